This is an optimization exercise on Yosys and OpenROAD, whose aim is small area, not a production implementation. At most, simulation tests tie the RTL to the original design; equivalence was not proved. The runs stand in the order in which they began. Some may have run side by side, so a run need not build on the results above it, and the first need not be the original design. Some runs may be left out. An edit can pass the tests and still lose a function that they never use. No functional check of the RTL was part of runs 3 and 6. Power is estimated from default activity; no workload was simulated.

$ cat design/flow/config.mk
export PLATFORM = sky130hd
export DESIGN_NAME = sdr_ctrl
export DESIGN_NICKNAME = sdr_ctrl
export VERILOG_FILES = /design/flow/design.v
export SDC_FILE = /design/flow/constraint.sdc
export NUM_CORES = 4
export LEC_CHECK = 0
export CAP_MARGIN = 20
export CORE_MARGIN = 2
export CORE_UTILIZATION = 40
export SLEW_MARGIN = 20
$ cat design/flow/constraint.sdc
create_clock -name core_clock -period 10.0 [get_ports {clk}]
set_input_delay 2.0000 -clock core_clock [delete_from_list [all_inputs] [get_ports {clk}]]
set_output_delay 2.0000 -clock core_clock [all_outputs]
set_load 0.01 [all_outputs]
$ cat design/flow/design.v
module async_transmitter(
	input clk,
	input rst,
	input TxD_start,
	input [7:0] TxD_data,
	output TxD,
	output TxD_busy
);
parameter ClkFrequency = 25000000;	 
parameter Baud = 512000;
wire BitTick;
BaudTickGen #(ClkFrequency, Baud) tickgen(.clk(clk), .rst(rst), .enable(TxD_busy), .tick(BitTick));
reg [3:0] TxD_state;
wire TxD_ready = (TxD_state==0);
assign TxD_busy = ~TxD_ready;
reg [7:0] TxD_shift;
always @(posedge clk)
if (rst)
begin
	TxD_shift <= 0;
	TxD_state <= 0;
end
else
begin
	if(TxD_ready & TxD_start)
		TxD_shift <= TxD_data;
	else
	if(TxD_state[3] & BitTick)
		TxD_shift <= (TxD_shift >> 1);
	case(TxD_state)
		4'b0000: if(TxD_start) TxD_state <= 4'b0100;
		4'b0100: if(BitTick) TxD_state <= 4'b1000;   
		4'b1000: if(BitTick) TxD_state <= 4'b1001;   
		4'b1001: if(BitTick) TxD_state <= 4'b1010;   
		4'b1010: if(BitTick) TxD_state <= 4'b1011;   
		4'b1011: if(BitTick) TxD_state <= 4'b1100;   
		4'b1100: if(BitTick) TxD_state <= 4'b1101;   
		4'b1101: if(BitTick) TxD_state <= 4'b1110;   
		4'b1110: if(BitTick) TxD_state <= 4'b1111;   
		4'b1111: if(BitTick) TxD_state <= 4'b0010;   
		4'b0010: if(BitTick) TxD_state <= 4'b0011;   
		4'b0011: if(BitTick) TxD_state <= 4'b0000;   
		default: if(BitTick) TxD_state <= 4'b0000;
	endcase
end
assign TxD = (TxD_state<4) | (TxD_state[3] & TxD_shift[0]);   
endmodule
module async_receiver(
	input clk,
	input rst,
	input RxD,
	output reg RxD_data_ready,
	output reg [7:0] RxD_data,   
	output RxD_idle,   
	output reg RxD_endofpacket   
);
parameter ClkFrequency = 25000000;  
parameter Baud = 512000;
parameter Oversampling = 16;   
reg [3:0] RxD_state;
wire OversamplingTick;
BaudTickGen #(ClkFrequency, Baud, Oversampling) tickgen(.clk(clk), .rst(rst), .enable(1'b1), .tick(OversamplingTick));
reg [1:0] RxD_sync;
always @(posedge clk) if (rst) RxD_sync <= 2'b11; else if(OversamplingTick) RxD_sync <= {RxD_sync[0], RxD};
reg [1:0] Filter_cnt;
reg RxD_bit;
always @(posedge clk)
if (rst)
begin
	Filter_cnt <= 2'b11;
	RxD_bit <= 1'b1;
end
else
if(OversamplingTick)
begin
	if(RxD_sync[1]==1'b1 && Filter_cnt!=2'b11) Filter_cnt <= Filter_cnt + 1'd1;
	else 
	if(RxD_sync[1]==1'b0 && Filter_cnt!=2'b00) Filter_cnt <= Filter_cnt - 1'd1;
	if(Filter_cnt==2'b11) RxD_bit <= 1'b1;
	else
	if(Filter_cnt==2'b00) RxD_bit <= 1'b0;
end
function integer log2(input integer v); begin log2=0; while(v>>log2) log2=log2+1; end endfunction
localparam l2o = log2(Oversampling);
reg [l2o-2:0] OversamplingCnt;
always @(posedge clk) if (rst) OversamplingCnt <= 0; else if(OversamplingTick) OversamplingCnt <= (RxD_state==0) ? 1'd0 : OversamplingCnt + 1'd1;
wire sampleNow = OversamplingTick && (OversamplingCnt==Oversampling/2-1);
always @(posedge clk)
if (rst) RxD_state <= 4'b0000; else
case(RxD_state)
	4'b0000: if(~RxD_bit) RxD_state <=     4'b0001 ;   
	4'b0001: if(sampleNow) RxD_state <= 4'b1000;   
	4'b1000: if(sampleNow) RxD_state <= 4'b1001;   
	4'b1001: if(sampleNow) RxD_state <= 4'b1010;   
	4'b1010: if(sampleNow) RxD_state <= 4'b1011;   
	4'b1011: if(sampleNow) RxD_state <= 4'b1100;   
	4'b1100: if(sampleNow) RxD_state <= 4'b1101;   
	4'b1101: if(sampleNow) RxD_state <= 4'b1110;   
	4'b1110: if(sampleNow) RxD_state <= 4'b1111;   
	4'b1111: if(sampleNow) RxD_state <= 4'b0010;   
	4'b0010: if(sampleNow) RxD_state <= 4'b0000;   
	default: RxD_state <= 4'b0000;
endcase
always @(posedge clk)
if (rst) RxD_data <= 0; else
if(sampleNow && RxD_state[3]) RxD_data <= {RxD_bit, RxD_data[7:1]};
always @(posedge clk)
if (rst) RxD_data_ready <= 0; else
begin
	RxD_data_ready <= (sampleNow && RxD_state==4'b0010 && RxD_bit);   
end
reg [l2o+1:0] GapCnt;
always @(posedge clk) if (rst) GapCnt<=0; else if (RxD_state!=0) GapCnt<=0; else if(OversamplingTick & ~GapCnt[log2(Oversampling)+1]) GapCnt <= GapCnt + 1'h1;
assign RxD_idle = GapCnt[l2o+1];
always @(posedge clk) if (rst) RxD_endofpacket <= 0; else RxD_endofpacket <= OversamplingTick & ~GapCnt[l2o+1] & &GapCnt[l2o:0];
endmodule
module BaudTickGen(
	input clk, rst, enable,
	output tick   
);
parameter ClkFrequency = 25000000;
parameter Baud = 512000;
parameter Oversampling = 1;
function integer log2(input integer v); begin log2=0; while(v>>log2) log2=log2+1; end endfunction
localparam AccWidth = log2(ClkFrequency/Baud)+8;   
reg [AccWidth:0] Acc;
localparam ShiftLimiter = log2(Baud*Oversampling >> (31-AccWidth));   
localparam Inc = ((Baud*Oversampling << (AccWidth-ShiftLimiter))+(ClkFrequency>>(ShiftLimiter+1)))/(ClkFrequency>>ShiftLimiter);
always @(posedge clk) if (rst) Acc <= 0; else if(enable) Acc <= Acc[AccWidth-1:0] + Inc[AccWidth:0]; else Acc <= Inc[AccWidth:0];
assign tick = Acc[AccWidth];
endmodule
`timescale 1 ns / 1 ps
module dds_fm (
	output wire fout,
	input wire clk,
	input wire signed [31:0] faza_m,
	input wire signed [31:0] faza_f0,
	input wire rst
);
reg signed [31:0] Accum;
always @(posedge clk)
	if (rst)
		Accum<=0;
	else
		begin
			Accum<=Accum+faza_f0+faza_m;	
		end
	assign 	fout=Accum[31];
endmodule
`timescale 1 ns / 1 ps
module master_control (
	output wire [7:0] tx_data,
	output wire send,
	output wire [31:0] fm_freq,
	output wire [31:0] am_freq,
	output wire [1:0] switch,
	output wire led1, 
	output wire [18:0] adr_sram,
	output wire [15:0] wdata_sram,
	input  wire [15:0] rdata_sram, 
	output wire [31:0] sample_code,
	output wire z,
	output wire wr,
	output wire rd,	
	output wire tst,
	output wire regim_sram,
	input wire clk,
	input wire rbyte_ready,
	input wire uart_busy,
	input wire rst,
	input wire [7:0] rx_data
);
reg [7:0] step;
reg [7:0] char_byte [0:2];
reg flag_send;
reg [7:0] command [0:8]	;  
reg [7:0] crc;
reg [7:0] index; 
reg flag_start;
reg flag_end;
reg flag_rcv;
reg flag_crc_ok; 
reg [7:0] flag_error;
reg [31:0] freq_fm; 
reg [31:0] freq_am; 
reg [1:0] pos_switch;
reg led_ok;	  
reg flag_uart_tx;	 
reg [7:0] msg; 
reg [18:0] reg_adr_sram;
reg [15:0] mem_wdata;
reg [15:0] mem_rdata;
reg [31:0] cont_sample_clk;
reg reg_wr;
reg reg_rd;
reg regim_reg;  
reg tst_reg;
reg reg_z;
reg [31:0] zzz;
always @(posedge clk)
if (rst)
begin
zzz<=0;
led_ok<=0;
end
else
if (flag_crc_ok==1)
begin
zzz<=0;
end else
begin
if (zzz!=32'h0012000) begin zzz<=zzz+1; led_ok<=0; end else  led_ok<=1;
end
always @(posedge clk)
	if (rst)
		begin
		command[0]<=0;
		command[1]<=0;
		command[2]<=0;
		command[3]<=0;
		command[4]<=0;
		command[5]<=0;
		command[6]<=0;
		command[7]<=0;
		command[8]<=0;
		flag_send<=0;
		index<=0;
		flag_start<=0;
		flag_end<=0;
		crc<=0;	
		flag_rcv<=0;
		flag_crc_ok<=0;	
		flag_error<=0;
		msg<=0;
		reg_z<=0;
		char_byte[0]<=0;
		char_byte[1]<=0;
		char_byte[2]<=0;
		freq_fm<=32'h4cccccc;
		freq_am<=32'h33333333;
		pos_switch<=0;
		reg_adr_sram<=0;
		mem_wdata<=0;
		cont_sample_clk<=0;
		reg_wr<=0;
		reg_rd<=0;
		regim_reg<=0;
		tst_reg<=0;
		end 
	else
		if (rbyte_ready==1)     
			begin  
			char_byte[0]<=rx_data;
			char_byte[1]<=char_byte[0];
			char_byte[2]<=char_byte[1];
			flag_rcv<=1;
			end	
		else
	 if (flag_rcv==1)   
	 begin
		 flag_rcv<=0;
		 if ((char_byte[2]=="~")&&	  
			 (char_byte[1]=="0")&&
			 (char_byte[0]=="_"))
			begin 
			command[0]<=0;
			command[1]<=0;
			command[2]<=0;
			command[3]<=0;
			command[4]<=0;
			command[5]<=0;
			command[6]<=0;
			command[7]<=0;
			command[8]<=0;
				crc<=0;
				flag_start<=1;
				index<=0;
				flag_crc_ok<=0;
				flag_error<=0;
				msg<=0;
			end	 
		 if (flag_start==1)			  
			begin
			index<=index+1;
			command[index]<=char_byte[0];
			if (index<5) crc<=crc+char_byte[0];
			end	
	  end 
	  else
		  if ((flag_start==1)&&(index==6)) 	   
			  begin
				  flag_start<=0;
				  if (crc==command[index-1]) flag_crc_ok<=1; 
				  else 
					  begin  
					  flag_error<=1; 	 
					  flag_send<=1;
					  end 			  
			  end
			  else
				if (flag_crc_ok==1)	   
					begin
						flag_crc_ok<=0;
						flag_send<=1;
						reg_z<=1;
						if (command[0]=="f")    
							begin 								
								freq_fm<=(command[1]<<24)+(command[2]<<16)+(command[3]<<8)+(command[4]<<0);								
							end 
						else	
						if (command[0]=="a")     
							begin 								
								freq_am<=(command[1]<<24)+(command[2]<<16)+(command[3]<<8)+(command[4]<<0);								
							end 
						else
						if (command[0]=="z")     
							begin 								
								reg_adr_sram<=(command[1]<<24)+(command[2]<<16)+(command[3]<<8)+(command[4]<<0);
								flag_error<=8'h12;
							end 
						else 
						if (command[0]=="w")     
							begin 								
								mem_wdata<=(command[1]<<24)+(command[2]<<16)+(command[3]<<8)+(command[4]<<0);
								reg_wr<=1;
								flag_error<=8'h11;
							end 
						else
						if (command[0]=="c")     
							begin 								
								cont_sample_clk<=(command[1]<<24)+(command[2]<<16)+(command[3]<<8)+(command[4]<<0);
								reg_wr<=1;
							end 
						else
						if (command[0]=="r")     
							begin 								
								reg_rd<=1;
								flag_error<=8'h10; 
							end 
						else
						if (command[0]=="g")     
							begin 								
								reg_rd<=1;
							   regim_reg<=command[4];
							end 
						else
						if (command[0]=="i")     
							begin 								
								reg_rd<=1;
							   tst_reg<=command[4];
							end
						else
						if (command[0]=="s")	  
							begin 								
								pos_switch<=command[4];								
							end
							else  flag_error<=2; 
					end	
					else 
						if ((flag_send==1)||(flag_error>0))	 
							begin
								pos_switch<={1'b0,pos_switch[0]};
								reg_wr<=0;
								reg_rd<=0;
								flag_error<=0;
								flag_send<=0;
								msg<=flag_error;
								reg_z<=0;
							end
reg [8*14:1] string1;	
reg [8*11:1] string2;
reg [8*15:1] string3;  
reg [8*4 :1] string4;   
reg [8*12:1] string5;  
reg [8*13:1] string6;
reg [7:0] send_byte; 
reg [7:0] inx;	
reg [24:1] string_data;
always @(posedge clk)
	if (rst)
		begin
		 step<=0;
		 flag_uart_tx<=0; 
		 send_byte<=0;
		 inx<=0;		 
		 mem_rdata<=0;
		 string_data<=0;
		 string1 <= ("Hello, World!"<<8)+8'h0d;
		 string2 <= ("Error crc!"<<8)+8'h0d;
		 string3 <= ("Error command!"<<8)+8'h0d;
		 string4 <= ("ok!"<<8)+8'h0d;
		 string5 <= ("command WR!" <<8)+8'h0d;
		 string6 <= ("command ADR!"<<8)+8'h0d;
		end 
	else 
		if (step==0)
			begin
			flag_uart_tx<=0;
			step<=1;
			end
			else 			
		if (flag_send==1)
			begin
			 step<=2;
			 inx<=0; 
			 mem_rdata<=rdata_sram;
			string_data<={8'h7e,rdata_sram};  
  			string1 <= ("Hello, World!"<<8)+8'h0d;	
 			string2 <= ("Error crc!"<<8)+8'h0d;
 			string3 <= ("Error command!"<<8)+8'h0d;  
 			string4 <= ("ok!"<<8)+8'h0d;   
 			string5 <= ("command WR!" <<8)+8'h0d;  
 			string6 <= ("command ADR!"<<8)+8'h0d;
			end
		else
			if (step==2)
				begin
					if ((uart_busy==0)&&(flag_uart_tx==0))
						begin
							case (msg)
								8'h00:
									begin
									if (inx==4)  step<=0; else step<=3;
								    send_byte<=string4[8*4:8*4-7];
									string4<=string4<<8;									
									end
								8'h01:
									begin
									if (inx==11) step<=0; else step<=3;
									send_byte<=string2[8*11:8*11-7];
									string2<=string2<<8;
									end
								8'h02:
									begin
									if (inx==15) step<=0; else step<=3;
									send_byte<=string3[8*15:8*15-7];
									string3<=string3<<8;
									end	
								8'h10:
									begin
									if (inx==3) step<=0; else step<=3;
									send_byte<=string_data[8*3:8*3-7];
									string_data<=string_data<<8;
									end
								8'h11:
									begin
									if (inx==12) step<=0; else step<=3;
									send_byte<=string5[8*5:8*5-7];
									string5<=string5<<8;
									end	
								8'h12:
									begin
									if (inx==13) step<=0; else step<=3;
									send_byte<=string6[8*5:8*5-7];
									string6<=string6<<8;
									end
								8'hff: 
									begin
									if (inx==14) step<=0; else step<=3;
									send_byte<=string1[8*14:8*14-7];
									string1<=string1<<8; 
									end
							endcase
						end												
				end	
				else
					if (step==3)
						begin						
							inx<=inx+1; 
							flag_uart_tx<=1;
							step<=4;							
						end	
					else
						if (step==4)
							begin
							flag_uart_tx<=0;
							step<=2;									
							end				
assign 	send   =flag_uart_tx;
assign  tx_data=send_byte;			
assign 	fm_freq=freq_fm;
assign  am_freq=freq_am;
assign  switch =pos_switch;
assign  led1   =led_ok;	 
assign wr=reg_wr;
assign rd=reg_rd;
assign adr_sram  =reg_adr_sram;
assign wdata_sram=mem_wdata;
assign regim_sram=regim_reg;
assign sample_code=cont_sample_clk;
assign tst=tst_reg;
assign z=reg_z;
endmodule
`timescale 1 ns / 1 ps
module control_flash (	
	output wire tx_uart,
	input  wire rx_uart,
	output wire [7:0] command_data,
	output wire wr,
	output wire [23:0] adr_flash,
	input  wire [31:0] rddata_flash,
	input  wire bff,  
	input  wire rd,	
	output wire pause,
	input wire clk,
	input wire rst
);
reg pause_reg;
reg [31:0] rddata_flesh_reg;
reg [ 7:0] command_flash_reg; 
reg [23:0] reg_adr_flash;
reg [7:0] step;
reg [7:0] char_byte [0:2];
reg flag_send;
reg flag_send2;
reg [7:0] command [0:8]	;  
reg [7:0] crc;
reg [7:0] index; 
reg flag_start;
reg flag_end;
reg flag_rcv;
reg flag_crc_ok; 
reg [7:0] flag_error;
reg flag_uart_tx;	 
reg [7:0] msg; 
reg [7:0] msg2; 
reg [31:0] cont_sample_clk;
reg reg_wr;
reg reg_rd;
wire uart_busy;
wire [7:0] rx_data;
wire rbyte_ready;
assign 	command_data=command_flash_reg;
assign 	adr_flash=reg_adr_flash;
assign  wr=reg_wr; 
assign pause=pause_reg; 
always @(posedge clk)
if (rst)
	begin
		rddata_flesh_reg<=0;
		flag_send2<=0;
		msg2<=0;
	end
else
if (rd||bff)  
	begin
		rddata_flesh_reg<=rddata_flash;
		flag_send2<=1;
		if ( rd) msg2<=8'hf0;else 
		if (bff) msg2<=8'hf1;     
	end
else flag_send2<=0;
always @(posedge clk)
	if (rst)
		begin
		command[0]<=0;
		command[1]<=0;
		command[2]<=0;
		command[3]<=0;
		command[4]<=0;
		command[5]<=0;
		command[6]<=0;
		command[7]<=0;
		command[8]<=0;
		flag_send<=0;
		index<=0;
		flag_start<=0;
		flag_end<=0;
		crc<=0;	
		flag_rcv<=0;
		flag_crc_ok<=0;	
		flag_error<=0;
		msg<=0;
		char_byte[0]<=0;
		char_byte[1]<=0;
		char_byte[2]<=0;
		reg_wr<=0;
		reg_rd<=0;
		command_flash_reg<=0;
		reg_adr_flash<=0;
		end 
	else
		if (rbyte_ready==1)     
			begin  
			char_byte[0]<=rx_data;
			char_byte[1]<=char_byte[0];
			char_byte[2]<=char_byte[1];
			flag_rcv<=1;
			end	
		else
	 if (flag_rcv==1)   
	 begin
		 flag_rcv<=0;
		 if ((char_byte[2]=="~")&&	  
			 (char_byte[1]=="1")&&	  
			 (char_byte[0]=="_"))
			begin 
			command[0]<=0;
			command[1]<=0;
			command[2]<=0;
			command[3]<=0;
			command[4]<=0;
			command[5]<=0;
			command[6]<=0;
			command[7]<=0;
			command[8]<=0;
			crc<=0;
			flag_start<=1;
			index<=0;
			flag_crc_ok<=0;
			flag_error<=0;
			msg<=0;
			end	 
		 if (flag_start==1)			  
			begin
			index<=index+1;
			command[index]<=char_byte[0];
			if (index<5) crc<=crc+char_byte[0];
			end	
	  end 
	  else
		  if ((flag_start==1)&&(index==6)) 	   
			  begin
				  flag_start<=0;
				  if (crc==command[index-1]) flag_crc_ok<=1; 
				  else 
					  begin  
					  flag_error<=1; 	 
					  flag_send<=1;
					  end 			  
			  end
			  else
				if (flag_crc_ok==1)	   
					begin
						flag_crc_ok<=0;
						reg_wr<=1;  
						if (command[0]==8'h9f)     
							begin 								
								command_flash_reg<=8'h9f;
								flag_error<=8'haa; 
							end 
						else 
						if (command[0]==8'hc7)     
							begin 								
								command_flash_reg<=8'hc7;
								flag_error<=8'h00;
									flag_send<=1;
							end 
						else
						if (command[0]==8'h81)     
							begin 								
								command_flash_reg<=8'h81;
								reg_adr_flash<={command[1],command[2],command[3]};
								flag_error<=8'h00;
									flag_send<=1;
							end 
						else
						if (command[0]==8'hd7)     
							begin 								
								command_flash_reg<=8'hd7;
								flag_error<=8'haa; 
							end 
						else
						if (command[0]==8'he8)     
							begin 								
							   command_flash_reg<=8'he8; 
							   reg_adr_flash<={command[1],command[2],command[3]};
							   flag_error<=8'h00; 
									flag_send<=1;
							end 
						else
						if (command[0]==8'hd4)     
							begin 								
							   command_flash_reg<=8'hd4;
							   reg_adr_flash<={command[1],command[2],command[3]};
							   flag_error<=8'haa; 
							end
						else
						if (command[0]==8'hd6)	  
							begin 								
							   command_flash_reg<=8'hd6;
							   reg_adr_flash<={command[1],command[2],command[3]};
							   flag_error<=8'haa; 
							end
						else
						if (command[0]==8'h83)	  
							begin 								
							   command_flash_reg<=8'h83;
							   reg_adr_flash<={command[1],command[2],command[3]};
							   flag_error<=8'h00; 
										flag_send<=1;
							end
						else
						if (command[0]==8'h86)	  
							begin 								
							   command_flash_reg<=8'h86;
							   reg_adr_flash<={command[1],command[2],command[3]};
							   flag_error<=8'h00; 
										flag_send<=1;
							end
						else
						if (command[0]==8'h84)	  
							begin 								
							   command_flash_reg<=8'h84;
							   reg_adr_flash<={command[1],command[2],command[3]};
							   flag_error<=8'h00; 
										flag_send<=1;
							end
						else
						if (command[0]==8'h87)	  
							begin 								
							   command_flash_reg<=8'h87;
							   reg_adr_flash<={command[1],command[2],command[3]};
							   flag_error<=8'h00; 
										flag_send<=1;
							end
						else
						if (command[0]==8'h82)	  
							begin 								
							   command_flash_reg<=8'h82;
							   reg_adr_flash<={command[1],command[2],command[3]};
							   flag_error<=8'h00; 
										flag_send<=1;
							end
						else
						if (command[0]==8'h85)	  
							begin 								
							   command_flash_reg<=8'h85;
							   reg_adr_flash<={command[1],command[2],command[3]};
							   flag_error<=8'h00; 
										flag_send<=1;
							end
							else  flag_error<=2; 
					end	
					else 
						if ((flag_send==1)||(flag_error>0))	 
							begin
								reg_wr<=0;
								reg_rd<=0;
								flag_error<=0;
								flag_send<=0;
								msg<=flag_error;								
							end
reg [8*14:1] string1;	
reg [8*11:1] string2;
reg [8*15:1] string3;  
reg [8*4 :1] string4;   
reg [8*12:1] string5;  
reg [8*13:1] string6;
reg [8*13:1] string7;
reg [7:0] send_byte; 
reg [7:0] inx;	
reg [64:1] string_data;
reg [7:0] message;
always @(posedge clk)
	if (rst)
		begin
		 step<=0;
		 flag_uart_tx<=0; 
		 send_byte<=0;
		 inx<=0;		 
		 pause_reg<=0;
		 message<=0;
		 string_data<=0;
		 string1 <= ("Hello, World!"<<8)+8'h0d;
		 string2 <= ("Error crc!"<<8)+8'h0d;
		 string3 <= ("Error command!"<<8)+8'h0d;
		 string4 <= ("ok!"<<8)+8'h0d;
		 string5 <= ("command WR!" <<8)+8'h0d;
		 string6 <= ("command ADR!"<<8)+8'h0d;
		 string7 <= ("buffer full!"<<8)+8'h0d;
		end 
	else 
		if (step==0)
			begin
			flag_uart_tx<=0;
			step<=1;
			pause_reg<=0;
			end
			else 			
				if ((flag_send==1)||(flag_send2==1))
				begin
					 step<=2;
					 inx<=0;
					pause_reg<=1;
					string_data<={"~","k","_",rddata_flesh_reg,8'h0d};  
		  			string1 <= ("Hello, World!"<<8)+8'h0d;	
		 			string2 <= ("Error crc!"<<8)+8'h0d;
		 			string3 <= ("Error command!"<<8)+8'h0d;  
		 			string4 <= ("ok!"<<8)+8'h0d;   
		 			string5 <= ("command WR!" <<8)+8'h0d;  
		 			string6 <= ("command ADR!"<<8)+8'h0d;
					string7 <= ("buffer full!"<<8)+8'h0d;
					if (flag_send ) message<=msg;else
					if (flag_send2) message<=msg2;
				end
		else
			if (step==2)
				begin
					if ((uart_busy==0)&&(flag_uart_tx==0))
						begin
							case (message)
								8'h00:
									begin
									if (inx==4)  step<=0; else step<=3;
								   send_byte<=string4[8*4:8*4-7];
									string4<=string4<<8;									
									end
								8'h01:
									begin
									if (inx==11) step<=0; else step<=3;
									send_byte<=string2[8*11:8*11-7];
									string2<=string2<<8;
									end
								8'h02:
									begin
									if (inx==15) step<=0; else step<=3;
									send_byte<=string3[8*15:8*15-7];
									string3<=string3<<8;
									end	
								8'hf0:
									begin
									if (inx==8) step<=0; else step<=3;
									send_byte<=string_data[8*8:8*8-7];
									string_data<=string_data<<8;
									end
								8'hf1:
									begin
									if (inx==13) step<=0; else step<=3;
									send_byte<=string7[8*13:8*13-7];
									string7<=string7<<8;
									end
								8'h11:
									begin
									if (inx==12) step<=0; else step<=3;
									send_byte<=string5[8*5:8*5-7];
									string5<=string5<<8;
									end	
								8'h12:
									begin
									if (inx==13) step<=0; else step<=3;
									send_byte<=string6[8*5:8*5-7];
									string6<=string6<<8;
									end
								8'hff: 
									begin
									if (inx==14) step<=0; else step<=3;
									send_byte<=string1[8*14:8*14-7];
									string1<=string1<<8; 
									end
							endcase
						end												
				end	
				else
					if (step==3)
						begin						
							inx<=inx+1; 
							flag_uart_tx<=1;
							step<=4;							
						end	
					else
						if (step==4)
							begin
							flag_uart_tx<=0;
							step<=2;									
							end				
async_receiver
uart_rx(
	.clk(clk),
	.rst(rst),
	.RxD(rx_uart),
	.RxD_data_ready(rbyte_ready) ,
	.RxD_data(rx_data) ,   
	.RxD_idle(),   
	.RxD_endofpacket()   
);
async_transmitter
uart_tx(
	.clk(clk),
	.rst(rst),
	.TxD_start(flag_uart_tx),
	.TxD_data(send_byte),
	.TxD(tx_uart),
	.TxD_busy(uart_busy)
);
endmodule
 `timescale 1 ns / 1 ps
module upr_at45db321 (
	input wire rst,
	input wire clk,
	input wire [7:0] command,
	input wire en,
	input wire [23 :0] adr_data,
	input  wire [7 :0] data_in,
	output wire [31:0] data_out,
	output wire  fifo_rd,
	output wire  wr,
	output wire  bufer_full,
	output wire  flash_write,
	input  wire  pause,
	output wire  MOSI,
	output wire  CS_AT45,
	output wire  SCLK,
	input  wire  MISO
);
reg reg_fifo_rd;
reg [7:0] data_mosi;
reg [7:0] reg_comm;
reg [31:0] reg_data_out;
reg [31:0] read_data0; 
reg [31:0] read_data1;
reg wr_reg;
reg flash_write_reg;
reg reg_MOSI;
reg reg_SCLK;
reg reg_CS;
reg [7:0] MISO_data;
reg [2:0] frnt; 
reg [7:0] step;  
reg [15:0] sch_bit;  	 
reg [ 7:0] sch_bit_data; 
reg [31:0] comm_spi;	
reg [ 7:0] sch_tick;	 
reg [7:0] status;
reg [9:0] sch_byte;
reg bufer_full_reg;
assign bufer_full=bufer_full_reg;
assign data_out=read_data1;
assign MOSI=reg_MOSI;   
assign CS_AT45=reg_CS;
assign SCLK=(!reg_CS)?reg_SCLK:0;
assign wr=wr_reg;
assign fifo_rd=reg_fifo_rd;
assign flash_write=flash_write_reg;
always @(posedge clk) if (rst) frnt<=0; else frnt<={frnt[1:0],reg_SCLK};
always @(posedge clk)
	if (rst)
	begin
		sch_tick<=0;
		reg_SCLK<=0;
	end
	else
	begin
		if (sch_tick!=9) sch_tick<=sch_tick+1; 
		else
			begin			
				sch_tick<=0;
				reg_SCLK<=~reg_SCLK;				
			end	 		
	end
always @(posedge clk)
	if (rst) 
		begin
		step<=0;
		reg_CS<=1;
		reg_MOSI<=1;
		wr_reg<=0;
		status<=0;
		reg_fifo_rd<=0;
		data_mosi<=0;
		reg_comm<=0;
		read_data0<=0;
		read_data1<=0;
		flash_write_reg<=0;
		sch_bit<=0;
		sch_bit_data<=0;
		comm_spi<=0;
		sch_byte<=0;
		bufer_full_reg<=0;
		end
	else
		if (en)
		begin 
		reg_fifo_rd<=0;	
		reg_comm<=command;
		step<=1; 
		status<=0;
		reg_CS<=1;
		reg_MOSI<=1;
		wr_reg<=0;
		sch_bit_data<=0;
		sch_bit<=0;
		read_data0<=0; 
		data_mosi<=data_in;	
		sch_byte<=0;
		end
		else
			if (step==1)
				begin 
					step<=2;
					sch_bit_data<=0;
					case (reg_comm)	
					8'h9f:	   
					begin
						sch_bit<=32;
						comm_spi<={8'h9f,8'h00,8'h00,8'h00}; 
						status<=1;
						flash_write_reg<=0; 
					end	 
					8'hc7:	   
					begin
						sch_bit<=32;
						comm_spi<={8'hc7,8'h94,8'h80,8'h9a}; 
						status<=0; 
					end	
					8'h81:	   
					begin
						sch_bit<=32;
						comm_spi<={8'h81,adr_data[23:0]}; 
						status<=0;
					end
					8'hd7:	   
					begin
						sch_bit<=32;
						comm_spi<={8'hd7,8'h00,8'h00,8'h00};
						status<=1;	 
					end	
					8'he8:	   
					begin
						sch_bit<=64;
						comm_spi<={8'he8,adr_data[23:0]};  
						status<=2; 
					end	
					8'hd4:	   
					begin
						sch_bit<=32;
						comm_spi<={8'hd4,adr_data[23:0]};  
						status<=2; 
					end	 
					8'hd6:	   
					begin
						sch_bit<=32;
						comm_spi<={8'hd6,adr_data[23:0]};  
						status<=2; 
					end	
					8'h83:	   
					begin
						sch_bit<=32;
						comm_spi<={8'h83,adr_data[23:0]};  
						status<=1;
					end
					8'h86:	   
					begin
						sch_bit<=32;
						comm_spi<={8'h86,adr_data[23:0]};  
						status<=1;
					end
					8'h84:	   
					begin
						sch_bit<=32;
						comm_spi<={8'h84,adr_data[23:0]};  
						status<=3; 
					end	
					8'h87:	   
					begin
						sch_bit<=32;
						comm_spi<={8'h87,adr_data[23:0]};  
						status<=3; 
					end
					8'h82:	   
					begin
						sch_bit<=32;
						comm_spi<={8'h82,adr_data[23:0]};  
						status<=3; 
					end
					8'h85:	   
					begin
						sch_bit<=32;
						comm_spi<={8'h85,adr_data[23:0]};  
						status<=3; 
					end
					endcase				
				end
			else
			if (status==0)
				begin
					if (step==2)
						    begin
								if( sch_bit!=0) 
									begin
										if (frnt==3'b110)
											begin
											reg_CS<=0;
											reg_MOSI<=comm_spi[31];
											comm_spi<=comm_spi<<1;
											sch_bit<=sch_bit-1;	
											end
						    		 end
											else 
														begin
														step<=3;					
														reg_CS<=1;
														reg_MOSI<=1;
														read_data1<=read_data0;														
														end							
							end	
				end
				else
				if (status==1)
				begin
					if (step==2)
						    begin
								if( sch_bit!=0) 
									begin
										if (frnt==3'b110)
											begin
											reg_CS<=0;
											reg_MOSI<=comm_spi[31];
											comm_spi<=comm_spi<<1;
											sch_bit<=sch_bit-1;	
											if (reg_CS==0) sch_bit_data<=sch_bit_data+1;	
											if (sch_bit_data>7)  read_data0<={read_data0[30:0],MISO};
											end
						    		 end
											else 
														begin
														step<=3;					
														reg_CS<=1;
														reg_MOSI<=1;
														read_data1<=read_data0;	
														wr_reg<=1;
														end							
							end	
						else
							begin
							wr_reg<=0;							
							end
				end
				else
				if (pause==0)
				begin
							if (status==2)	    
							begin
								if (step==2)
										begin
											if (frnt==3'b110)
														begin
															reg_CS<=0;
															reg_MOSI<=comm_spi[31];
															comm_spi<=comm_spi<<1;
															sch_bit<=sch_bit-1;	
															read_data0<={read_data0[6:0],MISO};
															if (reg_CS==0) 
																begin
																	if (sch_bit_data!=7)  sch_bit_data<=sch_bit_data+1; 
																		else 
																			begin
																			sch_bit_data<=0;
																			read_data1<=read_data0[7:0]; 
																			wr_reg<=1;
																			end
																end
														end else wr_reg<=0;	
										end
							end
							else
								if (status==3)	  
									begin
									flash_write_reg<=1; 
									 if (step==2)
										begin
											if( sch_bit!=0) 
												begin
													if (frnt==3'b110)
														begin
														reg_CS<=0;
														reg_MOSI<=comm_spi[31];
														comm_spi<=comm_spi<<1;
														sch_bit<=sch_bit-1;								
														end
												end
												else
													if (frnt==3'b110)
														begin
															reg_MOSI<=data_mosi[7];
															data_mosi<=data_mosi<<1;	
															if (sch_bit_data!=7)  sch_bit_data<=sch_bit_data+1;
															else 
																begin 
																	data_mosi<=data_in;
																	reg_fifo_rd<=1;	
																	sch_bit_data<=0;
																	if (sch_byte<527) sch_byte<=sch_byte+1; 
																	else 
																		begin 
																			status<=4; 
																			bufer_full_reg<=1;
																		end
																end																
														end	else 
																begin 
																	reg_fifo_rd<=0;
																end	
										end							
									end
									else
										if (status==4)
											begin
											bufer_full_reg<=0;
											status<=0;
											step<=0;
											reg_CS<=1;	
											reg_MOSI<=1;
											end
			    end						
endmodule				
`timescale 1 ns / 1 ps
module sram_upr (
	output wire [15:0] data_to_fpga,
	output wire [15:0] data_to_sram,
	output wire [18:0] adr_sram,
	output wire cs_n,
	output wire we_n,
	output wire oe_n,
	output wire ub_n,
	output wire lb_n,
	input wire clk,			  
	input wire rst,
	input wire [15:0] data_fpga,	
	input wire [15:0] data_sram,
	input wire wr,
	input wire rd,
	input wire [18:0] adr,
	input wire tst,
	input wire [15:0] data_fpga_comp,	
	input wire wr_comp,
	input wire rd_comp,
	input wire [18:0] adr_comp
);
reg cs;
reg we;
reg oe;
reg ub;
reg lb;	
reg [15:0] data_rd;
reg [15:0] data_wr;  
reg [18:0] data_adr;
reg [7:0] step;
always @(posedge clk)
	if (rst)
		begin
			cs<=1;
			we<=1;
			oe<=1;
			ub<=1;
			lb<=1;
			data_rd<=0;
			data_wr<=0;
			data_adr<=0;
			step<=8'hff;
		end
	else
	if ((wr)||(wr_comp))
		begin
			cs<=0;
			we<=0;
			oe<=1;
			ub<=0;
			lb<=0;
			if (tst==0)
				begin
					data_adr<=adr;
			        data_wr <=data_fpga;
				end
			else 
				begin
					data_adr<=adr_comp;
			        data_wr <=data_fpga_comp;
				end
		end
	else
		if ((rd)||(rd_comp))
			begin
			step<=0;
			end
			else
				if (step==0)
					begin
						cs<=0;
						we<=1;
						oe<=0;
						ub<=0;
						lb<=0;	
						if (tst==1) data_adr<=adr; else data_adr<=adr_comp;
						step<=1;
					end	
				else
					if (step==1)
						begin							
						data_rd<=data_sram;
						step<=2;
						end
					else
						if (step==2)
							begin
							cs<=1;
							we<=1;
							oe<=1;
							ub<=1;
							lb<=1;	
							step<=3;
							end	
						else 
							begin
							cs<=1;
							we<=1;
							oe<=1;
							ub<=1;
							lb<=1;							
							end
assign 	data_to_fpga=data_rd;
assign 	adr_sram    =data_adr;
assign 	data_to_sram=data_wr;
assign 	cs_n=cs;
assign  we_n=we;
assign 	oe_n=oe;
assign  ub_n=ub;
assign 	lb_n=lb;
endmodule
`timescale 1 ns / 1 ps
module dma_sram_dds (
	output wire [15:0] data,
	output wire [18:0] adr,
	output wire wr,	
	output wire rd,
	input wire clk,		 
	input wire [31:0] code_clk_sample,
	input wire [15:0] in,
	input wire rst,
	input wire regim,   
	input wire en
);
reg [18:0] adr_sch_wr;
reg [18:0] adr_sch_rd;
reg [15:0] data_reg; 
reg wr_reg; 
reg rd_reg;
reg [2:0] fnt1;
reg [2:0] fnt2;
wire clk_sample;  
assign data=data_reg;
assign adr=(regim==1)?adr_sch_wr:adr_sch_rd;
assign wr=wr_reg;	 
assign rd=rd_reg;
always @(posedge clk) if (rst) fnt2<=0; else fnt2<={fnt2[1:0],regim};
always @(posedge clk) if (rst) fnt1<=0; else fnt1<={fnt1[1:0],clk_sample};
always @(posedge clk)
	if (rst)
	begin
		adr_sch_wr<=0;	
		data_reg<=0;
		wr_reg<=0;
	end
	else
		if (fnt2==3'b001)
			begin
			adr_sch_wr<=0;	
			end
			else
				if (regim==1)
				begin
					if (en)
					begin
						data_reg<=in;
						adr_sch_wr<=adr_sch_wr+1;
						wr_reg<=1;
					end
					else wr_reg<=0;	 
				end
always @(posedge clk)
	if (rst)
		begin
			adr_sch_rd<=0;			
			rd_reg<=0;
		end
	else
		if (fnt2==3'b110)
			begin				
			 adr_sch_rd<=0;					
			end
			else
			if (regim==0)
			begin
				if (fnt1==3'b001)
				begin
					adr_sch_rd<=adr_sch_rd+1;
					rd_reg<=1;			
				end
				else  rd_reg<=0;
			end
dds_fm
dds_sample(
	.fout(clk_sample),
	.clk(clk), 
	.faza_m (0), 
	.faza_f0(code_clk_sample),    
	.rst(rst)
);	
endmodule
`timescale 1ns / 1ps
module sdr_ctrl(
	input  wire clk,
	input  wire rst,
	input  wire        uart_rx,
	output wire        uart_tx,
	input  wire        stream_rx,
	output wire [31:0] fm_freq,
	output wire [31:0] am_freq,
	output wire [1:0]  chanel_am_fm,
	output wire        led1,
	output wire        z,
	output wire [31:0] sample_code,
	output wire [18:0] sram_a,
	output wire [15:0] sram_dout,
	input  wire [15:0] sram_din,
	output wire        sram_ce0,
	output wire        sram_we,
	output wire        sram_lb,
	output wire        sram_oe,
	output wire        sram_ub,
	input  wire        MISO_AT45,
	output wire        MOSI_AT45,
	output wire        SCLK_AT45,
	output wire        CS_AT45,
	input  wire [7:0]  flash_din,
	output wire        flash_fifo_rd,
	output wire        flash_write
);
wire uart_reciv_byte_flag;
wire [7:0] resive_byte_fpga;
async_receiver
fpga_u2_rx(
	.clk(clk),
	.rst(rst),
	.RxD(uart_rx),
	.RxD_data_ready(uart_reciv_byte_flag) ,
	.RxD_data(resive_byte_fpga) ,
	.RxD_idle(),
	.RxD_endofpacket()
);
wire send_uart_fpga;
wire uart_fpga_busy;
wire [7:0] send_byte_fpga;
wire tx_uart1;
wire tx_uart2;
assign uart_tx=tx_uart1&tx_uart2;
async_transmitter
fpga_u2_tx(
	.clk(clk),
	.rst(rst),
	.TxD_start(send_uart_fpga),
	.TxD_data(send_byte_fpga),
	.TxD(tx_uart1),
	.TxD_busy(uart_fpga_busy)
);
wire [15:0] data_sram_rd;
wire [15:0] data_sram_wr;
wire [18:0] wadr_sram;
wire wr;
wire rd;
wire regim_reg;
wire [18:0] adr_sram_comp;
wire [15:0] data_sram_comp;
wire wr_comp;
wire rd_comp;
wire tst_comp;
master_control
m1(
	.tx_data(send_byte_fpga),
	.send(send_uart_fpga),
	.fm_freq(fm_freq),
	.am_freq(am_freq),
	.switch(chanel_am_fm),
	.led1(led1),
	.adr_sram(adr_sram_comp),
	.wdata_sram(data_sram_comp),
	.rdata_sram(data_sram_rd),
	.sample_code(sample_code),
	.z(z),
	.wr(wr_comp),
	.rd(rd_comp),
	.tst(tst_comp),
	.regim_sram(regim_reg),
	.clk(clk),
	.rbyte_ready(uart_reciv_byte_flag),
	.uart_busy(uart_fpga_busy),
	.rst(rst),
	.rx_data(resive_byte_fpga)
);
wire uart_stream_reciv_byte_flag;
wire [7:0] stream_resive_byte_fpga;
async_receiver
fpga_u3_rx(
	.clk(clk),
	.rst(rst),
	.RxD(stream_rx),
	.RxD_data_ready(uart_stream_reciv_byte_flag) ,
	.RxD_data(stream_resive_byte_fpga) ,
	.RxD_idle(),
	.RxD_endofpacket()
);
dma_sram_dds
dma1(
	.data(data_sram_wr),
	.adr(wadr_sram),
	.wr(wr),
	.rd(rd),
	.clk(clk),
	.code_clk_sample(32'h3eea20),
	.in({8'hff,stream_resive_byte_fpga}),
	.rst(rst),
	.regim(regim_reg),
	.en(uart_stream_reciv_byte_flag)
);
sram_upr
s1(
	.data_to_fpga(data_sram_rd),
	.data_to_sram(sram_dout),
	.adr_sram(sram_a),
	.cs_n(sram_ce0),
	.we_n(sram_we),
	.oe_n(sram_oe),
	.ub_n(sram_ub),
	.lb_n(sram_lb),
	.clk(clk),
	.rst(rst),
	.data_fpga(data_sram_wr),
	.data_sram(sram_din),
	.wr(wr),
	.rd(rd),
	.adr(wadr_sram),
	.tst(tst_comp),
	.data_fpga_comp(data_sram_comp),
	.wr_comp(wr_comp),
	.rd_comp(rd_comp),
	.adr_comp(adr_sram_comp)
);
wire [7:0] command_to_spi;
wire en_to_spi;
wire [23:0] adr_to_spi;
wire [31:0] data_from_spi;
wire wr_to_comp_from_spi;
wire bufer_full_to_comp;
wire uart_pause;
control_flash
cf1(
	.tx_uart(tx_uart2),
	.rx_uart(uart_rx),
	.command_data(command_to_spi),
	.wr(en_to_spi),
	.adr_flash(adr_to_spi),
	.rddata_flash(data_from_spi),
	.bff(bufer_full_to_comp),
	.rd(wr_to_comp_from_spi),
	.pause(uart_pause),
	.clk(clk),
	.rst(rst)
);
upr_at45db321
upr_at45db321_1(
	.rst(rst),
	.clk(clk),
	.command(command_to_spi),
	.en(en_to_spi),
	.adr_data(adr_to_spi),
	.data_in(flash_din),
	.data_out(data_from_spi),
	.fifo_rd(flash_fifo_rd),
	.wr(wr_to_comp_from_spi),
	.bufer_full(bufer_full_to_comp),
	.flash_write(flash_write),
	.pause(uart_pause),
	.MOSI(MOSI_AT45),
	.CS_AT45(CS_AT45),
	.SCLK(SCLK_AT45),
	.MISO(MISO_AT45)
);
endmodule
$ cat design/flow/run.sh
#!/bin/bash
# synth_recipe.tcl (not shown) runs the flow's synth.tcl, then flattens the netlist and writes it again
# the make line also repeats each setting of config.mk as NAME=value (left out here)
make -C /OpenROAD-flow-scripts/flow DESIGN_CONFIG=/design/flow/config.mk WORK_HOME=/design/flow/orfs CLKGATE_MAP_FILE= SYNTH_SCRIPT=/design/flow/synth_recipe.tcl finish
==> reports/results.ini, run 1 <==
[status]
outcome = timing/DRC/antenna clean

[sta]
post-route-period-util_pct = 46.5
tightest_slew_ns = 1.09
period_needed_ns = 4.65
finalSetupViolCount = 0
finalSetupTns_ns = 0
skew_ns = 0.0245
hold_viol_final = 0
slew_violations = 0
rsz0062_at_grt = false
fmax_mhz = 215
slew_headroom_pct = 26.9

[yosys]
synth.area.mux_share_pct = 6.51
synth_area_per_cell_um2 = 9.55
yosysSeqAreaShare_pct = 53.3
synth_ff_type = dfxtp_1
synth_area_leader_cell = dfxtp_1
ys_async_sr_fraction_pct = 0
synth_edf_count = 256
synth-compound-area-share_pct = 13.1
ys_types = 85
yosys.cell_count.top_type = dfxtp_1
synthXorXnorAreaFrac_pct = 3.03
synth_top_family_by_area = simple AND/OR/NAND/NOR gates
synth_nets = 6536
synth.top_cells.by_count = 1257 x dfxtp_1, 914 x nor2_1, 662 x nand2_1
synthCells = 6451
synth.area.top_cells = dfxtp_1 41%, edfxtp_1 12%, nor2_1 5.6%
synth_top_area_share_pct = 40.8
ys_ff_latch = 1513
synth_simple_gate_area_share_pct = 19.6
yosysWarnings = 12
synth_fa_ha_area_share_pct = 1.16
syn_area_mm2 = 0.0616

[route]
routedWlPerCell_um = 17.0
firstDrtPassIters = 6
vias_per_cell = 5.31
drtAntennaViolNets = 0
routed_wirelength_um = 146000
drt_iter0_drc = 3250
drc = 0
vias = 45700

[place]
gp_congestion = 0.856
io_buffer_count = 174
hpwl_um = 95000

[floorplanning]
core-area_mm2 = 0.154
ios = 175
die_h_um = 396
die_w_um = 396
dieArea_mm2 = 0.157
fp-row-count = 144
initial_core_util_pct = 40.1

[global_route]
grt_overflow = 0
antenna_found_initial = 4
grt_usage_pct = 18.2
grt_pass1_vias = 43100
grt_max_degree = 171
grt_first_pass_wirelength_um = 235000

[clock_tree]
clk_path_buf_depth = 3
cts_htree_levels = 4
clk_latency_ns = 0.80
cts_resized = 0
clock_sinks = 1513
cts_tree = built
postCtsSetupBuffers = 0
clk_pin_slew_worst_paths_ns = 0.06
cts_buffers = 157
cts-root-buf = clkbuf_16
cts_hold_buf = 0

[critical_path]
cp-end-kind = flop
crit_required_ns = 10.70
crit_path_start_kind = flop
critPathArrivalTime_ns = 5.35
slowest_stage = buf_4
path_class = reg -> reg
path_cells = buf_4 > inv_1 > ha_1 > buf_4 > mux4_2 > mux4_2 > xor2_1 > nor4_1 > nand4_1 > or3_1 > a31oi_1
rrSetupSlack_ns = 5.35
path_max_fanout = 50
critPathMaxStageDelay_ns = 0.56

[layout]
drive_gt1_share_pct = 7.22
reg_top3 = cf1.command: 128 flops, m1.command: 128 flops
nets = 6512
syn_to_final_growth_pct = 13.9

[pwr]
power_density_mw_per_mm2 = 185
p_leak_nw = 24.5
power_mw = 13.0
peakVddDrop_uv = 188

[run]
cap_violations = 0

[worst_hold_path]
hold_path.class = reg -> reg

power breakdown:
| group | switching (mW) | total [mW] | internal (mW) |
|---|---|---|---|
| sequential | 0.131 | 6.42 | 6.29 |
| clock | 2.46 | 6.00 | 3.53 |
| combinational | 0.328 | 0.544 | 0.216 |
| total | 2.92 | 13.0 | 10.0 |
final timing paths:
path                                              start                                    end  cells after the start
hold reg to reg   cf1.command_flash_reg[7]$_SDFFE_PP0P_  cf1.command_flash_reg[7]$_SDFFE_PP0P_                      2
setup / recovery               m1.index[0]$_SDFFE_PP0P_            m1.flag_crc_ok$_SDFFE_PP0P_                     11
hold / removal    cf1.command_flash_reg[7]$_SDFFE_PP0P_  cf1.command_flash_reg[7]$_SDFFE_PP0P_                      2
setup reg to reg               m1.index[0]$_SDFFE_PP0P_            m1.flag_crc_ok$_SDFFE_PP0P_                     11
critical path: cells and delay by family, from the launching register on:
kind                       cells  cell delay, ns
AOI/OAI and AO/OA              1            0.13
buffers and inverters          3            1.34
adders and majority gates      1            0.53
DFF                            1            0.31
muxes                          2            1.04
xor gates and xnor gates       1            0.15
and+or+nand+nor                3            1.02
per-stage QoR:
step                      area (µm²)  instances  util (%)  setup slack (ns)  hold slack, ns
after CTS                      70200       8594      45.7              5.35           0.452
after global routing           70200       8594      45.7              5.14           0.468
after global placement         64900       8312      42.3              5.15           0.432
final                          70200       8595      45.7              5.35           0.450
after detailed placement       64900       8312      42.3              5.14           0.441
after floorplan                61600       6451         -              6.20           0.418
cells in the final DEF (no fill, tap or decap), drive strengths merged, types with 65 or more instances in the layout:
cell / synthesis / final
nand2: 662 / 662
dfxtp: 1257 / 1257
o21ai: 140 / 140
nand3: 146 / 146
mux4: 65 / 65
nand2b: 161 / 161
clkbuf: 351 / 219
xnor2: 103 / 103
a22o: 80 / 80
a21oi: 447 / 447
buf: 83 / 78
xor2: 109 / 109
and2: 161 / 161
inv: 86 / 96
mux2i: 243 / 243
nor2: 917 / 917
edfxtp: 256 / 256
a22oi: 151 / 151
clkdlybuf4s50: 0 / 173
nor3: 142 / 142
o22ai: 133 / 133
cell families after synthesis:
| family | Yosys count |
|---|---|
| flops | 1513 |
| mux | 318 |
| compound gates | 1259 |
| fa+ha+maj | 56 |
| buf+inv | 520 |
| simple gates | 2573 |
| xor+xnor | 212 |
routing by layer:
metal	global-route usage (%)	vias to the layer above	share of wire [%]
li1	-	22600	-
met4	4.94	0	2.1
met3	3.32	209	4.8
met5	0	-	0
met1	25.4	21900	47
met2	28.9	904	46
layout make-up:
class	count	area, µm²
Timing Repair Buffer	251	2340
Sequential cell	1513	32900
Antenna cell	1	2.50
Clock inverter	63	796
Fill cell	14500	83300
Multi-Input combinational cell	4418	26800
Tap cell	2044	2560
Inverter	86	323
Clock buffer	219	4520
==> run 2, diff against run 1 <==
==> design/flow/design.v (replaced) <==
module uart_os_tick(
	input  clk,
	input  rst,
	output tick
);
reg [14:0] Acc;
always @(posedge clk) if (rst) Acc <= 0; else Acc <= Acc[13:0] + 15'd5369;
assign tick = Acc[14];
endmodule
module async_receiver(
	input  clk,
	input  rst,
	input  tick,            
	input  RxD,
	output reg RxD_data_ready,
	output reg [7:0] RxD_data
);
reg [3:0] RxD_state;
reg [1:0] RxD_sync;
reg [1:0] Filter_cnt;
reg       RxD_bit;
reg [3:0] OversamplingCnt;
always @(posedge clk) if (rst) RxD_sync <= 2'b11; else if (tick) RxD_sync <= {RxD_sync[0], RxD};
always @(posedge clk)
if (rst) begin
	Filter_cnt <= 2'b11;
	RxD_bit <= 1'b1;
end else if (tick) begin
	if (RxD_sync[1] && Filter_cnt != 2'b11) Filter_cnt <= Filter_cnt + 1'd1;
	else if (!RxD_sync[1] && Filter_cnt != 2'b00) Filter_cnt <= Filter_cnt - 1'd1;
	if (Filter_cnt == 2'b11) RxD_bit <= 1'b1;
	else if (Filter_cnt == 2'b00) RxD_bit <= 1'b0;
end
always @(posedge clk) if (rst) OversamplingCnt <= 0; else if (tick) OversamplingCnt <= (RxD_state == 0) ? 4'd0 : OversamplingCnt + 1'd1;
wire sampleNow = tick && (OversamplingCnt == 4'd7);
always @(posedge clk)
if (rst) RxD_state <= 4'b0000; else
case (RxD_state)
	4'b0000: if (~RxD_bit)  RxD_state <= 4'b0001;
	4'b0001: if (sampleNow) RxD_state <= 4'b1000;
	4'b1000: if (sampleNow) RxD_state <= 4'b1001;
	4'b1001: if (sampleNow) RxD_state <= 4'b1010;
	4'b1010: if (sampleNow) RxD_state <= 4'b1011;
	4'b1011: if (sampleNow) RxD_state <= 4'b1100;
	4'b1100: if (sampleNow) RxD_state <= 4'b1101;
	4'b1101: if (sampleNow) RxD_state <= 4'b1110;
	4'b1110: if (sampleNow) RxD_state <= 4'b1111;
	4'b1111: if (sampleNow) RxD_state <= 4'b0010;
	4'b0010: if (sampleNow) RxD_state <= 4'b0000;
	default: RxD_state <= 4'b0000;
endcase
always @(posedge clk)
if (rst) RxD_data <= 0; else
if (sampleNow && RxD_state[3]) RxD_data <= {RxD_bit, RxD_data[7:1]};
always @(posedge clk)
if (rst) RxD_data_ready <= 0; else
RxD_data_ready <= (sampleNow && RxD_state == 4'b0010 && RxD_bit);
endmodule
module async_transmitter(
	input  clk,
	input  rst,
	input  TxD_start,
	input  [7:0] TxD_data,
	output TxD,
	output TxD_busy
);
reg [3:0]  TxD_state;
reg [10:0] Acc;              
wire BitTick = Acc[10];
assign TxD_busy = (TxD_state != 0);
always @(posedge clk)
if (rst) Acc <= 0;
else if (TxD_busy) Acc <= Acc[9:0] + 11'd21;
else Acc <= 11'd21;
always @(posedge clk)
if (rst) TxD_state <= 0; else
case (TxD_state)
	4'b0000: if (TxD_start) TxD_state <= 4'b0100;
	4'b0100: if (BitTick) TxD_state <= 4'b1000;
	4'b1000: if (BitTick) TxD_state <= 4'b1001;
	4'b1001: if (BitTick) TxD_state <= 4'b1010;
	4'b1010: if (BitTick) TxD_state <= 4'b1011;
	4'b1011: if (BitTick) TxD_state <= 4'b1100;
	4'b1100: if (BitTick) TxD_state <= 4'b1101;
	4'b1101: if (BitTick) TxD_state <= 4'b1110;
	4'b1110: if (BitTick) TxD_state <= 4'b1111;
	4'b1111: if (BitTick) TxD_state <= 4'b0010;
	4'b0010: if (BitTick) TxD_state <= 4'b0011;
	4'b0011: if (BitTick) TxD_state <= 4'b0000;
	default: if (BitTick) TxD_state <= 4'b0000;
endcase
assign TxD = (TxD_state < 4) | (TxD_state[3] & TxD_data[TxD_state[2:0]]);
endmodule
module dds_fm (
	output wire fout,
	input  wire clk,
	input  wire rst
);
reg [26:0] Accum;
always @(posedge clk)
	if (rst) Accum <= 0;
	else     Accum <= Accum + 27'h1f751;
assign fout = Accum[26];
endmodule
module master_control (
	output reg  [7:0]  tx_data,
	output reg         send,
	output reg  [31:0] fm_freq,
	output reg  [31:0] am_freq,
	output reg  [1:0]  switch,
	output reg         led1,
	output reg  [18:0] adr_sram,
	output reg  [15:0] wdata_sram,
	input  wire [15:0] rdata_sram,
	output reg  [31:0] sample_code,
	output reg         z,
	output reg         wr,
	output reg         rd,
	output reg         tst,
	output reg         regim_sram,
	input  wire clk,
	input  wire rst,
	input  wire flag_rcv,
	input  wire [7:0] c0,
	input  wire [7:0] c1,
	input  wire [7:0] c2,
	input  wire uart_busy
);
localparam K_NONE = 4'd0, K_F = 4'd1, K_A = 4'd2, K_Z = 4'd3, K_W = 4'd4, K_C = 4'd5,
           K_R = 4'd6, K_G = 4'd7, K_I = 4'd8, K_S = 4'd9;
localparam M_OK = 3'd0, M_CRC = 3'd1, M_CMD = 3'd2, M_DATA = 3'd3, M_WR = 3'd4, M_ADR = 3'd5;
function [3:0] kenc(input [7:0] b);
	case (b)
		"f": kenc = K_F; "a": kenc = K_A; "z": kenc = K_Z; "w": kenc = K_W; "c": kenc = K_C;
		"r": kenc = K_R; "g": kenc = K_G; "i": kenc = K_I; "s": kenc = K_S;
		default: kenc = K_NONE;
	endcase
endfunction
reg [3:0] cmd0;
reg [7:0] cmd1, cmd2;
reg [7:0] crc;
reg [2:0] index;
reg flag_start;
reg flag_crc_ok;
reg flag_send;
reg [2:0] flag_error;
reg [2:0] msg;
reg [16:0] zzz;
wire start_seq = (c2 == "~") && (c1 == "0") && (c0 == "_");
always @(posedge clk)
if (rst) begin
	zzz <= 0;
	led1 <= 0;
end else if (flag_crc_ok) begin
	zzz <= 0;
end else if (zzz != 17'h12000) begin
	zzz <= zzz + 1'd1;
	led1 <= 0;
end else led1 <= 1;
always @(posedge clk)
	if (rst) begin
		cmd0 <= K_NONE;
		cmd1 <= 0;
		cmd2 <= 0;
		flag_send <= 0;
		index <= 0;
		flag_start <= 0;
		crc <= 0;
		flag_crc_ok <= 0;
		flag_error <= M_OK;
		msg <= M_OK;
		z <= 0;
		fm_freq <= 32'h4cccccc;
		am_freq <= 32'h33333333;
		switch <= 0;
		adr_sram <= 0;
		wdata_sram <= 0;
		sample_code <= 0;
		wr <= 0;
		rd <= 0;
		regim_sram <= 0;
		tst <= 0;
	end else if (flag_rcv) begin
		if (start_seq) begin
			cmd0 <= K_NONE;
			crc <= 0;
			flag_start <= 1;
			index <= 0;
			flag_crc_ok <= 0;
			flag_error <= M_OK;
			msg <= M_OK;
		end
		if (flag_start) begin
			index <= index + 1'd1;
			case (index)
				3'd0: cmd0 <= kenc(c0);
				3'd1: cmd1 <= c0;
				3'd2: cmd2 <= c0;
				default: ;
			endcase
			if (index < 5) crc <= crc + c0;
		end
	end else if (flag_start && index == 3'd6) begin
		flag_start <= 0;
		if (crc == c0) flag_crc_ok <= 1;
		else begin
			flag_error <= M_CRC;
			flag_send <= 1;
		end
	end else if (flag_crc_ok) begin
		flag_crc_ok <= 0;
		flag_send <= 1;
		z <= 1;
		case (cmd0)
			K_F: fm_freq <= {cmd1, cmd2, c2, c1};
			K_A: am_freq <= {cmd1, cmd2, c2, c1};
			K_Z: begin adr_sram <= {cmd2[2:0], c2, c1}; flag_error <= M_ADR; end
			K_W: begin wdata_sram <= {c2, c1}; wr <= 1; flag_error <= M_WR; end
			K_C: begin sample_code <= {cmd1, cmd2, c2, c1}; wr <= 1; end
			K_R: begin rd <= 1; flag_error <= M_DATA; end
			K_G: begin rd <= 1; regim_sram <= c1[0]; end
			K_I: begin rd <= 1; tst <= c1[0]; end
			K_S: switch <= c1[1:0];
			default: flag_error <= M_CMD;
		endcase
	end else if (flag_send) begin
		switch <= {1'b0, switch[0]};
		wr <= 0;
		rd <= 0;
		flag_error <= M_OK;
		flag_send <= 0;
		msg <= flag_error;
		z <= 0;
	end
reg [2:0]  step;
reg [7:0]  inx;
reg [2:0]  n_ok;
reg [15:0] rdata;
function [7:0] t_ok(input [2:0] i);
	case (i) 0: t_ok = "o"; 1: t_ok = "k"; 2: t_ok = "!"; 3: t_ok = 8'h0d; default: t_ok = 0; endcase
endfunction
function [7:0] t_crc(input [7:0] i);
	case (i)
		0: t_crc = "E"; 1: t_crc = "r"; 2: t_crc = "r"; 3: t_crc = "o"; 4: t_crc = "r"; 5: t_crc = " ";
		6: t_crc = "c"; 7: t_crc = "r"; 8: t_crc = "c"; 9: t_crc = "!"; 10: t_crc = 8'h0d;
		default: t_crc = 0;
	endcase
endfunction
function [7:0] t_cmd(input [7:0] i);
	case (i)
		0: t_cmd = "E"; 1: t_cmd = "r"; 2: t_cmd = "r"; 3: t_cmd = "o"; 4: t_cmd = "r"; 5: t_cmd = " ";
		6: t_cmd = "c"; 7: t_cmd = "o"; 8: t_cmd = "m"; 9: t_cmd = "m"; 10: t_cmd = "a"; 11: t_cmd = "n";
		12: t_cmd = "d"; 13: t_cmd = "!"; 14: t_cmd = 8'h0d;
		default: t_cmd = 0;
	endcase
endfunction
function [7:0] t_wr(input [7:0] i);
	case (i) 0: t_wr = " "; 1: t_wr = "W"; 2: t_wr = "R"; 3: t_wr = "!"; 4: t_wr = 8'h0d; default: t_wr = 0; endcase
endfunction
function [7:0] t_adr(input [7:0] i);
	case (i) 0: t_adr = "A"; 1: t_adr = "D"; 2: t_adr = "R"; 3: t_adr = "!"; 4: t_adr = 8'h0d; default: t_adr = 0; endcase
endfunction
always @(posedge clk)
	if (rst) begin
		step <= 0;
		send <= 0;
		tx_data <= 0;
		inx <= 0;
		n_ok <= 0;
		rdata <= 0;
	end else if (step == 3'd0) begin
		send <= 0;
		step <= 3'd1;
	end else if (flag_send) begin
		step <= 3'd2;
		inx <= 0;
		n_ok <= 0;
		rdata <= rdata_sram;
	end else if (step == 3'd2) begin
		if (!uart_busy && !send) begin
			case (msg)
				M_OK: begin
					step <= (inx == 4) ? 3'd0 : 3'd3;
					tx_data <= t_ok(n_ok);
					if (n_ok != 3'd4) n_ok <= n_ok + 1'd1;
				end
				M_CRC: begin
					step <= (inx == 11) ? 3'd0 : 3'd3;
					tx_data <= t_crc(inx);
				end
				M_CMD: begin
					step <= (inx == 15) ? 3'd0 : 3'd3;
					tx_data <= t_cmd(inx);
				end
				M_DATA: begin
					step <= (inx == 3) ? 3'd0 : 3'd3;
					tx_data <= (inx == 0) ? 8'h7e : (inx == 1) ? rdata[15:8] : (inx == 2) ? rdata[7:0] : 8'h00;
				end
				M_WR: begin
					step <= (inx == 12) ? 3'd0 : 3'd3;
					tx_data <= t_wr(inx);
				end
				M_ADR: begin
					step <= (inx == 13) ? 3'd0 : 3'd3;
					tx_data <= t_adr(inx);
				end
				default: ;
			endcase
		end
	end else if (step == 3'd3) begin
		inx <= inx + 1'd1;
		send <= 1;
		step <= 3'd4;
	end else if (step == 3'd4) begin
		send <= 0;
		step <= 3'd2;
	end
endmodule
module control_flash (
	output reg  [7:0]  tx_data,
	output reg         send,
	input  wire        uart_busy,
	output reg  [3:0]  command_data,     
	output reg         wr,
	output reg  [23:0] adr_flash,
	input  wire [22:0] rddata_flash,     
	input  wire        bff,
	input  wire        rd,
	output reg         pause,
	input  wire clk,
	input  wire rst,
	input  wire flag_rcv,
	input  wire [7:0] c0,
	input  wire [7:0] c1,
	input  wire [7:0] c2
);
localparam K_NONE = 4'd0, K_9F = 4'd1, K_C7 = 4'd2, K_81 = 4'd3, K_D7 = 4'd4, K_E8 = 4'd5,
           K_D4 = 4'd6, K_D6 = 4'd7, K_83 = 4'd8, K_86 = 4'd9, K_84 = 4'd10, K_87 = 4'd11,
           K_82 = 4'd12, K_85 = 4'd13;
localparam M_OK = 2'd0, M_CRC = 2'd1, M_CMD = 2'd2, M_NONE = 2'd3;
localparam R_OK = 3'd0, R_CRC = 3'd1, R_CMD = 3'd2, R_NONE = 3'd3, R_DATA = 3'd4, R_FULL = 3'd5;
function [3:0] kenc(input [7:0] b);
	case (b)
		8'h9f: kenc = K_9F; 8'hc7: kenc = K_C7; 8'h81: kenc = K_81; 8'hd7: kenc = K_D7;
		8'he8: kenc = K_E8; 8'hd4: kenc = K_D4; 8'hd6: kenc = K_D6; 8'h83: kenc = K_83;
		8'h86: kenc = K_86; 8'h84: kenc = K_84; 8'h87: kenc = K_87; 8'h82: kenc = K_82;
		8'h85: kenc = K_85;
		default: kenc = K_NONE;
	endcase
endfunction
reg [22:0] rddata;
reg flag_send2;
reg msg2_full;
always @(posedge clk)
if (rst) begin
	rddata <= 0;
	flag_send2 <= 0;
	msg2_full <= 0;
end else if (rd || bff) begin
	rddata <= rddata_flash;
	flag_send2 <= 1;
	msg2_full <= !rd;
end else flag_send2 <= 0;
reg [3:0] cmd0;
reg [7:0] cmd1, cmd2;
reg [7:0] crc;
reg [2:0] index;
reg flag_start;
reg flag_crc_ok;
reg flag_send;
reg [1:0] flag_error;
reg [1:0] msg;
wire start_seq = (c2 == "~") && (c1 == "1") && (c0 == "_");
wire [23:0] adr_new = {cmd1, cmd2, c2};
always @(posedge clk)
	if (rst) begin
		cmd0 <= K_NONE;
		cmd1 <= 0;
		cmd2 <= 0;
		flag_send <= 0;
		index <= 0;
		flag_start <= 0;
		crc <= 0;
		flag_crc_ok <= 0;
		flag_error <= M_OK;
		msg <= M_OK;
		wr <= 0;
		command_data <= K_NONE;
		adr_flash <= 0;
	end else if (flag_rcv) begin
		if (start_seq) begin
			cmd0 <= K_NONE;
			crc <= 0;
			flag_start <= 1;
			index <= 0;
			flag_crc_ok <= 0;
			flag_error <= M_OK;
			msg <= M_OK;
		end
		if (flag_start) begin
			index <= index + 1'd1;
			case (index)
				3'd0: cmd0 <= kenc(c0);
				3'd1: cmd1 <= c0;
				3'd2: cmd2 <= c0;
				default: ;
			endcase
			if (index < 5) crc <= crc + c0;
		end
	end else if (flag_start && index == 3'd6) begin
		flag_start <= 0;
		if (crc == c0) flag_crc_ok <= 1;
		else begin
			flag_error <= M_CRC;
			flag_send <= 1;
		end
	end else if (flag_crc_ok) begin
		flag_crc_ok <= 0;
		wr <= 1;
		if (cmd0 != K_NONE) command_data <= cmd0;
		case (cmd0)
			K_9F, K_D7: flag_error <= M_NONE;
			K_D4, K_D6: begin adr_flash <= adr_new; flag_error <= M_NONE; end
			K_C7: begin flag_error <= M_OK; flag_send <= 1; end
			K_81, K_E8, K_83, K_86, K_84, K_87, K_82, K_85:
				begin adr_flash <= adr_new; flag_error <= M_OK; flag_send <= 1; end
			default: flag_error <= M_CMD;
		endcase
	end else if (flag_send || flag_error != M_OK) begin
		wr <= 0;
		flag_error <= M_OK;
		flag_send <= 0;
		msg <= flag_error;
	end
reg [2:0] step;
reg [7:0] inx;
reg [2:0] message;
function [7:0] t_ok(input [7:0] i);
	case (i) 0: t_ok = "o"; 1: t_ok = "k"; 2: t_ok = "!"; 3: t_ok = 8'h0d; default: t_ok = 0; endcase
endfunction
function [7:0] t_crc(input [7:0] i);
	case (i)
		0: t_crc = "E"; 1: t_crc = "r"; 2: t_crc = "r"; 3: t_crc = "o"; 4: t_crc = "r"; 5: t_crc = " ";
		6: t_crc = "c"; 7: t_crc = "r"; 8: t_crc = "c"; 9: t_crc = "!"; 10: t_crc = 8'h0d;
		default: t_crc = 0;
	endcase
endfunction
function [7:0] t_cmd(input [7:0] i);
	case (i)
		0: t_cmd = "E"; 1: t_cmd = "r"; 2: t_cmd = "r"; 3: t_cmd = "o"; 4: t_cmd = "r"; 5: t_cmd = " ";
		6: t_cmd = "c"; 7: t_cmd = "o"; 8: t_cmd = "m"; 9: t_cmd = "m"; 10: t_cmd = "a"; 11: t_cmd = "n";
		12: t_cmd = "d"; 13: t_cmd = "!"; 14: t_cmd = 8'h0d;
		default: t_cmd = 0;
	endcase
endfunction
function [7:0] t_full(input [7:0] i);
	case (i)
		0: t_full = "b"; 1: t_full = "u"; 2: t_full = "f"; 3: t_full = "f"; 4: t_full = "e"; 5: t_full = "r";
		6: t_full = " "; 7: t_full = "f"; 8: t_full = "u"; 9: t_full = "l"; 10: t_full = "l"; 11: t_full = "!";
		12: t_full = 8'h0d;
		default: t_full = 0;
	endcase
endfunction
function [7:0] t_data(input [7:0] i, input [22:0] d);
	case (i)
		0: t_data = "~"; 1: t_data = "k"; 2: t_data = "_"; 3: t_data = 8'h00;
		4: t_data = {1'b0, d[22:16]}; 5: t_data = d[15:8]; 6: t_data = d[7:0]; 7: t_data = 8'h0d;
		default: t_data = 0;
	endcase
endfunction
always @(posedge clk)
	if (rst) begin
		step <= 0;
		send <= 0;
		tx_data <= 0;
		inx <= 0;
		pause <= 0;
		message <= R_OK;
	end else if (step == 3'd0) begin
		send <= 0;
		step <= 3'd1;
		pause <= 0;
	end else if (flag_send || flag_send2) begin
		step <= 3'd2;
		inx <= 0;
		pause <= 1;
		if (flag_send) message <= {1'b0, msg};
		else message <= msg2_full ? R_FULL : R_DATA;
	end else if (step == 3'd2) begin
		if (!uart_busy && !send) begin
			case (message)
				R_OK: begin
					step <= (inx == 4) ? 3'd0 : 3'd3;
					tx_data <= t_ok(inx);
				end
				R_CRC: begin
					step <= (inx == 11) ? 3'd0 : 3'd3;
					tx_data <= t_crc(inx);
				end
				R_CMD: begin
					step <= (inx == 15) ? 3'd0 : 3'd3;
					tx_data <= t_cmd(inx);
				end
				R_DATA: begin
					step <= (inx == 8) ? 3'd0 : 3'd3;
					tx_data <= t_data(inx, rddata);
				end
				R_FULL: begin
					step <= (inx == 13) ? 3'd0 : 3'd3;
					tx_data <= t_full(inx);
				end
				default: ;
			endcase
		end
	end else if (step == 3'd3) begin
		inx <= inx + 1'd1;
		send <= 1;
		step <= 3'd4;
	end else if (step == 3'd4) begin
		send <= 0;
		step <= 3'd2;
	end
endmodule
module upr_at45db321 (
	input  wire rst,
	input  wire clk,
	input  wire [3:0] command,
	input  wire en,
	input  wire [23:0] adr_data,
	input  wire [7:0] data_in,
	output wire [22:0] data_out,     
	output reg  fifo_rd,
	output reg  wr,
	output reg  bufer_full,
	output reg  flash_write,
	input  wire pause,
	output reg  MOSI,
	output reg  CS_AT45,
	output wire SCLK,
	input  wire MISO
);
localparam K_NONE = 4'd0, K_9F = 4'd1, K_C7 = 4'd2, K_81 = 4'd3, K_D7 = 4'd4, K_E8 = 4'd5,
           K_D4 = 4'd6, K_D6 = 4'd7, K_83 = 4'd8, K_86 = 4'd9, K_84 = 4'd10, K_87 = 4'd11,
           K_82 = 4'd12, K_85 = 4'd13;
reg [3:0] sch_tick;
reg reg_SCLK;
reg [1:0] step;
reg [2:0] status;
reg [7:0] data_mosi;
reg [22:0] read_data0;
reg [22:0] read_data1;
reg [5:0] E;
reg [9:0] sch_byte;
assign data_out = read_data1;
assign SCLK = !CS_AT45 ? reg_SCLK : 1'b0;
always @(posedge clk)
	if (rst) begin
		sch_tick <= 0;
		reg_SCLK <= 0;
	end else if (sch_tick != 4'd9) sch_tick <= sch_tick + 1'd1;
	else begin
		sch_tick <= 0;
		reg_SCLK <= ~reg_SCLK;
	end
wire edge_ = (sch_tick == 4'd1) && !reg_SCLK;
reg [7:0] cbyte;
always @(*)
	case (command)
		K_9F: cbyte = 8'h9f; K_C7: cbyte = 8'hc7; K_81: cbyte = 8'h81; K_D7: cbyte = 8'hd7;
		K_E8: cbyte = 8'he8; K_D4: cbyte = 8'hd4; K_D6: cbyte = 8'hd6; K_83: cbyte = 8'h83;
		K_86: cbyte = 8'h86; K_84: cbyte = 8'h84; K_87: cbyte = 8'h87; K_82: cbyte = 8'h82;
		K_85: cbyte = 8'h85; default: cbyte = 8'h00;
	endcase
wire [23:0] tail = (command == K_9F || command == K_D7) ? 24'h000000 :
                   (command == K_C7) ? 24'h94809a : adr_data;
wire [31:0] word = {cbyte, tail};
wire wbit = E[5] ? 1'b0 : word[~E[4:0]];
always @(posedge clk)
	if (rst) begin
		step <= 0;
		CS_AT45 <= 1;
		MOSI <= 1;
		wr <= 0;
		status <= 0;
		fifo_rd <= 0;
		data_mosi <= 0;
		read_data0 <= 0;
		read_data1 <= 0;
		flash_write <= 0;
		E <= 0;
		sch_byte <= 0;
		bufer_full <= 0;
	end else if (en) begin
		fifo_rd <= 0;
		step <= 2'd1;
		status <= 0;
		CS_AT45 <= 1;
		MOSI <= 1;
		wr <= 0;
		read_data0 <= 0;
		data_mosi <= data_in;
		sch_byte <= 0;
	end else if (step == 2'd1) begin
		step <= 2'd2;
		E <= 0;
		case (command)
			K_9F: begin status <= 3'd1; flash_write <= 0; end
			K_C7, K_81: status <= 3'd0;
			K_D7, K_83, K_86: status <= 3'd1;
			K_E8, K_D4, K_D6: status <= 3'd2;
			K_84, K_87, K_82, K_85: status <= 3'd3;
			default: E <= 6'd32;      
		endcase
	end else if (status == 3'd0) begin
		if (step == 2'd2) begin
			if (!E[5]) begin
				if (edge_) begin
					CS_AT45 <= 0;
					MOSI <= wbit;
					E <= E + 1'd1;
				end
			end else begin
				step <= 2'd3;
				CS_AT45 <= 1;
				MOSI <= 1;
				read_data1 <= read_data0;
			end
		end
	end else if (status == 3'd1) begin
		if (step == 2'd2) begin
			if (!E[5]) begin
				if (edge_) begin
					CS_AT45 <= 0;
					MOSI <= wbit;
					E <= E + 1'd1;
					if (E >= 6'd9) read_data0 <= {read_data0[21:0], MISO};
				end
			end else begin
				step <= 2'd3;
				CS_AT45 <= 1;
				MOSI <= 1;
				read_data1 <= read_data0;
				wr <= 1;
			end
		end else wr <= 0;
	end else if (!pause) begin
		if (status == 3'd2) begin
			if (step == 2'd2) begin
				if (edge_) begin
					CS_AT45 <= 0;
					MOSI <= wbit;
					E <= (E == 6'd39) ? 6'd32 : E + 1'd1;
					read_data0 <= {15'd0, read_data0[6:0], MISO};
					if (!CS_AT45 && E[2:0] == 3'd0) begin
						read_data1 <= {15'd0, read_data0[7:0]};
						wr <= 1;
					end
				end else wr <= 0;
			end
		end else if (status == 3'd3) begin
			flash_write <= 1;
			if (step == 2'd2) begin
				if (!E[5]) begin
					if (edge_) begin
						CS_AT45 <= 0;
						MOSI <= wbit;
						E <= E + 1'd1;
					end
				end else if (edge_) begin
					MOSI <= data_mosi[7];
					data_mosi <= data_mosi << 1;
					if (E[2:0] != 3'd7) E <= E + 1'd1;
					else begin
						E <= 6'd32;
						data_mosi <= data_in;
						fifo_rd <= 1;
						if (sch_byte < 10'd527) sch_byte <= sch_byte + 1'd1;
						else begin
							status <= 3'd4;
							bufer_full <= 1;
						end
					end
				end else fifo_rd <= 0;
			end
		end else if (status == 3'd4) begin
			bufer_full <= 0;
			status <= 0;
			step <= 0;
			CS_AT45 <= 1;
			MOSI <= 1;
		end
	end
endmodule
module sram_upr (
	output wire [15:0] data_to_fpga,
	output wire [15:0] data_to_sram,
	output wire [18:0] adr_sram,
	output wire cs_n,
	output wire we_n,
	output wire oe_n,
	output wire ub_n,
	output wire lb_n,
	input  wire clk,
	input  wire rst,
	input  wire [15:0] data_fpga,
	input  wire [15:0] data_sram,
	input  wire wr,
	input  wire rd,
	input  wire [18:0] adr,
	input  wire tst,
	input  wire [15:0] data_fpga_comp,
	input  wire wr_comp,
	input  wire rd_comp,
	input  wire [18:0] adr_comp
);
reg cs;                  
reg we;
reg oe;
reg [15:0] data_rd;
reg [15:0] data_wr;
reg [18:0] data_adr;
reg [1:0]  step;         
always @(posedge clk)
	if (rst) begin
		cs <= 1; we <= 1; oe <= 1;
		data_rd <= 0; data_wr <= 0; data_adr <= 0;
		step <= 2'd3;
	end else if (wr || wr_comp) begin
		cs <= 0; we <= 0; oe <= 1;
		if (!tst) begin data_adr <= adr;      data_wr <= data_fpga; end
		else      begin data_adr <= adr_comp; data_wr <= data_fpga_comp; end
	end else if (rd || rd_comp) begin
		step <= 0;
	end else if (step == 2'd0) begin
		cs <= 0; we <= 1; oe <= 0;
		data_adr <= tst ? adr : adr_comp;
		step <= 2'd1;
	end else if (step == 2'd1) begin
		data_rd <= data_sram;
		step <= 2'd2;
	end else begin
		cs <= 1; we <= 1; oe <= 1;
		step <= 2'd3;
	end
assign data_to_fpga = data_rd;
assign adr_sram     = data_adr;
assign data_to_sram = data_wr;
assign cs_n = cs;
assign we_n = we;
assign oe_n = oe;
assign ub_n = cs;
assign lb_n = cs;
endmodule
module dma_sram_dds (
	output wire [15:0] data,
	output wire [18:0] adr,
	output wire wr,
	output wire rd,
	input  wire clk,
	input  wire [7:0] in,
	input  wire rst,
	input  wire regim,
	input  wire en
);
reg [18:0] adr_sch_wr;
reg [18:0] adr_sch_rd;
reg [7:0]  data_lo;
reg        data_hi;         
reg wr_reg;
reg rd_reg;
reg [1:0] fnt1;
reg [1:0] fnt2;
wire clk_sample;
assign data = {{8{data_hi}}, data_lo};
assign adr  = regim ? adr_sch_wr : adr_sch_rd;
assign wr   = wr_reg;
assign rd   = rd_reg;
always @(posedge clk) if (rst) fnt2 <= 0; else fnt2 <= {fnt2[0], regim};
always @(posedge clk) if (rst) fnt1 <= 0; else fnt1 <= {fnt1[0], clk_sample};
always @(posedge clk)
	if (rst) begin
		adr_sch_wr <= 0;
		data_lo <= 0;
		data_hi <= 0;
		wr_reg <= 0;
	end else if (fnt2 == 2'b01) begin
		adr_sch_wr <= 0;
	end else if (regim) begin
		if (en) begin
			data_lo <= in;
			data_hi <= 1'b1;
			adr_sch_wr <= adr_sch_wr + 1'd1;
			wr_reg <= 1;
		end else wr_reg <= 0;
	end
always @(posedge clk)
	if (rst) begin
		adr_sch_rd <= 0;
		rd_reg <= 0;
	end else if (fnt2 == 2'b10) begin
		adr_sch_rd <= 0;
	end else if (!regim) begin
		if (fnt1 == 2'b01) begin
			adr_sch_rd <= adr_sch_rd + 1'd1;
			rd_reg <= 1;
		end else rd_reg <= 0;
	end
dds_fm dds_sample(.fout(clk_sample), .clk(clk), .rst(rst));
endmodule
`timescale 1ns / 1ps
module sdr_ctrl(
	input  wire clk,
	input  wire rst,
	input  wire        uart_rx,
	output wire        uart_tx,
	input  wire        stream_rx,
	output wire [31:0] fm_freq,
	output wire [31:0] am_freq,
	output wire [1:0]  chanel_am_fm,
	output wire        led1,
	output wire        z,
	output wire [31:0] sample_code,
	output wire [18:0] sram_a,
	output wire [15:0] sram_dout,
	input  wire [15:0] sram_din,
	output wire        sram_ce0,
	output wire        sram_we,
	output wire        sram_lb,
	output wire        sram_oe,
	output wire        sram_ub,
	input  wire        MISO_AT45,
	output wire        MOSI_AT45,
	output wire        SCLK_AT45,
	output wire        CS_AT45,
	input  wire [7:0]  flash_din,
	output wire        flash_fifo_rd,
	output wire        flash_write
);
wire os_tick;
uart_os_tick os_tick_gen(.clk(clk), .rst(rst), .tick(os_tick));
wire rx_ready;
wire [7:0] rx_byte;
async_receiver cmd_rx(
	.clk(clk), .rst(rst), .tick(os_tick), .RxD(uart_rx),
	.RxD_data_ready(rx_ready), .RxD_data(rx_byte)
);
reg [7:0] c0, c1, c2;
reg flag_rcv;
always @(posedge clk)
	if (rst) begin
		c0 <= 0; c1 <= 0; c2 <= 0;
		flag_rcv <= 0;
	end else begin
		flag_rcv <= rx_ready;
		if (rx_ready) begin
			c0 <= rx_byte;
			c1 <= c0;
			c2 <= c1;
		end
	end
wire send1, busy1, send2, busy2;
wire [7:0] byte1, byte2;
wire tx_uart1, tx_uart2;
assign uart_tx = tx_uart1 & tx_uart2;
async_transmitter tx1(.clk(clk), .rst(rst), .TxD_start(send1), .TxD_data(byte1), .TxD(tx_uart1), .TxD_busy(busy1));
async_transmitter tx2(.clk(clk), .rst(rst), .TxD_start(send2), .TxD_data(byte2), .TxD(tx_uart2), .TxD_busy(busy2));
wire [15:0] data_sram_rd;
wire [15:0] data_sram_wr;
wire [18:0] wadr_sram;
wire wr, rd;
wire regim_reg;
wire [18:0] adr_sram_comp;
wire [15:0] data_sram_comp;
wire wr_comp, rd_comp, tst_comp;
master_control m1(
	.tx_data(byte1), .send(send1),
	.fm_freq(fm_freq), .am_freq(am_freq), .switch(chanel_am_fm), .led1(led1),
	.adr_sram(adr_sram_comp), .wdata_sram(data_sram_comp), .rdata_sram(data_sram_rd),
	.sample_code(sample_code), .z(z), .wr(wr_comp), .rd(rd_comp), .tst(tst_comp),
	.regim_sram(regim_reg),
	.clk(clk), .rst(rst), .flag_rcv(flag_rcv), .c0(c0), .c1(c1), .c2(c2), .uart_busy(busy1)
);
wire stream_ready;
wire [7:0] stream_byte;
async_receiver stream_rx_i(
	.clk(clk), .rst(rst), .tick(os_tick), .RxD(stream_rx),
	.RxD_data_ready(stream_ready), .RxD_data(stream_byte)
);
dma_sram_dds dma1(
	.data(data_sram_wr), .adr(wadr_sram), .wr(wr), .rd(rd),
	.clk(clk), .in(stream_byte), .rst(rst), .regim(regim_reg), .en(stream_ready)
);
sram_upr s1(
	.data_to_fpga(data_sram_rd), .data_to_sram(sram_dout), .adr_sram(sram_a),
	.cs_n(sram_ce0), .we_n(sram_we), .oe_n(sram_oe), .ub_n(sram_ub), .lb_n(sram_lb),
	.clk(clk), .rst(rst),
	.data_fpga(data_sram_wr), .data_sram(sram_din), .wr(wr), .rd(rd), .adr(wadr_sram),
	.tst(tst_comp), .data_fpga_comp(data_sram_comp), .wr_comp(wr_comp), .rd_comp(rd_comp),
	.adr_comp(adr_sram_comp)
);
wire [3:0] command_to_spi;
wire en_to_spi;
wire [23:0] adr_to_spi;
wire [22:0] data_from_spi;
wire wr_from_spi;
wire bufer_full;
wire uart_pause;
control_flash cf1(
	.tx_data(byte2), .send(send2), .uart_busy(busy2),
	.command_data(command_to_spi), .wr(en_to_spi), .adr_flash(adr_to_spi),
	.rddata_flash(data_from_spi), .bff(bufer_full), .rd(wr_from_spi), .pause(uart_pause),
	.clk(clk), .rst(rst), .flag_rcv(flag_rcv), .c0(c0), .c1(c1), .c2(c2)
);
upr_at45db321 upr_at45db321_1(
	.rst(rst), .clk(clk),
	.command(command_to_spi), .en(en_to_spi), .adr_data(adr_to_spi),
	.data_in(flash_din), .data_out(data_from_spi),
	.fifo_rd(flash_fifo_rd), .wr(wr_from_spi), .bufer_full(bufer_full),
	.flash_write(flash_write), .pause(uart_pause),
	.MOSI(MOSI_AT45), .CS_AT45(CS_AT45), .SCLK(SCLK_AT45), .MISO(MISO_AT45)
);
endmodule
==> reports/results.ini, run 2 <==
[status]
outcome = timing/DRC/antenna clean

[sta]
hold_viol_final = 0
tightest_slew_ns = 1.08
post-route-period-util_pct = 46.6
finalSetupViolCount = 0
fmax_mhz = 214
slew_violations = 0
finalSetupTns_ns = 0
skew_ns = 0.0327
rsz0062_at_grt = false
period_needed_ns = 4.66
slew_headroom_pct = 27.6

[critical_path]
crit_required_ns = 8.00
critPathArrivalTime_ns = 2.66
crit_path_start_kind = flop
rr_worst_depth = 8
startpoint = tx1.TxD_state[0]$_SDFFE_PP0P_
r2r_end = upr_at45db321_1.sch_byte[6]$_SDFFE_PP0P_
cp-end-kind = output pin
path_max_fanout = 10
rrSetupSlack_ns = 6.70
path_class = reg -> out
r2r-start = upr_at45db321_1.E[0]$_SDFFE_PP0P_

[clock_tree]
cts-root-buf = clkbuf_16
cts_resized = 0
cts_tree = built
cts_buffers = 81
clk_path_buf_depth = 3
cts_hold_buf = 0
clk_pin_slew_worst_paths_ns = 0.06
postCtsSetupBuffers = 0
clk_latency_ns = 0.64
cts_htree_levels = 3
clock_sinks = 730

[layout]
syn_to_final_growth_pct = 15.7
drive_gt1_share_pct = 5.96
antenna_cells = 0
layout_commonest_cell = dfxtp_1
nets = 4105
seq_area_mm2 = 0.0146
fillerInstances = 8051
utilization_pct = 46.5
layout_common_cells = 730 x dfxtp_1, 630 x nand2_1, 468 x nor2_1
fin_cells = 5132
reg_top3 = m1.am_freq: 32 flops, m1.fm_freq: 32 flops, m1.sample_code: 32 flops
multi_input_area_mm2 = 0.0169

[place]
io_buffer_count = 174
dp.cells = 4984
hpwl_um = 54600
gp_congestion = 0.808

[route]
routed_wirelength_um = 82000
top_layer = met4
wl_met3_um = 2920
wl_met2_um = 39200
drc = 0
drt_iter0_drc = 1757
drtAntennaViolNets = 0
vias = 27100
routedWlPerCell_um = 16.0
firstDrtPassIters = 5
wl_met1_um = 38200
vias_per_cell = 5.29

[global_route]
grt_max_degree = 155
grt_first_pass_wirelength_um = 134000
grt_pass1_vias = 25200
grt_overflow = 0
antenna_found_initial = 0
grt_usage_pct = 18.8

[pwr]
p_switching_mw = 1.42
power_density_mw_per_mm2 = 167
p_int_mw = 4.94
swShare_pct = 22.4
sequentialPowerShare_pct = 47.2
power_mw = 6.37
power_frac_comb_pct = 3.6
p_leak_nw = 13.5
p_clk_share_pct = 49.2
peakVddDrop_uv = 130

[yosys]
synth_nets = 4096
synth_area_per_cell_um2 = 8.24
synth_edf_count = 0
yosysWarnings = 10
yosysSeqAreaShare_pct = 44.5
ys_types = 86
ys_ff_latch = 730
ys_async_sr_fraction_pct = 0
yosys.cell_count.top_type = dfxtp_1
synthCells = 3989
synth_area_leader_cell = dfxtp_1
synth_top_area_share_pct = 44.5
synth_ff_type = dfxtp_1
syn_area_mm2 = 0.0329
synth.area.top_cells = dfxtp_1 44%, nand2_1 7.2%, a21oi_1 6.2%
synth.top_cells.by_count = 730 x dfxtp_1, 630 x nand2_1, 470 x nor2_1

[worst_hold_path]
holdPathStages = 2
whs_endpoint = tx2.Acc[10]$_SDFF_PP0_
worstHoldStart = tx2.Acc[9]$_SDFF_PP0_
hold_path.class = reg -> reg

[floorplanning]
initial_core_util_pct = 40.2
fp-row-count = 105
ios = 175
die_w_um = 291
core-area_mm2 = 0.0817
dieArea_mm2 = 0.0845
die_h_um = 291

[run]
cap_violations = 0

[run 2: cell types whose count changed after synthesis, sizes merged, moves of 54 or more]
cell / change
dfxtp: -527
nand2b: -117
edfxtp: -256
nor3: -67
mux4: -57
a22o: -67
and2: -140
a22oi: -93
o22a: -58
o22ai: -126
nor2: -447
clkbuf: -105
mux2i: -95
xnor2: -54
[run 2: cells by family (layout without fill, tap and decap cells)]
kind of cell,Yosys count,count (layout),synth area share (%)
AO/OA/AOI/OAI,874,874,16.3
XOR/XNOR,123,123,3.28
adder cells (fa/ha/maj),78,78,3.01
buffers and inverters,364,437,4.26
flip-flops,730,730,44.5
multiplexers,163,163,5.29
AND/OR/NAND/NOR,1657,1657,23.4
[run 2: metrics by stage]
| step | worst slack [ns] | hold WS [ns] | instance area, µm² |
|---|---|---|---|
| after global routing | 5.15 | 0.462 | 38000 |
| after detailed placement | 5.39 | 0.434 | 35200 |
| after global placement | 5.41 | 0.430 | 35200 |
| after CTS | 5.24 | 0.444 | 38000 |
| final | 5.34 | 0.438 | 38000 |
| after floorplan | 6.19 | 0.414 | 32900 |
[run 2: layout make-up]
type | count | share of cell area [%]
well taps | 1070 | 3.52
inverters | 81 | 0.800
clock buffers | 123 | 6.38
clock inverters | 24 | 1.10
flip-flops and latches | 730 | 38.4
repair buffers | 209 | 5.33
multi-input cells | 2895 | 44.4
[run 2: worst max-delay path by stage]
stage	end	slack [ns]
6_report	uart_tx	5.34
3_5_place_dp	flop	5.39
2_1_floorplan	flop	6.19
5_1_grt	uart_tx	5.15
4_1_cts	uart_tx	5.24
3_3_place_gp	flop	5.41
[run 2: power by group through the flow]
stage	logic, mW	clock network, mW	registers (mW)
6_report	0.232	3.13	3.00
4_1_cts	0.235	3.21	3.00
2_1_floorplan	0.197	0	3.05
3_3_place_gp	0.231	0	3.07
3_5_place_dp	0.232	0	3.07
5_1_grt	0.263	3.33	3.01
[run 2: layer usage]
metal	track usage, %	up-vias
met5	0	-
met4	5.21	0
met3	2.36	115
met2	32.0	448
met1	25.1	12800
li1	-	13800
[run 2: worst max-delay path: stages (launching register included)]
cell,delay [ns]
dfxtp_1,0.54
mux4_2,0.56
nor3b_1,0.30
nor3_1,0.13
clkdlybuf4s50_1,0.50
==> run 3, diff against run 2 <==
--- a/design/flow/design.v
+++ b/design/flow/design.v
@@ -50,7 +50,6 @@
 	default: RxD_state <= 4'b0000;
 endcase
 always @(posedge clk)
-if (rst) RxD_data <= 0; else
 if (sampleNow && RxD_state[3]) RxD_data <= {RxD_bit, RxD_data[7:1]};
 always @(posedge clk)
 if (rst) RxD_data_ready <= 0; else
@@ -159,16 +158,9 @@
 end else led1 <= 1;
 always @(posedge clk)
 	if (rst) begin
-		cmd0 <= K_NONE;
-		cmd1 <= 0;
-		cmd2 <= 0;
 		flag_send <= 0;
-		index <= 0;
 		flag_start <= 0;
-		crc <= 0;
 		flag_crc_ok <= 0;
-		flag_error <= M_OK;
-		msg <= M_OK;
 		z <= 0;
 		fm_freq <= 32'h4cccccc;
 		am_freq <= 32'h33333333;
@@ -264,10 +256,6 @@
 	if (rst) begin
 		step <= 0;
 		send <= 0;
-		tx_data <= 0;
-		inx <= 0;
-		n_ok <= 0;
-		rdata <= 0;
 	end else if (step == 3'd0) begin
 		send <= 0;
 		step <= 3'd1;
@@ -348,19 +336,13 @@
 		default: kenc = K_NONE;
 	endcase
 endfunction
-reg [22:0] rddata;
 reg flag_send2;
 reg msg2_full;
 always @(posedge clk)
-if (rst) begin
-	rddata <= 0;
-	flag_send2 <= 0;
-	msg2_full <= 0;
-end else if (rd || bff) begin
-	rddata <= rddata_flash;
-	flag_send2 <= 1;
-	msg2_full <= !rd;
-end else flag_send2 <= 0;
+	if (rst) flag_send2 <= 0;
+	else flag_send2 <= rd || bff;
+always @(posedge clk)
+	if (rd || bff) msg2_full <= !rd;
 reg [3:0] cmd0;
 reg [7:0] cmd1, cmd2;
 reg [7:0] crc;
@@ -374,19 +356,12 @@
 wire [23:0] adr_new = {cmd1, cmd2, c2};
 always @(posedge clk)
 	if (rst) begin
-		cmd0 <= K_NONE;
-		cmd1 <= 0;
-		cmd2 <= 0;
 		flag_send <= 0;
-		index <= 0;
 		flag_start <= 0;
-		crc <= 0;
 		flag_crc_ok <= 0;
 		flag_error <= M_OK;
-		msg <= M_OK;
 		wr <= 0;
 		command_data <= K_NONE;
-		adr_flash <= 0;
 	end else if (flag_rcv) begin
 		if (start_seq) begin
 			cmd0 <= K_NONE;
@@ -472,10 +447,7 @@
 	if (rst) begin
 		step <= 0;
 		send <= 0;
-		tx_data <= 0;
-		inx <= 0;
 		pause <= 0;
-		message <= R_OK;
 	end else if (step == 3'd0) begin
 		send <= 0;
 		step <= 3'd1;
@@ -503,7 +475,7 @@
 				end
 				R_DATA: begin
 					step <= (inx == 8) ? 3'd0 : 3'd3;
-					tx_data <= t_data(inx, rddata);
+					tx_data <= t_data(inx, rddata_flash);
 				end
 				R_FULL: begin
 					step <= (inx == 13) ? 3'd0 : 3'd3;
@@ -583,12 +555,7 @@
 		wr <= 0;
 		status <= 0;
 		fifo_rd <= 0;
-		data_mosi <= 0;
-		read_data0 <= 0;
-		read_data1 <= 0;
 		flash_write <= 0;
-		E <= 0;
-		sch_byte <= 0;
 		bufer_full <= 0;
 	end else if (en) begin
 		fifo_rd <= 0;
@@ -623,7 +590,6 @@
 				step <= 2'd3;
 				CS_AT45 <= 1;
 				MOSI <= 1;
-				read_data1 <= read_data0;
 			end
 		end
 	end else if (status == 3'd1) begin
--- a/design/flow/config.mk
+++ b/design/flow/config.mk
@@ -5,7 +5,11 @@
 export SDC_FILE = /design/flow/constraint.sdc
 export NUM_CORES = 4
 export LEC_CHECK = 0
+export ABC_AREA = 1
 export CAP_MARGIN = 20
 export CORE_MARGIN = 2
 export CORE_UTILIZATION = 40
+export CTS_BUF_LIST = sky130_fd_sc_hd__clkbuf_4
+export CTS_CLUSTER_DIAMETER = 40
+export CTS_CLUSTER_SIZE = 10
 export SLEW_MARGIN = 20
==> reports/results.ini, run 3 <==
[place]
gp_congestion = 0.894
io_buffer_count = 174
hpwl_um = 56200
post-place-ws_ns = 5.07

[global_route]
grt_overflow = 0
grt_usage_pct = 19.8
grt_max_degree = 164
antenna_found_initial = 4
grt_pass1_vias = 24100
grt_first_pass_wirelength_um = 130000

[floorplanning]
fp-row-count = 102
core-area_mm2 = 0.0776
die_h_um = 284
die_w_um = 284
initial_core_util_pct = 40.5
dieArea_mm2 = 0.0809
ios = 175

[yosys]
synth_top_area_share_pct = 30.0
syn_area_mm2 = 0.0315
synth_nets = 3920
synthCells = 3813
synth_ff_type = dfxtp_1
synth.area.top_cells = dfxtp_1 30%, edfxtp_1 22%, nor2_1 7.3%
yosys.cell_count.top_type = nor2_1
synth.top_cells.by_count = 615 x nor2_1, 595 x nand2_1, 472 x dfxtp_1
synth_area_leader_cell = dfxtp_1
ys_ff_latch = 707
synth_edf_count = 235
ys_async_sr_fraction_pct = 0
yosysWarnings = 10
yosysSeqAreaShare_pct = 52.5
ys_types = 73
synth_area_per_cell_um2 = 8.25

[sta]
finalSetupTns_ns = 0
skew_ns = 0.0965
whs_ns = 0.427
fin_ws_ns = 5.16
fmax_mhz = 207
finalSetupViolCount = 0
hold_viol_final = 0
slew_violations = 0
rsz0062_at_grt = false
post-route-period-util_pct = 48.4
period_needed_ns = 4.84
tightest_slew_ns = 1.01
slew_headroom_pct = 32.3

[route]
routedWlPerCell_um = 15.9
routed_wirelength_um = 81900
drt_iter0_drc = 1740
drtAntennaViolNets = 0
firstDrtPassIters = 8
vias_per_cell = 5.03
drc = 0
vias = 25800

[pwr]
p_leak_nw = 14.4
power_density_mw_per_mm2 = 165
peakVddDrop_uv = 89.7

[worst_hold_path]
hold_path.class = reg -> reg

[critical_path]
path_cells = inv_1 > nor2_1 > a22oi_1 > nand2_1 > a21oi_1 > nor3_1 > clkdlybuf4s50_1
crit_path_start_kind = flop
path_max_fanout = 6
cp-end-kind = output pin
critPathArrivalTime_ns = 2.84
crit_family = buffers and inverters
crit_required_ns = 8.00
path_class = reg -> out
critPathBufInv = 2
slowest_stage = clkdlybuf4s50_1
critPathMaxStageDelay_ns = 0.61

[clock_tree]
cts_hold_buf = 0
clock_sinks = 707
cts-root-buf = clkbuf_4
cts_resized = 0
cts_tree = built
clk_latency_ns = 0.98
postCtsSetupBuffers = 0
clk_pin_slew_worst_paths_ns = 0.10
cts_buffers = 109
cts_htree_levels = 3
clk_path_buf_depth = 3

[layout]
drive_gt1_share_pct = 8.00
layout_common_cells = 611 x nor2_1, 595 x nand2_1, 472 x dfxtp_1
syn_to_final_growth_pct = 14.4
fillerInstances = 7747
nets = 4102
layout_commonest_cell = nor2_1
reg_top3 = m1.am_freq: 32 flops, m1.fm_freq: 32 flops, m1.sample_code: 32 flops

[run]
cap_violations = 0

[status]
outcome = timing/DRC/antenna clean

run 3: cell types whose count changed in the layout (fill, tap and decap cells not counted), sizes merged, moves of 44 or more:
cell    before  now
nand2b      44    0
dfxtp      730  472
edfxtp       0  235
mux2i      148    0
a22oi       58    8
inv         81  487
nand3       99  168
a21oi      410  238
o21ai      123  370
nor2       470  631
a211oi      66   21
nor2b       53    0
run 3: power breakdown:
group / internal (mW) / switching [mW] / total [mW]
Combinational: 0.198 / 0.387 / 0.585
Clock: 1.04 / 1.16 / 2.20
Sequential: 3.05 / 0.0861 / 3.14
Total: 4.30 / 1.63 / 5.93
run 3: stage by stage:
stage          instance area, µm²  utilization (%)  std cells  total power, mW
2_1_floorplan               31500                -       3813             3.63
3_3_place_gp                34100             44.0       4923             3.78
3_5_place_dp                34100             44.0       4923             3.79
4_1_cts                     35900             46.3       5128             5.99
5_1_grt                     36000             46.4       5135             6.24
6_report                    36000             46.4       5135             5.93
run 3: path summary, 6_finish.rpt:
kind                                 startpoint                          end  slack, ns  depth (start not counted)
setup / recovery  tx1.TxD_state[1]$_SDFFE_PP0P_                      uart_tx       5.16                          7
hold / removal            cf1.cmd2[4]$_DFFE_PP_  cf1.adr_flash[12]$_DFFE_PP_       0.43                          0
setup reg to reg      m1.flag_send$_SDFFE_PP0P_                         flop       6.73                         11
hold reg to reg           cf1.cmd2[4]$_DFFE_PP_  cf1.adr_flash[12]$_DFFE_PP_       0.43                          0
run 3: layout make-up:
cell class | instances | area (µm²) | share of cell area, %
diodes | 6 | 15.0 | 0.0417
clock buffers | 128 | 961 | 2.67
clock inverters | 77 | 832 | 2.31
inverters | 475 | 1790 | 4.98
multi-input cells | 2510 | 12700 | 35.3
flip-flops and latches | 707 | 16500 | 45.9
well taps | 1040 | 1300 | 3.62
repair buffers | 192 | 1880 | 5.22
run 3: cells by family after synthesis:
kind of cell	synth area share, %
AND/OR/NAND/NOR	21.5
XOR/XNOR	1.11
flip-flops	52.5
multiplexers	0.251
adder cells (fa/ha/maj)	3.15
AO/OA/AOI/OAI	14.2
buffers and inverters	7.37
run 3: metal layers:
layer / track usage (%) / wire length [µm]
met4: 5.92 / 2100
met5: 0 / 0
met3: 3.38 / 4430
met1: 26.8 / 37700
met2: 32.4 / 37700
==> run 4, diff against run 3 <==
--- a/design/flow/design.v
+++ b/design/flow/design.v
@@ -123,6 +123,9 @@
 	input  wire [7:0] c0,
 	input  wire [7:0] c1,
 	input  wire [7:0] c2,
+	input  wire [7:0] c3,
+	input  wire [7:0] c4,
+	input  wire [7:0] c5,
 	input  wire uart_busy
 );
 localparam K_NONE = 4'd0, K_F = 4'd1, K_A = 4'd2, K_Z = 4'd3, K_W = 4'd4, K_C = 4'd5,
@@ -135,8 +138,7 @@
 		default: kenc = K_NONE;
 	endcase
 endfunction
-reg [3:0] cmd0;
-reg [7:0] cmd1, cmd2;
+reg clean;         
 reg [7:0] crc;
 reg [2:0] index;
 reg flag_start;
@@ -145,6 +147,7 @@
 reg [2:0] flag_error;
 reg [2:0] msg;
 reg [16:0] zzz;
+wire [3:0] cmd0 = clean ? kenc(c5) : K_NONE;
 wire start_seq = (c2 == "~") && (c1 == "0") && (c0 == "_");
 always @(posedge clk)
 if (rst) begin
@@ -174,7 +177,7 @@
 		tst <= 0;
 	end else if (flag_rcv) begin
 		if (start_seq) begin
-			cmd0 <= K_NONE;
+			clean <= !flag_start;
 			crc <= 0;
 			flag_start <= 1;
 			index <= 0;
@@ -184,12 +187,6 @@
 		end
 		if (flag_start) begin
 			index <= index + 1'd1;
-			case (index)
-				3'd0: cmd0 <= kenc(c0);
-				3'd1: cmd1 <= c0;
-				3'd2: cmd2 <= c0;
-				default: ;
-			endcase
 			if (index < 5) crc <= crc + c0;
 		end
 	end else if (flag_start && index == 3'd6) begin
@@ -204,11 +201,11 @@
 		flag_send <= 1;
 		z <= 1;
 		case (cmd0)
-			K_F: fm_freq <= {cmd1, cmd2, c2, c1};
-			K_A: am_freq <= {cmd1, cmd2, c2, c1};
-			K_Z: begin adr_sram <= {cmd2[2:0], c2, c1}; flag_error <= M_ADR; end
+			K_F: fm_freq <= {c4, c3, c2, c1};
+			K_A: am_freq <= {c4, c3, c2, c1};
+			K_Z: begin adr_sram <= {c3[2:0], c2, c1}; flag_error <= M_ADR; end
 			K_W: begin wdata_sram <= {c2, c1}; wr <= 1; flag_error <= M_WR; end
-			K_C: begin sample_code <= {cmd1, cmd2, c2, c1}; wr <= 1; end
+			K_C: begin sample_code <= {c4, c3, c2, c1}; wr <= 1; end
 			K_R: begin rd <= 1; flag_error <= M_DATA; end
 			K_G: begin rd <= 1; regim_sram <= c1[0]; end
 			K_I: begin rd <= 1; tst <= c1[0]; end
@@ -320,7 +317,10 @@
 	input  wire flag_rcv,
 	input  wire [7:0] c0,
 	input  wire [7:0] c1,
-	input  wire [7:0] c2
+	input  wire [7:0] c2,
+	input  wire [7:0] c3,
+	input  wire [7:0] c4,
+	input  wire [7:0] c5
 );
 localparam K_NONE = 4'd0, K_9F = 4'd1, K_C7 = 4'd2, K_81 = 4'd3, K_D7 = 4'd4, K_E8 = 4'd5,
            K_D4 = 4'd6, K_D6 = 4'd7, K_83 = 4'd8, K_86 = 4'd9, K_84 = 4'd10, K_87 = 4'd11,
@@ -343,8 +343,7 @@
 	else flag_send2 <= rd || bff;
 always @(posedge clk)
 	if (rd || bff) msg2_full <= !rd;
-reg [3:0] cmd0;
-reg [7:0] cmd1, cmd2;
+reg clean;         
 reg [7:0] crc;
 reg [2:0] index;
 reg flag_start;
@@ -352,8 +351,9 @@
 reg flag_send;
 reg [1:0] flag_error;
 reg [1:0] msg;
+wire [3:0] cmd0 = clean ? kenc(c5) : K_NONE;
 wire start_seq = (c2 == "~") && (c1 == "1") && (c0 == "_");
-wire [23:0] adr_new = {cmd1, cmd2, c2};
+wire [23:0] adr_new = {c4, c3, c2};
 always @(posedge clk)
 	if (rst) begin
 		flag_send <= 0;
@@ -364,7 +364,7 @@
 		command_data <= K_NONE;
 	end else if (flag_rcv) begin
 		if (start_seq) begin
-			cmd0 <= K_NONE;
+			clean <= !flag_start;
 			crc <= 0;
 			flag_start <= 1;
 			index <= 0;
@@ -374,12 +374,6 @@
 		end
 		if (flag_start) begin
 			index <= index + 1'd1;
-			case (index)
-				3'd0: cmd0 <= kenc(c0);
-				3'd1: cmd1 <= c0;
-				3'd2: cmd2 <= c0;
-				default: ;
-			endcase
 			if (index < 5) crc <= crc + c0;
 		end
 	end else if (flag_start && index == 3'd6) begin
@@ -810,7 +804,7 @@
 	.clk(clk), .rst(rst), .tick(os_tick), .RxD(uart_rx),
 	.RxD_data_ready(rx_ready), .RxD_data(rx_byte)
 );
-reg [7:0] c0, c1, c2;
+reg [7:0] c0, c1, c2, c3, c4, c5;
 reg flag_rcv;
 always @(posedge clk)
 	if (rst) begin
@@ -824,6 +818,12 @@
 			c2 <= c1;
 		end
 	end
+always @(posedge clk)
+	if (rx_ready) begin
+		c3 <= c2;
+		c4 <= c3;
+		c5 <= c4;
+	end
 wire send1, busy1, send2, busy2;
 wire [7:0] byte1, byte2;
 wire tx_uart1, tx_uart2;
@@ -844,7 +844,7 @@
 	.adr_sram(adr_sram_comp), .wdata_sram(data_sram_comp), .rdata_sram(data_sram_rd),
 	.sample_code(sample_code), .z(z), .wr(wr_comp), .rd(rd_comp), .tst(tst_comp),
 	.regim_sram(regim_reg),
-	.clk(clk), .rst(rst), .flag_rcv(flag_rcv), .c0(c0), .c1(c1), .c2(c2), .uart_busy(busy1)
+	.clk(clk), .rst(rst), .flag_rcv(flag_rcv), .c0(c0), .c1(c1), .c2(c2), .c3(c3), .c4(c4), .c5(c5), .uart_busy(busy1)
 );
 wire stream_ready;
 wire [7:0] stream_byte;
@@ -875,7 +875,7 @@
 	.tx_data(byte2), .send(send2), .uart_busy(busy2),
 	.command_data(command_to_spi), .wr(en_to_spi), .adr_flash(adr_to_spi),
 	.rddata_flash(data_from_spi), .bff(bufer_full), .rd(wr_from_spi), .pause(uart_pause),
-	.clk(clk), .rst(rst), .flag_rcv(flag_rcv), .c0(c0), .c1(c1), .c2(c2)
+	.clk(clk), .rst(rst), .flag_rcv(flag_rcv), .c0(c0), .c1(c1), .c2(c2), .c3(c3), .c4(c4), .c5(c5)
 );
 upr_at45db321 upr_at45db321_1(
 	.rst(rst), .clk(clk),
==> reports/results.ini, run 4 <==
[pwr]
p_int_mw = 4.27
power_frac_comb_pct = 9.3
power_density_mw_per_mm2 = 163
p_clk_share_pct = 38.0
p_leak_nw = 14.6
sequentialPowerShare_pct = 52.7
p_switching_mw = 1.53
peakVddDrop_uv = 81.0
swShare_pct = 26.4

[critical_path]
crit_path_start_kind = flop
rrSetupSlack_ns = 6.51
critPathCapture = uart_tx
r2r-start = m1.wr$_SDFFE_PP0P_
cp-end-kind = output pin
path_max_fanout = 6
crit_required_ns = 8.00
path_class = reg -> out
r2r_end = s1.data_adr[0]$_SDFFE_PP0P_
critPathArrivalTime_ns = 2.75
rr_worst_depth = 8
startpoint = tx1.TxD_state[1]$_SDFFE_PP0P_

[clock_tree]
cts_hold_buf = 0
cts-root-buf = clkbuf_4
clk_latency_ns = 0.91
cts_htree_levels = 3
cts_resized = 0
clk_path_buf_depth = 3
cts_buffers = 107
clk_pin_slew_worst_paths_ns = 0.11
clock_sinks = 693
cts_tree = built
postCtsSetupBuffers = 0

[route]
vias = 26000
drtAntennaViolNets = 0
drt_iter0_drc = 1753
drc = 0
routedWlPerCell_um = 15.3
firstDrtPassIters = 6
vias_per_cell = 5.02
routed_wirelength_um = 79200

[status]
outcome = timing/DRC/antenna clean

[sta]
fmax_mhz = 211
period_needed_ns = 4.75
post-route-period-util_pct = 47.5
finalSetupTns_ns = 0
slew_violations = 0
rsz0062_at_grt = false
skew_ns = 0.0623
whs_ns = 0.433
tightest_slew_ns = 1.07
finalSetupViolCount = 0
hold_viol_final = 0
slew_headroom_pct = 28.5

[worst_hold_path]
worstHoldStart = s1.data_rd[6]$_SDFFE_PP0P_
hold_path.class = reg -> reg
holdPathStages = 0

[place]
hpwl_um = 55100
io_buffer_count = 174
gp_congestion = 0.883

[yosys]
ys_async_sr_fraction_pct = 0
synth_area_per_cell_um2 = 8.07
yosysWarnings = 10
ys_ff_latch = 693
ys_types = 62
synth_ff_type = dfxtp_1
synth.area.top_cells = dfxtp_1 30%, edfxtp_1 21%, nand2_1 8.6%
syn_area_mm2 = 0.0311
synth_top_area_share_pct = 30.4
synth_nets = 3956
yosys.cell_count.top_type = nand2_1
synth_edf_count = 221
synthCells = 3854
yosysSeqAreaShare_pct = 51.7
synth_area_leader_cell = dfxtp_1
synth.top_cells.by_count = 714 x nand2_1, 559 x nor2_1, 472 x dfxtp_1

[floorplanning]
die_h_um = 283
core-area_mm2 = 0.0772
dieArea_mm2 = 0.0800
initial_core_util_pct = 40.3
ios = 175
fp-row-count = 102
die_w_um = 283

[global_route]
grt_overflow = 0
antenna_found_initial = 2
grt_max_degree = 90
grt_usage_pct = 19.7
grt_pass1_vias = 24300
grt_first_pass_wirelength_um = 127000

[layout]
layout_common_cells = 714 x nand2_1, 557 x nor2_1, 471 x dfxtp_1
nets = 4143
reg_top3 = m1.am_freq: 32 flops, m1.fm_freq: 32 flops, m1.sample_code: 32 flops
drive_gt1_share_pct = 7.01
syn_to_final_growth_pct = 14.6
layout_commonest_cell = nand2_1

[run]
cap_violations = 0

[run 4: cell count changes after synthesis, sizes merged, moves of 9 or more]
cell / delta
o211ai: +14
nor2: -57
nand2: +115
clkinv: +10
inv: -20
nor3: -24
edfxtp: -14
o21ai: -20
nand3: +26
a21oi: +40
o21a: +9
[run 4: stage by stage]
stage | instances | area (µm²) | utilization (%) | worst slack (ns) | power, mW
3_3_place_gp | 4972 | 33800 | 43.8 | 5.07 | 3.65
6_report | 5178 | 35600 | 46.2 | 5.25 | 5.80
3_5_place_dp | 4972 | 33800 | 43.8 | 5.01 | 3.66
4_1_cts | 5175 | 35600 | 46.1 | 5.14 | 5.87
2_1_floorplan | 3854 | 31100 | - | 3.29 | 3.52
5_1_grt | 5178 | 35600 | 46.2 | 5.02 | 6.09
[run 4: layout make-up]
type / count / area (µm²)
diodes: 3 / 7.51
repair buffers: 194 / 1890
fillers: 7672 / 41600
well taps: 1040 / 1300
clock buffers: 131 / 983
inverters: 465 / 1750
flip-flops and latches: 693 / 16100
multi-input cells: 2580 / 12800
clock inverters: 72 / 820
[run 4: metal layers]
metal,share of wire (%),vias up,global-route usage [%]
met3,4.5,121,2.99
met5,0,-,0
met2,46,513,32.3
met4,2.1,0,5.48
li1,-,13300,-
met1,47,12000,27.0
[run 4: worst min-delay path by stage]
stage	slack, ns	endpoint
floorplan	0.40	dma1.dds_sample.Accum[0]$_SDFF_PP0_
finish	0.43	m1.rdata[6]$_DFFE_PP_
detailed placement	0.41	m1.rdata[3]$_DFFE_PP_
global placement	0.41	os_tick_gen.Acc[0]$_SDFF_PP0_
global route	0.45	cmd_rx.RxD_data[7]$_DFFE_PP_
CTS	0.43	m1.rdata[6]$_DFFE_PP_
[run 4: critical path, cell delays in order, from the launching register on]
cell and delay [ns]:
dfxtp_1 0.36, nor2_1 0.28, a221oi_1 0.15, a31oi_1 0.29, o22ai_1 0.19, inv_1 0.08
clkdlybuf4s50_1 0.52
[run 4: cells by family (layout without fill, tap and decap cells)]
| kind of cell | after synthesis | count (layout) | share of synthesized area [%] |
|---|---|---|---|
| DFF | 693 | 693 | 51.7 |
| muxes | 7 | 7 | 0.253 |
| xor gates and xnor gates | 35 | 35 | 0.985 |
| AOI/OAI and AO/OA | 792 | 792 | 14.3 |
| adders and majority gates | 73 | 73 | 2.98 |
| buffers and inverters | 581 | 862 | 7.24 |
| other | 0 | 3 | 0 |
| and+or+nand+nor | 1673 | 1673 | 22.5 |
[run 4: power groups by stage]
stage / clock network (mW) / logic, mW / registers (mW)
2_1_floorplan: 0 / 0.416 / 3.10
3_3_place_gp: 0 / 0.529 / 3.12
3_5_place_dp: 0 / 0.535 / 3.12
4_1_cts: 2.27 / 0.538 / 3.06
5_1_grt: 2.39 / 0.627 / 3.07
6_report: 2.20 / 0.538 / 3.06
==> run 5, diff against run 4 <==
--- a/design/flow/design.v
+++ b/design/flow/design.v
@@ -13,7 +13,8 @@
 	input  tick,            
 	input  RxD,
 	output reg RxD_data_ready,
-	output reg [7:0] RxD_data
+	output reg [7:0] RxD_data,
+	output first_shift      
 );
 reg [3:0] RxD_state;
 reg [1:0] RxD_sync;
@@ -31,8 +32,9 @@
 	if (Filter_cnt == 2'b11) RxD_bit <= 1'b1;
 	else if (Filter_cnt == 2'b00) RxD_bit <= 1'b0;
 end
-always @(posedge clk) if (rst) OversamplingCnt <= 0; else if (tick) OversamplingCnt <= (RxD_state == 0) ? 4'd0 : OversamplingCnt + 1'd1;
+always @(posedge clk) if (tick) OversamplingCnt <= (RxD_state == 0) ? 4'd0 : OversamplingCnt + 1'd1;
 wire sampleNow = tick && (OversamplingCnt == 4'd7);
+assign first_shift = sampleNow && (RxD_state == 4'b1000);
 always @(posedge clk)
 if (rst) RxD_state <= 4'b0000; else
 case (RxD_state)
@@ -149,16 +151,17 @@
 reg [16:0] zzz;
 wire [3:0] cmd0 = clean ? kenc(c5) : K_NONE;
 wire start_seq = (c2 == "~") && (c1 == "0") && (c0 == "_");
+localparam [16:0] ZZZ_END = 17'h01cdb;
 always @(posedge clk)
 if (rst) begin
 	zzz <= 0;
 	led1 <= 0;
 end else if (flag_crc_ok) begin
 	zzz <= 0;
-end else if (zzz != 17'h12000) begin
-	zzz <= zzz + 1'd1;
-	led1 <= 0;
-end else led1 <= 1;
+end else begin
+	zzz <= {zzz[15:0], ~(zzz[16] ^ zzz[13])};
+	led1 <= (zzz == ZZZ_END) || (led1 && !z);
+end
 always @(posedge clk)
 	if (rst) begin
 		flag_send <= 0;
@@ -225,29 +228,25 @@
 reg [7:0]  inx;
 reg [2:0]  n_ok;
 reg [15:0] rdata;
+localparam [63:0] S_OK = 64'h6f6b210d00000000;
+localparam [127:0] S_CRC = 128'h4572726f7220637263210d0000000000;
+localparam [127:0] S_CMD = 128'h4572726f7220636f6d6d616e64210d00;
+localparam [63:0] S_WR = 64'h205752210d000000;
+localparam [63:0] S_ADR = 64'h414452210d000000;
 function [7:0] t_ok(input [2:0] i);
-	case (i) 0: t_ok = "o"; 1: t_ok = "k"; 2: t_ok = "!"; 3: t_ok = 8'h0d; default: t_ok = 0; endcase
+	t_ok = S_OK[8*(7 - i) +: 8];
 endfunction
 function [7:0] t_crc(input [7:0] i);
-	case (i)
-		0: t_crc = "E"; 1: t_crc = "r"; 2: t_crc = "r"; 3: t_crc = "o"; 4: t_crc = "r"; 5: t_crc = " ";
-		6: t_crc = "c"; 7: t_crc = "r"; 8: t_crc = "c"; 9: t_crc = "!"; 10: t_crc = 8'h0d;
-		default: t_crc = 0;
-	endcase
+	t_crc = (i[7:4] == 0) ? S_CRC[8*(15 - i[3:0]) +: 8] : 8'h00;
 endfunction
 function [7:0] t_cmd(input [7:0] i);
-	case (i)
-		0: t_cmd = "E"; 1: t_cmd = "r"; 2: t_cmd = "r"; 3: t_cmd = "o"; 4: t_cmd = "r"; 5: t_cmd = " ";
-		6: t_cmd = "c"; 7: t_cmd = "o"; 8: t_cmd = "m"; 9: t_cmd = "m"; 10: t_cmd = "a"; 11: t_cmd = "n";
-		12: t_cmd = "d"; 13: t_cmd = "!"; 14: t_cmd = 8'h0d;
-		default: t_cmd = 0;
-	endcase
+	t_cmd = (i[7:4] == 0) ? S_CMD[8*(15 - i[3:0]) +: 8] : 8'h00;
 endfunction
 function [7:0] t_wr(input [7:0] i);
-	case (i) 0: t_wr = " "; 1: t_wr = "W"; 2: t_wr = "R"; 3: t_wr = "!"; 4: t_wr = 8'h0d; default: t_wr = 0; endcase
+	t_wr = (i[7:3] == 0) ? S_WR[8*(7 - i[2:0]) +: 8] : 8'h00;
 endfunction
 function [7:0] t_adr(input [7:0] i);
-	case (i) 0: t_adr = "A"; 1: t_adr = "D"; 2: t_adr = "R"; 3: t_adr = "!"; 4: t_adr = 8'h0d; default: t_adr = 0; endcase
+	t_adr = (i[7:3] == 0) ? S_ADR[8*(7 - i[2:0]) +: 8] : 8'h00;
 endfunction
 always @(posedge clk)
 	if (rst) begin
@@ -402,40 +401,28 @@
 		msg <= flag_error;
 	end
 reg [2:0] step;
-reg [7:0] inx;
+reg [3:0] inx;       
 reg [2:0] message;
-function [7:0] t_ok(input [7:0] i);
-	case (i) 0: t_ok = "o"; 1: t_ok = "k"; 2: t_ok = "!"; 3: t_ok = 8'h0d; default: t_ok = 0; endcase
-endfunction
-function [7:0] t_crc(input [7:0] i);
-	case (i)
-		0: t_crc = "E"; 1: t_crc = "r"; 2: t_crc = "r"; 3: t_crc = "o"; 4: t_crc = "r"; 5: t_crc = " ";
-		6: t_crc = "c"; 7: t_crc = "r"; 8: t_crc = "c"; 9: t_crc = "!"; 10: t_crc = 8'h0d;
-		default: t_crc = 0;
-	endcase
-endfunction
-function [7:0] t_cmd(input [7:0] i);
-	case (i)
-		0: t_cmd = "E"; 1: t_cmd = "r"; 2: t_cmd = "r"; 3: t_cmd = "o"; 4: t_cmd = "r"; 5: t_cmd = " ";
-		6: t_cmd = "c"; 7: t_cmd = "o"; 8: t_cmd = "m"; 9: t_cmd = "m"; 10: t_cmd = "a"; 11: t_cmd = "n";
-		12: t_cmd = "d"; 13: t_cmd = "!"; 14: t_cmd = 8'h0d;
-		default: t_cmd = 0;
-	endcase
-endfunction
-function [7:0] t_full(input [7:0] i);
-	case (i)
-		0: t_full = "b"; 1: t_full = "u"; 2: t_full = "f"; 3: t_full = "f"; 4: t_full = "e"; 5: t_full = "r";
-		6: t_full = " "; 7: t_full = "f"; 8: t_full = "u"; 9: t_full = "l"; 10: t_full = "l"; 11: t_full = "!";
-		12: t_full = 8'h0d;
-		default: t_full = 0;
-	endcase
-endfunction
-function [7:0] t_data(input [7:0] i, input [22:0] d);
-	case (i)
-		0: t_data = "~"; 1: t_data = "k"; 2: t_data = "_"; 3: t_data = 8'h00;
-		4: t_data = {1'b0, d[22:16]}; 5: t_data = d[15:8]; 6: t_data = d[7:0]; 7: t_data = 8'h0d;
-		default: t_data = 0;
-	endcase
+localparam [127:0] S_OK = 128'h6f6b210d000000000000000000000000;
+localparam [127:0] S_CRC = 128'h4572726f7220637263210d0000000000;
+localparam [127:0] S_CMD = 128'h4572726f7220636f6d6d616e64210d00;
+localparam [127:0] S_DATA = 128'h7e6b5f000000000d0000000000000000;    
+localparam [127:0] S_FULL = 128'h6275666665722066756c6c210d000000;
+function [7:0] t_ok(input [3:0] i);
+	t_ok = S_OK[8*(15 - i) +: 8];
+endfunction
+function [7:0] t_crc(input [3:0] i);
+	t_crc = S_CRC[8*(15 - i) +: 8];
+endfunction
+function [7:0] t_cmd(input [3:0] i);
+	t_cmd = S_CMD[8*(15 - i) +: 8];
+endfunction
+function [7:0] t_full(input [3:0] i);
+	t_full = S_FULL[8*(15 - i) +: 8];
+endfunction
+function [7:0] t_data(input [3:0] i, input [22:0] d);
+	t_data = (i == 4'd4) ? {1'b0, d[22:16]} : (i == 4'd5) ? d[15:8] : (i == 4'd6) ? d[7:0] :
+	         S_DATA[8*(15 - i) +: 8];
 endfunction
 always @(posedge clk)
 	if (rst) begin
@@ -517,6 +504,7 @@
 reg [22:0] read_data1;
 reg [5:0] E;
 reg [9:0] sch_byte;
+localparam [9:0] BYTE_END = 10'h190;
 assign data_out = read_data1;
 assign SCLK = !CS_AT45 ? reg_SCLK : 1'b0;
 always @(posedge clk)
@@ -529,14 +517,8 @@
 		reg_SCLK <= ~reg_SCLK;
 	end
 wire edge_ = (sch_tick == 4'd1) && !reg_SCLK;
-reg [7:0] cbyte;
-always @(*)
-	case (command)
-		K_9F: cbyte = 8'h9f; K_C7: cbyte = 8'hc7; K_81: cbyte = 8'h81; K_D7: cbyte = 8'hd7;
-		K_E8: cbyte = 8'he8; K_D4: cbyte = 8'hd4; K_D6: cbyte = 8'hd6; K_83: cbyte = 8'h83;
-		K_86: cbyte = 8'h86; K_84: cbyte = 8'h84; K_87: cbyte = 8'h87; K_82: cbyte = 8'h82;
-		K_85: cbyte = 8'h85; default: cbyte = 8'h00;
-	endcase
+localparam [127:0] CBYTES = 128'h00_9f_c7_81_d7_e8_d4_d6_83_86_84_87_82_85_00_00;
+wire [7:0] cbyte = CBYTES[8*(15 - command) +: 8];
 wire [23:0] tail = (command == K_9F || command == K_D7) ? 24'h000000 :
                    (command == K_C7) ? 24'h94809a : adr_data;
 wire [31:0] word = {cbyte, tail};
@@ -634,7 +616,7 @@
 						E <= 6'd32;
 						data_mosi <= data_in;
 						fifo_rd <= 1;
-						if (sch_byte < 10'd527) sch_byte <= sch_byte + 1'd1;
+						if (sch_byte != BYTE_END) sch_byte <= {sch_byte[8:0], ~(sch_byte[9] ^ sch_byte[6])};
 						else begin
 							status <= 3'd4;
 							bufer_full <= 1;
@@ -799,27 +781,33 @@
 wire os_tick;
 uart_os_tick os_tick_gen(.clk(clk), .rst(rst), .tick(os_tick));
 wire rx_ready;
+wire rx_first;
 wire [7:0] rx_byte;
 async_receiver cmd_rx(
 	.clk(clk), .rst(rst), .tick(os_tick), .RxD(uart_rx),
-	.RxD_data_ready(rx_ready), .RxD_data(rx_byte)
+	.RxD_data_ready(rx_ready), .RxD_data(rx_byte), .first_shift(rx_first)
 );
-reg [7:0] c0, c1, c2, c3, c4, c5;
+wire [7:0] c0 = rx_byte;
+reg [7:0] c1, c2, c3, c4, c5;
 reg flag_rcv;
+reg pend;           
+wire push = rx_first && pend;
 always @(posedge clk)
 	if (rst) begin
-		c0 <= 0; c1 <= 0; c2 <= 0;
+		c1 <= 0; c2 <= 0;
 		flag_rcv <= 0;
+		pend <= 0;
 	end else begin
 		flag_rcv <= rx_ready;
-		if (rx_ready) begin
-			c0 <= rx_byte;
+		if (rx_ready) pend <= 1'b1;
+		else if (rx_first) pend <= 1'b0;
+		if (push) begin
 			c1 <= c0;
 			c2 <= c1;
 		end
 	end
 always @(posedge clk)
-	if (rx_ready) begin
+	if (push) begin
 		c3 <= c2;
 		c4 <= c3;
 		c5 <= c4;
@@ -850,7 +838,7 @@
 wire [7:0] stream_byte;
 async_receiver stream_rx_i(
 	.clk(clk), .rst(rst), .tick(os_tick), .RxD(stream_rx),
-	.RxD_data_ready(stream_ready), .RxD_data(stream_byte)
+	.RxD_data_ready(stream_ready), .RxD_data(stream_byte), .first_shift()
 );
 dma_sram_dds dma1(
 	.data(data_sram_wr), .adr(wadr_sram), .wr(wr), .rd(rd),
==> design/flow/flow/run.sh (new file) <==
#!/bin/bash
# The standard layout (standard.sh) with these changes:
#  - synthesis maps logic with flow/area.abc (two rounds of strash; dc2;
#    dch -f; amap) instead of ORFS's abc script, and leaves adders to abc
#    (ADDER_MAP_FILE empty). Registers are mapped before abc, untouched;
#  - port buffers are sky130_fd_sc_hd__buf_1;
#  - clock tree synthesis uses CTS_ARGS below (clkbuf_8, no dummy loads).
# Every tool writes its log under orfs/logs as in the standard flow; this
# script's own output and make's go to run_sh.log.
set -euo pipefail
exec > run_sh.log 2>&1
W=$(pwd)
{
  echo 'proc abc {args} {'
  echo '  set i [lsearch -exact $args -script]'
  echo "  if { \$i >= 0 } { lset args [expr {\$i + 1}] $W/flow/area.abc }"
  echo '  yosys abc {*}$args'
  echo '}'
  cat synth_recipe.tcl
} > my_synth.tcl
sed -e "s#SYNTH_SCRIPT=[^ ]*synth_recipe.tcl#SYNTH_SCRIPT=$W/my_synth.tcl ADDER_MAP_FILE=#" standard.sh > my_standard.sh
grep -q "SYNTH_SCRIPT=$W/my_synth.tcl ADDER_MAP_FILE=" my_standard.sh
export BUFFER_PORTS_ARGS="-buffer_cell sky130_fd_sc_hd__buf_1"
export CTS_ARGS="-sink_clustering_enable -repair_clock_nets -dont_use_dummy_load -buf_list sky130_fd_sc_hd__clkbuf_8 -sink_clustering_size 18 -sink_clustering_max_diameter 60"
bash my_standard.sh
==> design/flow/flow/area.abc (new file) <==
strash
dc2
dch -f
amap
strash
dc2
dch -f
amap
==> design/flow/standard.sh (new file) <==
#!/bin/bash
# synth_recipe.tcl (not shown) runs the flow's synth.tcl, then flattens the netlist and writes it again
# the make line also repeats each setting of config.mk as NAME=value (left out here)
make -C /OpenROAD-flow-scripts/flow DESIGN_CONFIG=/design/flow/config.mk WORK_HOME=/design/flow/orfs CLKGATE_MAP_FILE= SYNTH_SCRIPT=/design/flow/synth_recipe.tcl "${@:-finish}"
--- a/design/flow/config.mk
+++ b/design/flow/config.mk
@@ -9,7 +9,4 @@
 export CAP_MARGIN = 20
 export CORE_MARGIN = 2
 export CORE_UTILIZATION = 40
-export CTS_BUF_LIST = sky130_fd_sc_hd__clkbuf_4
-export CTS_CLUSTER_DIAMETER = 40
-export CTS_CLUSTER_SIZE = 10
 export SLEW_MARGIN = 20
removed: design/flow/run.sh
==> reports/results.ini, run 5 <==
[route]
drt_iter0_drc = 1803
firstDrtPassIters = 6
vias = 21800
routed_wirelength_um = 71200
drc = 0
vias_per_cell = 5.67
routedWlPerCell_um = 18.5
drtAntennaViolNets = 0

[place]
place_area_mm2 = 0.0278
gp_congestion = 0.881
hpwl_um = 50300
io_buffer_count = 174
dp.cells = 3788
post-place-ws_ns = 5.40

[layout]
drive_gt1_share_pct = 3.02
layout_commonest_cell = nor2_1
fillerInstances = 6240
layout_common_cells = 543 x nor2_1, 414 x dfxtp_1, 264 x clkinv_1
nets = 3014
seq_area_mm2 = 0.0150
multi_input_area_mm2 = 0.00984
reg_top3 = m1.am_freq: 32 flops, m1.fm_freq: 32 flops, m1.sample_code: 32 flops
utilization_pct = 44.4
antenna_cells = 0
fin_cells = 3838
fin_area_mm2 = 0.0285
syn_to_final_growth_pct = 10.4

[critical_path]
crit_path_start_kind = flop
rrSetupSlack_ns = 5.69
path_class = reg -> reg
critPathMaxStageDelay_ns = 0.31
r2r_end = dma1.dds_sample.Accum[26]$_SDFF_PP0_
crit_family = simple AND/OR/NAND/NOR gates
rr_worst_depth = 29
path_max_fanout = 4
cp-end-kind = flop
critPathBufInv = 7
r2r-start = dma1.dds_sample.Accum[1]$_SDFF_PP0_
cp_common_cell = nor2_1
critPathArrivalTime_ns = 4.89
crit_required_ns = 10.58
slowest_stage = dfxtp_1

[clock_tree]
postCtsSetupBuffers = 0
clk_latency_ns = 0.73
cts_hold_buf = 0
clock_sinks = 639
cts_tree = built
clk_path_buf_depth = 3
cts_htree_levels = 2
cts_buffers = 50
cts_resized = 0
clk_pin_slew_worst_paths_ns = 0.11
cts-root-buf = clkbuf_8

[yosys]
synth_area_leader_cell = dfxtp_1
synthCells = 2730
ys_ff_latch = 639
ys_async_sr_fraction_pct = 0
synth_ff_type = dfxtp_1
synth.area.top_cells = dfxtp_1 32%, edfxtp_1 26%, nor2_1 7.9%
synth_top_area_share_pct = 32.1
synth_nets = 2759
yosys.cell_count.top_type = nor2_1
synth_edf_count = 225
synth_area_per_cell_um2 = 9.47
ys_types = 54
yosysWarnings = 10
synth.top_cells.by_count = 546 x nor2_1, 414 x dfxtp_1, 265 x clkinv_1
syn_area_mm2 = 0.0259
yosysSeqAreaShare_pct = 58.2

[sta]
finalSetupTns_ns = 0
skew_ns = 0.133
period_needed_ns = 4.31
rsz0062_at_grt = false
whs_ns = 0.393
tightest_slew_ns = 1.04
finalSetupViolCount = 0
fmax_mhz = 232
post-route-period-util_pct = 43.1
fin_ws_ns = 5.69
slew_violations = 0
slew_headroom_pct = 30.6
hold_viol_final = 0

[global_route]
grt_first_pass_wirelength_um = 112000
antenna_found_initial = 1
grt_overflow = 0
grt_pass1_vias = 20400
grt_usage_pct = 20.8
grt_max_degree = 120

[worst_hold_path]
whs_endpoint = m1.rdata[7]$_DFFE_PP_
worstHoldStart = s1.data_rd[7]$_SDFFE_PP0P_
hold_path.class = reg -> reg
holdPathStages = 0

[floorplanning]
dieArea_mm2 = 0.0667
die_h_um = 258
die_w_um = 258
core-area_mm2 = 0.0642
fp-row-count = 93
ios = 175
initial_core_util_pct = 40.3

[status]
outcome = timing/DRC/antenna clean

[run]
cap_violations = 0

[pwr]
power_mw = 4.44
peakVddDrop_uv = 131
p_leak_nw = 9.31
power_density_mw_per_mm2 = 156

-- run 5: worst reg2reg max path, delay by kind of cell, from the launching register on --
| family | cells | cell delay [ns] |
|---|---|---|
| AO/OA/AOI/OAI | 1 | 0.28 |
| flip-flops | 1 | 0.31 |
| AND/OR/NAND/NOR | 21 | 2.99 |
| buffers and inverters | 7 | 0.68 |
-- run 5: final cells by class --
type / count / area share, %
multi-input cells: 1824 / 34.5
repair buffers: 205 / 3.16
inverters: 265 / 3.49
clock buffers: 50 / 2.41
flip-flops and latches: 639 / 52.7
well taps: 855 / 3.75
-- run 5: cell families after synthesis --
logic type	after synthesis	synth area share [%]
AO/OA/AOI/OAI	734	19.3
flip-flops	639	58.2
AND/OR/NAND/NOR	1090	18.6
buffers and inverters	267	3.91
-- run 5: worst max path at each step --
stage	cells past startpoint	start	endpoint
finish	29	dma1.dds_sample.Accum[1]$_SDFF_PP0_	dma1.dds_sample.Accum[26]$_SDFF_PP0_
global route	29	dma1.dds_sample.Accum[1]$_SDFF_PP0_	dma1.dds_sample.Accum[26]$_SDFF_PP0_
global placement	6	rst	m1.flag_error[0]$_SDFFCE_PP0P_
detailed placement	6	rst	m1.flag_error[1]$_SDFFCE_PP0P_
CTS	8	tx2.TxD_state[0]$_SDFFE_PP0P_	uart_tx
floorplan	3	rst	cf1.adr_flash[0]$_DFFE_PP_
-- run 5: layer usage --
| layer | GRT usage (%) | vias to the layer above | wire length (µm) |
|---|---|---|---|
| met4 | 6.09 | 0 | 1920 |
| met3 | 3.76 | 118 | 4420 |
| met5 | 0 | - | 0 |
| met2 | 34.1 | 711 | 32800 |
| li1 | - | 10500 | - |
| met1 | 28.1 | 10500 | 32100 |
-- run 5: power by group --
group	internal [mW]	leakage, nW	switching, mW
logic	0.130	3.56	0.258
registers	2.75	5.40	0.0544
clock network	0.447	0.359	0.805
==> run 6, diff against run 5 <==
--- a/design/flow/design.v
+++ b/design/flow/design.v
@@ -540,7 +540,6 @@
 		CS_AT45 <= 1;
 		MOSI <= 1;
 		wr <= 0;
-		read_data0 <= 0;
 		data_mosi <= data_in;
 		sch_byte <= 0;
 	end else if (step == 2'd1) begin
==> reports/results.ini, run 6 <==
[critical_path]
path_cells = clkinv_1 > nand4_1 > nor3_1 > clkinv_1 > o31ai_1 > o41ai_1 > nor2_1 > nand3_1 > nor2_4 > clkinv_1 > o221a_1
startpoint = c5[4]$_DFFE_PP_
cp_common_cell = clkinv_1
cp-end-kind = flop
critPathMaxStageDelay_ns = 1.12
critPathBufInv = 3
crit_family = simple AND/OR/NAND/NOR gates
crit_required_ns = 10.57
path_max_fanout = 36
critPathArrivalTime_ns = 5.29
rrSetupSlack_ns = 5.28
path_class = reg -> reg
slowest_stage = clkinv_1
crit_path_start_kind = flop
r2r-start = c5[4]$_DFFE_PP_

[clock_tree]
cts_resized = 0
clock_sinks = 639
cts-root-buf = clkbuf_8
cts_hold_buf = 0
cts_htree_levels = 2
postCtsSetupBuffers = 0
cts_tree = built
clk_latency_ns = 0.70
clk_pin_slew_worst_paths_ns = 0.11
cts_buffers = 50
clk_path_buf_depth = 3

[yosys]
yosysSeqAreaShare_pct = 58.2
synthCells = 2733
synth_area_per_cell_um2 = 9.46
syn_area_mm2 = 0.0259
synth_top_area_share_pct = 32.1
yosys.cell_count.top_type = nor2_1
synth_nets = 2762
synth.top_cells.by_count = 512 x nor2_1, 414 x dfxtp_1, 288 x clkinv_1
synth_area_leader_cell = dfxtp_1
yosysWarnings = 10
synth.area.top_cells = dfxtp_1 32%, edfxtp_1 26%, nor2_1 7.4%
ys_ff_latch = 639
synth_ff_type = dfxtp_1
synth_edf_count = 225
ys_types = 57
ys_async_sr_fraction_pct = 0

[layout]
reg_top3 = m1.am_freq: 32 flops, m1.fm_freq: 32 flops, m1.sample_code: 32 flops
layout_common_cells = 510 x nor2_1, 414 x dfxtp_1, 287 x clkinv_1
syn_to_final_growth_pct = 10.2
fin_cells = 3836
nets = 3010
drive_gt1_share_pct = 2.85
utilization_pct = 44.4
layout_commonest_cell = nor2_1

[floorplanning]
ios = 175
fp-row-count = 93
dieArea_mm2 = 0.0667
die_h_um = 258
die_w_um = 258
initial_core_util_pct = 40.3
core-area_mm2 = 0.0642

[run]
cap_violations = 0

[sta]
rsz0062_at_grt = false
finalSetupViolCount = 0
post-route-period-util_pct = 47.2
hold_viol_final = 0
skew_ns = 0.102
tightest_slew_ns = 1.04
slew_violations = 0
finalSetupTns_ns = 0
fmax_mhz = 212
period_needed_ns = 4.72
slew_headroom_pct = 30.3

[worst_hold_path]
hold_path.class = reg -> reg
worstHoldStart = m1.zzz[14]$_SDFF_PP0_

[global_route]
grt_first_pass_wirelength_um = 110000
grt_overflow = 0
grt_pass1_vias = 20600
grt_usage_pct = 20.2
antenna_found_initial = 1
grt_max_degree = 175

[place]
io_buffer_count = 174
hpwl_um = 49200
gp_congestion = 0.903
dp.cells = 3784

[route]
drtAntennaViolNets = 0
firstDrtPassIters = 6
routedWlPerCell_um = 18.0
routed_wirelength_um = 69000
vias_per_cell = 5.59
vias = 21400
drt_iter0_drc = 1677
drc = 0

[pwr]
p_leak_nw = 9.31
sequentialPowerShare_pct = 63.6
p_int_mw = 3.31
peakVddDrop_uv = 124
power_frac_comb_pct = 8.1
p_switching_mw = 1.09
p_clk_share_pct = 28.3
swShare_pct = 24.8
power_density_mw_per_mm2 = 154

[status]
outcome = timing/DRC/antenna clean

run 6: changes by cell type after synthesis, sizes merged, moves of 9 or more:
cell,previous run,this run
o221a,12,26
a21oi,115,132
nor3,144,163
a211oi,28,85
a31oi,64,54
a22oi,142,62
nand3,38,28
o21ai,125,150
clkinv,265,288
o221ai,19,10
o22ai,65,54
o21a,26,14
nor2,546,512
run 6: final timing paths:
path                                 endpoint  depth (start not counted)
setup reg to reg  m1.fm_freq[27]$_SDFFE_PP0P_                         11
hold reg to reg         m1.zzz[15]$_SDFF_PP0_                          2
hold / removal          m1.zzz[15]$_SDFF_PP0_                          2
setup / recovery  m1.fm_freq[27]$_SDFFE_PP0P_                         11
run 6: worst min-delay path, stage by stage, from the launching register on:
cell      delay (ns)
dfxtp_1         0.30
clkinv_1        0.05
nor2_1          0.04
run 6: power by group through the flow:
stage,sequential (mW),clock (mW),combinational (mW)
detailed placement,2.85,0,0.353
global placement,2.85,0,0.344
finish,2.79,1.24,0.356
CTS,2.79,1.30,0.354
floorplan,2.83,0,0.261
global route,2.80,1.39,0.411
run 6: area by class of cell:
cell class | count | area (µm²)
clock buffers | 50 | 688
diodes | 2 | 5.00
multi-input cells | 1804 | 9760
repair buffers | 198 | 850
well taps | 855 | 1070
fillers | 6360 | 35700
inverters | 288 | 1080
flip-flops and latches | 639 | 15000
run 6: kinds of logic after synthesis:
kind of cell	count (synthesis)	share of synthesized area (%)
buffers and inverters	290	4.24
AND/OR/NAND/NOR	1066	18.3
AO/OA/AOI/OAI	738	19.3
flip-flops	639	58.2
run 6: through the flow:
stage / power (mW) / setup WS (ns) / cell area [µm²] / hold WS (ns)
5_1_grt: 4.60 / 4.88 / 28500 / 0.408
3_5_place_dp: 3.20 / 5.16 / 27800 / 0.415
4_1_cts: 4.44 / 5.43 / 28500 / 0.389
2_1_floorplan: 3.09 / 3.52 / 25900 / 0.398
3_3_place_gp: 3.19 / 5.28 / 27800 / 0.412
6_report: 4.39 / 5.28 / 28500 / 0.387
run 6: per-layer routing:
metal / track usage (%) / wire length, µm / vias to the layer above / part of all wire, %
met1: 27.4 / 31300 / 10300 / 45
met3: 3.29 / 3780 / 114 / 5.5
met4: 5.09 / 1470 / 0 / 2.1
li1: - / - / 10500 / -
met2: 33.8 / 32500 / 594 / 47
met5: 0 / 0 / - / 0
==> run 7, diff against run 6 <==
--- a/design/flow/design.v
+++ b/design/flow/design.v
@@ -146,7 +146,6 @@
 reg flag_start;
 reg flag_crc_ok;
 reg flag_send;
-reg [2:0] flag_error;
 reg [2:0] msg;
 reg [16:0] zzz;
 wire [3:0] cmd0 = clean ? kenc(c5) : K_NONE;
@@ -185,7 +184,6 @@
 			flag_start <= 1;
 			index <= 0;
 			flag_crc_ok <= 0;
-			flag_error <= M_OK;
 			msg <= M_OK;
 		end
 		if (flag_start) begin
@@ -196,32 +194,31 @@
 		flag_start <= 0;
 		if (crc == c0) flag_crc_ok <= 1;
 		else begin
-			flag_error <= M_CRC;
+			msg <= M_CRC;
 			flag_send <= 1;
 		end
 	end else if (flag_crc_ok) begin
 		flag_crc_ok <= 0;
 		flag_send <= 1;
 		z <= 1;
+		msg <= M_OK;
 		case (cmd0)
 			K_F: fm_freq <= {c4, c3, c2, c1};
 			K_A: am_freq <= {c4, c3, c2, c1};
-			K_Z: begin adr_sram <= {c3[2:0], c2, c1}; flag_error <= M_ADR; end
-			K_W: begin wdata_sram <= {c2, c1}; wr <= 1; flag_error <= M_WR; end
+			K_Z: begin adr_sram <= {c3[2:0], c2, c1}; msg <= M_ADR; end
+			K_W: begin wdata_sram <= {c2, c1}; wr <= 1; msg <= M_WR; end
 			K_C: begin sample_code <= {c4, c3, c2, c1}; wr <= 1; end
-			K_R: begin rd <= 1; flag_error <= M_DATA; end
+			K_R: begin rd <= 1; msg <= M_DATA; end
 			K_G: begin rd <= 1; regim_sram <= c1[0]; end
 			K_I: begin rd <= 1; tst <= c1[0]; end
 			K_S: switch <= c1[1:0];
-			default: flag_error <= M_CMD;
+			default: msg <= M_CMD;
 		endcase
 	end else if (flag_send) begin
 		switch <= {1'b0, switch[0]};
 		wr <= 0;
 		rd <= 0;
-		flag_error <= M_OK;
 		flag_send <= 0;
-		msg <= flag_error;
 		z <= 0;
 	end
 reg [2:0]  step;
==> reports/results.ini, run 7 <==
[clock_tree]
clk_pin_slew_worst_paths_ns = 0.11
clock_sinks = 636
clk_latency_ns = 0.68
cts_buffers = 52
cts-root-buf = clkbuf_8
postCtsSetupBuffers = 0
cts_tree = built
cts_hold_buf = 0
cts_resized = 0
cts_htree_levels = 2
clk_path_buf_depth = 3

[floorplanning]
die_h_um = 257
core-area_mm2 = 0.0633
die_w_um = 257
initial_core_util_pct = 40.5
dieArea_mm2 = 0.0662
fp-row-count = 92
ios = 175

[global_route]
grt_max_degree = 143
grt_pass1_vias = 20500
grt_overflow = 0
grt_usage_pct = 21.7
grt_first_pass_wirelength_um = 116000
antenna_found_initial = 0

[sta]
post-route-period-util_pct = 44.6
period_needed_ns = 4.46
finalSetupViolCount = 0
slew_headroom_pct = 32.3
fin_ws_ns = 5.54
slew_violations = 0
rsz0062_at_grt = false
finalSetupTns_ns = 0
skew_ns = 0.0915
hold_viol_final = 0
fmax_mhz = 224
tightest_slew_ns = 1.01

[route]
top_layer = met4
drt_iter0_drc = 1843
wl_met3_um = 4250
vias = 21600
vias_per_cell = 5.65
routedWlPerCell_um = 19.3
routed_wirelength_um = 73500
wl_met2_um = 34900
wl_met1_um = 32300
firstDrtPassIters = 6
drtAntennaViolNets = 0
drc = 0

[critical_path]
slowest_stage = dfxtp_1
cp-end-kind = flop
r2r-start = dma1.dds_sample.Accum[0]$_SDFF_PP0_
critPathMaxStageDelay_ns = 0.34
crit_path_start_kind = flop
path_class = reg -> reg
rrSetupSlack_ns = 5.54
cp_common_cell = nor2_1
critPathArrivalTime_ns = 5.05
crit_required_ns = 10.59
rr_worst_depth = 29
path_max_fanout = 5
r2r_end = dma1.dds_sample.Accum[26]$_SDFF_PP0_

[yosys]
syn_area_mm2 = 0.0257
synth.top_cells.by_count = 536 x nor2_1, 414 x dfxtp_1, 280 x clkinv_1
yosysWarnings = 10
synth_area_leader_cell = dfxtp_1
synth_nets = 2746
ys_ff_latch = 636
synth_edf_count = 222
synth_ff_type = dfxtp_1
yosysSeqAreaShare_pct = 58.3
synth_area_per_cell_um2 = 9.45
synth.area.top_cells = dfxtp_1 32%, edfxtp_1 26%, nor2_1 7.8%
ys_async_sr_fraction_pct = 0
synthCells = 2717
yosys.cell_count.top_type = nor2_1
ys_types = 51
synth_top_area_share_pct = 32.3

[worst_hold_path]
whs_endpoint = dma1.fnt1[1]$_SDFF_PP0_
holdPathStages = 2
worstHoldStart = dma1.fnt1[0]$_SDFF_PP0_
hold_path.class = reg -> reg

[layout]
syn_to_final_growth_pct = 10.5
drive_gt1_share_pct = 3.10
layout_commonest_cell = nor2_1
antenna_cells = 0
reg_top3 = m1.am_freq: 32 flops, m1.fm_freq: 32 flops, m1.sample_code: 32 flops
layout_common_cells = 534 x nor2_1, 414 x dfxtp_1, 278 x clkinv_1
utilization_pct = 44.8
nets = 2999

[place]
post-place-ws_ns = 5.14
io_buffer_count = 174
hpwl_um = 52400
gp_congestion = 0.892

[pwr]
power_density_mw_per_mm2 = 155
peakVddDrop_uv = 95.0
p_leak_nw = 9.31
power_mw = 4.39

[run]
cap_violations = 0

[status]
outcome = timing/DRC/antenna clean

[run 7: cell count changes after synthesis, sizes merged, moves of 8 or more]
cell / delta
o22ai: +19
clkinv: -8
nor2: +24
nand3: +8
a211oi: -51
a21oi: -20
nor2b: -8
o21ai: -25
a22oi: +66
[run 7: worst max-delay path by stage]
stage | slack (ns) | from | cells past startpoint | to
4_1_cts | 5.15 | c5[5]$_DFFE_PP_ | 12 | m1.sample_code[24]$_SDFFE_PP0P_
3_5_place_dp | 5.14 | c5[5]$_DFFE_PP_ | 12 | m1.sample_code[19]$_SDFFE_PP0P_
3_3_place_gp | 5.36 | c5[5]$_DFFE_PP_ | 13 | m1.sample_code[26]$_SDFFE_PP0P_
5_1_grt | 4.86 | dma1.dds_sample.Accum[0]$_SDFF_PP0_ | 29 | dma1.dds_sample.Accum[26]$_SDFF_PP0_
6_report | 5.54 | dma1.dds_sample.Accum[0]$_SDFF_PP0_ | 29 | dma1.dds_sample.Accum[26]$_SDFF_PP0_
2_1_floorplan | 4.94 | rst | 3 | upr_at45db321_1.read_data0[0]$_DFFE_PP_
[run 7: report_power, final]
group	internal, mW	total (mW)	switching [mW]
Combinational	0.113	0.339	0.226
Clock	0.463	1.28	0.817
Sequential	2.73	2.77	0.0477
[run 7: logic make-up after synthesis]
kind of cell           count (synthesis)  synth area share, %
AOI/OAI and AO/OA                    713                 18.9
buffers and inverters                282                 4.15
DFF                                  636                 58.3
and+or+nand+nor                     1086                 18.7
[run 7: area by class of cell]
type | instances | area [µm²]
sequential | 636 | 15000
tap | 846 | 1060
timing repair buffer | 201 | 872
multi-input combinational | 1799 | 9700
inverter | 280 | 1050
fill | 6211 | 35000
clock buffer | 52 | 716
[run 7: worst max-delay path: cells and delay by family (launching register included)]
family          cells  cell delay (ns)
buf+inv             8             0.79
compound gates      1             0.25
flops               1             0.34
simple gates       20             3.02
[run 7: metal layers]
layer	vias to the layer above	GRT usage [%]
met4	0	6.82
met2	714	36.0
met3	129	3.22
met5	-	0
met1	10300	29.2
li1	10400	-
[run 7: metrics by stage]
| step | area [µm²] | std cells | hold slack [ns] |
|---|---|---|---|
| 2_1_floorplan | 25700 | 2717 | 0.398 |
| 3_3_place_gp | 27600 | 3762 | 0.407 |
| 3_5_place_dp | 27600 | 3762 | 0.414 |
| 4_1_cts | 28400 | 3814 | 0.408 |
| 5_1_grt | 28400 | 3814 | 0.431 |
| 6_report | 28400 | 3814 | 0.417 |
==> run 8, diff against run 7 <==
--- a/design/flow/config.mk
+++ b/design/flow/config.mk
@@ -6,7 +6,7 @@
 export NUM_CORES = 4
 export LEC_CHECK = 0
 export ABC_AREA = 1
-export CAP_MARGIN = 20
+export CAP_MARGIN = 5
 export CORE_MARGIN = 2
 export CORE_UTILIZATION = 40
-export SLEW_MARGIN = 20
+export SLEW_MARGIN = 5
==> reports/results.ini, run 8 <==
[sta]
slew_headroom_pct = 23.7
slew_violations = 0
fmax_mhz = 203
period_needed_ns = 4.92
skew_ns = 0.0941
post-route-period-util_pct = 49.2
hold_viol_final = 0
finalSetupTns_ns = 0
tightest_slew_ns = 1.14
finalSetupViolCount = 0
rsz0062_at_grt = false

[clock_tree]
cts_resized = 0
cts_tree = built
cts_buffers = 52
clock_sinks = 636
postCtsSetupBuffers = 0
clk_path_buf_depth = 3
clk_latency_ns = 0.69
cts_hold_buf = 0
clk_pin_slew_worst_paths_ns = 0.11
cts_htree_levels = 2
cts-root-buf = clkbuf_8

[critical_path]
path_max_fanout = 33
rrSetupSlack_ns = 5.08
crit_path_start_kind = flop
cp-end-kind = flop
critPathArrivalTime_ns = 5.44
crit_required_ns = 10.52
path_class = reg -> reg

[place]
dp.cells = 3762
hpwl_um = 52400
gp_congestion = 0.892
place_area_mm2 = 0.0276
io_buffer_count = 174

[layout]
layout_commonest_cell = nor2_1
utilization_pct = 44.8
layout_common_cells = 534 x nor2_1, 414 x dfxtp_1, 279 x clkinv_1
syn_to_final_growth_pct = 10.4
reg_top3 = m1.am_freq: 32 flops, m1.fm_freq: 32 flops, m1.sample_code: 32 flops
fillerInstances = 6189
antenna_cells = 0
drive_gt1_share_pct = 3.03
fin_cells = 3814
nets = 2999
fin_area_mm2 = 0.0284

[global_route]
grt-busiest-layer = met2
gr-usage-met1_pct = 29.2
use_met2_pct = 36.0
grt_first_pass_wirelength_um = 115000
grt_usage_pct = 21.6
grt_max_degree = 143
grt_pass1_vias = 20500
antenna_found_initial = 0
grtUsageMet3_pct = 2.91
grt_overflow = 0

[route]
routedWlPerCell_um = 19.3
drtAntennaViolNets = 0
drc = 0
routed_wirelength_um = 73600
drt_iter0_drc = 1740
vias_per_cell = 5.67
firstDrtPassIters = 5
vias = 21600

[run]
cap_violations = 0

[yosys]
yosys.cell_count.top_type = nor2_1
ys_types = 51
synth.area.top_cells = dfxtp_1 32%, edfxtp_1 26%, nor2_1 7.8%
synth_ff_type = dfxtp_1
yosysSeqAreaShare_pct = 58.3
synth_area_per_cell_um2 = 9.45
synth_nets = 2746
synth_area_leader_cell = dfxtp_1
synth.top_cells.by_count = 536 x nor2_1, 414 x dfxtp_1, 280 x clkinv_1
synthCells = 2717
yosysWarnings = 10
syn_area_mm2 = 0.0257
synth_top_area_share_pct = 32.3
ys_ff_latch = 636
synth_edf_count = 222
ys_async_sr_fraction_pct = 0

[pwr]
power_density_mw_per_mm2 = 155
peakVddDrop_uv = 99.5
p_leak_nw = 9.31

[floorplanning]
die_w_um = 257
ios = 175
fp-row-count = 92
dieArea_mm2 = 0.0662
core-area_mm2 = 0.0633
die_h_um = 257
initial_core_util_pct = 40.5

[status]
outcome = timing/DRC/antenna clean

[worst_hold_path]
hold_path.class = reg -> reg

run 8: cell counts after synthesis:
Identical to the previous run, type by type.
run 8: cells by family after synthesis:
kind of cell,count (synthesis),synth area share (%)
AO/OA/AOI/OAI,713,18.9
flip-flops,636,58.3
AND/OR/NAND/NOR,1086,18.7
buffers and inverters,282,4.15
run 8: report_power, final:
part	leakage (nW)	total, mW	switching, mW	internal (mW)
Clock	0.374	1.27	0.812	0.463
Combinational	3.54	0.337	0.225	0.112
Sequential	5.40	2.77	0.0482	2.73
run 8: per-layer routing:
| layer | share of wire (%) | wire length (µm) |
|---|---|---|
| met1 | 44 | 32400 |
| met2 | 48 | 35100 |
| met3 | 5.4 | 3970 |
| met4 | 2.9 | 2110 |
| met5 | 0 | 0 |
run 8: through the flow:
stage | hold WS, ns | setup WS [ns] | total power [mW]
floorplan | 0.398 | 4.94 | 3.06
CTS | 0.419 | 5.14 | 4.43
global placement | 0.407 | 5.36 | 3.16
finish | 0.415 | 5.08 | 4.39
detailed placement | 0.414 | 5.12 | 3.17
global route | 0.432 | 4.64 | 4.57
run 8: final timing paths:
kind | startpoint | endpoint | cells after the start
setup / recovery | c5[5]$_DFFE_PP_ | m1.sample_code[27]$_SDFFE_PP0P_ | 12
hold / removal | dma1.fnt1[0]$_SDFF_PP0_ | dma1.fnt1[1]$_SDFF_PP0_ | 2
setup reg to reg | c5[5]$_DFFE_PP_ | m1.sample_code[27]$_SDFFE_PP0P_ | 12
hold reg to reg | dma1.fnt1[0]$_SDFF_PP0_ | dma1.fnt1[1]$_SDFF_PP0_ | 2
run 8: layout make-up:
class	count	area (µm²)	area share, %
repair buffers	201	872	3.08
flip-flops and latches	636	15000	52.7
inverters	280	1050	3.71
well taps	846	1060	3.73
clock buffers	52	716	2.52
multi-input cells	1799	9700	34.2
run 8: worst max-delay path, cell delays in order (launching register included):
cell and delay [ns]:
edfxtp_1 0.39, clkinv_1 0.11, or3_1 0.38, or2_0 0.27
or3_1 0.35, o21bai_1 0.20, o41ai_1 0.12, nor2_1 0.25
nand2_1 0.18, nor2_4 0.78, clkinv_1 1.20, a22oi_1 0.49
nor2_1 0.07
==> run 9, diff against run 8 <==
--- a/design/flow/design.v
+++ b/design/flow/design.v
@@ -128,6 +128,7 @@
 	input  wire [7:0] c3,
 	input  wire [7:0] c4,
 	input  wire [7:0] c5,
+	input  wire       sum_ok,        
 	input  wire uart_busy
 );
 localparam K_NONE = 4'd0, K_F = 4'd1, K_A = 4'd2, K_Z = 4'd3, K_W = 4'd4, K_C = 4'd5,
@@ -141,7 +142,6 @@
 	endcase
 endfunction
 reg clean;         
-reg [7:0] crc;
 reg [2:0] index;
 reg flag_start;
 reg flag_crc_ok;
@@ -180,7 +180,6 @@
 	end else if (flag_rcv) begin
 		if (start_seq) begin
 			clean <= !flag_start;
-			crc <= 0;
 			flag_start <= 1;
 			index <= 0;
 			flag_crc_ok <= 0;
@@ -188,11 +187,10 @@
 		end
 		if (flag_start) begin
 			index <= index + 1'd1;
-			if (index < 5) crc <= crc + c0;
 		end
 	end else if (flag_start && index == 3'd6) begin
 		flag_start <= 0;
-		if (crc == c0) flag_crc_ok <= 1;
+		if (sum_ok && !start_seq) flag_crc_ok <= 1;
 		else begin
 			msg <= M_CRC;
 			flag_send <= 1;
@@ -316,7 +314,8 @@
 	input  wire [7:0] c2,
 	input  wire [7:0] c3,
 	input  wire [7:0] c4,
-	input  wire [7:0] c5
+	input  wire [7:0] c5,
+	input  wire       sum_ok         
 );
 localparam K_NONE = 4'd0, K_9F = 4'd1, K_C7 = 4'd2, K_81 = 4'd3, K_D7 = 4'd4, K_E8 = 4'd5,
            K_D4 = 4'd6, K_D6 = 4'd7, K_83 = 4'd8, K_86 = 4'd9, K_84 = 4'd10, K_87 = 4'd11,
@@ -340,7 +339,6 @@
 always @(posedge clk)
 	if (rd || bff) msg2_full <= !rd;
 reg clean;         
-reg [7:0] crc;
 reg [2:0] index;
 reg flag_start;
 reg flag_crc_ok;
@@ -361,7 +359,6 @@
 	end else if (flag_rcv) begin
 		if (start_seq) begin
 			clean <= !flag_start;
-			crc <= 0;
 			flag_start <= 1;
 			index <= 0;
 			flag_crc_ok <= 0;
@@ -370,11 +367,10 @@
 		end
 		if (flag_start) begin
 			index <= index + 1'd1;
-			if (index < 5) crc <= crc + c0;
 		end
 	end else if (flag_start && index == 3'd6) begin
 		flag_start <= 0;
-		if (crc == c0) flag_crc_ok <= 1;
+		if (sum_ok && !start_seq) flag_crc_ok <= 1;
 		else begin
 			flag_error <= M_CRC;
 			flag_send <= 1;
@@ -808,6 +804,8 @@
 		c4 <= c3;
 		c5 <= c4;
 	end
+wire [7:0] frame_sum = c5 + c4 + c3 + c2 + c1;
+wire sum_ok = (frame_sum == c0);
 wire send1, busy1, send2, busy2;
 wire [7:0] byte1, byte2;
 wire tx_uart1, tx_uart2;
@@ -828,7 +826,7 @@
 	.adr_sram(adr_sram_comp), .wdata_sram(data_sram_comp), .rdata_sram(data_sram_rd),
 	.sample_code(sample_code), .z(z), .wr(wr_comp), .rd(rd_comp), .tst(tst_comp),
 	.regim_sram(regim_reg),
-	.clk(clk), .rst(rst), .flag_rcv(flag_rcv), .c0(c0), .c1(c1), .c2(c2), .c3(c3), .c4(c4), .c5(c5), .uart_busy(busy1)
+	.clk(clk), .rst(rst), .flag_rcv(flag_rcv), .c0(c0), .c1(c1), .c2(c2), .c3(c3), .c4(c4), .c5(c5), .sum_ok(sum_ok), .uart_busy(busy1)
 );
 wire stream_ready;
 wire [7:0] stream_byte;
@@ -859,7 +857,7 @@
 	.tx_data(byte2), .send(send2), .uart_busy(busy2),
 	.command_data(command_to_spi), .wr(en_to_spi), .adr_flash(adr_to_spi),
 	.rddata_flash(data_from_spi), .bff(bufer_full), .rd(wr_from_spi), .pause(uart_pause),
-	.clk(clk), .rst(rst), .flag_rcv(flag_rcv), .c0(c0), .c1(c1), .c2(c2), .c3(c3), .c4(c4), .c5(c5)
+	.clk(clk), .rst(rst), .flag_rcv(flag_rcv), .c0(c0), .c1(c1), .c2(c2), .c3(c3), .c4(c4), .c5(c5), .sum_ok(sum_ok)
 );
 upr_at45db321 upr_at45db321_1(
 	.rst(rst), .clk(clk),
--- a/design/flow/config.mk
+++ b/design/flow/config.mk
@@ -6,7 +6,7 @@
 export NUM_CORES = 4
 export LEC_CHECK = 0
 export ABC_AREA = 1
-export CAP_MARGIN = 5
+export CAP_MARGIN = 20
 export CORE_MARGIN = 2
 export CORE_UTILIZATION = 40
-export SLEW_MARGIN = 5
+export SLEW_MARGIN = 20
==> reports/results.ini, run 9 <==
[yosys]
synthCells = 2744
synth_edf_count = 206
synth.area.top_cells = dfxtp_1 33%, edfxtp_1 24%, nor2_1 8.4%
synth_ff_type = dfxtp_1
yosysSeqAreaShare_pct = 57.0
syn_area_mm2 = 0.0254
synth_top_area_share_pct = 32.6
ys_async_sr_fraction_pct = 0
synth.top_cells.by_count = 565 x nor2_1, 414 x dfxtp_1, 254 x clkinv_1
yosysWarnings = 10
yosys.cell_count.top_type = nor2_1
ys_types = 59
synth_area_per_cell_um2 = 9.26
ys_ff_latch = 620
synth_nets = 2773
synth_area_leader_cell = dfxtp_1

[clock_tree]
clock_sinks = 620
cts_htree_levels = 2
cts_hold_buf = 0
postCtsSetupBuffers = 0
cts_resized = 0
clk_latency_ns = 0.69
cts_buffers = 45
clk_pin_slew_worst_paths_ns = 0.11
clk_path_buf_depth = 3
cts-root-buf = clkbuf_8
cts_tree = built

[sta]
fin_ws_ns = 4.71
slew_violations = 0
rsz0062_at_grt = false
finalSetupTns_ns = 0
slew_headroom_pct = 28.3
fmax_mhz = 189
skew_ns = 0.103
post-route-period-util_pct = 52.9
hold_viol_final = 0
tightest_slew_ns = 1.07
period_needed_ns = 5.29
whs_ns = 0.416
finalSetupViolCount = 0

[layout]
layout_common_cells = 563 x nor2_1, 414 x dfxtp_1, 253 x clkinv_1
fillerInstances = 6161
syn_to_final_growth_pct = 10.3
layout_commonest_cell = nor2_1
reg_top3 = m1.am_freq: 32 flops, m1.fm_freq: 32 flops, m1.sample_code: 32 flops
nets = 3021
drive_gt1_share_pct = 2.84
fin_area_mm2 = 0.0280

[route]
vias = 21400
routed_wirelength_um = 69300
drc = 0
drt_iter0_drc = 1606
drtAntennaViolNets = 0
vias_per_cell = 5.59
firstDrtPassIters = 6
routedWlPerCell_um = 18.1

[floorplanning]
initial_core_util_pct = 40.3
die_w_um = 256
fp-row-count = 92
die_h_um = 256
core-area_mm2 = 0.0630
ios = 175
dieArea_mm2 = 0.0655

[global_route]
grt_first_pass_wirelength_um = 111000
grt_pass1_vias = 20200
grt_overflow = 0
grt_usage_pct = 20.5
antenna_found_initial = 1
grt_max_degree = 88

[run]
cap_violations = 0

[critical_path]
critPathArrivalTime_ns = 5.73
slowest_stage = clkinv_1
crit_family = simple AND/OR/NAND/NOR gates
path_class = reg -> reg
critPathBufInv = 4
crit_path_start_kind = flop
path_cells = clkinv_1 > nor4_1 > clkinv_1 > o22ai_1 > o31ai_1 > clkinv_1 > a21oi_1 > nor2_1 > nand2_1 > nor2_4 > clkinv_1 > a22oi_1 > nor2_1
path_max_fanout = 33
cp_common_cell = clkinv_1
cp-end-kind = flop
crit_required_ns = 10.44
critPathMaxStageDelay_ns = 1.11

[place]
place_area_mm2 = 0.0274
hpwl_um = 49700
io_buffer_count = 174
gp_congestion = 0.893
post-place-ws_ns = 4.88

[status]
outcome = timing/DRC/antenna clean

[pwr]
power_density_mw_per_mm2 = 151
peakVddDrop_uv = 106
power_mw = 4.22
p_leak_nw = 9.15

[worst_hold_path]
hold_path.class = reg -> reg

[run 9: changes by cell type after synthesis, sizes merged, moves of 11 or more]
| cell | delta |
|---|---|
| a211oi | +34 |
| a21oi | +38 |
| a22oi | -36 |
| clkinv | -26 |
| edfxtp | -16 |
| nor2 | +29 |
| nor3 | -14 |
| o21ai | +32 |
| o221ai | +11 |
| o22ai | -24 |
[run 9: power by group]
group	leakage [nW]	internal, mW	switching, mW	total [mW]
clock	0.324	0.404	0.766	1.17
combinational	3.57	0.114	0.237	0.351
sequential	5.26	2.65	0.0470	2.70
[run 9: stage by stage]
stage                     utilization, %  cells
after global routing                44.5   3837
final                               44.5   3837
after global placement              43.4   3790
after floorplan                        -   2744
after detailed placement            43.4   3790
after CTS                           44.4   3835
[run 9: layout make-up]
class                      instances  area, µm²  share of cell area [%]
antenna                            1       2.50                 0.00894
clock buffer                      45        619                    2.21
inverter                         254        953                    3.40
multi-input combinational       1868      10000                    35.7
sequential                       620      14500                    51.7
tap                              846       1060                    3.78
timing repair buffer             203        895                    3.19
[run 9: per-layer routing]
layer	wire length, µm	global-route usage, %	vias to the layer above
li1	-	-	10500
met1	30500	27.2	10200
met2	33400	34.9	630
met3	3650	3.12	114
met4	1780	5.62	0
met5	0	0	-
[run 9: kinds of logic (layout without fill, tap and decap cells)]
group | after synthesis | in the layout | synth area share (%)
buffers and inverters | 256 | 502 | 3.81
other | 0 | 1 | 0
flip-flops | 620 | 620 | 57.0
AO/OA/AOI/OAI | 756 | 756 | 19.8
XOR/XNOR | 3 | 3 | 0.103
AND/OR/NAND/NOR | 1109 | 1109 | 19.3
[run 9: path summary, 6_finish.rpt]
| check | to | slack (ns) | from | cells after the start |
|---|---|---|---|---|
| setup reg to reg | m1.sample_code[13]$_SDFFE_PP0P_ | 4.71 | c5[5]$_DFFE_PP_ | 13 |
| setup / recovery | m1.sample_code[13]$_SDFFE_PP0P_ | 4.71 | c5[5]$_DFFE_PP_ | 13 |
| hold / removal | upr_at45db321_1.read_data1[0]$_DFFE_PP_ | 0.42 | upr_at45db321_1.read_data0[0]$_DFFE_PP_ | 0 |
| hold reg to reg | upr_at45db321_1.read_data1[0]$_DFFE_PP_ | 0.42 | upr_at45db321_1.read_data0[0]$_DFFE_PP_ | 0 |
==> run 10, diff against run 9 <==
--- a/design/flow/config.mk
+++ b/design/flow/config.mk
@@ -8,5 +8,5 @@
 export ABC_AREA = 1
 export CAP_MARGIN = 20
 export CORE_MARGIN = 2
-export CORE_UTILIZATION = 40
+export CORE_UTILIZATION = 55
 export SLEW_MARGIN = 20
==> reports/results.ini, run 10 <==
[route]
vias = 21500
drtAntennaViolNets = 0
drc = 0
drt_iter0_drc = 2104
routed_wirelength_um = 66600
vias_per_cell = 6.00
firstDrtPassIters = 6
routedWlPerCell_um = 18.6

[clock_tree]
postCtsSetupBuffers = 0
cts_htree_levels = 2
clock_sinks = 620
cts_buffers = 44
cts_tree = built
cts-root-buf = clkbuf_8
cts_resized = 0
clk_path_buf_depth = 3
clk_pin_slew_worst_paths_ns = 0.12
clk_latency_ns = 0.64
cts_hold_buf = 0

[pwr]
p_leak_nw = 9.14
power_density_mw_per_mm2 = 152
peakVddDrop_uv = 149

[floorplanning]
fp-row-count = 78
die_h_um = 219
dieArea_mm2 = 0.0479
ios = 175
core-area_mm2 = 0.0455
die_w_um = 219
initial_core_util_pct = 55.8

[critical_path]
critPathArrivalTime_ns = 5.52
cp-end-kind = flop
crit_required_ns = 10.52
path_max_fanout = 34
rrSetupSlack_ns = 5.00
crit_path_start_kind = flop
path_class = reg -> reg

[global_route]
grt-busiest-layer = met2
grt_usage_pct = 27.4
grtUsageMet3_pct = 3.31
grt_first_pass_wirelength_um = 106000
grt_pass1_vias = 19800
antenna_found_initial = 0
use_met2_pct = 45.4
grt_overflow = 0
gr-usage-met1_pct = 38.0
grt_max_degree = 84

[sta]
finalSetupViolCount = 0
period_needed_ns = 5.00
slew_violations = 0
tightest_slew_ns = 1.05
rsz0062_at_grt = false
slew_headroom_pct = 30.1
whs_ns = 0.429
skew_ns = 0.0565
hold_viol_final = 0
finalSetupTns_ns = 0
fmax_mhz = 200
post-route-period-util_pct = 50.0

[worst_hold_path]
hold_path.class = reg -> reg

[status]
outcome = timing/DRC/antenna clean

[layout]
reg_top3 = m1.am_freq: 32 flops, m1.fm_freq: 32 flops, m1.sample_code: 32 flops
drive_gt1_share_pct = 2.84
utilization_pct = 60.8
syn_to_final_growth_pct = 8.94
layout_commonest_cell = nor2_1
fin_cells = 3589
multi_input_area_mm2 = 0.0100
nets = 3020
antenna_cells = 0
fillerInstances = 3960
layout_common_cells = 562 x nor2_1, 414 x dfxtp_1, 253 x clkinv_1
seq_area_mm2 = 0.0145

[run]
cap_violations = 0

[yosys]
synth_area_per_cell_um2 = 9.26
synth.top_cells.by_count = 565 x nor2_1, 414 x dfxtp_1, 254 x clkinv_1
yosysWarnings = 10
synth_area_leader_cell = dfxtp_1
ys_async_sr_fraction_pct = 0
ys_ff_latch = 620
yosys.cell_count.top_type = nor2_1
synth_nets = 2773
synth_ff_type = dfxtp_1
synth_top_area_share_pct = 32.6
synthCells = 2744
syn_area_mm2 = 0.0254
yosysSeqAreaShare_pct = 57.0
ys_types = 59
synth.area.top_cells = dfxtp_1 33%, edfxtp_1 24%, nor2_1 8.4%
synth_edf_count = 206

[place]
dp.cells = 3544
hpwl_um = 47300
io_buffer_count = 174
gp_congestion = 0.902

==> run 10: critical path, stage by stage (launching register included) <==
cell      delay [ns]
edfxtp_1        0.50
clkinv_1        0.20
nand4_1         0.25
nor3_1          0.11
o31ai_1         0.70
clkinv_1        0.30
a21oi_1         0.30
nor2_1          0.12
clkinv_1        0.08
nand2_1         0.13
nor4b_2         0.32
buf_4           0.39
clkinv_1        0.87
a221o_1         0.61
==> run 10: worst paths after layout <==
path	start	cells past startpoint	end
max	c5[7]$_DFFE_PP_	13	m1.am_freq[24]$_SDFFE_PP1P_
min	dma1.fnt1[0]$_SDFF_PP0_	2	dma1.fnt1[1]$_SDFF_PP0_
max reg2reg	c5[7]$_DFFE_PP_	13	m1.am_freq[24]$_SDFFE_PP1P_
min reg2reg	dma1.fnt1[0]$_SDFF_PP0_	2	dma1.fnt1[1]$_SDFF_PP0_
==> run 10: stage by stage <==
step                      power [mW]  cell area [µm²]  worst slack (ns)
after floorplan                 2.99            25400              3.26
after global placement          3.09            27000              5.01
after detailed placement        3.10            27000              4.92
after CTS                       4.23            27600              5.09
after global routing            4.37            27700              4.34
final                           4.20            27700              5.00
==> run 10: kinds of logic after synthesis <==
kind of cell | count (synthesis) | synth area share, %
xor gates and xnor gates | 3 | 0.103
DFF | 620 | 57.0
buffers and inverters | 256 | 3.81
and+or+nand+nor | 1109 | 19.3
AOI/OAI and AO/OA | 756 | 19.8
==> run 10: layer usage <==
metal  up-vias  share of wire [%]  wire length (µm)
met1     10200                 45             29800
met2       688                 48             31700
met4         0                2.3              1530
met3       102                5.5              3650
met5         -                  0                 0
li1      10500                  -                 -
==> run 10: power breakdown <==
part | internal [mW] | switching (mW)
Combinational | 0.114 | 0.235
Sequential | 2.65 | 0.0473
Clock | 0.397 | 0.749
==> run 10: area by class of cell <==
cell class | instances | area share, %
Sequential cell | 620 | 52.3
Multi-Input combinational cell | 1868 | 36.1
Inverter | 254 | 3.45
Timing Repair Buffer | 203 | 3.19
Tap cell | 600 | 2.71
Clock buffer | 44 | 2.19
==> run 11, diff against run 10 <==
--- a/design/flow/design.v
+++ b/design/flow/design.v
@@ -70,8 +70,7 @@
 wire BitTick = Acc[10];
 assign TxD_busy = (TxD_state != 0);
 always @(posedge clk)
-if (rst) Acc <= 0;
-else if (TxD_busy) Acc <= Acc[9:0] + 11'd21;
+if (TxD_busy) Acc <= Acc[9:0] + 11'd21;
 else Acc <= 11'd21;
 always @(posedge clk)
 if (rst) TxD_state <= 0; else
@@ -334,8 +333,7 @@
 reg flag_send2;
 reg msg2_full;
 always @(posedge clk)
-	if (rst) flag_send2 <= 0;
-	else flag_send2 <= rd || bff;
+	flag_send2 <= rd || bff;
 always @(posedge clk)
 	if (rd || bff) msg2_full <= !rd;
 reg clean;         
@@ -709,7 +707,7 @@
 assign adr  = regim ? adr_sch_wr : adr_sch_rd;
 assign wr   = wr_reg;
 assign rd   = rd_reg;
-always @(posedge clk) if (rst) fnt2 <= 0; else fnt2 <= {fnt2[0], regim};
+always @(posedge clk) fnt2 <= {fnt2[0], regim};
 always @(posedge clk) if (rst) fnt1 <= 0; else fnt1 <= {fnt1[0], clk_sample};
 always @(posedge clk)
 	if (rst) begin
--- a/design/flow/config.mk
+++ b/design/flow/config.mk
@@ -8,5 +8,5 @@
 export ABC_AREA = 1
 export CAP_MARGIN = 20
 export CORE_MARGIN = 2
-export CORE_UTILIZATION = 55
+export CORE_UTILIZATION = 70
 export SLEW_MARGIN = 20
==> reports/results.ini, run 11 <==
[status]
outcome = timing/DRC/antenna clean

[layout]
fin_cells = 3485
reg_top3 = m1.am_freq: 32 flops, m1.fm_freq: 32 flops, m1.sample_code: 32 flops
syn_to_final_growth_pct = 7.86
drive_gt1_share_pct = 2.48
layout_common_cells = 584 x nor2_1, 414 x dfxtp_1, 256 x clkinv_1
layout_commonest_cell = nor2_1
antenna_cells = 0
utilization_pct = 77.0
nets = 3055

[critical_path]
rr_worst_depth = 31
rrSetupSlack_ns = 4.63
path_max_fanout = 9
crit_path_start_kind = flop
cp-end-kind = flop
slowest_stage = dfxtp_1
crit_family = compound AO/OA/AOI/OAI gates
worst-path-stages = 31
cp_common_cell = nor2_1
critPathArrivalTime_ns = 5.91
path_class = reg -> reg
r2r-start = c2[2]$_SDFFE_PP0P_
critPathBufInv = 3
critPathMaxStageDelay_ns = 0.64
r2r_end = cf1.flag_error[0]$_SDFFE_PP0P_
critPathCapture = cf1.flag_error[0]$_SDFFE_PP0P_
startpoint = c2[2]$_SDFFE_PP0P_
crit_required_ns = 10.55

[yosys]
yosysWarnings = 10
synth_edf_count = 206
synth.area.mux_share_pct = 0
synth_top_family_by_area = simple AND/OR/NAND/NOR gates
synthXorXnorAreaFrac_pct = 0.0688
synth.top_cells.by_count = 588 x nor2_1, 414 x dfxtp_1, 258 x clkinv_1
synthCells = 2788
ys_async_sr_fraction_pct = 0
synth_area_per_cell_um2 = 9.13
synth_area_leader_cell = dfxtp_1
syn_area_mm2 = 0.0255
ys_ff_latch = 620
yosys.cell_count.top_type = nor2_1
yosysSeqAreaShare_pct = 56.9
synth-compound-area-share_pct = 19.3
synth.area.top_cells = dfxtp_1 33%, edfxtp_1 24%, nor2_1 8.7%
synth_simple_gate_area_share_pct = 19.9
ys_types = 52
synth_top_area_share_pct = 32.6
synth_ff_type = dfxtp_1
synth_fa_ha_area_share_pct = 0
synth_nets = 2817

[clock_tree]
cts_tree = built
postCtsSetupBuffers = 0
cts_hold_buf = 0
clk_path_buf_depth = 3
clock_sinks = 620
cts-root-buf = clkbuf_8
cts_resized = 0
cts_buffers = 42
clk_latency_ns = 0.72
cts_htree_levels = 2
clk_pin_slew_worst_paths_ns = 0.10

[sta]
post-route-period-util_pct = 53.7
period_needed_ns = 5.37
rsz0062_at_grt = false
tightest_slew_ns = 1.14
hold_viol_final = 0
slew_headroom_pct = 23.4
fmax_mhz = 186
whs_ns = 0.366
slew_violations = 0
skew_ns = 0.136
finalSetupTns_ns = 0
finalSetupViolCount = 0

[global_route]
grt_first_pass_wirelength_um = 109000
grt_pass1_vias = 21500
gr-usage-met1_pct = 46.4
grt-busiest-layer = met2
grt_overflow = 0
grt_usage_pct = 35.5
antenna_found_initial = 0
use_met2_pct = 58.3
grt_max_degree = 99
grtUsageMet3_pct = 5.95

[pwr]
p_leak_nw = 9.21
peakVddDrop_uv = 150
power_mw = 4.27
power_density_mw_per_mm2 = 156

[route]
drt_iter0_drc = 2393
routed_wirelength_um = 68000
vias_per_cell = 6.53
routedWlPerCell_um = 19.5
vias = 22700
drtAntennaViolNets = 0
firstDrtPassIters = 8
drc = 0

[place]
hpwl_um = 48200
gp_congestion = 0.957
dp.cells = 3443
io_buffer_count = 174

[floorplanning]
dieArea_mm2 = 0.0379
initial_core_util_pct = 71.4
die_w_um = 195
core-area_mm2 = 0.0357
ios = 175
fp-row-count = 69
die_h_um = 195

[run]
cap_violations = 0

[worst_hold_path]
hold_path.class = reg -> reg

-- run 11: cell types whose count changed in the layout (fill, tap and decap cells not counted), sizes merged, moves of 6 or more --
cell    before  now
nand3       41   50
a31oi       56   69
or2         12    3
a22oi       92  143
o22ai       49   43
nand2      171  197
a211oi      68   32
nor2b       39   48
buf        202  195
nor2       565  588
-- run 11: how the worst min path moves through the flow --
stage          slack (ns)            startpoint  cells after the start                   end
6_report             0.37  m1.zzz[6]$_SDFF_PP0_                      2  m1.zzz[7]$_SDFF_PP0_
5_1_grt              0.39  m1.zzz[6]$_SDFF_PP0_                      2  m1.zzz[7]$_SDFF_PP0_
4_1_cts              0.37  m1.zzz[6]$_SDFF_PP0_                      2  m1.zzz[7]$_SDFF_PP0_
3_5_place_dp         0.38  dma1.fnt2[0]$_DFF_P_                      0  dma1.fnt2[1]$_DFF_P_
3_3_place_gp         0.37  dma1.fnt2[0]$_DFF_P_                      0  dma1.fnt2[1]$_DFF_P_
2_1_floorplan        0.36  dma1.fnt2[0]$_DFF_P_                      0  dma1.fnt2[1]$_DFF_P_
-- run 11: power breakdown --
part / switching [mW] / total (mW) / internal (mW)
registers: 0.0550 / 2.72 / 2.66
clock network: 0.756 / 1.13 / 0.379
logic: 0.281 / 0.417 / 0.136
total: 1.09 / 4.27 / 3.18
-- run 11: area by class of cell --
cell class / count / area, µm²
inverter: 258 / 970
multi-input combinational: 1908 / 10000
sequential: 620 / 14500
fill: 2448 / 8200
clock buffer: 42 / 578
timing repair buffer: 196 / 822
tap: 461 / 577
-- run 11: kinds of logic after synthesis --
logic type	after synthesis
and+or+nand+nor	1160
DFF	620
AOI/OAI and AO/OA	746
buffers and inverters	260
xor gates and xnor gates	2
-- run 11: metrics by stage --
stage / setup slack (ns) / instance area (µm²)
after detailed placement: 5.07 / 26900
final: 4.63 / 27500
after global placement: 5.46 / 26900
after global routing: 4.21 / 27500
after floorplan: 4.99 / 25500
after CTS: 4.91 / 27400
-- run 11: metal layers --
metal  share of wire (%)  vias to the layer above
met1                  39                    10700
met4                 4.8                        0
met5                   0                        -
li1                    -                    10600
met3                 8.8                      224
met2                  47                     1223
-- run 11: worst register-to-register path, delay by kind of cell, from the launching register on --
family                 cells  cell delay, ns
and+or+nand+nor           13            1.28
DFF                        1            0.64
AOI/OAI and AO/OA         15            2.82
buffers and inverters      3            0.47
==> run 12, diff against run 11 <==
--- a/design/flow/config.mk
+++ b/design/flow/config.mk
@@ -8,5 +8,5 @@
 export ABC_AREA = 1
 export CAP_MARGIN = 20
 export CORE_MARGIN = 2
-export CORE_UTILIZATION = 70
+export CORE_UTILIZATION = 55
 export SLEW_MARGIN = 20
==> reports/results.ini, run 12 <==
[clock_tree]
cts-root-buf = clkbuf_8
clk_path_buf_depth = 3
postCtsSetupBuffers = 0
cts_buffers = 47
cts_tree = built
cts_htree_levels = 2
cts_hold_buf = 0
clock_sinks = 620
clk_latency_ns = 0.68
cts_resized = 0
clk_pin_slew_worst_paths_ns = 0.09

[sta]
post-route-period-util_pct = 51.7
rsz0062_at_grt = false
hold_viol_final = 0
finalSetupTns_ns = 0
fmax_mhz = 193
slew_headroom_pct = 32.2
skew_ns = 0.0985
tightest_slew_ns = 1.01
fin_ws_ns = 4.83
finalSetupViolCount = 0
period_needed_ns = 5.17
slew_violations = 0

[floorplanning]
fp-row-count = 78
initial_core_util_pct = 56.0
die_w_um = 219
die_h_um = 219
ios = 175
dieArea_mm2 = 0.0480
core-area_mm2 = 0.0455

[route]
vias_per_cell = 6.03
drc = 0
vias = 21900
firstDrtPassIters = 6
drtAntennaViolNets = 0
routed_wirelength_um = 68000
drt_iter0_drc = 2141
routedWlPerCell_um = 18.7

[global_route]
antenna_found_initial = 1
grt_max_degree = 88
grt_first_pass_wirelength_um = 108000
grt_pass1_vias = 20400
grt_usage_pct = 28.0
grt_overflow = 0

[layout]
nets = 3062
fin_cells = 3631
layout_common_cells = 583 x nor2_1, 414 x dfxtp_1, 257 x clkinv_1
antenna_cells = 0
utilization_pct = 61.0
layout_commonest_cell = nor2_1
reg_top3 = m1.am_freq: 32 flops, m1.fm_freq: 32 flops, m1.sample_code: 32 flops
drive_gt1_share_pct = 2.74
syn_to_final_growth_pct = 8.94

[yosys]
synth.area.mux_share_pct = 0
synth-compound-area-share_pct = 19.3
synth.area.top_cells = dfxtp_1 33%, edfxtp_1 24%, nor2_1 8.7%
synth_top_family_by_area = simple AND/OR/NAND/NOR gates
synth_top_area_share_pct = 32.6
synth_nets = 2817
synth_area_per_cell_um2 = 9.13
syn_area_mm2 = 0.0255
yosysSeqAreaShare_pct = 56.9
synth_simple_gate_area_share_pct = 19.9
synth_fa_ha_area_share_pct = 0
ys_async_sr_fraction_pct = 0
synth_edf_count = 206
ys_types = 52
synthCells = 2788
synthXorXnorAreaFrac_pct = 0.0688
ys_ff_latch = 620
synth.top_cells.by_count = 588 x nor2_1, 414 x dfxtp_1, 258 x clkinv_1
synth_ff_type = dfxtp_1
yosys.cell_count.top_type = nor2_1
synth_area_leader_cell = dfxtp_1
yosysWarnings = 10

[critical_path]
path_class = reg -> reg
cp-end-kind = flop
critPathMaxStageDelay_ns = 0.66
cp_common_cell = nor2_1
critPathArrivalTime_ns = 5.71
rrSetupSlack_ns = 4.83
crit_path_start_kind = flop
path_max_fanout = 9
slowest_stage = dfxtp_1
crit_required_ns = 10.53

[pwr]
power_density_mw_per_mm2 = 155
power_mw = 4.31
p_leak_nw = 9.25
peakVddDrop_uv = 123

[place]
gp_congestion = 0.944
hpwl_um = 48500
dp.cells = 3584
io_buffer_count = 174
post-place-ws_ns = 5.05

[worst_hold_path]
hold_path.class = reg -> reg

[run]
cap_violations = 0

[status]
outcome = timing/DRC/antenna clean

## run 12: cell types whose count changed in the layout (fill, tap and decap cells not counted), sizes merged
| cell | delta |
|---|---|
| clkbuf | +5 |
| buf | +2 |
## run 12: cell families (layout without fill, tap and decap cells)
kind of cell | Yosys count | in the layout
AOI/OAI and AO/OA | 746 | 746
xor gates and xnor gates | 2 | 2
buffers and inverters | 260 | 503
DFF | 620 | 620
and+or+nand+nor | 1160 | 1160
## run 12: routing by layer
metal	GRT usage [%]	wire (µm)
met1	38.0	30000
met2	45.1	31300
met3	4.86	4490
met4	9.93	2240
met5	0	16
## run 12: critical path: cells and delay by family (launching register included)
family / cells / cell delay [ns]
AND/OR/NAND/NOR: 13 / 1.26
flip-flops: 1 / 0.66
AO/OA/AOI/OAI: 15 / 2.66
buffers and inverters: 3 / 0.45
## run 12: final cells by class
type / count / area [µm²]
inverters: 258 / 968
clock buffers: 47 / 647
multi-input cells: 1908 / 10000
flip-flops and latches: 620 / 14500
fillers: 4032 / 17800
well taps: 600 / 751
repair buffers: 198 / 837
## run 12: stage by stage
step / area (µm²) / hold slack (ns)
finish: 27700 / 0.401
global route: 27700 / 0.418
CTS: 27700 / 0.405
detailed placement: 27100 / 0.384
global placement: 27100 / 0.368
floorplan: 25500 / 0.357
## run 12: final timing paths
check,from,endpoint,cells after the start
worst max-delay path,c2[2]$_SDFFE_PP0P_,cf1.flag_error[0]$_SDFFE_PP0P_,31
worst min register to register,tx2.Acc[0]$_SDFF_PP1_,tx2.Acc[0]$_SDFF_PP1_,1
worst max register to register,c2[2]$_SDFFE_PP0P_,cf1.flag_error[0]$_SDFFE_PP0P_,31
worst min-delay path,tx2.Acc[0]$_SDFF_PP1_,tx2.Acc[0]$_SDFF_PP1_,1
## run 12: report_power, final
group	internal (mW)	leakage (nW)	switching, mW
sequential	2.66	5.29	0.0505
combinational	0.136	3.63	0.268
clock	0.421	0.338	0.766
total	3.22	9.25	1.08
==> run 13, diff against run 12 <==
--- a/design/flow/flow/run.sh
+++ b/design/flow/flow/run.sh
@@ -1,8 +1,9 @@
 #!/bin/bash
 # The standard layout (standard.sh) with these changes:
-#  - synthesis maps logic with flow/area.abc (two rounds of strash; dc2;
-#    dch -f; amap) instead of ORFS's abc script, and leaves adders to abc
-#    (ADDER_MAP_FILE empty). Registers are mapped before abc, untouched;
+#  - synthesis optimizes and maps logic with flow/area.abc (&deepsyn, then
+#    two rounds of dch -f; amap) instead of ORFS's abc script, and leaves
+#    adders to abc (ADDER_MAP_FILE empty). Registers are mapped before abc
+#    and are untouched;
 #  - port buffers are sky130_fd_sc_hd__buf_1;
 #  - clock tree synthesis uses CTS_ARGS below (clkbuf_8, no dummy loads).
 # Every tool writes its log under orfs/logs as in the standard flow; this
==> design/flow/flow/area.abc (replaced) <==
strash
&get -n
&deepsyn -T 60
&put
dch -f
amap
strash
dc2
dch -f
amap
==> reports/results.ini, run 13 <==
[status]
outcome = timing/DRC/antenna clean

[sta]
finalSetupTns_ns = 0
post-route-period-util_pct = 55.1
period_needed_ns = 5.51
tightest_slew_ns = 1.12
fmax_mhz = 182
rsz0062_at_grt = false
skew_ns = 0.0406
finalSetupViolCount = 0
hold_viol_final = 0
slew_violations = 0
slew_headroom_pct = 25.0

[worst_hold_path]
holdPathStages = 0
hold_path.class = reg -> reg
worstHoldStart = dma1.fnt2[0]$_DFF_P_
whs_endpoint = dma1.fnt2[1]$_DFF_P_

[yosys]
synth.top_cells.by_count = 414 x dfxtp_1, 410 x nor2_1, 332 x clkinv_1
yosysSeqAreaShare_pct = 59.8
synth_ff_type = dfxtp_1
ys_types = 55
synth_area_leader_cell = dfxtp_1
synth_edf_count = 206
synthCells = 2548
synth_nets = 2577
synth.area.top_cells = dfxtp_1 34%, edfxtp_1 26%, nor2_1 6.4%
ys_async_sr_fraction_pct = 0
syn_area_mm2 = 0.0242
yosysWarnings = 10
synth_area_per_cell_um2 = 9.50
synth_top_area_share_pct = 34.2
ys_ff_latch = 620
yosys.cell_count.top_type = dfxtp_1

[clock_tree]
cts_resized = 0
clock_sinks = 620
cts_htree_levels = 2
cts_tree = built
clk_path_buf_depth = 3
cts_buffers = 43
clk_pin_slew_worst_paths_ns = 0.11
postCtsSetupBuffers = 0
clk_latency_ns = 0.65
cts_hold_buf = 0
cts-root-buf = clkbuf_8

[floorplanning]
die_w_um = 214
initial_core_util_pct = 56.0
ios = 175
dieArea_mm2 = 0.0457
fp-row-count = 76
die_h_um = 214
core-area_mm2 = 0.0433

[critical_path]
path_class = reg -> reg
r2r_end = m1.msg[2]$_SDFFCE_PP0P_
startpoint = c1[0]$_SDFFE_PP0P_
r2r-start = c1[0]$_SDFFE_PP0P_
rr_worst_depth = 25
crit_path_start_kind = flop
cp-end-kind = flop
critPathArrivalTime_ns = 5.88
crit_required_ns = 10.37
path_max_fanout = 12
rrSetupSlack_ns = 4.49

[global_route]
grt_overflow = 0
antenna_found_initial = 0
grt_pass1_vias = 18500
grt_first_pass_wirelength_um = 100000
grt_max_degree = 56
grt_usage_pct = 28.0

[layout]
layout_commonest_cell = dfxtp_1
multi_input_area_mm2 = 0.00853
fin_cells = 3369
syn_to_final_growth_pct = 9.07
nets = 2815
layout_common_cells = 414 x dfxtp_1, 410 x nor2_1, 331 x clkinv_1
antenna_cells = 0
reg_top3 = m1.am_freq: 32 flops, m1.fm_freq: 32 flops, m1.sample_code: 32 flops
seq_area_mm2 = 0.0145
utilization_pct = 61.0
fillerInstances = 3759
drive_gt1_share_pct = 2.66

[pwr]
p_switching_uw = 895
power_density_mw_per_mm2 = 150
peakVddDrop_uv = 128
p_clk_share_pct = 28.7
sequentialPowerShare_pct = 66.9
power_frac_comb_pct = 4.4
p_int_mw = 3.07
p_leak_nw = 8.75
swShare_pct = 22.6

[route]
drtAntennaViolNets = 0
top_layer = met4
drc = 0
vias_per_cell = 5.90
routed_wirelength_um = 64400
wl_met1_um = 28100
vias = 19900
drt_iter0_drc = 1614
wl_met3_um = 4500
wl_met2_um = 29300
routedWlPerCell_um = 19.1
firstDrtPassIters = 7

[run]
cap_violations = 0

[place]
hpwl_um = 46600
dp.cells = 3325
gp_congestion = 0.920
io_buffer_count = 174

[run 13: cell types whose count changed after synthesis, sizes merged, moves of 26 or more]
cell,previous run,this run
o22ai,43,115
nor3,147,108
a22oi,143,13
clkinv,258,332
and3,55,28
a221o,4,30
nand2,197,144
nor2,588,410
o21ai,155,192
a31oi,69,20
nand3,50,79
[run 13: cell type report]
type | instances | area share, %
Multi-Input combinational cell | 1594 | 32.3
Timing Repair Buffer | 195 | 3.17
Sequential cell | 620 | 54.8
Inverter | 332 | 4.72
Tap cell | 585 | 2.77
Clock buffer | 43 | 2.24
[run 13: worst max path at each step]
| stage | slack (ns) | end |
|---|---|---|
| floorplan | 4.27 | s1.data_adr[11]$_SDFFE_PP0P_ |
| global placement | 4.33 | s1.data_adr[13]$_SDFFE_PP0P_ |
| detailed placement | 4.65 | m1.msg[1]$_SDFFCE_PN0P_ |
| CTS | 4.60 | m1.msg[2]$_SDFFCE_PP0P_ |
| global route | 4.05 | m1.msg[2]$_SDFFCE_PP0P_ |
| finish | 4.49 | m1.msg[2]$_SDFFCE_PP0P_ |
[run 13: routing by layer]
layer  track usage, %  up-vias
li1                 -     9622
met1             37.9     9406
met5                0        -
met4             11.9        0
met2             45.1      729
met3             4.22      120
[run 13: logic make-up (layout without fill, tap and decap cells)]
logic type	Yosys count	in the layout	share of synthesized area, %
flops	620	620	59.8
simple gates	902	902	16.7
buf+inv	334	570	5.21
compound gates	692	692	18.3
[run 13: critical path, cell delays in order, from the launching register on]
cell and delay [ns]:
dfxtp_1 0.45, clkinv_1 0.39, o22ai_1 0.33, o22ai_1 0.14, nor2_1 0.32, clkinv_1 0.16, nor3_1 0.16, o32ai_1 0.11
a21oi_1 0.21, nor2_1 0.06, a21oi_1 0.18, nor2_1 0.07, o21ai_0 0.22, nor2_1 0.11, o21ai_0 0.32, nand2_1 0.10
a32oi_1 0.25, clkinv_1 0.15, nor2_1 0.12, o221ai_1 0.10, a21oi_1 0.15, o41ai_1 0.09, or2_0 0.33, or3_1 0.44
o211ai_1 0.11, nand2b_1 0.15
[run 13: through the flow]
step / power [mW] / setup WS, ns / hold slack (ns) / area, µm²
3_3_place_gp: 2.87 / 4.33 / 0.359 / 25800
2_1_floorplan: 2.82 / 4.27 / 0.344 / 24200
5_1_grt: 4.10 / 4.05 / 0.407 / 26400
3_5_place_dp: 2.88 / 4.65 / 0.360 / 25800
4_1_cts: 3.99 / 4.60 / 0.398 / 26400
6_report: 3.96 / 4.49 / 0.391 / 26400
[run 13: power by group through the flow]
| stage | clock (mW) | combinational [mW] | sequential (mW) |
|---|---|---|---|
| floorplan | 0 | 0.121 | 2.70 |
| global placement | 0 | 0.167 | 2.71 |
| detailed placement | 0 | 0.173 | 2.71 |
| CTS | 1.17 | 0.174 | 2.65 |
| global route | 1.24 | 0.200 | 2.66 |
| finish | 1.14 | 0.175 | 2.65 |
==> run 14, diff against run 13 <==
--- a/design/flow/flow/run.sh
+++ b/design/flow/flow/run.sh
@@ -1,7 +1,7 @@
 #!/bin/bash
 # The standard layout (standard.sh) with these changes:
-#  - synthesis optimizes and maps logic with flow/area.abc (&deepsyn, then
-#    two rounds of dch -f; amap) instead of ORFS's abc script, and leaves
+#  - synthesis optimizes and maps logic with flow/area.abc (two rounds of
+#    &deepsyn, dch -f, amap) instead of ORFS's abc script, and leaves
 #    adders to abc (ADDER_MAP_FILE empty). Registers are mapped before abc
 #    and are untouched;
 #  - port buffers are sky130_fd_sc_hd__buf_1;
==> design/flow/flow/area.abc (replaced) <==
strash
&get -n
&deepsyn -T 60
&put
dch -f
amap
strash
&get -n
&deepsyn -T 30
&put
dch -f
amap
==> reports/results.ini, run 14 <==
[route]
firstDrtPassIters = 5
routedWlPerCell_um = 18.7
drt_iter0_drc = 1423
vias = 19100
drc = 0
vias_per_cell = 5.79
drtAntennaViolNets = 0
routed_wirelength_um = 61800

[critical_path]
path_max_fanout = 7
critPathBufInv = 2
crit_path_start_kind = flop
path_class = reg -> reg
critPathMaxStageDelay_ns = 0.47
slowest_stage = dfxtp_1
cp-end-kind = flop
crit_required_ns = 10.54
cp_common_cell = nor2_1
rrSetupSlack_ns = 4.98
crit_family = compound AO/OA/AOI/OAI gates
critPathArrivalTime_ns = 5.56

[sta]
fmax_mhz = 199
fin_ws_ns = 4.98
skew_ns = 0.0561
tightest_slew_ns = 1.12
slew_violations = 0
hold_viol_final = 0
post-route-period-util_pct = 50.2
slew_headroom_pct = 25.6
period_needed_ns = 5.02
finalSetupViolCount = 0
finalSetupTns_ns = 0
rsz0062_at_grt = false

[floorplanning]
ios = 175
dieArea_mm2 = 0.0454
core-area_mm2 = 0.0431
fp-row-count = 76
initial_core_util_pct = 55.8
die_h_um = 213
die_w_um = 213

[layout]
fillerInstances = 3802
drive_gt1_share_pct = 2.69
layout_common_cells = 414 x dfxtp_1, 384 x nor2_1, 354 x clkinv_1
syn_to_final_growth_pct = 8.92
reg_top3 = m1.am_freq: 32 flops, m1.fm_freq: 32 flops, m1.sample_code: 32 flops
layout_commonest_cell = dfxtp_1
nets = 2745
fin_area_mm2 = 0.0262
antenna_cells = 0

[pwr]
p_clk_share_pct = 28.9
power_density_mw_per_mm2 = 151
p_int_mw = 3.06
power_mw = 3.94
p_leak_nw = 8.64
sequentialPowerShare_pct = 67.0
p_switching_uw = 886
swShare_pct = 22.4
power_frac_comb_pct = 4.1
peakVddDrop_uv = 121

[place]
post-place-ws_ns = 4.64
hpwl_um = 44900
io_buffer_count = 174
gp_congestion = 0.919
place_area_mm2 = 0.0256

[clock_tree]
cts_buffers = 43
cts-root-buf = clkbuf_8
clk_latency_ns = 0.64
clk_pin_slew_worst_paths_ns = 0.11
cts_hold_buf = 0
clk_path_buf_depth = 3
cts_resized = 0
clock_sinks = 620
postCtsSetupBuffers = 0
cts_htree_levels = 2
cts_tree = built

[run]
cap_violations = 0

[yosys]
synthCells = 2481
yosysWarnings = 10
yosysSeqAreaShare_pct = 60.2
synth_nets = 2510
ys_async_sr_fraction_pct = 0
synth_edf_count = 206
ys_types = 52
synth_top_area_share_pct = 34.5
synth_ff_type = dfxtp_1
syn_area_mm2 = 0.0240
synth.area.top_cells = dfxtp_1 34%, edfxtp_1 26%, nor2_1 6.0%
yosys.cell_count.top_type = dfxtp_1
synth_area_per_cell_um2 = 9.68
ys_ff_latch = 620
synth.top_cells.by_count = 414 x dfxtp_1, 387 x nor2_1, 355 x clkinv_1
synth_area_leader_cell = dfxtp_1

[global_route]
grt_first_pass_wirelength_um = 95600
grt_usage_pct = 26.8
antenna_found_initial = 0
grt_overflow = 0
grt_pass1_vias = 18000
grt_max_degree = 54

[worst_hold_path]
hold_path.class = reg -> reg

[status]
outcome = timing/DRC/antenna clean

[run 14: layer usage]
| metal | routed length (µm) | global-route usage, % | share of wire [%] | vias to the layer above |
|---|---|---|---|---|
| met5 | 0 | 0 | 0 | - |
| met4 | 2130 | 10.3 | 3.5 | 0 |
| met3 | 3220 | 3.60 | 5.2 | 112 |
| met2 | 29600 | 45.2 | 48 | 545 |
| met1 | 26900 | 35.1 | 43 | 9100 |
| li1 | - | - | - | 9352 |
[run 14: cells by family after synthesis]
kind of cell,after synthesis,share of synthesized area [%]
and+or+nand+nor,830,15.5
buffers and inverters,357,5.61
DFF,620,60.2
AOI/OAI and AO/OA,674,18.6
[run 14: path summary, 6_finish.rpt]
| kind | startpoint | to | cells past startpoint |
|---|---|---|---|
| worst min register to register | dma1.fnt2[0]$_DFF_P_ | dma1.fnt2[1]$_DFF_P_ | 0 |
| worst max-delay path | c2[1]$_SDFFE_PP0P_ | cf1.flag_error[1]$_SDFFE_PP0P_ | 25 |
| worst max register to register | c2[1]$_SDFFE_PP0P_ | cf1.flag_error[1]$_SDFFE_PP0P_ | 25 |
| worst min-delay path | dma1.fnt2[0]$_DFF_P_ | dma1.fnt2[1]$_DFF_P_ | 0 |
[run 14: power groups by stage]
stage               sequential [mW]  combinational (mW)  clock (mW)
finish                         2.64               0.160        1.14
detailed placement             2.70               0.160           0
global route                   2.65               0.181        1.25
floorplan                      2.70               0.110           0
CTS                            2.64               0.161        1.17
global placement               2.70               0.156           0
[run 14: area by class of cell]
type | instances | area [µm²] | share of cell area (%)
inverter | 355 | 1330 | 5.09
sequential | 620 | 14500 | 55.3
clock buffer | 43 | 592 | 2.26
multi-input combinational | 1504 | 8250 | 31.5
tap | 585 | 732 | 2.80
timing repair buffer | 192 | 792 | 3.03
[run 14: per-stage QoR]
stage / utilization, % / instances / hold WS [ns]
global placement: 59.4 / 3256 / 0.372
global route: 60.8 / 3299 / 0.415
CTS: 60.7 / 3299 / 0.405
finish: 60.8 / 3299 / 0.385
floorplan: - / 2481 / 0.355
detailed placement: 59.4 / 3256 / 0.382
==> run 15, diff against run 14 <==
--- a/design/flow/config.mk
+++ b/design/flow/config.mk
@@ -8,5 +8,5 @@
 export ABC_AREA = 1
 export CAP_MARGIN = 20
 export CORE_MARGIN = 2
-export CORE_UTILIZATION = 55
+export CORE_UTILIZATION = 70
 export SLEW_MARGIN = 20
==> reports/results.ini, run 15 <==
[sta]
post-route-period-util_pct = 53.2
slew_headroom_pct = 24.0
fmax_mhz = 188
hold_viol_final = 0
tightest_slew_ns = 1.14
rsz0062_at_grt = false
finalSetupTns_ns = 0
period_needed_ns = 5.32
finalSetupViolCount = 0
slew_violations = 0
skew_ns = 0.0913

[clock_tree]
cts_hold_buf = 0
cts_tree = built
cts_htree_levels = 2
clk_pin_slew_worst_paths_ns = 0.11
clk_latency_ns = 0.65
cts_resized = 0
postCtsSetupBuffers = 0
cts_buffers = 42
clock_sinks = 620
cts-root-buf = clkbuf_8
clk_path_buf_depth = 3

[critical_path]
crit_path_start_kind = flop
cp-end-kind = flop
critPathArrivalTime_ns = 5.80
cp_common_cell = nor2_1
path_max_fanout = 8
critPathMaxStageDelay_ns = 0.48
crit_required_ns = 10.48
path_class = reg -> reg
slowest_stage = a221oi_1

[yosys]
synthXorXnorAreaFrac_pct = 0
synth_top_family_by_area = compound AO/OA/AOI/OAI gates
synthCells = 2481
synth-compound-area-share_pct = 18.6
ys_ff_latch = 620
synth_nets = 2510
synth_simple_gate_area_share_pct = 15.5
synth.area.top_cells = dfxtp_1 34%, edfxtp_1 26%, nor2_1 6.0%
synth_ff_type = dfxtp_1
synth_top_area_share_pct = 34.5
synth_area_per_cell_um2 = 9.68
yosys.cell_count.top_type = dfxtp_1
synth.area.mux_share_pct = 0
yosysSeqAreaShare_pct = 60.2
synth_edf_count = 206
ys_async_sr_fraction_pct = 0
synth_area_leader_cell = dfxtp_1
syn_area_mm2 = 0.0240
synth.top_cells.by_count = 414 x dfxtp_1, 387 x nor2_1, 355 x clkinv_1
synth_fa_ha_area_share_pct = 0
yosysWarnings = 10
ys_types = 52

[route]
drt_iter0_drc = 2074
firstDrtPassIters = 6
vias = 20000
drc = 0
routedWlPerCell_um = 19.7
drtAntennaViolNets = 0
vias_per_cell = 6.34
routed_wirelength_um = 62100

[global_route]
grt_max_degree = 53
grt_overflow = 0
grt_pass1_vias = 19200
grt_first_pass_wirelength_um = 98700
grt_usage_pct = 34.3
antenna_found_initial = 0

[layout]
fillerInstances = 2225
multi_input_area_mm2 = 0.00826
layout_commonest_cell = dfxtp_1
seq_area_mm2 = 0.0145
antenna_cells = 0
reg_top3 = m1.am_freq: 32 flops, m1.fm_freq: 32 flops, m1.sample_code: 32 flops
nets = 2742
syn_to_final_growth_pct = 8.15
fin_cells = 3159
drive_gt1_share_pct = 2.62
layout_common_cells = 414 x dfxtp_1, 384 x nor2_1, 355 x clkinv_1

[place]
gp_congestion = 0.987
dp.cells = 3117
io_buffer_count = 174
hpwl_um = 45300

[floorplanning]
dieArea_mm2 = 0.0358
ios = 175
die_w_um = 189
core-area_mm2 = 0.0337
die_h_um = 189
fp-row-count = 67
initial_core_util_pct = 71.3

[status]
outcome = timing/DRC/antenna clean

[pwr]
power_mw = 3.92
peakVddDrop_uv = 131
power_density_mw_per_mm2 = 151
p_leak_nw = 8.62

[run]
cap_violations = 0

[worst_hold_path]
hold_path.class = reg -> reg

## run 15: cell types whose count changed in the layout (fill, tap and decap cells not counted), sizes merged
| cell | change |
|---|---|
| buf | -2 |
| clkinv | +1 |
| clkbuf | -1 |
| inv | -1 |
## run 15: power breakdown
part	switching (mW)	total, mW	internal [mW]	leakage [nW]
combinational	0.112	0.164	0.0516	3.04
sequential	0.0272	2.65	2.62	5.28
clock	0.734	1.11	0.379	0.302
total	0.873	3.92	3.05	8.62
## run 15: stage by stage
step	hold slack (ns)	utilization, %	area [µm²]	worst slack (ns)
after floorplan	0.355	-	24000	4.71
after global placement	0.361	75.3	25400	4.91
after detailed placement	0.367	75.3	25400	4.78
after CTS	0.395	77.0	26000	4.94
after global routing	0.405	77.1	26000	4.14
final	0.402	77.1	26000	4.68
## run 15: worst max-delay path: cells and delay by family (launching register included)
family / cells / cell delay [ns]
simple gates: 14 / 2.12
flops: 1 / 0.41
compound gates: 10 / 2.26
buf+inv: 2 / 0.41
## run 15: kinds of logic after synthesis
group,Yosys count
AO/OA/AOI/OAI,674
AND/OR/NAND/NOR,830
buffers and inverters,357
flip-flops,620
## run 15: metal layers
metal	vias to the layer above	wire length, µm	track usage, %
met1	9513	24600	44.0
met2	999	30000	58.6
met5	-	0	0
met4	0	2910	15.3
met3	182	4660	4.69
li1	9337	-	-
## run 15: area by class of cell
cell class	instances	share of cell area, %
clock buffer	42	2.22
tap	448	2.16
multi-input combinational	1504	31.8
timing repair buffer	190	3.00
sequential	620	55.7
inverter	355	5.13
## run 15: path summary, 6_finish.rpt
path,from,end,slack (ns),cells past startpoint
worst max-delay path,c2[0]$_SDFFE_PP0P_,cf1.flag_error[1]$_SDFFE_PP0P_,4.68,26
worst min-delay path,dma1.fnt2[0]$_DFF_P_,dma1.fnt2[1]$_DFF_P_,0.40,0
worst max register to register,c2[0]$_SDFFE_PP0P_,cf1.flag_error[1]$_SDFFE_PP0P_,4.68,26
worst min register to register,dma1.fnt2[0]$_DFF_P_,dma1.fnt2[1]$_DFF_P_,0.40,0

==> port drivers added, routing unchanged <==
How much do the figures lean on ideal ports? The routed layouts below were timed once more, with nothing changed but the port constraints. Step 1, drivers: a clkbuf_16 drives clk and a buf_2 each remaining input, both assumed. Step 2 times the ports against the registers' clock, not the clock port: input delays grow and output delays shrink by t, the midpoint of the rising clock arrivals with the driver on. a / b / c = ideal ports / drivers / drivers and shift; a / b = the first two.
run | t, ns | slack for setup (ns) | worst setup path after step 2 | worst data-port slew with drivers (ns) | pins driven straight from the clock port
run 1 | 0.867 | 5.353 / 5.353 / 5.062 | input to register | 0.06 | 1
run 2 | 0.690 | 5.337 / 5.271 / 5.397 | input to register | 0.05 | 1
run 3 | 0.980 | 5.160 / 5.100 / 5.166 | input to register | 0.08 | 1
run 4 | 0.934 | 5.252 / 5.191 / 5.029 | input to register | 0.04 | 1
run 5 | 0.718 | 5.691 / 5.683 / 5.423 | input to register | 0.04 | 1
run 6 | 0.707 | 5.278 / 5.278 / 5.131 | input to register | 0.05 | 1
run 7 | 0.706 | 5.542 / 5.489 / 5.233 | input to register | 0.04 | 1
run 8 | 0.702 | 5.079 / 5.079 / 5.079 | register to register | 0.04 | 1
run 9 | 0.693 | 4.709 / 4.709 / 4.709 | register to register | 0.05 | 1
run 10 | 0.671 | 4.998 / 4.998 / 4.948 | input to register | 0.04 | 1
run 11 | 0.704 | 4.635 / 4.635 / 4.635 | register to register | 0.05 | 1
run 12 | 0.694 | 4.827 / 4.827 / 4.827 | register to register | 0.08 | 1
run 13 | 0.682 | 4.492 / 4.492 / 4.492 | register to register | 0.05 | 1
run 14 | 0.669 | 4.978 / 4.978 / 4.633 | input to register | 0.05 | 1
run 15 | 0.655 | 4.682 / 4.682 / 4.677 | input to register | 0.06 | 1
After both steps every run listed still meets setup and hold. For run 14, which loses most, drivers alone change the setup slack by 0.000 ns; drivers and shift together by -0.345 ns.
